This is an optimization exercise on Yosys and OpenROAD, whose aim is small area, not a production implementation. In this exercise RTL edits were held to simulation tests only and were not proved equivalent to the original. The runs stand in the order in which they began. Some may have run side by side, so a run need not build on the results above it, and the first need not be the original design. The series may have gaps, and a smaller design here may also do less where the tests do not look. The clock cells of runs 18 to 21 come from the design's own scripts or RTL, not from TritonCTS. The clock port is modelled as an ideal driver, which makes a skipped or thinned clock tree look cheaper than it is; a real chip needs a root buffer or a tree. Power figures rest on the tool's default switching activity, not on a simulated workload.

`flow/run.sh`:
```
#!/bin/bash
# synth_recipe.tcl (not shown) runs the flow's synth.tcl, then flattens the netlist and writes it again
# the make line also repeats each setting of config.mk as NAME=value (left out here)
make -C /OpenROAD-flow-scripts/flow DESIGN_CONFIG=/design/flow/config.mk WORK_HOME=/design/flow/orfs CLKGATE_MAP_FILE= SYNTH_SCRIPT=/design/flow/synth_recipe.tcl finish
```
`flow/config.mk`:
```
export PLATFORM = sky130hd
export DESIGN_NAME = top_control_unit
export DESIGN_NICKNAME = top_control_unit
export VERILOG_FILES = /design/flow/design.v
export SDC_FILE = /design/flow/constraint.sdc
export NUM_CORES = 4
export LEC_CHECK = 0
export CAP_MARGIN = 20
export CORE_MARGIN = 2
export CORE_UTILIZATION = 40
export SLEW_MARGIN = 20
```
`flow/constraint.sdc`:
```
create_clock -name core_clock -period 30.0 [get_ports {clk}]
set_input_delay 6.0000 -clock core_clock [delete_from_list [all_inputs] [get_ports {clk}]]
set_output_delay 6.0000 -clock core_clock [all_outputs]
set_load 0.01 [all_outputs]
```
`flow/design.v`:
```
`timescale 1ns / 1ps
module helper_bcd_to_7seg(
    input wire [3:0] bcd_in,
    output reg [6:0] seg_out
);
    always @(*) begin
        case (bcd_in)
            4'd0: seg_out = 7'b1000000;
            4'd1: seg_out = 7'b1111001;
            4'd2: seg_out = 7'b0100100;
            4'd3: seg_out = 7'b0110000;
            4'd4: seg_out = 7'b0011001;
            4'd5: seg_out = 7'b0010010;
            4'd6: seg_out = 7'b0000010;
            4'd7: seg_out = 7'b1111000;
            4'd8: seg_out = 7'b0000000;
            4'd9: seg_out = 7'b0010000;
            4'd10: seg_out = 7'b0111111;  
            default: seg_out = 7'b1111111;  
        endcase
    end
endmodule
`timescale 1ns / 1ps
module seven_seg_display(
    input wire clk,
    input wire reset,  
    input wire [15:0] bcd_digit,   
    output wire [6:0] seg,  
    output wire [3:0] an            
);
    reg [2:0] digit_index;
    reg [3:0] current_bcd;
    reg [19:0] refresh_counter;
    wire [6:0] seg_out;
    helper_bcd_to_7seg d5 (.bcd_in(current_bcd),.seg_out(seg_out));
    always @(posedge clk or posedge reset) begin
        if (reset) begin
            refresh_counter <= 0;
            digit_index <= 0;
        end else begin
            refresh_counter <= refresh_counter + 1;
            if (refresh_counter == 10) begin
                refresh_counter <= 0;
                digit_index <= digit_index + 1;
                if (digit_index == 3'd3)  
                    digit_index <= 0;
            end
        end
    end
    always @(*) begin
        case (digit_index)
            3'd0: current_bcd = bcd_digit[3:0];      
            3'd1: current_bcd = bcd_digit[7:4];      
            3'd2: current_bcd = bcd_digit[11:8];     
            3'd3: current_bcd = bcd_digit[15:12];    
            default: current_bcd = 4'd15;            
        endcase
    end 
    assign seg = seg_out;
reg [3:0] an_reg;
always @(*) begin
    case (digit_index)
        3'd0: an_reg = 4'b1110;  
        3'd1: an_reg = 4'b1101;  
        3'd2: an_reg = 4'b1011;  
        3'd3: an_reg = 4'b0111;  
        default: an_reg = 4'b1111;
    endcase
end
assign an = an_reg;
endmodule
`timescale 1ns / 1ps
module bin_to_bcd #( parameter W = 18)   
  ( input [W-1:0] bin,   
    output reg [W+(W-4)/3:0] bcd);  
  integer i,j;
  always @(bin) begin
    for(i = 0; i <= W+(W-4)/3; i = i+1) bcd[i] = 0;      
    bcd[W-1:0] = bin;                                    
    for(i = 0; i <= W-4; i = i+1)                        
      for(j = 0; j <= i/3; j = j+1)                      
        if (bcd[W-i+4*j -: 4] > 4)                       
          bcd[W-i+4*j -: 4] = bcd[W-i+4*j -: 4] + 4'd3;  
  end
endmodule
`timescale 1ns / 1ps
  module serial_parallel_multiplier(
    input clk, rst,
    input start,
    input [7:0] x, y,
    output reg [15:0] P,
    output reg flag
    );
     reg state;
    reg [7:0] x_reg;
    reg [7:0] y_reg;
    reg s;
    reg [3:0] counter;
    always @(posedge clk , posedge rst) begin
        if (rst) begin
            flag <= 0;
            x_reg <= 0;
            y_reg <= 0;
            P <= 0;
            counter <= 0;
            state <= 0;
        end
        else if (start && state == 0) begin
            state <= 1;
            flag <= 0;
               s <= x[7] ^ y[7];
            y_reg <= y[7] ? (~y + 1) : y;
            x_reg <= x[7] ? (~x + 1) : x;
                P <= 0;
           counter <= 8;
        end
        else if (state) begin
            if (counter > 0) begin
                P <= P + (y_reg[0] ? ({8'b0, x_reg} << (8 - counter)) : 0);
                y_reg <= {y_reg[7], y_reg[7:1]};
                counter <= counter - 1;
            end
            else begin
                P <= s ? (~P + 1) : P;
                flag <= 1;
                state <= 0;
            end
        end
    end
endmodule
`timescale 1ns / 1ps
module top_control_unit(
    input wire clk,
    input wire reset,
    input wire btnL,
    input wire btnR,
    input wire btnC,
    input wire [7:0] multiplicand,
    input wire [7:0] multiplier,
    output wire [6:0] seg,
    output wire [3:0] an,
    output led
);
    wire left_pressed, right_pressed, start_pressed;
    pushbutton_detector pb_left (
        .clk(clk),
        .reset(reset),
        .x(btnL),
        .z(left_pressed)
    );
    pushbutton_detector pb_right (
        .clk(clk),
        .reset(reset),
        .x(btnR),
        .z(right_pressed)
    );
    pushbutton_detector pb_center (
        .clk(clk),
        .reset(reset),
        .x(btnC),
        .z(start_pressed)
    );
    wire [15:0] product;
    wire done;
    serial_parallel_multiplier spm (
        .clk(clk),
        .rst(reset),
        .start(start_pressed),
        .x(multiplicand),
        .y(multiplier),
        .P(product),
        .flag(done)
    );
    assign led = done;
    wire [19:0] bcd_unsigned;
    wire sign_bit = product[15];
    wire [15:0] productabs = sign_bit ? (~product + 1) : product;
    bin_to_bcd #(.W(16)) converter (
        .bin(productabs),
        .bcd(bcd_unsigned)
    );
    reg [1:0] state;
    wire [3:0] d0 = bcd_unsigned[3:0];
    wire [3:0] d1 = bcd_unsigned[7:4];
    wire [3:0] d2 = bcd_unsigned[11:8];
    wire [3:0] d3 = bcd_unsigned[15:12];
    wire [3:0] d4 = bcd_unsigned[19:16];
    wire [3:0] d5 = sign_bit ? 4'd10 : 4'd15;
    reg [15:0] active_digits;   
    wire tick;
    clockDivider #(50) divide (clk,reset,tick);
   always @(posedge clk or posedge reset) begin
    if (reset)
        state <= 0;
    else if (tick) begin
        case (state)
            2'd0: if (right_pressed) state <= 1;
            2'd1: begin
                if (right_pressed) state <= 2;
                else if (left_pressed) state <= 0;
            end
            2'd2: if (left_pressed) state <= 1;
            default: state <= 0;
        endcase
    end
end
    always @(*) begin
        case (state)
            2'd0: active_digits = {d5, d4, d3, d2};  
            2'd1: active_digits = {d5, d3, d2, d1};  
            2'd2: active_digits = {d5, d2, d1, d0};  
            default: active_digits = {d5, d4, d3, d2};
        endcase
    end
    seven_seg_display display_unit (
        .clk(clk),
        .reset(reset),
        .bcd_digit(active_digits),  
        .seg(seg),
        .an(an)
    );
endmodule
module pushbutton_detector(
input clk,reset,x,
output z
    );
wire tick;
clockDivider #(50) divide (clk,reset,tick);
wire out;
debouncer deb(clk,tick,reset,x,out);
wire out2;
synchronizer sync(clk,tick,reset,out,out2);
wire out3;
rising_edge rizz(clk,tick,reset,out2,out3);
assign z = out3;     
endmodule
module rising_edge(
input clk, en, reset, x,
output reg z
    );
    reg x_prev;
    always @(posedge clk or posedge reset) begin
        if (reset) begin
            x_prev <= 0;
            z <= 0;
        end else if (en) begin
            z <= x & ~x_prev;   
            x_prev <= x;
        end
    end
endmodule
module debouncer(input clk, en, rst, in, output out);
reg q1,q2,q3;
always@(posedge clk, posedge rst) begin
if(rst == 1'b1) begin
q1 <= 0;
q2 <= 0;
q3 <= 0;
end
else if (en) begin
q1 <= in;
q2 <= q1;
q3 <= q2;
end
end
assign out = (rst) ? 0 : q1&q2&q3;
endmodule
module synchronizer ( input wire clk, en, rst, sig, output reg sig1 );
 reg meta;
 always @(posedge clk, posedge rst) begin
 if (rst) begin
 meta <= 0;
 sig1 <= 0;
 end
 else if (en) begin
 meta <= sig;
 sig1 <= meta;
 end
 end
endmodule
module clockDivider #(parameter n = 50000000)
(input clk, rst, output tick);
wire [31:0] count;
reg clk_out;
counter_x_bit #(32,n) counterMod
(.clk(clk), .reset(rst),.en(1'b1), .count(count));
assign tick = (count == n-1) && !clk_out;
always @ (posedge clk, posedge rst) begin
if (rst)  
clk_out <= 0;
else if (count == n-1)
clk_out <= ~ clk_out;
end
endmodule
module counter_x_bit #(parameter x = 3, n = 6)
(input clk, reset, en, output reg [x-1:0] count);
always @(posedge clk, posedge reset) begin
if (reset == 1)
    count <= 0; 
else if(!en)
    count <= count; 
else if(count == n-1)
    count <= 0; 
else
    count <= count + 1;
end
endmodule
```
==> flow_metrics.tcl, run 1 <==
set metrics [dict create \
    portBuffers 32 \
    ant_nets 0 \
    critPathSlowestCell "or4_1" \
    cts_num_sinks 217 \
    grt_pass1_vias 16337 \
    ys_async_sr_fraction_pct 99.5 \
    vias_per_cell 5.89 \
    die_h_microns 225 \
    fmax_ghz 0.0436 \
    muxShareOfSynthArea_pct 5.68 \
    globalRouteMet1Util_pct 24.1 \
    synth_ff_type "dfrtp_1" \
    crit_buf_inv 3 \
    row_count 81 \
    fp.coreArea_sq_mm 0.0486 \
    synth_top_family_by_area "compound AO/OA/AOI/OAI gates" \
    drive_gt1_share_pct 7.98 \
    max_slew.worst_pin.slew_ns 0.978 \
    finalHoldViolCount 0 \
    nets 2411 \
    io_pins 33 \
    grt_busiest_layer "met2" \
    reg2regPathDepth 23 \
    antenna_found_initial 1 \
    drt-initial-drc-count 1087 \
    diodes 0 \
    cp.arrival_ns 16.96 \
    synthAdderAreaFrac_pct 5.59 \
    cpLargestDelayFamily "simple AND/OR/NAND/NOR gates" \
    routedWlPerCell_microns 15.3 \
    end_kind "output pin" \
    grt_overflow_total 0 \
    met3_usage_pct 1.45 \
    rsz0062_at_grt "no" \
    synthSimpleGateAreaFrac_pct 23.2 \
    crit_path_max_incr_delay_ns 0.71 \
    detailed_place_hpwl_mm 33.5 \
    htree_levels 1 \
    dieArea_sq_mm 0.0508 \
    netlist_area_sq_mm 0.0196 \
    finalClockSkew_ns 0.00810 \
    ctsHoldBuffers 0 \
    gp_congestion 0.885 \
    setup_viol 0 \
    synth_compound_area_share_pct 23.4 \
    met2_usage_pct 29.9 \
    die_w_microns 225 \
    synth_edf_count 1 \
    clkTransAtPathRegs_ns 0.06 \
    ys_seq_area_share_pct 27.7 \
    slew_viol_final 0 \
    grt_pass1_wl_mm 77.6 \
    vias 17315 \
    numCtsBuffers 23 \
    cts_resized 0 \
    post_cts_buffers 0 \
    tns_ns 0 \
    critical_path_class "reg -> out" \
    synth_cell_type_count 131 \
    totalWireLength_mm 44.9 \
    clk_latency_ns 0.50 \
    synth_xor_area_share_pct 10.7 \
    root_buffer "clkbuf_16" \
    synth_seq_cells 217 \
    path_depth 54 \
    start_kind "register" \
    cts_tree "yes" \
    synth_cells 2323 \
    area_growth_pct 7.81 \
    period_minus_slack_ns 22.96 \
    crit_fanout 12 \
    start_util_pct 40.3 \
    critPathRequiredTime_ns 24.00 \
    synth_nets 2431 \
    hp-class "reg -> reg" \
    grt_max_degree 95 \
    maxCapViolCount 0 \
    hold_depth 2 \
    cts.path.max_buffers 3 \
    status "no timing/DRC/antenna violations" \
    finalCritPeriodShare_pct 76.5 \
    syn_avg_cell_area_sq_um 8.44 \
    ys_warn_count 11 \
    drc_errors 0 \
    cpMostUsedCell "ha_1" \
    max-slew-margin-rel_pct 33.0 \
    dr.pass1.iters 5 \
    grtUsageTotal_pct 17.4 \
]
-- placed cells by master, fill, tap and decap left out, types with 57 or more instances in the layout --
master	Yosys	layout
a21oi_1	110	110
nor3_1	65	65
nand3_1	106	106
xnor2_1	168	167
nand2_1	211	211
xor2_1	57	57
ha_1	86	86
nor2_1	202	202
o21ai_0	105	104
inv_1	90	89
dfrtp_1	216	216
-- metrics by stage --
stage	cell area (sq um)	utilization, %	hold WS, ns	setup slack [ns]	std cells
2_1_floorplan	19600	-	0.427	9.93	2323
3_3_place_gp	20300	41.8	0.440	8.23	2899
3_5_place_dp	20300	41.8	0.456	7.69	2899
4_1_cts	21100	43.4	0.471	7.10	2939
5_1_grt	21100	43.4	0.491	5.70	2940
6_report	21100	43.4	0.466	7.04	2940
-- layout make-up --
| class | instances | area (sq um) |
|---|---|---|
| clock buffer | 36 | 684 |
| clock inverter | 4 | 70.1 |
| fill | 4791 | 27500 |
| inverter | 92 | 353 |
| multi-input combinational | 1934 | 13500 |
| sequential | 217 | 5440 |
| tap | 622 | 778 |
| timing repair buffer | 35 | 340 |
-- kinds of logic (layout without fill, tap and decap cells) --
kind of cell | Yosys count | in the layout
AOI/OAI and AO/OA | 617 | 617
xor gates and xnor gates | 233 | 233
adders and majority gates | 87 | 87
buffers and inverters | 172 | 167
DFF | 217 | 217
muxes | 102 | 102
and+or+nand+nor | 895 | 895
-- layer usage --
metal | vias to the layer above | share of wire [%]
met5 | - | 0.029
met1 | 8319 | 48
met2 | 339 | 47
li1 | 8601 | -
met3 | 54 | 3.3
met4 | 2 | 1.6
-- tightest hold or removal path, stage by stage (launching register included) --
cell     delay [ns]
dfrtp_1        0.32
nand2_1        0.06
nand2_1        0.06
-- cell usage after synthesis, types with 22 or more instances --
cell | count | area [sq um]
dfrtp_1 | 216 | 5410
nand2_1 | 211 | 792
nor2_1 | 202 | 758
xnor2_1 | 168 | 1470
a21oi_1 | 110 | 551
nand3_1 | 106 | 531
o21ai_0 | 105 | 526
inv_1 | 90 | 338
ha_1 | 86 | 1080
nor3_1 | 65 | 325
xor2_1 | 57 | 499
mux2i_1 | 51 | 510
nand4_1 | 51 | 319
clkbuf_1 | 50 | 188
and3_1 | 48 | 300
mux2_2 | 42 | 473
nor4_1 | 34 | 213
a211oi_1 | 32 | 240
nand2b_1 | 26 | 163
and2_1 | 25 | 156
a31oi_1 | 22 | 138
o211ai_1 | 22 | 165
or3_1 | 22 | 138
-- path summary, 6_finish.rpt --
check	startpoint	endpoint	slack [ns]
setup / recovery	spm.P[6]	seg[3]	7.04
max in group asynchronous	reset	pb_right.divide.counterMod.count[31]	22.60
hold reg to reg	spm.y_reg[7]	spm.y_reg[7]	0.47
setup reg to reg	spm.counter[0]	spm.P[15]	24.61
min in group asynchronous	reset	pb_center.divide.counterMod.count[21]	6.12
hold / removal	spm.y_reg[7]	spm.y_reg[7]	0.47
Power of run 1 is not shown: the default activity estimate is doubtful for this run.
==> run 2, diff against run 1 <==
==> flow/design.v (replaced) <==
`timescale 1ns / 1ps
module helper_bcd_to_7seg(
    input wire [3:0] bcd_in,
    output reg [6:0] seg_out
);
    always @(*) begin
        case (bcd_in)
            4'd0: seg_out = 7'b1000000;
            4'd1: seg_out = 7'b1111001;
            4'd2: seg_out = 7'b0100100;
            4'd3: seg_out = 7'b0110000;
            4'd4: seg_out = 7'b0011001;
            4'd5: seg_out = 7'b0010010;
            4'd6: seg_out = 7'b0000010;
            4'd7: seg_out = 7'b1111000;
            4'd8: seg_out = 7'b0000000;
            4'd9: seg_out = 7'b0010000;
            4'd10: seg_out = 7'b0111111;  
            default: seg_out = 7'b1111111;  
        endcase
    end
endmodule
`timescale 1ns / 1ps
module seven_seg_display(
    input wire [1:0] digit_index,
    input wire [1:0] state,
    input wire neg,
    input wire [19:0] bcd,
    output wire [6:0] seg,
    output reg [3:0] an
);
    reg [3:0] cur;
    always @(*) begin
        case ({state, digit_index})
            4'b00_00: cur = bcd[11:8];
            4'b00_01: cur = bcd[15:12];
            4'b00_10: cur = bcd[19:16];
            4'b01_00: cur = bcd[7:4];
            4'b01_01: cur = bcd[11:8];
            4'b01_10: cur = bcd[15:12];
            4'b10_00: cur = bcd[3:0];
            4'b10_01: cur = bcd[7:4];
            4'b10_10: cur = bcd[11:8];
            default:  cur = neg ? 4'd10 : 4'd15;
        endcase
    end
    helper_bcd_to_7seg d5 (.bcd_in(cur), .seg_out(seg));
    always @(*) begin
        case (digit_index)
            2'd0: an = 4'b1110;
            2'd1: an = 4'b1101;
            2'd2: an = 4'b1011;
            default: an = 4'b0111;
        endcase
    end
endmodule
`timescale 1ns / 1ps
module bin_to_bcd(
    input [7:0] x,
    output h,
    output [3:0] t, u
);
    wire [7:0] m = x[7] ? (~x + 1'b1) : x;
    assign h = (m >= 8'd100);
    wire [6:0] r = h ? m - 8'd100 : m;
    assign t = r / 7'd10;
    assign u = r % 7'd10;
endmodule
`timescale 1ns / 1ps
module serial_parallel_multiplier(
    input clk, rst,
    input start,
    input [7:0] x, y,
    output [19:0] bcd,
    output neg,
    output flag
);
    reg [3:0] cnt;
    reg [7:0] xr;      
    reg [7:0] yr;      
    reg s;             
    reg [16:0] p;      
    wire idle = (cnt == 4'd0) || (cnt == 4'd10);
    wire step = (cnt != 4'd0) && (cnt <= 4'd8);
    assign flag = (cnt == 4'd10);
    wire y7 = s ^ xr[7];
    wire ybit = yr[7] ^ (y7 & (|yr[6:0]));
    wire [3:0] xu, xt;
    wire xh;
    bin_to_bcd conv (.x(xr), .h(xh), .t(xt), .u(xu));
    wire [4:0] v0 = {p[3:0], 1'b0} + (ybit ? xu : 4'd0);
    wire [1:0] c1 = (v0 >= 5'd20) ? 2'd2 : (v0 >= 5'd10) ? 2'd1 : 2'd0;
    wire [3:0] n0 = v0 - (c1 == 2'd2 ? 5'd20 : c1 == 2'd1 ? 5'd10 : 5'd0);
    wire [4:0] v1 = {p[7:4], 1'b0} + (ybit ? xt : 4'd0) + c1;
    wire [1:0] c2 = (v1 >= 5'd20) ? 2'd2 : (v1 >= 5'd10) ? 2'd1 : 2'd0;
    wire [3:0] n1 = v1 - (c2 == 2'd2 ? 5'd20 : c2 == 2'd1 ? 5'd10 : 5'd0);
    wire [4:0] v2 = {p[11:8], 1'b0} + (ybit & xh) + c2;
    wire [1:0] c3 = (v2 >= 5'd20) ? 2'd2 : (v2 >= 5'd10) ? 2'd1 : 2'd0;
    wire [3:0] n2 = v2 - (c3 == 2'd2 ? 5'd20 : c3 == 2'd1 ? 5'd10 : 5'd0);
    wire [4:0] v3 = {p[15:12], 1'b0} + c3;
    wire c4 = (v3 >= 5'd10);
    wire [3:0] n3 = v3 - (c4 ? 5'd10 : 5'd0);
    always @(posedge clk or posedge rst) begin
        if (rst)
            cnt <= 0;
        else if (start && idle)
            cnt <= 1;
        else if (!idle)
            cnt <= cnt + 1'b1;
    end
    always @(posedge clk) begin
        if (start && idle) begin
            xr <= x;
            yr <= y;
            s <= x[7] ^ y[7];
            p <= 17'd0;
        end else if (step) begin
            yr <= {yr[6:0], 1'b0};
            p <= {c4, n3, n2, n1, n0};
        end
    end
    assign bcd = {3'd0, p};
    assign neg = s & (|p);
endmodule
`timescale 1ns / 1ps
module top_control_unit(
    input wire clk,
    input wire reset,
    input wire btnL,
    input wire btnR,
    input wire btnC,
    input wire [7:0] multiplicand,
    input wire [7:0] multiplier,
    output wire [6:0] seg,
    output wire [3:0] an,
    output led
);
    reg [1:0] c4;
    reg [4:0] c25;
    reg [3:0] c11;
    always @(posedge clk or posedge reset) begin
        if (reset) begin
            c4 <= 0;
            c25 <= 0;
            c11 <= 0;
        end else begin
            c4 <= c4 + 1'b1;
            c25 <= (c25 == 5'd24) ? 5'd0 : c25 + 1'b1;
            c11 <= (c11 == 4'd10) ? 4'd0 : c11 + 1'b1;
        end
    end
    wire tick = (c4 == 2'd1) && (c25 == 5'd24);
    wire [1:0] digit_index = c11[1:0] - c4;
    wire left_pressed, right_pressed, start_pressed;
    pushbutton_detector pb_left  (.clk(clk), .reset(reset), .en(tick), .x(btnL), .z(left_pressed));
    pushbutton_detector pb_right (.clk(clk), .reset(reset), .en(tick), .x(btnR), .z(right_pressed));
    pushbutton_detector pb_center(.clk(clk), .reset(reset), .en(tick), .x(btnC), .z(start_pressed));
    wire [19:0] bcd;
    wire neg;
    serial_parallel_multiplier spm (
        .clk(clk), .rst(reset), .start(start_pressed),
        .x(multiplicand), .y(multiplier),
        .bcd(bcd), .neg(neg), .flag(led)
    );
    reg [1:0] state;
    always @(posedge clk or posedge reset) begin
        if (reset)
            state <= 0;
        else if (tick) begin
            case (state)
                2'd0: if (right_pressed) state <= 1;
                2'd1: begin
                    if (right_pressed) state <= 2;
                    else if (left_pressed) state <= 0;
                end
                2'd2: if (left_pressed) state <= 1;
                default: state <= 0;
            endcase
        end
    end
    seven_seg_display display_unit (
        .digit_index(digit_index),
        .state(state),
        .neg(neg),
        .bcd(bcd),
        .seg(seg),
        .an(an)
    );
endmodule
module pushbutton_detector(
    input clk, reset, en, x,
    output reg z
);
    reg q1, q2, q3, meta, sig1, x_prev;
    always @(posedge clk or posedge reset) begin
        if (reset) begin
            q1 <= 0; q2 <= 0; q3 <= 0;
            meta <= 0; sig1 <= 0;
            x_prev <= 0; z <= 0;
        end else if (en) begin
            q1 <= x; q2 <= q1; q3 <= q2;
            meta <= q1 & q2 & q3;
            sig1 <= meta;
            z <= sig1 & ~x_prev;
            x_prev <= sig1;
        end
    end
endmodule
==> flow_metrics.tcl, run 2 <==
set metrics [dict create \
    dr.pass1.iters 8 \
    drc_errors 0 \
    htree_levels 3 \
    start_kind "register" \
    largest_reg_flops 17 \
    totalWireLength_mm 11.3 \
    ys_warn_count 5 \
    ys_seq_area_share_pct 33.5 \
    cpMostUsedCell "ha_1" \
    gp_congestion 0.899 \
    synth_cell_type_count 79 \
    ant_nets 0 \
    antenna_found_initial 0 \
    crit_fanout 12 \
    critPathRequiredTime_ns 30.19 \
    layout_commonest_cell "nand2_1" \
    root_buffer "clkbuf_16" \
    largest_registers "spm.p (17), spm.xr (8), spm.yr (8)" \
    yosys-top-cells-count "nand2_1 (63), nor2_1 (47), inv_1 (45), a21oi_1 (40), dfrtp_1 (38)" \
    fp.coreArea_sq_mm 0.0132 \
    slew_viol_final 0 \
    numCtsBuffers 9 \
    finalClockSkew_ns 0.00886 \
    critPathSlowestCell "fa_1" \
    setup_viol 0 \
    crit_path_max_incr_delay_ns 0.55 \
    area_growth_pct 13.6 \
    drive_gt1_share_pct 10.8 \
    die_w_microns 120 \
    status "no timing/DRC/antenna violations" \
    maxCapViolCount 0 \
    netlist_area_sq_mm 0.00538 \
    synth_ff_type "dfrtp_1" \
    synth.top_cells.by_area "dfrtp_1 (18%), edfxtp_1 (9.5%), ha_1 (8.4%)" \
    synth_top_area_cell "dfrtp_1" \
    finalCritPeriodShare_pct 35.9 \
    synth_cells 605 \
    grt_max_degree 39 \
    detailed_place_hpwl_mm 8.43 \
    cts.path.max_buffers 2 \
    start_util_pct 40.8 \
    grtUsageTotal_pct 16.2 \
    period_minus_slack_ns 10.78 \
    io_pins 33 \
    grt_pass1_wl_mm 19.3 \
    portBuffers 32 \
    cts_resized 0 \
    fin_area_sq_mm 0.00611 \
    vias_per_cell 5.50 \
    grt_pass1_vias 4240 \
    synth_top_area_share_pct 17.7 \
    syn_avg_cell_area_sq_um 8.89 \
    diodes 0 \
    synth_most_common_cell "nand2_1" \
    vias 4419 \
    die_h_microns 120 \
    final_cell_mix "nand2_1 (63), nor2_1 (47), inv_1 (45), a21oi_1 (40), dfrtp_1 (38)" \
    nets 686 \
    dpl_worst_slack_ns 19.34 \
    grt_overflow_total 0 \
    post_cts_buffers 0 \
    finalHoldViolCount 0 \
    largest_register "spm.p" \
    synth_nets 669 \
    max_slew.worst_pin.slew_ns 0.970 \
    fin_ws_ns 19.22 \
    clkTransAtPathRegs_ns 0.06 \
    cp.arrival_ns 10.97 \
    cts_tree "yes" \
    synth_edf_count 17 \
    end_kind "register" \
    max-slew-margin-rel_pct 35.2 \
    fmax_ghz 0.0928 \
    row_count 42 \
    routedWlPerCell_microns 14.0 \
    hold_ws_ns 0.454 \
    cts_num_sinks 72 \
    synth_seq_cells 72 \
    drt-initial-drc-count 401 \
    clk_latency_ns 0.33 \
    critical_path_class "reg -> reg" \
    dieArea_sq_mm 0.0144 \
    hp-class "reg -> reg" \
    tns_ns 0 \
    ys_async_sr_fraction_pct 52.8 \
    rsz0062_at_grt "no" \
    ctsHoldBuffers 0 \
    post_dp_cell_area_sq_mm 0.00582 \
]
run 2: metal layers:
metal / vias to the layer above / wire, microns / track usage [%]
li1: 2202 / - / -
met1: 2096 / 5240 / 21.3
met2: 97 / 5390 / 26.6
met3: 24 / 359 / 2.42
met4: 0 / 280 / 6.76
met5: - / 0 / 0
run 2: layout make-up:
type / count / area (sq um)
clock buffer: 11 / 253
inverter: 45 / 169
timing repair buffer: 37 / 358
multi-input combinational: 457 / 3280
fill: 1251 / 7080
sequential: 72 / 1800
clock inverter: 5 / 30.0
tap: 176 / 220
run 2: cell families after synthesis:
kind of cell    Yosys count  synth area share, %
flops                    72                 33.5
simple gates            199                 18.6
buf+inv                  76                 5.56
compound gates          148                 18.6
fa+ha+maj                43                 11.0
xor+xnor                 32                 5.35
mux                      35                 7.42
run 2: worst max-delay path, delay by kind of cell (launching register included):
kind                       cells  cell delay (ns)
and+or+nand+nor                9             1.61
DFF                            1             0.50
AOI/OAI and AO/OA             12             2.31
xor gates and xnor gates       4             1.05
buffers and inverters          5             0.43
muxes                          1             0.22
adders and majority gates     14             4.54
run 2: final timing paths:
path                                start           end  slack [ns]  depth (start not counted)
min in group asynchronous           reset        c11[3]        6.08                          3
worst max-delay path            spm.xr[0]     spm.p[15]       19.22                         45
max in group asynchronous           reset  pb_left.sig1       23.58                          3
worst min-delay path                c4[0]         c4[0]        0.45                          1
worst min register to register      c4[0]         c4[0]        0.45                          1
worst max register to register  spm.xr[0]     spm.p[15]       19.22                         45
run 2: metrics by stage:
stage               utilization, %  std cells
detailed placement            44.2        787
global route                  46.3        803
global placement              44.2        787
CTS                           46.3        803
finish                        46.3        803
floorplan                        -        605
Power of run 2 is not shown: the default activity estimate is doubtful for this run.
==> run 3, diff against run 2 <==
--- a/flow/config.mk
+++ b/flow/config.mk
@@ -7,2 +7,3 @@
 export LEC_CHECK = 0
+export ABC_AREA = 1
 export CAP_MARGIN = 20
@@ -10,2 +11,3 @@
 export CORE_UTILIZATION = 40
+export CTS_BUF_LIST = sky130_fd_sc_hd__clkbuf_8
 export SLEW_MARGIN = 20
==> flow_metrics.tcl, run 3 <==
set metrics [dict create \
    cts.path.max_buffers 2 \
    die_w_microns 114 \
    finalClockSkew_ns 0.0153 \
    critical_path_class "reg -> out" \
    cts_num_sinks 72 \
    clk_latency_ns 0.36 \
    drc_errors 0 \
    dieArea_sq_mm 0.0131 \
    drive_gt1_share_pct 10.9 \
    start_util_pct 40.8 \
    tns_ns 0 \
    start_kind "register" \
    post_cts_buffers 0 \
    synth_edf_count 17 \
    fp.coreArea_sq_mm 0.0120 \
    largest_reg_flops 17 \
    synth_top_area_share_pct 19.5 \
    row_count 40 \
    grtUsageTotal_pct 16.1 \
    synth_seq_cells 72 \
    hold_depth 1 \
    max-slew-margin-rel_pct 60.2 \
    vias_per_cell 4.91 \
    synth_ff_type "dfrtp_1" \
    synth_most_common_cell "nand2_1" \
    clkTransAtPathRegs_ns 0.08 \
    rsz0062_at_grt "no" \
    netlist_area_sq_mm 0.00488 \
    cp.arrival_ns 3.50 \
    largest_register "spm.p" \
    drt-initial-drc-count 136 \
    layout_commonest_cell "nand2_1" \
    antenna_found_initial 0 \
    ys_seq_area_share_pct 36.9 \
    finalCritPeriodShare_pct 31.7 \
    grt_pass1_vias 3819 \
    final_util_pct 46.4 \
    synth_cell_type_count 52 \
    slew_viol_final 0 \
    fin_ws_ns 20.50 \
    dpl_worst_slack_ns 20.86 \
    die_h_microns 114 \
    gp_congestion 0.848 \
    cts_resized 0 \
    ant_nets 0 \
    htree_levels 3 \
    synth_top_area_cell "dfrtp_1" \
    root_buffer "clkbuf_8" \
    portBuffers 32 \
    grt_overflow_total 0 \
    totalWireLength_mm 9.70 \
    synth_nets 672 \
    io_pins 33 \
    diodes 0 \
    synth_cells 608 \
    yosys-top-cells-count "nand2_1 (151), inv_1 (96), dfrtp_1 (38), ha_1 (36), o21ai_0 (34)" \
    hp-class "reg -> reg" \
    fmax_ghz 0.105 \
    status "no timing/DRC/antenna violations" \
    ys_warn_count 5 \
    cts_tree "yes" \
    period_minus_slack_ns 9.50 \
    dr.pass1.iters 4 \
    final_cell_mix "nand2_1 (151), inv_1 (96), dfrtp_1 (38), ha_1 (36), o21ai_0 (34)" \
    reg2regPathDepth 58 \
    ctsHoldBuffers 0 \
    area_growth_pct 13.7 \
    ys_async_sr_fraction_pct 52.8 \
    vias 3907 \
    nets 708 \
    critPathRequiredTime_ns 24.00 \
    numCtsBuffers 9 \
    routedWlPerCell_microns 12.2 \
    max_slew.worst_pin.slew_ns 0.595 \
    largest_registers "spm.p (17), spm.xr (8), spm.yr (8)" \
    syn_avg_cell_area_sq_um 8.03 \
    end_kind "output pin" \
    setup_viol 0 \
    grt_max_degree 39 \
    detailed_place_hpwl_mm 7.47 \
    finalHoldViolCount 0 \
    maxCapViolCount 0 \
    synth.top_cells.by_area "dfrtp_1 (19%), nand2_1 (12%), edfxtp_1 (10%)" \
    grt_pass1_wl_mm 17.0 \
    crit_fanout 4 \
]
## run 3: changes by cell type after synthesis, sizes merged, moves of 10 or more
cell    change
nand3      +20
inv        +59
clkbuf     -18
nor2       -13
xnor2      -10
mux2       -26
a21oi      -15
nand2     +107
## run 3: kinds of logic (layout without fill, tap and decap cells)
family / after synthesis / in the layout / synth area share (%)
AO/OA/AOI/OAI: 89 / 89 / 11.1
XOR/XNOR: 26 / 26 / 5.20
adder cells (fa/ha/maj): 43 / 43 / 12.1
AND/OR/NAND/NOR: 264 / 264 / 25.7
flip-flops: 72 / 72 / 36.9
buffers and inverters: 114 / 155 / 8.92
## run 3: critical path, stage by stage (launching register included)
cell and delay [ns]:
dfrtp_1 0.40, inv_1 0.10, ha_1 0.16, xor2_1 0.17
xor2_1 0.27, inv_1 0.07, nor2_1 0.12, inv_1 0.09
o22ai_2 0.17, inv_1 0.06, o2111ai_1 0.16, and2_1 0.22
inv_1 0.10, ha_1 0.29, nor2_1 0.04, o21ai_0 0.15
clkdlybuf4s50_1 0.56
## run 3: final cells by class
class	count	area, sq um
clock inverters	5	38.8
fillers	1169	6410
inverters	105	394
repair buffers	34	335
clock buffers	11	151
multi-input cells	422	2650
well taps	147	184
flip-flops and latches	72	1800
## run 3: worst paths after layout
path | from | endpoint | slack [ns]
max | c11[0] | seg[3] | 20.50
min | pb_left.x_prev | pb_left.z | 0.46
max reg2reg | spm.xr[0] | spm.p[15] | 20.91
min reg2reg | pb_left.x_prev | pb_left.z | 0.46
max in group asynchronous | reset | c25[3] | 23.62
min in group asynchronous | reset | spm.cnt[3] | 6.05
## run 3: layer usage
layer / part of all wire, % / vias up / global-route usage [%] / wire length, microns
li1: - / 2027 / - / -
met1: 46 / 1826 / 20.0 / 4430
met2: 50 / 39 / 28.0 / 4860
met3: 2.6 / 15 / 3.34 / 249
met4: 1.6 / 0 / 5.37 / 153
met5: 0 / - / 0 / 0
## run 3: metrics by stage
stage / cells / hold WS (ns) / instance area, sq um
floorplan: 608 / 0.428 / 4880
global placement: 780 / 0.447 / 5360
detailed placement: 780 / 0.452 / 5360
CTS: 796 / 0.465 / 5550
global route: 796 / 0.475 / 5550
finish: 796 / 0.459 / 5550
Power of run 3 is not shown: the default activity estimate is doubtful for this run.
==> run 4, diff against run 3 <==
==> flow/flow/run.sh (new file) <==
#!/bin/bash
bash standard.sh > standard.log 2>&1
==> flow/standard.sh (new file) <==
#!/bin/bash
# synth_recipe.tcl (not shown) runs the flow's synth.tcl, then flattens the netlist and writes it again
# the make line also repeats each setting of config.mk as NAME=value (left out here)
make -C /OpenROAD-flow-scripts/flow DESIGN_CONFIG=/design/flow/config.mk WORK_HOME=/design/flow/orfs CLKGATE_MAP_FILE= SYNTH_SCRIPT=/design/flow/synth_recipe.tcl "${@:-finish}"
removed: flow/run.sh
==> flow_metrics.tcl, run 4 <==
set metrics [dict create \
    status "no timing/DRC/antenna violations" \
    start_kind "register" \
    end_kind "output pin" \
    drt-initial-drc-count 136 \
    finalCritPeriodShare_pct 31.7 \
    hp-class "reg -> reg" \
    grtUsageTotal_pct 16.1 \
    synth_top_area_share_pct 19.5 \
    regArea_sq_mm 0.00180 \
    synth_compound_area_share_pct 11.1 \
    drc_errors 0 \
    layout_commonest_cell "nand2_1" \
    multiInputGateArea_sq_mm 0.00265 \
    synth_top_area_cell "dfrtp_1" \
    netlist_area_sq_mm 0.00488 \
    largest_register "spm.p" \
    fmax_ghz 0.105 \
    routedWlPerCell_microns 12.2 \
    synth.top_cells.by_area "dfrtp_1 (19%), nand2_1 (12%), edfxtp_1 (10%)" \
    ys_warn_count 5 \
    yosys-top-cells-count "nand2_1 (151), inv_1 (96), dfrtp_1 (38), ha_1 (36), o21ai_0 (34)" \
    totalWireLength_mm 9.70 \
    finalHoldViolCount 0 \
    grt_pass1_wl_mm 17.0 \
    area_growth_pct 13.7 \
    synth_nets 672 \
    synth_xor_area_share_pct 5.20 \
    max_slew.worst_pin.slew_ns 0.595 \
    diodes 0 \
    rsz0062_at_grt "no" \
    die_w_microns 114 \
    drive_gt1_share_pct 10.9 \
    ant_nets 0 \
    synth_cells 608 \
    gp_congestion 0.848 \
    fp.coreArea_sq_mm 0.0120 \
    clkTransAtPathRegs_ns 0.08 \
    antenna_found_initial 0 \
    portBuffers 32 \
    htree_levels 3 \
    syn_avg_cell_area_sq_um 8.03 \
    synthAdderAreaFrac_pct 12.1 \
    vias_per_cell 4.91 \
    final_cell_mix "nand2_1 (151), inv_1 (96), dfrtp_1 (38), ha_1 (36), o21ai_0 (34)" \
    clk_latency_ns 0.36 \
    synth_cell_type_count 52 \
    largest_registers "spm.p (17), spm.xr (8), spm.yr (8)" \
    grt_overflow_total 0 \
    synth_top_family_by_area "simple AND/OR/NAND/NOR gates" \
    cp.arrival_ns 3.50 \
    cts_resized 0 \
    slew_viol_final 0 \
    row_count 40 \
    largest_reg_flops 17 \
    crit_fanout 4 \
    cts_num_sinks 72 \
    vias 3907 \
    setup_viol 0 \
    maxCapViolCount 0 \
    ys_async_sr_fraction_pct 52.8 \
    numCtsBuffers 9 \
    synth_ff_type "dfrtp_1" \
    root_buffer "clkbuf_8" \
    cts.path.max_buffers 2 \
    muxShareOfSynthArea_pct 0 \
    synth_edf_count 17 \
    nets 708 \
    critPathRequiredTime_ns 24.00 \
    critical_path_class "reg -> out" \
    start_util_pct 40.8 \
    finalClockSkew_ns 0.0153 \
    grt_max_degree 39 \
    post_cts_buffers 0 \
    synth_seq_cells 72 \
    io_pins 33 \
    synth_most_common_cell "nand2_1" \
    synthSimpleGateAreaFrac_pct 25.7 \
    grt_pass1_vias 3819 \
    die_h_microns 114 \
    cts_tree "yes" \
    ys_seq_area_share_pct 36.9 \
    detailed_place_hpwl_mm 7.47 \
    max-slew-margin-rel_pct 60.2 \
    tns_ns 0 \
    dieArea_sq_mm 0.0131 \
    dr.pass1.iters 4 \
    period_minus_slack_ns 9.50 \
    ctsHoldBuffers 0 \
    fill_cells 1169 \
]
==> run 4: stage by stage <==
step,utilization [%],setup WS [ns],area (sq um),hold slack [ns],std cells
after floorplan,-,21.46,4880,0.428,608
after global placement,44.8,20.94,5360,0.447,780
after detailed placement,44.8,20.86,5360,0.452,780
after CTS,46.4,20.46,5550,0.465,796
after global routing,46.4,20.04,5550,0.475,796
final,46.4,20.50,5550,0.459,796
==> run 4: critical path, cell delays in order (launching register included) <==
cell	delay, ns
dfrtp_1	0.40
inv_1	0.10
ha_1	0.16
xor2_1	0.17
xor2_1	0.27
inv_1	0.07
nor2_1	0.12
inv_1	0.09
o22ai_2	0.17
inv_1	0.06
o2111ai_1	0.16
and2_1	0.22
inv_1	0.10
ha_1	0.29
nor2_1	0.04
o21ai_0	0.15
clkdlybuf4s50_1	0.56
==> run 4: cell type report <==
cell class | count | share of cell area (%)
multi-input cells | 422 | 47.7
clock inverters | 5 | 0.699
clock buffers | 11 | 2.73
repair buffers | 34 | 6.04
inverters | 105 | 7.10
well taps | 147 | 3.31
flip-flops and latches | 72 | 32.5
==> run 4: logic make-up (layout without fill, tap and decap cells) <==
kind of cell    count (synthesis)  count (layout)
simple gates                  264             264
xor+xnor                       26              26
flops                          72              72
compound gates                 89              89
fa+ha+maj                      43              43
buf+inv                       114             155
==> run 4: path summary, 6_finish.rpt <==
| path | from | to | slack (ns) | cells past startpoint |
|---|---|---|---|---|
| worst max-delay path | c11[0] | seg[3] | 20.50 | 16 |
| worst min-delay path | pb_left.x_prev | pb_left.z | 0.46 | 1 |
| worst max register to register | spm.xr[0] | spm.p[15] | 20.91 | 58 |
| worst min register to register | pb_left.x_prev | pb_left.z | 0.46 | 1 |
| max in group asynchronous | reset | c25[3] | 23.62 | 3 |
| min in group asynchronous | reset | spm.cnt[3] | 6.05 | 3 |
==> run 4: metal layers <==
layer	vias to the layer above	global-route usage, %	share of wire (%)
met4	0	5.37	1.6
met1	1826	20.0	46
met5	-	0	0
met2	39	28.0	50
met3	15	3.34	2.6
li1	2027	-	-
Power of run 4 is not shown: the default activity estimate is doubtful for this run.
==> run 5, diff against run 4 <==
==> flow/flow/run.sh (replaced) <==
#!/bin/bash
# Standard synthesis, then the combinational logic re-mapped for area with
# yosys/abc (registers untouched), then the standard layout with small port
# buffers and a lighter clock tree.
set -euo pipefail
W=$(pwd)
R=$W/orfs/results/sky130hd/top_control_unit/base
LIB=$FLOW_HOME/platforms/sky130hd/lib/sky130_fd_sc_hd__tt_025C_1v80.lib

bash standard.sh $R/1_2_yosys.v > synth.log 2>&1
cp $R/1_2_yosys.v synth_std.v
cp $LIB lib.lib
python3 flow/splitlib.py lib.lib comb.lib seq.lib > splitlib.log 2>&1
yosys -s flow/resyn.ys > resyn.log 2>&1
cp synth_resyn.v $R/1_2_yosys.v
rm -f lib.lib comb.lib seq.lib

bash standard.sh \
  "BUFFER_PORTS_ARGS=-buffer_cell sky130_fd_sc_hd__buf_1" \
  "CTS_ARGS=-sink_clustering_enable -repair_clock_nets -buf_list sky130_fd_sc_hd__clkbuf_8 -dont_use_dummy_load" \
  finish > layout.log 2>&1
==> flow/flow/resyn.abc (new file) <==
strash
dch -f
map -a
strash
dch -f
map -a
strash
dch -f
map -a
topo
==> flow/flow/resyn.ys (new file) <==
# Re-map the combinational logic of the standard synthesis for area.
# Registers are read as black boxes, so they keep their cells and names.
read_liberty -lib seq.lib
read_liberty -ignore_miss_func comb.lib
read_verilog -defer synth_std.v
hierarchy -top top_control_unit
flatten
delete t:$scopeinfo
opt_clean
tee -o stat_before.txt stat
abc -liberty lib.lib -dont_use *probe* -dont_use *lpflow* -dont_use *clkbuf* -dont_use *clkinv* -dont_use *dly* -script flow/resyn.abc
opt_clean -purge
hilomap -singleton -hicell sky130_fd_sc_hd__conb_1 HI -locell sky130_fd_sc_hd__conb_1 LO
splitnets
opt_clean -purge
tee -o stat_after.txt stat -liberty lib.lib
write_verilog -noattr -nohex -nodec synth_resyn.v
==> flow/flow/splitlib.py (new file) <==
import re,sys
src=open(sys.argv[1]).read()
# find cell groups by brace matching
out_comb=[];out_seq=[]
i=0
m=re.search(r'\n\s*cell\s*\(',src)
header=src[:m.start()]
pos=m.start()
cells=[]
while True:
    m=re.compile(r'\n\s*cell\s*\(\s*"?([\w]+)"?\s*\)\s*\{').search(src,pos)
    if not m: break
    j=m.end(); depth=1
    while depth:
        c=src[j]
        if c=='{': depth+=1
        elif c=='}': depth-=1
        j+=1
    body=src[m.start():j]
    seq=bool(re.search(r'\n\s*(ff|latch|statetable|ff_bank)\s*\(',body))
    cells.append((m.group(1),seq,body))
    pos=j
tail='\n}\n'
open(sys.argv[2],'w').write(header+''.join(b for n,s,b in cells if not s)+tail)
open(sys.argv[3],'w').write(header+''.join(b for n,s,b in cells if s)+tail)
print(len(cells), sum(s for n,s,b in cells))
--- a/flow/config.mk
+++ b/flow/config.mk
@@ -11,3 +11,2 @@
 export CORE_UTILIZATION = 40
-export CTS_BUF_LIST = sky130_fd_sc_hd__clkbuf_8
 export SLEW_MARGIN = 20
==> flow_metrics.tcl, run 5 <==
set metrics [dict create \
    status "no timing/DRC/antenna violations" \
    syn_avg_cell_area_sq_um 7.39 \
    cts_tree "yes" \
    slew_viol_final 0 \
    fp.coreArea_sq_mm 0.00977 \
    largest_registers "spm.p (17), spm.xr (8), spm.yr (8)" \
    htree_levels 3 \
    final_cell_mix "inv_1 (109), nand2_1 (97), nor2_1 (96), o21ai_0 (40), dfrtp_1 (38)" \
    antenna_found_initial 0 \
    largest_reg_flops 17 \
    portBuffers 32 \
    grtUsageTotal_pct 16.9 \
    layout_commonest_cell "inv_1" \
    vias 3559 \
    dieArea_sq_mm 0.0108 \
    row_count 36 \
    path_cells "inv_1, nor2_1, nor2_1, xor2_1, inv_1, nor2_1, inv_1, o22ai_1, inv_1, o2111ai_1, nand2_1, nor2_1, inv_1, nand2_1, inv_1, o21ai_0, buf_1" \
    grt_pass1_wl_mm 15.1 \
    start_kind "register" \
    cpMostUsedCell "inv_1" \
    ys_warn_count 5 \
    netlist_area_sq_mm 0.00401 \
    crit_fanout 4 \
    critPathSlowestCell "dfrtp_1" \
    synth_nets 564 \
    drive_gt1_share_pct 3.41 \
    cts_resized 0 \
    max_slew.worst_pin.slew_ns 0.869 \
    gp_congestion 0.923 \
    maxCapViolCount 0 \
    ant_nets 0 \
    m1WireLength_mm 4.01 \
    grt_pass1_vias 3474 \
    die_w_microns 104 \
    finalClockSkew_ns 0.0291 \
    numCtsBuffers 9 \
    rrSetupSlack_ns 21.02 \
    crit_buf_inv 7 \
    period_minus_slack_ns 9.01 \
    dr_wl_met3_microns 314 \
    io_pins 33 \
    cpLargestDelayFamily "simple AND/OR/NAND/NOR gates" \
    critical_path_class "reg -> out" \
    clk_latency_ns 0.34 \
    grt_overflow_total 0 \
    cts_num_sinks 72 \
    finalHoldViolCount 0 \
    start_util_pct 41.0 \
    end_kind "output pin" \
    highest_layer "met4" \
    root_buffer "clkbuf_8" \
    area_growth_pct 10.9 \
    drc_errors 0 \
    ctsHoldBuffers 0 \
    dr_wl_met2_mm 4.09 \
    synth_cells 543 \
    setup_viol 0 \
    hp-class "reg -> reg" \
    dr.pass1.iters 5 \
    crit_path_max_incr_delay_ns 0.40 \
    clkTransAtPathRegs_ns 0.06 \
    largest_register "spm.p" \
    cts.path.max_buffers 2 \
    fmax_ghz 0.111 \
    detailed_place_hpwl_mm 6.54 \
    finalCritPeriodShare_pct 30.0 \
    post_cts_buffers 0 \
    rsz0062_at_grt "no" \
    max-slew-margin-rel_pct 42.0 \
    tns_ns 0 \
    critPathRequiredTime_ns 24.00 \
    die_h_microns 104 \
    nets 610 \
    drt-initial-drc-count 211 \
    routedWlPerCell_microns 11.9 \
    diodes 0 \
    cp.arrival_ns 3.01 \
    vias_per_cell 4.94 \
    grt_max_degree 39 \
    totalWireLength_mm 8.56 \
]
## run 5: cell count changes in the layout (fill, tap and decap cells not counted), moves of 10 or more
cell,previous run,this run
nand3_1,28,9
clkdlybuf4s50_1,32,0
buf_1,0,32
nor2_1,30,96
ha_1,36,0
nand2_2,12,0
nand3_2,10,0
nand2_1,151,97
inv_1,96,109
## run 5: final cells by class
cell class	count	area, sq um
flip-flops and latches	72	1800
clock buffers	9	124
well taps	133	166
fillers	1001	5330
repair buffers	35	143
multi-input cells	362	1810
inverters	109	409
## run 5: worst paths after layout
path / depth (start not counted) / from / endpoint
hold reg to reg: 1 / c25[0] / c25[0]
setup / recovery: 17 / c11[1] / seg[3]
min in group asynchronous: 3 / reset / spm.cnt[3]
hold / removal: 1 / c25[0] / c25[0]
max in group asynchronous: 3 / reset / c25[4]
setup reg to reg: 66 / spm.xr[1] / spm.p[14]
## run 5: worst register-to-register path: cells and delay by family (launching register included)
family,cells,cell delay (ns)
and+or+nand+nor,34,3.71
DFF,1,0.41
adders and majority gates,1,0.38
xor gates and xnor gates,5,0.82
buffers and inverters,14,1.12
AOI/OAI and AO/OA,12,2.37
## run 5: metal layers
layer / track usage [%] / vias up
li1: - / 1832
met1: 21.0 / 1633
met2: 28.4 / 80
met3: 3.32 / 14
met4: 7.53 / 0
met5: 0 / -
## run 5: per-stage QoR
step / utilization, % / std cells / hold slack (ns) / setup WS (ns) / instance area, sq um
2_1_floorplan: - / 543 / 0.415 / 21.75 / 4010
3_3_place_gp: 44.3 / 711 / 0.435 / 21.40 / 4330
6_report: 45.5 / 720 / 0.443 / 20.99 / 4450
4_1_cts: 45.5 / 720 / 0.445 / 20.97 / 4450
3_5_place_dp: 44.3 / 711 / 0.435 / 21.18 / 4330
5_1_grt: 45.5 / 720 / 0.452 / 19.58 / 4450
Power of run 5 is not shown: the default activity estimate is doubtful for this run.
==> run 6, diff against run 5 <==
--- a/flow/design.v
+++ b/flow/design.v
@@ -58,3 +58,3 @@
 module bin_to_bcd(
-    input [7:0] x,
+    input [6:0] m,
     output h,
@@ -62,7 +62,13 @@
 );
-    wire [7:0] m = x[7] ? (~x + 1'b1) : x;
-    assign h = (m >= 8'd100);
-    wire [6:0] r = h ? m - 8'd100 : m;
-    assign t = r / 7'd10;
-    assign u = r % 7'd10;
+    function [3:0] add3(input [3:0] v);
+        add3 = (v >= 4'd5) ? v + 4'd3 : v;
+    endfunction
+    wire [3:0] a1 = add3({1'b0, m[6:4]});
+    wire [3:0] a2 = add3({a1[2:0], m[3]});
+    wire [3:0] a3 = add3({a2[2:0], m[2]});
+    wire [3:0] a4 = add3({1'b0, a1[3], a2[3], a3[3]});
+    wire [3:0] a5 = add3({a3[2:0], m[1]});
+    assign u = {a5[2:0], m[0]};
+    assign t = {a4[2:0], a5[3]};
+    assign h = a4[3];
 endmodule
@@ -84,2 +90,3 @@
     wire step = (cnt != 4'd0) && (cnt <= 4'd8);
+    wire cap = start && idle;
     assign flag = (cnt == 4'd10);
@@ -89,15 +96,10 @@
     wire xh;
-    bin_to_bcd conv (.x(xr), .h(xh), .t(xt), .u(xu));
-    wire [4:0] v0 = {p[3:0], 1'b0} + (ybit ? xu : 4'd0);
-    wire [1:0] c1 = (v0 >= 5'd20) ? 2'd2 : (v0 >= 5'd10) ? 2'd1 : 2'd0;
-    wire [3:0] n0 = v0 - (c1 == 2'd2 ? 5'd20 : c1 == 2'd1 ? 5'd10 : 5'd0);
-    wire [4:0] v1 = {p[7:4], 1'b0} + (ybit ? xt : 4'd0) + c1;
-    wire [1:0] c2 = (v1 >= 5'd20) ? 2'd2 : (v1 >= 5'd10) ? 2'd1 : 2'd0;
-    wire [3:0] n1 = v1 - (c2 == 2'd2 ? 5'd20 : c2 == 2'd1 ? 5'd10 : 5'd0);
-    wire [4:0] v2 = {p[11:8], 1'b0} + (ybit & xh) + c2;
-    wire [1:0] c3 = (v2 >= 5'd20) ? 2'd2 : (v2 >= 5'd10) ? 2'd1 : 2'd0;
-    wire [3:0] n2 = v2 - (c3 == 2'd2 ? 5'd20 : c3 == 2'd1 ? 5'd10 : 5'd0);
-    wire [4:0] v3 = {p[15:12], 1'b0} + c3;
-    wire c4 = (v3 >= 5'd10);
-    wire [3:0] n3 = v3 - (c4 ? 5'd10 : 5'd0);
+    bin_to_bcd conv (.m(xr[6:0] ^ {7{xr[7]}}), .h(xh), .t(xt), .u(xu));
+    wire k0, k1, k2, k3, c0, c1, c2, c3, k4, c4;
+    wire [3:0] n0, n1, n2, n3, n4;
+    bcd_step_digit s0 (.p(p[3:0]),   .kin(1'b0), .a(ybit ? xu : 4'd0),   .cin(ybit & xr[7]), .kout(k0), .cout(c0), .q(n0));
+    bcd_step_digit s1 (.p(p[7:4]),   .kin(k0),   .a(ybit ? xt : 4'd0),   .cin(c0), .kout(k1), .cout(c1), .q(n1));
+    bcd_step_digit s2 (.p(p[11:8]),  .kin(k1),   .a({3'd0, ybit & xh}), .cin(c1), .kout(k2), .cout(c2), .q(n2));
+    bcd_step_digit s3 (.p(p[15:12]), .kin(k2),   .a(4'd0),               .cin(c2), .kout(k3), .cout(c3), .q(n3));
+    wire n4b = k3 | c3;
     always @(posedge clk or posedge rst) begin
@@ -105,3 +107,3 @@
             cnt <= 0;
-        else if (start && idle)
+        else if (cap)
             cnt <= 1;
@@ -111,3 +113,3 @@
     always @(posedge clk) begin
-        if (start && idle) begin
+        if (cap) begin
             xr <= x;
@@ -115,7 +117,8 @@
             s <= x[7] ^ y[7];
+        end else
+            yr <= {yr[6:0], 1'b0};
+        if (cap)
             p <= 17'd0;
-        end else if (step) begin
-            yr <= {yr[6:0], 1'b0};
-            p <= {c4, n3, n2, n1, n0};
-        end
+        else if (step)
+            p <= {n4b, n3, n2, n1, n0};
     end
@@ -123,2 +126,17 @@
     assign neg = s & (|p);
+endmodule
+module bcd_step_digit(
+    input [3:0] p,
+    input kin,
+    input [3:0] a,
+    input cin,
+    output kout,
+    output cout,
+    output [3:0] q
+);
+    assign kout = p[3] | (p[2] & (p[1] | p[0]));
+    wire [3:0] pc = p + {1'b0, kout, kout};    
+    wire [4:0] sm = {1'b0, pc[2:0], kin} + {1'b0, a} + cin;
+    assign cout = sm[4] | (sm[3] & (sm[2] | sm[1]));
+    assign q = {sm[3] ^ (cout & (sm[2] | sm[1])), sm[2] ^ (cout & ~sm[1]), sm[1] ^ cout, sm[0]};
 endmodule
--- a/flow/flow/splitlib.py
+++ b/flow/flow/splitlib.py
@@ -1,2 +1,3 @@
-import re,sys
+import re,sys,os
+KEEPFA=os.environ.get('KEEPFA','0')=='1'
 src=open(sys.argv[1]).read()
@@ -19,3 +20,3 @@
     body=src[m.start():j]
-    seq=bool(re.search(r'\n\s*(ff|latch|statetable|ff_bank)\s*\(',body))
+    seq=bool(re.search(r'\n\s*(ff|latch|statetable|ff_bank)\s*\(',body)) or (KEEPFA and re.match(r'sky130_fd_sc_hd__(fa|ha)_\d',m.group(1)) is not None)
     cells.append((m.group(1),seq,body))
==> flow_metrics.tcl, run 6 <==
set metrics [dict create \
    detailed_place_hpwl_mm 6.25 \
    grt_pass1_vias 3239 \
    vias 3535 \
    post_cts_buffers 0 \
    numCtsBuffers 9 \
    htree_levels 3 \
    status "no timing/DRC/antenna violations" \
    maxCapViolCount 0 \
    ctsHoldBuffers 0 \
    largest_reg_flops 17 \
    cts_tree "yes" \
    synth_nets 568 \
    grt_max_degree 39 \
    max_slew.worst_pin.slew_ns 0.790 \
    max-slew-margin-rel_pct 46.8 \
    final_cell_mix "nand2_1 (115), nor2_1 (98), inv_1 (92), dfrtp_1 (38), o21ai_0 (37)" \
    cp.arrival_ns 2.70 \
    totalWireLength_mm 8.35 \
    ys_warn_count 6 \
    hp-class "reg -> reg" \
    largest_register "spm.p" \
    grtUsageTotal_pct 16.8 \
    grt_pass1_wl_mm 14.0 \
    start_util_pct 40.7 \
    layout_commonest_cell "nand2_1" \
    end_kind "output pin" \
    die_w_microns 103 \
    critPathRequiredTime_ns 24.00 \
    gp_congestion 0.858 \
    routedWlPerCell_microns 11.5 \
    dr.pass1.iters 5 \
    largest_registers "spm.p (17), spm.xr (8), spm.yr (8)" \
    finalHoldViolCount 0 \
    drt-initial-drc-count 198 \
    syn_avg_cell_area_sq_um 7.17 \
    start_kind "register" \
    row_count 36 \
    antenna_found_initial 0 \
    hold_ws_ns 0.452 \
    fmax_ghz 0.115 \
    io_pins 33 \
    fp.coreArea_sq_mm 0.00964 \
    drc_errors 0 \
    vias_per_cell 4.88 \
    drive_gt1_share_pct 2.88 \
    cts.path.max_buffers 2 \
    nets 614 \
    diodes 0 \
    area_growth_pct 11.0 \
    synth_cells 547 \
    slew_viol_final 0 \
    dieArea_sq_mm 0.0106 \
    cts_resized 0 \
    critical_path_class "reg -> out" \
    finalClockSkew_ns 0.0172 \
    netlist_area_sq_mm 0.00392 \
    rsz0062_at_grt "no" \
    fill_cells 995 \
    clk_latency_ns 0.35 \
    setup_viol 0 \
    grt_overflow_total 0 \
    finalCritPeriodShare_pct 29.0 \
    portBuffers 32 \
    clkTransAtPathRegs_ns 0.07 \
    root_buffer "clkbuf_8" \
    crit_fanout 5 \
    period_minus_slack_ns 8.70 \
    die_h_microns 103 \
    ant_nets 0 \
    cts_num_sinks 72 \
    tns_ns 0 \
]
## run 6: metrics by stage
stage          setup slack [ns]  cell area, sq um  utilization [%]  instances
5_1_grt                   20.94              4350             45.2        724
2_1_floorplan             21.98              3920                -        547
3_3_place_gp              21.80              4230             43.9        715
4_1_cts                   21.30              4350             45.2        724
3_5_place_dp              21.70              4230             43.9        715
6_report                  21.30              4350             45.2        724
## run 6: layer usage
layer | global-route usage, % | wire length, microns
met2 | 29.4 | 4060
met1 | 20.0 | 3900
met4 | 7.89 | 134
met5 | 0 | 0
met3 | 3.12 | 260
## run 6: layout make-up
type / instances / area, sq um / area share [%]
multi-input combinational: 383 / 1850 / 42.6
tap: 133 / 166 / 3.82
timing repair buffer: 35 / 143 / 3.28
inverter: 92 / 345 / 7.93
sequential: 72 / 1720 / 39.6
clock buffer: 9 / 124 / 2.85
## run 6: worst max-delay path, cell delays in order, from the launching register on
cell      delay (ns)
dfrtp_1         0.41
xnor2_1         0.30
xnor2_1         0.19
nor2_1          0.08
inv_1           0.09
o22ai_1         0.11
a221oi_1        0.27
nand3_1         0.14
inv_1           0.15
nand2_1         0.10
o21ai_0         0.21
nand2_1         0.08
nand2_1         0.07
buf_1           0.16
## run 6: worst paths after layout
check	from	to	slack, ns	cells past startpoint
worst max-delay path	c11[1]	seg[0]	21.30	13
max in group asynchronous	reset	c4[0]	23.93	3
worst min-delay path	spm.yr[0]	spm.yr[1]	0.45	2
worst max register to register	spm.xr[7]	spm.p[14]	22.87	52
worst min register to register	spm.yr[0]	spm.yr[1]	0.45	2
min in group asynchronous	reset	pb_left.q1	5.72	3
Power of run 6 is not shown: the default activity estimate is doubtful for this run.
==> run 7, diff against run 6 <==
--- a/flow/design.v
+++ b/flow/design.v
@@ -27,3 +27,3 @@
     input wire neg,
-    input wire [19:0] bcd,
+    input wire [14:0] prod,       
     output wire [6:0] seg,
@@ -31,17 +31,15 @@
 );
-    reg [3:0] cur;
+    wire [2:0] k = {1'b0, digit_index} + 3'd2 - {1'b0, state};
+    reg [6:0] v;
     always @(*) begin
-        case ({state, digit_index})
-            4'b00_00: cur = bcd[11:8];
-            4'b00_01: cur = bcd[15:12];
-            4'b00_10: cur = bcd[19:16];
-            4'b01_00: cur = bcd[7:4];
-            4'b01_01: cur = bcd[11:8];
-            4'b01_10: cur = bcd[15:12];
-            4'b10_00: cur = bcd[3:0];
-            4'b10_01: cur = bcd[7:4];
-            4'b10_10: cur = bcd[11:8];
-            default:  cur = neg ? 4'd10 : 4'd15;
+        case (k[2:1])
+            2'd0: v = prod[6:0];
+            2'd1: v = prod[13:7];
+            default: v = {6'd0, prod[14]};
         endcase
     end
+    wire [3:0] tens, units;
+    bin_to_bcd conv (.m(v), .t(tens), .u(units));
+    wire [3:0] cur = (digit_index == 2'd3) ? (neg ? 4'd10 : 4'd15) :
+                     (k[0] ? tens : units);
     helper_bcd_to_7seg d5 (.bcd_in(cur), .seg_out(seg));
@@ -59,3 +57,2 @@
     input [6:0] m,
-    output h,
     output [3:0] t, u
@@ -68,7 +65,5 @@
     wire [3:0] a3 = add3({a2[2:0], m[2]});
-    wire [3:0] a4 = add3({1'b0, a1[3], a2[3], a3[3]});
     wire [3:0] a5 = add3({a3[2:0], m[1]});
     assign u = {a5[2:0], m[0]};
-    assign t = {a4[2:0], a5[3]};
-    assign h = a4[3];
+    assign t = {a1[3], a2[3], a3[3], a5[3]};
 endmodule
@@ -79,3 +74,3 @@
     input [7:0] x, y,
-    output [19:0] bcd,
+    output [14:0] prod,    
     output neg,
@@ -87,3 +82,4 @@
     reg s;             
-    reg [16:0] p;      
+    reg [6:0] d0, d1;
+    reg d2;
     wire idle = (cnt == 4'd0) || (cnt == 4'd10);
@@ -94,12 +90,9 @@
     wire ybit = yr[7] ^ (y7 & (|yr[6:0]));
-    wire [3:0] xu, xt;
-    wire xh;
-    bin_to_bcd conv (.m(xr[6:0] ^ {7{xr[7]}}), .h(xh), .t(xt), .u(xu));
-    wire k0, k1, k2, k3, c0, c1, c2, c3, k4, c4;
-    wire [3:0] n0, n1, n2, n3, n4;
-    bcd_step_digit s0 (.p(p[3:0]),   .kin(1'b0), .a(ybit ? xu : 4'd0),   .cin(ybit & xr[7]), .kout(k0), .cout(c0), .q(n0));
-    bcd_step_digit s1 (.p(p[7:4]),   .kin(k0),   .a(ybit ? xt : 4'd0),   .cin(c0), .kout(k1), .cout(c1), .q(n1));
-    bcd_step_digit s2 (.p(p[11:8]),  .kin(k1),   .a({3'd0, ybit & xh}), .cin(c1), .kout(k2), .cout(c2), .q(n2));
-    bcd_step_digit s3 (.p(p[15:12]), .kin(k2),   .a(4'd0),               .cin(c2), .kout(k3), .cout(c3), .q(n3));
-    wire n4b = k3 | c3;
+    wire [6:0] xm = xr[6:0] ^ {7{xr[7]}};
+    wire [8:0] t0 = {1'b0, d0, 1'b0} + (ybit ? {2'b0, xm} : 9'd0) + (ybit & xr[7]);
+    wire [1:0] q0 = (t0 >= 9'd300) ? 2'd3 : (t0 >= 9'd200) ? 2'd2 : (t0 >= 9'd100) ? 2'd1 : 2'd0;
+    wire [6:0] n0 = t0 - q0 * 7'd100;
+    wire [7:0] t1 = {d1, 1'b0} + q0;
+    wire q1 = (t1 >= 8'd100);
+    wire [6:0] n1 = t1 - (q1 ? 8'd100 : 8'd0);
     always @(posedge clk or posedge rst) begin
@@ -119,24 +112,10 @@
             yr <= {yr[6:0], 1'b0};
-        if (cap)
-            p <= 17'd0;
-        else if (step)
-            p <= {n4b, n3, n2, n1, n0};
-    end
-    assign bcd = {3'd0, p};
-    assign neg = s & (|p);
-endmodule
-module bcd_step_digit(
-    input [3:0] p,
-    input kin,
-    input [3:0] a,
-    input cin,
-    output kout,
-    output cout,
-    output [3:0] q
-);
-    assign kout = p[3] | (p[2] & (p[1] | p[0]));
-    wire [3:0] pc = p + {1'b0, kout, kout};    
-    wire [4:0] sm = {1'b0, pc[2:0], kin} + {1'b0, a} + cin;
-    assign cout = sm[4] | (sm[3] & (sm[2] | sm[1]));
-    assign q = {sm[3] ^ (cout & (sm[2] | sm[1])), sm[2] ^ (cout & ~sm[1]), sm[1] ^ cout, sm[0]};
+        if (cap) begin
+            d0 <= 0; d1 <= 0; d2 <= 0;
+        end else if (step) begin
+            d0 <= n0; d1 <= n1; d2 <= q1;
+        end
+    end
+    assign prod = {d2, d1, d0};
+    assign neg = s & (|prod);
 endmodule
@@ -175,3 +154,3 @@
     pushbutton_detector pb_center(.clk(clk), .reset(reset), .en(tick), .x(btnC), .z(start_pressed));
-    wire [19:0] bcd;
+    wire [14:0] prod;
     wire neg;
@@ -180,3 +159,3 @@
         .x(multiplicand), .y(multiplier),
-        .bcd(bcd), .neg(neg), .flag(led)
+        .prod(prod), .neg(neg), .flag(led)
     );
@@ -202,3 +181,3 @@
         .neg(neg),
-        .bcd(bcd),
+        .prod(prod),
         .seg(seg),
==> flow_metrics.tcl, run 7 <==
set metrics [dict create \
    drc_errors 0 \
    grt_pass1_vias 3179 \
    hp-class "reg -> reg" \
    post_cts_buffers 0 \
    routedWlPerCell_microns 11.6 \
    maxCapViolCount 0 \
    clk_latency_ns 0.34 \
    fmax_ghz 0.0890 \
    cpMostUsedCell "nand2_1" \
    finalHoldViolCount 0 \
    diodes 0 \
    critical_path_class "reg -> out" \
    vias 3339 \
    cts_num_sinks 70 \
    portBuffers 32 \
    grt_max_degree 39 \
    row_count 35 \
    numCtsBuffers 9 \
    grtUsageTotal_pct 16.5 \
    ctsHoldBuffers 0 \
    area_growth_pct 10.6 \
    crit_fanout 7 \
    drive_gt1_share_pct 3.41 \
    fp.coreArea_sq_mm 0.00915 \
    synth_cells 515 \
    tns_ns 0 \
    max_slew.worst_pin.slew_ns 0.690 \
    end_kind "output pin" \
    min_to "pb_left.z" \
    gp_congestion 0.794 \
    rrSetupSlack_ns 24.75 \
    post_dp_cell_area_sq_mm 0.00402 \
    grt_pass1_wl_mm 13.4 \
    drt-initial-drc-count 123 \
    totalWireLength_mm 7.74 \
    detailed_place_hpwl_mm 5.67 \
    start_util_pct 41.0 \
    dr.pass1.iters 4 \
    htree_levels 3 \
    vias_per_cell 5.00 \
    reg2regPathDepth 35 \
    ant_nets 0 \
    r2r-start "spm.xr[7]" \
    status "no timing/DRC/antenna violations" \
    period_minus_slack_ns 11.23 \
    die_w_microns 101 \
    min-delay-start "pb_left.x_prev" \
    synth_nets 536 \
    ys_warn_count 6 \
    hold_ws_ns 0.442 \
    cpLargestDelayFamily "simple AND/OR/NAND/NOR gates" \
    root_buffer "clkbuf_8" \
    crit_buf_inv 8 \
    largest_registers "spm.xr (8), spm.yr (8)" \
    cts_resized 0 \
    slew_viol_final 0 \
    netlist_area_sq_mm 0.00375 \
    rsz0062_at_grt "no" \
    die_h_microns 101 \
    worst_r2r_endpoint "spm.d1[4]" \
    start_kind "register" \
    fin_area_sq_mm 0.00415 \
    antenna_found_initial 0 \
    finalCritPeriodShare_pct 37.4 \
    clkTransAtPathRegs_ns 0.07 \
    setup_viol 0 \
    hold_depth 1 \
    dieArea_sq_mm 0.0102 \
    critPathRequiredTime_ns 24.00 \
    fill_cells 946 \
    syn_avg_cell_area_sq_um 7.28 \
    cp.arrival_ns 5.23 \
    grt_overflow_total 0 \
    max-slew-margin-rel_pct 53.9 \
    io_pins 33 \
    crit_path_max_incr_delay_ns 0.40 \
    nets 580 \
    critPathSlowestCell "dfrtp_1" \
    finalClockSkew_ns 0.0218 \
    final_cell_mix "nand2_1 (120), inv_1 (85), nor2_1 (70), o21ai_0 (50), dfrtp_1 (38)" \
    cts.path.max_buffers 2 \
    layout_commonest_cell "nand2_1" \
    cts_tree "yes" \
]
[run 7: per-stage QoR]
step	util, %	setup slack [ns]	cells
after floorplan	-	19.78	515
after global placement	43.9	19.44	659
after detailed placement	43.9	19.12	659
after CTS	45.3	18.73	668
after global routing	45.3	17.95	668
final	45.3	18.77	668
[run 7: worst max-delay path by stage]
stage	start	end	slack (ns)	cells after the start
2_1_floorplan	c4[1]	seg[3]	19.78	33
3_3_place_gp	c11[0]	seg[3]	19.44	36
3_5_place_dp	c4[0]	seg[3]	19.12	36
4_1_cts	c4[0]	seg[3]	18.73	36
5_1_grt	c11[1]	seg[3]	17.95	40
6_report	c4[0]	seg[3]	18.77	36
[run 7: final cells by class]
type / count / area, sq um / area share (%)
Clock buffer: 9 / 124 / 2.99
Inverter: 85 / 319 / 7.69
Multi-Input combinational cell: 360 / 1760 / 42.4
Sequential cell: 70 / 1680 / 40.5
Tap cell: 111 / 139 / 3.35
Timing Repair Buffer: 33 / 128 / 3.08
[run 7: worst register-to-register path: cells and delay by family, from the launching register on]
kind / cells / cell delay, ns
and+or+nand+nor: 18 / 1.88
AOI/OAI and AO/OA: 7 / 1.47
DFF: 1 / 0.52
xor gates and xnor gates: 2 / 0.46
buffers and inverters: 8 / 0.80
[run 7: metal layers]
metal	GRT usage (%)	vias up	wire, microns	share of wire [%]
met1	19.7	1533	3660	47
li1	-	1760	-	-
met3	3.61	8	202	2.6
met2	28.9	38	3780	49
met4	6.22	0	102	1.3
met5	0	-	0	0
Power of run 7 is not shown: the default activity estimate is doubtful for this run.
==> run 8, diff against run 7 <==
--- a/flow/flow/run.sh
+++ b/flow/flow/run.sh
@@ -19,3 +19,3 @@
   "BUFFER_PORTS_ARGS=-buffer_cell sky130_fd_sc_hd__buf_1" \
-  "CTS_ARGS=-sink_clustering_enable -repair_clock_nets -buf_list sky130_fd_sc_hd__clkbuf_8 -dont_use_dummy_load" \
+  "CTS_ARGS=-sink_clustering_enable -repair_clock_nets -buf_list sky130_fd_sc_hd__clkbuf_8 -sink_clustering_size 40 -sink_clustering_max_diameter 200 -dont_use_dummy_load" \
   finish > layout.log 2>&1
==> flow_metrics.tcl, run 8 <==
set metrics [dict create \
    status "no timing/DRC/antenna violations" \
    max-slew-margin-rel_pct 53.9 \
    netlist_area_sq_mm 0.00375 \
    cp.arrival_ns 5.23 \
    cpMostUsedCell "nand2_1" \
    grt_pass1_vias 3179 \
    die_h_microns 101 \
    met2_usage_pct 28.9 \
    fill_cells 946 \
    setup_viol 0 \
    vias 3339 \
    crit_buf_inv 8 \
    nets 580 \
    start_kind "register" \
    critPathRequiredTime_ns 24.00 \
    grt_busiest_layer "met2" \
    grt_pass1_wl_mm 13.4 \
    globalRouteMet1Util_pct 19.7 \
    synth_nets 536 \
    gp_congestion 0.794 \
    start_util_pct 41.0 \
    routedWlPerCell_microns 11.6 \
    ant_nets 0 \
    grt_max_degree 39 \
    root_buffer "clkbuf_8" \
    io_pins 33 \
    max_slew.worst_pin.slew_ns 0.690 \
    rsz0062_at_grt "no" \
    cpLargestDelayFamily "simple AND/OR/NAND/NOR gates" \
    ctsHoldBuffers 0 \
    met3_usage_pct 3.61 \
    regArea_sq_mm 0.00168 \
    period_minus_slack_ns 11.23 \
    critPathSlowestCell "dfrtp_1" \
    hold_ws_ns 0.442 \
    antenna_found_initial 0 \
    cts_resized 0 \
    diodes 0 \
    multiInputGateArea_sq_mm 0.00176 \
    maxCapViolCount 0 \
    drt-initial-drc-count 123 \
    finalClockSkew_ns 0.0218 \
    detailed_place_hpwl_mm 5.67 \
    fin_ws_ns 18.77 \
    dpl_worst_slack_ns 19.12 \
    layout_commonest_cell "nand2_1" \
    htree_levels 3 \
    synth_cells 515 \
    critical_path_class "reg -> out" \
    hp-class "reg -> reg" \
    crit_fanout 7 \
    row_count 35 \
    portBuffers 32 \
    finalHoldViolCount 0 \
    finalCritPeriodShare_pct 37.4 \
    largest_registers "spm.xr (8), spm.yr (8)" \
    post_cts_buffers 0 \
    drive_gt1_share_pct 3.41 \
    cts_tree "yes" \
    clk_latency_ns 0.34 \
    totalWireLength_mm 7.74 \
    drc_errors 0 \
    dieArea_sq_mm 0.0102 \
    die_w_microns 101 \
    tns_ns 0 \
    final_cell_mix "nand2_1 (120), inv_1 (85), nor2_1 (70), o21ai_0 (50), dfrtp_1 (38)" \
    ys_warn_count 6 \
    numCtsBuffers 9 \
    clkTransAtPathRegs_ns 0.07 \
    grt_overflow_total 0 \
    end_kind "output pin" \
    crit_path_max_incr_delay_ns 0.40 \
    fmax_ghz 0.0890 \
    cts.path.max_buffers 2 \
    dr.pass1.iters 4 \
    syn_avg_cell_area_sq_um 7.28 \
    vias_per_cell 5.00 \
    cts_num_sinks 70 \
    area_growth_pct 10.6 \
    final_util_pct 45.3 \
    fp.coreArea_sq_mm 0.00915 \
    slew_viol_final 0 \
    grtUsageTotal_pct 16.5 \
]
run 8: worst paths after layout:
| path | start | to | slack, ns | cells past startpoint |
|---|---|---|---|---|
| min reg2reg | pb_left.x_prev | pb_left.z | 0.44 | 1 |
| min | pb_left.x_prev | pb_left.z | 0.44 | 1 |
| max in group asynchronous | reset | c11[0] | 23.91 | 3 |
| max | c4[0] | seg[3] | 18.77 | 36 |
| max reg2reg | spm.xr[7] | spm.d1[4] | 24.75 | 35 |
| min in group asynchronous | reset | pb_center.sig1 | 5.74 | 3 |
run 8: per-layer routing:
| layer | wire length, microns | up-vias |
|---|---|---|
| met5 | 0 | - |
| met1 | 3660 | 1533 |
| met3 | 202 | 8 |
| met4 | 102 | 0 |
| met2 | 3780 | 38 |
| li1 | - | 1760 |
run 8: area by class of cell:
cell class | count | share of cell area [%]
flip-flops and latches | 70 | 40.5
multi-input cells | 360 | 42.4
inverters | 85 | 7.69
well taps | 111 | 3.35
clock buffers | 9 | 2.99
repair buffers | 33 | 3.08
run 8: per-stage QoR:
stage / std cells / cell area [sq um]
CTS: 668 / 4140
global placement: 659 / 4020
detailed placement: 659 / 4020
global route: 668 / 4150
finish: 668 / 4150
floorplan: 515 / 3750
Power of run 8 is not shown: the default activity estimate is doubtful for this run.
==> run 9, diff against run 8 <==
--- a/flow/flow/run.sh
+++ b/flow/flow/run.sh
@@ -19,3 +19,3 @@
   "BUFFER_PORTS_ARGS=-buffer_cell sky130_fd_sc_hd__buf_1" \
-  "CTS_ARGS=-sink_clustering_enable -repair_clock_nets -buf_list sky130_fd_sc_hd__clkbuf_8 -sink_clustering_size 40 -sink_clustering_max_diameter 200 -dont_use_dummy_load" \
+  "CTS_ARGS=-sink_clustering_enable -repair_clock_nets -buf_list sky130_fd_sc_hd__clkbuf_16 -root_buf sky130_fd_sc_hd__clkbuf_16 -sink_clustering_size 100 -sink_clustering_max_diameter 500 -dont_use_dummy_load" \
   finish > layout.log 2>&1
==> flow_metrics.tcl, run 9 <==
set metrics [dict create \
    status "no timing/DRC/antenna violations" \
    routedWlPerCell_microns 11.7 \
    crit_fanout 7 \
    finalClockSkew_ns 0.0177 \
    grt_pass1_vias 3209 \
    critPathRequiredTime_ns 24.00 \
    grt_max_degree 39 \
    finalCritPeriodShare_pct 37.5 \
    setup_viol 0 \
    fmax_ghz 0.0889 \
    die_h_microns 101 \
    portBuffers 32 \
    largest_registers "spm.xr (8), spm.yr (8)" \
    final_cells 668 \
    period_minus_slack_ns 11.25 \
    syn_avg_cell_area_sq_um 7.28 \
    post_cts_buffers 0 \
    io_pins 33 \
    drive_gt1_share_pct 3.41 \
    vias_per_cell 5.02 \
    numPlacedInstances 659 \
    cts_resized 0 \
    gp_congestion 0.794 \
    drc_errors 0 \
    grtUsageTotal_pct 16.5 \
    htree_levels 3 \
    fp.coreArea_sq_mm 0.00915 \
    totalWireLength_mm 7.79 \
    area_growth_pct 13.3 \
    fin_area_sq_mm 0.00425 \
    cts_tree "yes" \
    final_cell_mix "nand2_1 (120), inv_1 (85), nor2_1 (70), o21ai_0 (50), dfrtp_1 (38)" \
    start_kind "register" \
    dpl_worst_slack_ns 19.12 \
    critical_path_class "reg -> out" \
    dr.pass1.iters 4 \
    cts_num_sinks 70 \
    critPathSlowestCell "dfrtp_1" \
    tns_ns 0 \
    cp.arrival_ns 5.25 \
    cpMostUsedCell "o21ai_0" \
    root_buffer "clkbuf_16" \
    die_w_microns 101 \
    synth_cells 515 \
    ant_nets 0 \
    synth_nets 536 \
    max_slew.worst_pin.slew_ns 0.691 \
    layout_commonest_cell "nand2_1" \
    dieArea_sq_mm 0.0102 \
    maxCapViolCount 0 \
    hp-class "reg -> reg" \
    clkTransAtPathRegs_ns 0.06 \
    ys_warn_count 6 \
    max-slew-margin-rel_pct 53.8 \
    finalHoldViolCount 0 \
    row_count 35 \
    post_dp_cell_area_sq_mm 0.00402 \
    start_util_pct 41.0 \
    ctsHoldBuffers 0 \
    fin_ws_ns 18.75 \
    cts.path.max_buffers 2 \
    grt_pass1_wl_mm 13.6 \
    fill_cells 941 \
    slew_viol_final 0 \
    nets 580 \
    rsz0062_at_grt "no" \
    vias 3354 \
    crit_buf_inv 8 \
    cpLargestDelayFamily "simple AND/OR/NAND/NOR gates" \
    end_kind "output pin" \
    antenna_found_initial 0 \
    numCtsBuffers 9 \
    detailed_place_hpwl_mm 5.67 \
    netlist_area_sq_mm 0.00375 \
    grt_overflow_total 0 \
    diodes 0 \
    crit_path_max_incr_delay_ns 0.39 \
    drt-initial-drc-count 134 \
    clk_latency_ns 0.33 \
]
[run 9: changes by cell type in the layout (fill, tap and decap cells not counted)]
cell,delta
clkbuf_8,-9
clkbuf_16,+9
[run 9: final cells by class]
class	count	area (sq um)	area share, %
multi-input combinational	360	1760	41.4
sequential	70	1680	39.6
inverter	85	319	7.51
timing repair buffer	33	128	3.00
tap	111	139	3.27
clock buffer	9	225	5.30
[run 9: worst paths after layout]
| check | startpoint | end | slack (ns) | cells after the start |
|---|---|---|---|---|
| max | c4[0] | seg[3] | 18.75 | 35 |
| min | spm.yr[4] | spm.yr[5] | 0.45 | 2 |
| max reg2reg | spm.xr[7] | spm.d1[4] | 24.75 | 35 |
| min reg2reg | spm.yr[4] | spm.yr[5] | 0.45 | 2 |
| max in group asynchronous | reset | state[1] | 23.89 | 3 |
| min in group asynchronous | reset | pb_center.sig1 | 5.76 | 3 |
[run 9: metal layers]
layer  track usage (%)  vias up  routed length (microns)
met1              20.0     1543                     3620
met4              6.22        0                      102
met5                 0        -                        0
li1                  -     1760                        -
met2              29.0       41                     3840
met3              3.19       10                      221
[run 9: stage by stage]
| step | util, % | hold WS (ns) |
|---|---|---|
| after CTS | 46.4 | 0.448 |
| final | 46.4 | 0.446 |
| after global placement | 43.9 | 0.428 |
| after floorplan | - | 0.419 |
| after global routing | 46.4 | 0.472 |
| after detailed placement | 43.9 | 0.432 |
[run 9: tightest hold or removal path, cell delays in order (launching register included)]
cell and delay [ns]:
dfxtp_1 0.32, nand2_1 0.05, nand2_1 0.04
Power of run 9 is not shown: the default activity estimate is doubtful for this run.
==> run 10, diff against run 9 <==
--- a/flow/design.v
+++ b/flow/design.v
@@ -3,20 +3,13 @@
     input wire [3:0] bcd_in,
-    output reg [6:0] seg_out
-);
-    always @(*) begin
-        case (bcd_in)
-            4'd0: seg_out = 7'b1000000;
-            4'd1: seg_out = 7'b1111001;
-            4'd2: seg_out = 7'b0100100;
-            4'd3: seg_out = 7'b0110000;
-            4'd4: seg_out = 7'b0011001;
-            4'd5: seg_out = 7'b0010010;
-            4'd6: seg_out = 7'b0000010;
-            4'd7: seg_out = 7'b1111000;
-            4'd8: seg_out = 7'b0000000;
-            4'd9: seg_out = 7'b0010000;
-            4'd10: seg_out = 7'b0111111;  
-            default: seg_out = 7'b1111111;  
-        endcase
-    end
+    output wire [6:0] seg_out
+);
+    wire A = bcd_in[3], B = bcd_in[2], C = bcd_in[1], D = bcd_in[0];
+    wire a = A | C | (B & D) | (~B & ~D);
+    wire b = ~B | (~C & ~D) | (C & D);
+    wire c = B | ~C | D;
+    wire d = A | (~B & ~D) | (~B & C) | (C & ~D) | (B & ~C & D);
+    wire e = (~B & ~D) | (C & ~D);
+    wire f = A | (~C & ~D) | (B & ~C) | (B & ~D);
+    wire g = A | (~B & C) | (B & ~C) | (C & ~D);
+    assign seg_out = ~{g, f, e, d, c, b, a};
 endmodule
@@ -32,15 +25,10 @@
     wire [2:0] k = {1'b0, digit_index} + 3'd2 - {1'b0, state};
-    reg [6:0] v;
-    always @(*) begin
-        case (k[2:1])
-            2'd0: v = prod[6:0];
-            2'd1: v = prod[13:7];
-            default: v = {6'd0, prod[14]};
-        endcase
-    end
+    wire [7:0] v = k[2] | k[1] ? prod[14:7] : {1'b0, prod[6:0]};
     wire [3:0] tens, units;
-    bin_to_bcd conv (.m(v), .t(tens), .u(units));
-    wire [3:0] cur = (digit_index == 2'd3) ? (neg ? 4'd10 : 4'd15) :
-                     (k[0] ? tens : units);
-    helper_bcd_to_7seg d5 (.bcd_in(cur), .seg_out(seg));
+    wire hund;
+    bin_to_bcd conv (.m(v), .hu(hund), .t(tens), .u(units));
+    wire [6:0] dseg;
+    helper_bcd_to_7seg d5 (.bcd_in(k[2] ? {3'd0, hund} : k[0] ? tens : units), .seg_out(dseg));
+    wire sign_digit = (digit_index == 2'd3);
+    assign seg = sign_digit ? {~neg, 6'b111111} : dseg;
     always @(*) begin
@@ -56,14 +44,22 @@
 module bin_to_bcd(
-    input [6:0] m,
+    input [7:0] m,
+    output hu,
     output [3:0] t, u
 );
-    function [3:0] add3(input [3:0] v);
-        add3 = (v >= 4'd5) ? v + 4'd3 : v;
-    endfunction
-    wire [3:0] a1 = add3({1'b0, m[6:4]});
-    wire [3:0] a2 = add3({a1[2:0], m[3]});
-    wire [3:0] a3 = add3({a2[2:0], m[2]});
-    wire [3:0] a5 = add3({a3[2:0], m[1]});
+    wire [3:0] a1, a2, a3, a4, a5, a6;
+    add3 s1 (.v({1'b0, m[7:5]}), .o(a1));
+    add3 s2 (.v({a1[2:0], m[4]}), .o(a2));
+    add3 s3 (.v({a2[2:0], m[3]}), .o(a3));
+    add3 s4 (.v({a3[2:0], m[2]}), .o(a4));
+    add3 s5 (.v({a4[2:0], m[1]}), .o(a5));
+    add3 s6 (.v({a1[3], a2[3], a3[3], a4[3]}), .o(a6));
     assign u = {a5[2:0], m[0]};
-    assign t = {a1[3], a2[3], a3[3], a5[3]};
+    assign t = {a6[2:0], a5[3]};
+    assign hu = a6[3];
+endmodule
+module add3(input [3:0] v, output [3:0] o);
+    assign o[3] = v[3] | (v[2] & (v[1] | v[0]));
+    assign o[2] = (v[3] & v[0]) | (v[2] & ~v[1] & ~v[0]);
+    assign o[1] = (v[3] & ~v[0]) | (~v[2] & v[1]) | (v[1] & v[0]);
+    assign o[0] = (v[3] & ~v[0]) | (~v[3] & ~v[2] & v[0]) | (v[2] & v[1] & ~v[0]);
 endmodule
@@ -82,4 +78,4 @@
     reg s;             
-    reg [6:0] d0, d1;
-    reg d2;
+    reg [6:0] d0;
+    reg [7:0] d1;
     wire idle = (cnt == 4'd0) || (cnt == 4'd10);
@@ -94,5 +90,3 @@
     wire [6:0] n0 = t0 - q0 * 7'd100;
-    wire [7:0] t1 = {d1, 1'b0} + q0;
-    wire q1 = (t1 >= 8'd100);
-    wire [6:0] n1 = t1 - (q1 ? 8'd100 : 8'd0);
+    wire [7:0] n1 = {d1[6:0], 1'b0} + q0;
     always @(posedge clk or posedge rst) begin
@@ -113,8 +107,8 @@
         if (cap) begin
-            d0 <= 0; d1 <= 0; d2 <= 0;
+            d0 <= 0; d1 <= 0;
         end else if (step) begin
-            d0 <= n0; d1 <= n1; d2 <= q1;
-        end
-    end
-    assign prod = {d2, d1, d0};
+            d0 <= n0; d1 <= n1;
+        end
+    end
+    assign prod = {d1, d0};
     assign neg = s & (|prod);
@@ -134,18 +128,26 @@
 );
-    reg [1:0] c4;
-    reg [4:0] c25;
-    reg [3:0] c11;
+    reg [1:0] a;
+    reg [4:0] s;
+    reg [1:0] digit_index;
+    reg [1:0] h;                        
+    wire [1:0] l = digit_index + a;     
+    wire wrap = h[1] & (l == 2'd2);     
+    wire f = s[4] ? (s[2] & (s[0] | s[3])) : ~s[2];
     always @(posedge clk or posedge reset) begin
         if (reset) begin
-            c4 <= 0;
-            c25 <= 0;
-            c11 <= 0;
+            a <= 0;
+            s <= 0;
+            digit_index <= 0;
+            h <= 0;
         end else begin
-            c4 <= c4 + 1'b1;
-            c25 <= (c25 == 5'd24) ? 5'd0 : c25 + 1'b1;
-            c11 <= (c11 == 4'd10) ? 4'd0 : c11 + 1'b1;
-        end
-    end
-    wire tick = (c4 == 2'd1) && (c25 == 5'd24);
-    wire [1:0] digit_index = c11[1:0] - c4;
+            a <= a + 1'b1;
+            s <= {s[3:0], f};
+            if (wrap) begin
+                h <= 2'b00;
+                digit_index <= digit_index + 1'b1;
+            end else if (l == 2'd3)
+                h <= {h[0], ~h[0]};
+        end
+    end
+    wire tick = (a == 2'd1) && (s == 5'b10000);
     wire left_pressed, right_pressed, start_pressed;
--- a/flow/flow/run.sh
+++ b/flow/flow/run.sh
@@ -19,3 +19,3 @@
   "BUFFER_PORTS_ARGS=-buffer_cell sky130_fd_sc_hd__buf_1" \
-  "CTS_ARGS=-sink_clustering_enable -repair_clock_nets -buf_list sky130_fd_sc_hd__clkbuf_16 -root_buf sky130_fd_sc_hd__clkbuf_16 -sink_clustering_size 100 -sink_clustering_max_diameter 500 -dont_use_dummy_load" \
+  "CTS_ARGS=-sink_clustering_enable -repair_clock_nets -buf_list sky130_fd_sc_hd__clkbuf_8 -dont_use_dummy_load" \
   finish > layout.log 2>&1
==> flow_metrics.tcl, run 10 <==
set metrics [dict create \
    status "no timing/DRC/antenna violations" \
    grt_overflow_total 0 \
    worst_r2r_endpoint "spm.d0[6]" \
    post_cts_buffers 0 \
    period_minus_slack_ns 10.76 \
    io_pins 33 \
    hp-class "reg -> reg" \
    r2r-start "spm.xr[7]" \
    cts_num_sinks 70 \
    largest_registers "spm.d1 (8), spm.xr (8), spm.yr (8)" \
    antenna_found_initial 0 \
    layout_commonest_cell "nand2_1" \
    portBuffers 32 \
    routedWlPerCell_microns 11.6 \
    final_cell_mix "nand2_1 (114), inv_1 (84), nor2_1 (78), o21ai_0 (48), dfrtp_1 (38)" \
    final_cells 655 \
    cts.path.max_buffers 2 \
    min-delay-start "s[3]" \
    drt-initial-drc-count 133 \
    cp.arrival_ns 4.76 \
    tns_ns 0 \
    detailed_place_hpwl_mm 5.69 \
    fill_cells 881 \
    grtUsageTotal_pct 16.2 \
    drc_errors 0 \
    finalHoldViolCount 0 \
    fp.coreArea_sq_mm 0.00881 \
    drive_gt1_share_pct 3.29 \
    syn_avg_cell_area_sq_um 7.30 \
    hold_depth 0 \
    critPathRequiredTime_ns 24.00 \
    start_kind "register" \
    ant_nets 0 \
    max-slew-margin-rel_pct 48.3 \
    diodes 0 \
    critical_path_class "reg -> out" \
    cpMostUsedCell "nand2_1" \
    start_util_pct 41.8 \
    clkTransAtPathRegs_ns 0.08 \
    grt_pass1_wl_mm 13.3 \
    clk_latency_ns 0.34 \
    die_h_microns 99.9 \
    crit_path_max_incr_delay_ns 0.50 \
    grt_max_degree 39 \
    ctsHoldBuffers 0 \
    numPlacedInstances 646 \
    cpLargestDelayFamily "compound AO/OA/AOI/OAI gates" \
    setup_viol 0 \
    fmax_ghz 0.0929 \
    vias 3309 \
    reg2regPathDepth 33 \
    cts_resized 0 \
    gp_congestion 0.873 \
    vias_per_cell 5.05 \
    end_kind "output pin" \
    die_w_microns 99.9 \
    maxCapViolCount 0 \
    nets 570 \
    row_count 34 \
    max_slew.worst_pin.slew_ns 0.773 \
    synth_cells 504 \
    numCtsBuffers 9 \
    slew_viol_final 0 \
    ys_warn_count 4 \
    totalWireLength_mm 7.60 \
    htree_levels 3 \
    rsz0062_at_grt "no" \
    finalCritPeriodShare_pct 35.9 \
    root_buffer "clkbuf_8" \
    min_to "s[4]" \
    grt_pass1_vias 3032 \
    dieArea_sq_mm 0.00998 \
    netlist_area_sq_mm 0.00368 \
    cts_tree "yes" \
    synth_nets 525 \
    finalClockSkew_ns 0.0234 \
    area_growth_pct 10.7 \
    crit_buf_inv 6 \
    rrSetupSlack_ns 25.45 \
    crit_fanout 14 \
    critPathSlowestCell "nor2_1" \
    dr.pass1.iters 4 \
]
run 10: cell type report:
| cell class | count | area (sq um) | area share (%) |
|---|---|---|---|
| multi-input combinational | 350 | 1680 | 41.3 |
| sequential | 70 | 1680 | 41.3 |
| inverter | 84 | 315 | 7.74 |
| timing repair buffer | 34 | 135 | 3.32 |
| tap | 108 | 135 | 3.32 |
| clock buffer | 9 | 124 | 3.04 |
run 10: how the worst max path moves through the flow:
stage	end	from	depth (start not counted)
detailed placement	seg[5]	digit_index[1]	26
global placement	seg[0]	digit_index[1]	26
floorplan	seg[3]	digit_index[1]	26
CTS	seg[5]	digit_index[1]	26
finish	seg[5]	digit_index[0]	26
global route	seg[5]	digit_index[0]	26
run 10: metrics by stage:
stage | cell area [sq um] | hold slack [ns] | setup slack [ns] | util, %
6_report | 4070 | 0.384 | 19.24 | 46.3
5_1_grt | 4070 | 0.397 | 18.50 | 46.3
4_1_cts | 4070 | 0.390 | 19.23 | 46.3
3_5_place_dp | 3950 | 0.371 | 19.64 | 44.9
3_3_place_gp | 3950 | 0.361 | 19.88 | 44.9
2_1_floorplan | 3680 | 0.354 | 20.38 | -
run 10: metal layers:
layer / part of all wire (%) / track usage [%] / vias up
met2: 46 / 26.0 / 64
li1: - / - / 1733
met5: 0 / 0 / -
met1: 49 / 21.8 / 1504
met4: 1.1 / 7.06 / 0
met3: 3.5 / 2.79 / 8
Power of run 10 is not shown: the default activity estimate is doubtful for this run.
==> run 11, diff against run 10 <==
--- a/flow/design.v
+++ b/flow/design.v
@@ -190,18 +190,14 @@
     input clk, reset, en, x,
-    output reg z
-);
-    reg q1, q2, q3, meta, sig1, x_prev;
-    always @(posedge clk or posedge reset) begin
-        if (reset) begin
-            q1 <= 0; q2 <= 0; q3 <= 0;
-            meta <= 0; sig1 <= 0;
-            x_prev <= 0; z <= 0;
-        end else if (en) begin
-            q1 <= x; q2 <= q1; q3 <= q2;
-            meta <= q1 & q2 & q3;
-            sig1 <= meta;
-            z <= sig1 & ~x_prev;
-            x_prev <= sig1;
-        end
-    end
-endmodule
+    output z
+);
+    reg [3:0] st;
+    wire [3:0] nx;
+    assign nx[0] = (~st[0] & x) | (st[2] & x);
+    assign nx[1] = (~st[3] & st[1]) | (st[2] & ~st[0] & x);
+    assign nx[2] = (st[0] & x) | (st[2] & st[1] & x);
+    assign nx[3] = st[1] & (st[3] | ~st[0]);
+    assign z = st[3] & ~st[1];
+    always @(posedge clk or posedge reset)
+        if (reset) st <= 4'd0;
+        else if (en) st <= nx;
+endmodule
==> flow_metrics.tcl, run 11 <==
set metrics [dict create \
    status "no timing/DRC/antenna violations" \
    r2r-start "spm.xr[7]" \
    finalCritPeriodShare_pct 35.1 \
    drt-initial-drc-count 145 \
    end_kind "output pin" \
    gp_congestion 0.852 \
    critPathSlowestCell "nor3_2" \
    cpLargestDelayFamily "simple AND/OR/NAND/NOR gates" \
    synth_nets 514 \
    reg2regPathDepth 28 \
    min_to "s[1]" \
    tns_ns 0 \
    layout_commonest_cell "nand2_1" \
    drc_errors 0 \
    period_minus_slack_ns 10.54 \
    clk_latency_ns 0.33 \
    totalWireLength_mm 7.30 \
    grt_overflow_total 0 \
    die_w_microns 97.1 \
    crit_fanout 15 \
    vias 3201 \
    post_dp_cell_area_sq_mm 0.00373 \
    nets 558 \
    max_slew.worst_pin.slew_ns 0.676 \
    setup_viol 0 \
    grt_pass1_wl_mm 13.3 \
    rsz0062_at_grt "no" \
    io_pins 33 \
    diodes 0 \
    grtUsageTotal_pct 16.7 \
    grt_max_degree 30 \
    critical_path_class "reg -> out" \
    row_count 33 \
    min-delay-start "s[0]" \
    rrSetupSlack_ns 25.52 \
    ctsHoldBuffers 0 \
    cts_tree "yes" \
    netlist_area_sq_mm 0.00347 \
    numPlacedInstances 631 \
    synth_cells 493 \
    worst_r2r_endpoint "spm.d1[7]" \
    cts_resized 0 \
    start_util_pct 41.8 \
    slew_viol_final 0 \
    largest_registers "spm.d1 (8), spm.xr (8), spm.yr (8)" \
    cts.path.max_buffers 2 \
    area_growth_pct 11.2 \
    detailed_place_hpwl_mm 5.67 \
    clkTransAtPathRegs_ns 0.06 \
    htree_levels 3 \
    die_h_microns 97.1 \
    hp-class "reg -> reg" \
    critPathRequiredTime_ns 24.00 \
    crit_path_max_incr_delay_ns 0.57 \
    dr.pass1.iters 5 \
    fp.coreArea_sq_mm 0.00830 \
    fmax_ghz 0.0949 \
    ant_nets 0 \
    finalClockSkew_ns 0.0231 \
    vias_per_cell 5.00 \
    fin_area_sq_mm 0.00386 \
    maxCapViolCount 0 \
    antenna_found_initial 0 \
    max-slew-margin-rel_pct 54.7 \
    final_cells 640 \
    cpMostUsedCell "inv_1" \
    cp.arrival_ns 4.54 \
    cts_num_sinks 61 \
    syn_avg_cell_area_sq_um 7.04 \
    post_cts_buffers 0 \
    crit_buf_inv 6 \
    grt_pass1_vias 3097 \
    start_kind "register" \
    numCtsBuffers 9 \
    root_buffer "clkbuf_8" \
    ys_warn_count 4 \
    hold_depth 0 \
    routedWlPerCell_microns 11.4 \
    final_cell_mix "nand2_1 (101), inv_1 (87), nor2_1 (63), o21ai_0 (48), a21oi_1 (33)" \
    portBuffers 32 \
    drive_gt1_share_pct 4.86 \
    finalHoldViolCount 0 \
    dieArea_sq_mm 0.00943 \
]
run 11: cell type report:
cell class	instances	area, sq um
Clock buffer	9	124
Fill cell	824	4440
Inverter	88	330
Multi-Input combinational cell	344	1690
Sequential cell	61	1460
Tap cell	105	131
Timing Repair Buffer	33	128
run 11: worst reg2reg max path, delay by kind of cell (launching register included):
| family | cells | cell delay [ns] |
|---|---|---|
| AO/OA/AOI/OAI | 7 | 1.24 |
| buffers and inverters | 5 | 0.43 |
| flip-flops | 1 | 0.49 |
| AND/OR/NAND/NOR | 16 | 2.17 |
run 11: layer usage:
layer,up-vias,routed length (microns),GRT usage (%)
li1,1713,-,-
met1,1442,3640,21.8
met2,42,3410,28.2
met3,4,196,2.66
met4,0,53,5.96
met5,-,0,0
run 11: how the worst max path moves through the flow:
stage             start      to  slack, ns  depth (start not counted)
2_1_floorplan  state[0]  seg[5]      20.06                         24
3_5_place_dp   state[0]  seg[3]      19.35                         25
6_report       state[0]  seg[3]      19.46                         25
3_3_place_gp   state[0]  seg[5]      19.65                         25
5_1_grt        state[0]  seg[3]      18.75                         26
4_1_cts        state[0]  seg[3]      19.02                         25
run 11: per-stage QoR:
stage / util [%] / setup WS (ns) / hold slack [ns]
floorplan: - / 20.06 / 0.354
global placement: 44.9 / 19.65 / 0.363
detailed placement: 44.9 / 19.35 / 0.364
CTS: 46.4 / 19.02 / 0.365
global route: 46.5 / 18.75 / 0.381
finish: 46.5 / 19.46 / 0.361
Power of run 11 is not shown: the default activity estimate is doubtful for this run.
==> run 12, diff against run 11 <==
--- a/flow/design.v
+++ b/flow/design.v
@@ -76,3 +76,2 @@
     reg [7:0] xr;      
-    reg [7:0] yr;      
     reg s;             
@@ -84,4 +83,4 @@
     assign flag = (cnt == 4'd10);
-    wire y7 = s ^ xr[7];
-    wire ybit = yr[7] ^ (y7 & (|yr[6:0]));
+    wire [7:0] ym = y[7] ? (~y + 1'b1) : y;
+    wire ybit = d1[7];
     wire [6:0] xm = xr[6:0] ^ {7{xr[7]}};
@@ -102,10 +101,10 @@
             xr <= x;
-            yr <= y;
             s <= x[7] ^ y[7];
-        end else
-            yr <= {yr[6:0], 1'b0};
+        end
         if (cap) begin
-            d0 <= 0; d1 <= 0;
+            d0 <= 0;
+            d1 <= ym;
         end else if (step) begin
-            d0 <= n0; d1 <= n1;
+            d0 <= n0;
+            d1 <= n1;
         end
==> flow_metrics.tcl, run 12 <==
set metrics [dict create \
    status "no timing/DRC/antenna violations" \
    drive_gt1_share_pct 2.98 \
    root_buffer "clkbuf_8" \
    worst_r2r_endpoint "spm.d0[6]" \
    synth_nets 485 \
    dieArea_sq_mm 0.00907 \
    crit_fanout 10 \
    grt_pass1_wl_mm 12.7 \
    post_cts_buffers 0 \
    row_count 33 \
    finalClockSkew_ns 0.0305 \
    cp.arrival_ns 4.83 \
    post_dp_cell_area_sq_mm 0.00361 \
    layout_commonest_cell "inv_1" \
    syn_avg_cell_area_sq_um 7.18 \
    portBuffers 32 \
    grt_pass1_vias 2833 \
    drc_errors 0 \
    area_growth_pct 10.5 \
    power_density_mw_per_mm2 31.0 \
    rsz0062_at_grt "no" \
    clkTransAtPathRegs_ns 0.10 \
    dr.pass1.iters 4 \
    io_pins 33 \
    r2r-start "spm.d1[7]" \
    fp.coreArea_sq_mm 0.00813 \
    largest_registers "spm.d1 (8), spm.xr (8), spm.d0 (7)" \
    vias_per_cell 5.05 \
    ant_nets 0 \
    detailed_place_hpwl_mm 5.68 \
    dpl_worst_slack_ns 19.57 \
    antenna_found_initial 0 \
    period_minus_slack_ns 10.83 \
    diodes 0 \
    drt-initial-drc-count 154 \
    fill_cells 836 \
    hp-class "reg -> reg" \
    min-delay-start "s[0]" \
    netlist_area_sq_mm 0.00333 \
    vdd_drop_max_uv 20.8 \
    gp_congestion 0.881 \
    cts_resized 0 \
    routedWlPerCell_microns 11.7 \
    finalHoldViolCount 0 \
    hold_depth 0 \
    setup_viol 0 \
    numPlacedInstances 604 \
    vias 3075 \
    fmax_ghz 0.0923 \
    maxCapViolCount 0 \
    slew_viol_final 0 \
    totalWireLength_mm 7.12 \
    fin_area_sq_mm 0.00368 \
    cts_tree "yes" \
    ys_warn_count 4 \
    synth_cells 464 \
    grt_max_degree 20 \
    numCtsBuffers 5 \
    final_cells 609 \
    grtUsageTotal_pct 17.4 \
    nets 527 \
    rrSetupSlack_ns 25.15 \
    end_kind "output pin" \
    tns_ns 0 \
    finalCritPeriodShare_pct 36.1 \
    max-slew-margin-rel_pct 58.6 \
    hold_ws_ns 0.389 \
    final_util_pct 45.3 \
    grt_overflow_total 0 \
    p_total_mw 0.114 \
    cts_num_sinks 53 \
    die_w_microns 95.3 \
    cts.path.max_buffers 2 \
    clk_latency_ns 0.31 \
    fin_ws_ns 19.17 \
    ctsHoldBuffers 0 \
    die_h_microns 95.3 \
    p_leak_nw 1.74 \
    critical_path_class "reg -> out" \
    start_kind "register" \
    start_util_pct 40.9 \
    htree_levels 2 \
    max_slew.worst_pin.slew_ns 0.615 \
    final_cell_mix "inv_1 (85), nor2_1 (75), nand2_1 (74), o21ai_0 (52), buf_1 (32)" \
    critPathRequiredTime_ns 24.00 \
    reg2regPathDepth 33 \
    min_to "s[1]" \
]
[run 12: metal layers]
layer	global-route usage (%)	vias up	routed length (microns)
met1	24.9	1381	3640
met4	5.19	0	108
met3	3.08	10	309
met5	0	-	0
met2	26.9	51	3070
li1	-	1633	-
[run 12: final cells by class]
| type | instances | area [sq um] | share of cell area (%) |
|---|---|---|---|
| multi-input combinational | 326 | 1640 | 44.4 |
| sequential | 53 | 1380 | 37.4 |
| inverter | 85 | 319 | 8.67 |
| timing repair buffer | 35 | 150 | 4.08 |
| tap | 105 | 131 | 3.57 |
| clock buffer | 5 | 68.8 | 1.87 |
[run 12: how the worst max path moves through the flow]
| stage | cells past startpoint | slack [ns] | to | start |
|---|---|---|---|---|
| detailed placement | 23 | 19.57 | seg[6] | state[0] |
| CTS | 23 | 19.21 | seg[6] | state[0] |
| global placement | 23 | 19.76 | seg[6] | state[0] |
| global route | 27 | 18.49 | seg[6] | state[0] |
| floorplan | 22 | 20.27 | seg[6] | state[0] |
| finish | 23 | 19.17 | seg[6] | state[0] |
[run 12: power breakdown]
part | switching [mW] | leakage [nW] | total (mW) | internal [mW]
logic | 0.00251 | 1.14 | 0.00400 | 0.00148
registers | 0 | 0.566 | 0.0743 | 0.0743
clock network | 0.0209 | 0.0359 | 0.0360 | 0.0151
[run 12: worst max-delay path: stages (launching register included)]
cell and delay [ns]:
dfrtp_1 0.39, inv_1 0.13, nor2_1 0.09, nand2_1 0.06
o21ai_0 0.10, nor2_1 0.43, inv_1 0.18, o21ai_0 0.39
inv_1 0.13, nor3_1 0.25, a21oi_1 0.10, o21ai_0 0.32
nand2_1 0.11, or2_2 0.31, o21ai_0 0.18, inv_1 0.11
a31oi_1 0.14, o21ai_0 0.14, o211ai_1 0.12, nand2_1 0.14
inv_1 0.14, o21ai_0 0.10, o32ai_1 0.26, buf_1 0.19
==> run 13, diff against run 12 <==
==> flow/flow/resyn.abc (replaced) <==
strash
&get -n
&deepsyn -T 120
&put
dch -f
amap
mfs
strash
dch -f
amap
topo
==> flow_metrics.tcl, run 13 <==
set metrics [dict create \
    netlist_area_sq_mm 0.00311 \
    vias_per_cell 5.33 \
    rsz0062_at_grt "no" \
    drt-initial-drc-count 112 \
    grt_pass1_wl_mm 11.7 \
    fp.coreArea_sq_mm 0.00761 \
    die_w_microns 92.1 \
    final_cell_mix "nor2_1 (74), inv_1 (64), nand2_1 (46), o21ai_0 (35), buf_1 (32)" \
    grt_pass1_vias 2687 \
    antenna_found_initial 0 \
    synth_nets 425 \
    max-slew-margin-rel_pct 56.3 \
    status "no timing/DRC/antenna violations" \
    cts_tree "yes" \
    ys_warn_count 4 \
    cts_num_sinks 53 \
    cpLargestDelayFamily "compound AO/OA/AOI/OAI gates" \
    power_density_mw_per_mm2 33.5 \
    cpMostUsedCell "nor2_1" \
    maxCapViolCount 0 \
    post_cts_buffers 0 \
    cts.path.max_buffers 2 \
    dr.pass1.iters 5 \
    met2_usage_pct 28.4 \
    grtUsageTotal_pct 16.9 \
    globalRouteMet1Util_pct 21.7 \
    htree_levels 2 \
    vdd_drop_max_uv 20.1 \
    totalWireLength_mm 6.82 \
    hp-class "reg -> reg" \
    io_pins 33 \
    syn_avg_cell_area_sq_um 7.69 \
    ctsHoldBuffers 0 \
    vias 2897 \
    numPlacedInstances 539 \
    fmax_ghz 0.0853 \
    drive_gt1_share_pct 1.58 \
    nets 465 \
    synth_cells 404 \
    diodes 0 \
    finalCritPeriodShare_pct 39.1 \
    critPathSlowestCell "o211ai_1" \
    layout_commonest_cell "nor2_1" \
    crit_fanout 9 \
    tns_ns 0 \
    finalClockSkew_ns 0.0156 \
    setup_viol 0 \
    numCtsBuffers 5 \
    root_buffer "clkbuf_8" \
    detailed_place_hpwl_mm 5.28 \
    critPathRequiredTime_ns 24.00 \
    area_growth_pct 10.4 \
    period_minus_slack_ns 11.72 \
    final_cells 544 \
    cts_resized 0 \
    end_kind "output pin" \
    die_h_microns 92.1 \
    portBuffers 32 \
    drc_errors 0 \
    grt_busiest_layer "met2" \
    gp_congestion 0.830 \
    slew_viol_final 0 \
    dieArea_sq_mm 0.00849 \
    crit_path_max_incr_delay_ns 0.51 \
    p_leak_nw 1.51 \
    grt_max_degree 30 \
    row_count 32 \
    finalHoldViolCount 0 \
    met3_usage_pct 2.96 \
    cp.arrival_ns 5.72 \
    start_util_pct 40.8 \
    clkTransAtPathRegs_ns 0.09 \
    start_kind "register" \
    max_slew.worst_pin.slew_ns 0.653 \
    clk_latency_ns 0.30 \
    grt_overflow_total 0 \
    ant_nets 0 \
    routedWlPerCell_microns 12.5 \
    critical_path_class "reg -> out" \
    largest_registers "spm.d1 (8), spm.xr (8), spm.d0 (7)" \
    final_util_pct 45.1 \
    crit_buf_inv 7 \
]
==> run 13: cell types whose count changed in the layout (fill, tap and decap cells not counted), sizes merged, moves of 4 or more <==
cell / change
o22ai: +9
nand2: -28
a21oi: -8
nand3: -4
inv: -20
o21ai: -17
o32ai: +11
nor3: -5
xor2: -18
o21a: +13
o31ai: -4
==> run 13: per-layer routing <==
metal	wire length (microns)	vias to the layer above	share of wire (%)
met1	3180	1315	47
met2	3170	73	46
met4	119	0	1.7
met3	351	8	5.1
met5	0	-	0
li1	-	1501	-
==> run 13: layout make-up <==
| cell class | instances | area, sq um |
|---|---|---|
| fill | 787 | 4180 |
| timing repair buffer | 33 | 128 |
| multi-input combinational | 286 | 1490 |
| inverter | 65 | 244 |
| tap | 102 | 128 |
| sequential | 53 | 1380 |
| clock buffer | 5 | 68.8 |
==> run 13: worst paths after layout <==
kind | slack (ns) | end | from | cells after the start
max | 18.28 | seg[0] | state[0] | 32
min | 0.38 | s[1] | s[0] | 0
max reg2reg | 24.90 | spm.d0[6] | spm.d1[7] | 29
min reg2reg | 0.38 | s[1] | s[0] | 0
max in group asynchronous | 23.85 | state[0] | reset | 2
min in group asynchronous | 5.73 | spm.cnt[1] | reset | 2
==> run 13: metrics by stage <==
stage	worst slack [ns]	instance area (sq um)	hold slack, ns	total power [mW]
2_1_floorplan	19.14	3110	0.354	0.0777
3_3_place_gp	18.94	3360	0.358	0.0793
3_5_place_dp	18.65	3360	0.363	0.0794
4_1_cts	18.31	3430	0.386	0.116
5_1_grt	17.44	3430	0.401	0.119
6_report	18.28	3430	0.384	0.115
==> run 13: worst reg2reg max path, delay by kind of cell (launching register included) <==
kind,cells,cell delay [ns]
simple gates,13,1.60
flops,1,0.45
compound gates,13,2.49
buf+inv,3,0.47
==> run 13: power breakdown <==
part	leakage, nW	internal (mW)	switching, mW
registers	0.602	0.0743	0
clock network	0.0359	0.0151	0.0220
logic	0.874	0.00120	0.00239
==> run 14, diff against run 13 <==
--- a/flow/design.v
+++ b/flow/design.v
@@ -79,6 +79,11 @@
     reg [7:0] d1;
-    wire idle = (cnt == 4'd0) || (cnt == 4'd10);
-    wire step = (cnt != 4'd0) && (cnt <= 4'd8);
+    wire idle = ~cnt[3] & ~cnt[1] & ~cnt[0];
+    wire step = cnt[3] | cnt[1];
     wire cap = start && idle;
-    assign flag = (cnt == 4'd10);
+    assign flag = ~cnt[3] & cnt[2] & ~cnt[1];
+    wire [3:0] cn;
+    assign cn[0] = (~cnt[2] & cnt[1]) | (cnt[3] & ~cnt[0]);
+    assign cn[1] = cnt[3] | (cnt[2] & cnt[1]);
+    assign cn[2] = ~(cnt[1] | (~cnt[2] & ~cnt[0] & ~start));
+    assign cn[3] = ~(cnt[0] | (~cnt[3] & ~cnt[1] & ~start));
     wire [7:0] ym = y[7] ? (~y + 1'b1) : y;
@@ -93,6 +98,4 @@
             cnt <= 0;
-        else if (cap)
-            cnt <= 1;
-        else if (!idle)
-            cnt <= cnt + 1'b1;
+        else
+            cnt <= cn;
     end
==> flow_metrics.tcl, run 14 <==
set metrics [dict create \
    crit_fanout 8 \
    hold_depth 0 \
    die_w_microns 91.8 \
    r2r-start "spm.xr[7]" \
    start_util_pct 41.8 \
    htree_levels 2 \
    clkTransAtPathRegs_ns 0.09 \
    switchingPower_mw 0.0245 \
    drc_errors 0 \
    power_frac_comb_pct 3.4 \
    max-slew-margin-rel_pct 48.1 \
    drive_gt1_share_pct 1.56 \
    status "no timing/DRC/antenna violations" \
    detailed_place_hpwl_mm 5.44 \
    dpl_worst_slack_ns 19.22 \
    finalCritPeriodShare_pct 37.5 \
    max_slew.worst_pin.slew_ns 0.770 \
    largest_registers "spm.d1 (8), spm.xr (8), spm.d0 (7)" \
    fmax_ghz 0.0890 \
    row_count 31 \
    sw_frac_of_total_pct 21.2 \
    finalClockSkew_ns 0.0170 \
    clk_latency_ns 0.30 \
    layout_commonest_cell "nor2_1" \
    netlist_area_sq_mm 0.00308 \
    io_pins 33 \
    final_cells 547 \
    die_h_microns 91.8 \
    grt_overflow_total 0 \
    grt_pass1_vias 2582 \
    finalHoldViolCount 0 \
    rrSetupSlack_ns 25.32 \
    area_growth_pct 10.9 \
    tns_ns 0 \
    drt-initial-drc-count 212 \
    dieArea_sq_mm 0.00842 \
    clock_power_share_pct 32.1 \
    cts.path.max_buffers 2 \
    fp.coreArea_sq_mm 0.00737 \
    ys_warn_count 4 \
    routedWlPerCell_microns 12.7 \
    post_cts_buffers 0 \
    critPathSlowestCell "a32oi_1" \
    cpMostUsedCell "nor2_1" \
    cp.arrival_ns 5.24 \
    hold_ws_ns 0.384 \
    reg2regPathDepth 22 \
    maxCapViolCount 0 \
    totalWireLength_mm 6.95 \
    grt_pass1_wl_mm 11.9 \
    cts_resized 0 \
    ant_nets 0 \
    rsz0062_at_grt "no" \
    diodes 0 \
    crit_path_max_incr_delay_ns 0.42 \
    setup_viol 0 \
    fin_area_sq_mm 0.00342 \
    start_kind "register" \
    gp_congestion 0.855 \
    synth_cells 409 \
    critPathRequiredTime_ns 24.00 \
    grtUsageTotal_pct 17.2 \
    dr.pass1.iters 5 \
    vias_per_cell 5.25 \
    slew_viol_final 0 \
    fin_ws_ns 18.76 \
    seqPwrFrac_pct 64.5 \
    numPlacedInstances 542 \
    portBuffers 32 \
    ctsHoldBuffers 0 \
    hp-class "reg -> reg" \
    syn_avg_cell_area_sq_um 7.53 \
    cellInternalPower_mw 0.0910 \
    p_leak_nw 1.51 \
    root_buffer "clkbuf_8" \
    numCtsBuffers 5 \
    final_cell_mix "nor2_1 (92), inv_1 (66), nand2_1 (42), o21ai_0 (37), buf_1 (32)" \
    vias 2871 \
    critical_path_class "reg -> out" \
    synth_nets 430 \
    final_util_pct 46.3 \
    p_total_mw 0.116 \
    nets 471 \
    grt_max_degree 25 \
    min-delay-start "s[1]" \
    cts_tree "yes" \
    period_minus_slack_ns 11.24 \
    vdd_drop_max_uv 17.5 \
    end_kind "output pin" \
    startpoint "state[1]" \
    worst_r2r_endpoint "spm.d0[6]" \
    min_to "s[2]" \
    post_dp_cell_area_sq_mm 0.00335 \
    cts_num_sinks 53 \
    antenna_found_initial 0 \
    power_density_mw_per_mm2 33.8 \
]
## run 14: worst max-delay path by stage
| stage | endpoint | slack, ns | depth (start not counted) |
|---|---|---|---|
| after global routing | seg[0] | 18.08 | 30 |
| after global placement | seg[0] | 19.48 | 28 |
| after CTS | seg[0] | 18.86 | 30 |
| after detailed placement | seg[0] | 19.22 | 30 |
| final | seg[0] | 18.76 | 30 |
| after floorplan | seg[0] | 19.65 | 28 |
## run 14: critical path: cells and delay by family (launching register included)
family / cells / cell delay (ns)
flip-flops: 1 / 0.38
buffers and inverters: 8 / 0.85
AO/OA/AOI/OAI: 10 / 2.07
AND/OR/NAND/NOR: 12 / 1.63
## run 14: power groups by stage
| stage | sequential (mW) | combinational, mW | clock [mW] |
|---|---|---|---|
| floorplan | 0.0760 | 0.00220 | 0 |
| global placement | 0.0760 | 0.00373 | 0 |
| detailed placement | 0.0760 | 0.00406 | 0 |
| CTS | 0.0745 | 0.00407 | 0.0385 |
| global route | 0.0745 | 0.00480 | 0.0403 |
| finish | 0.0745 | 0.00397 | 0.0371 |
## run 14: layout make-up
type | instances | area (sq um)
fillers | 770 | 3950
multi-input cells | 290 | 1460
flip-flops and latches | 53 | 1380
inverters | 66 | 248
repair buffers | 34 | 143
well taps | 99 | 124
clock buffers | 5 | 68.8
## run 14: per-layer routing
layer	part of all wire, %	global-route usage (%)	routed length, microns	vias to the layer above
met5	0	0	0	-
met4	1.5	4.85	101	0
met3	5.0	2.71	347	7
met2	42	25.4	2900	81
met1	52	26.2	3610	1292
li1	-	-	-	1491
==> run 15, diff against run 14 <==
--- a/flow/flow/run.sh
+++ b/flow/flow/run.sh
@@ -19,3 +19,3 @@
   "BUFFER_PORTS_ARGS=-buffer_cell sky130_fd_sc_hd__buf_1" \
-  "CTS_ARGS=-sink_clustering_enable -repair_clock_nets -buf_list sky130_fd_sc_hd__clkbuf_8 -dont_use_dummy_load" \
+  "CTS_ARGS=-sink_clustering_enable -repair_clock_nets -buf_list sky130_fd_sc_hd__clkbuf_4 -root_buf sky130_fd_sc_hd__clkbuf_8 -dont_use_dummy_load" \
   finish > layout.log 2>&1
==> flow_metrics.tcl, run 15 <==
set metrics [dict create \
    status "no timing/DRC/antenna violations" \
    p_total_mw 0.116 \
    max_slew.worst_pin.slew_ns 0.770 \
    setup_viol 0 \
    die_h_microns 91.8 \
    dr.pass1.iters 5 \
    vias 2871 \
    die_w_microns 91.8 \
    critical_path_class "reg -> out" \
    post_dp_cell_area_sq_mm 0.00335 \
    cp.arrival_ns 5.24 \
    largest_registers "spm.d1 (8), spm.xr (8), spm.d0 (7)" \
    critPathSlowestCell "a32oi_1" \
    antenna_found_initial 0 \
    root_buffer "clkbuf_8" \
    fmax_ghz 0.0890 \
    min_to "s[2]" \
    critPathRequiredTime_ns 24.00 \
    drive_gt1_share_pct 1.56 \
    vias_per_cell 5.25 \
    grt_overflow_total 0 \
    clkTransAtPathRegs_ns 0.09 \
    rsz0062_at_grt "no" \
    cpMostUsedCell "nor2_1" \
    post_cts_buffers 0 \
    period_minus_slack_ns 11.24 \
    fin_area_sq_mm 0.00342 \
    nets 471 \
    vdd_drop_max_uv 17.5 \
    start_kind "register" \
    detailed_place_hpwl_mm 5.44 \
    cts_resized 0 \
    final_cells 547 \
    portBuffers 32 \
    layout_commonest_cell "nor2_1" \
    final_cell_mix "nor2_1 (92), inv_1 (66), nand2_1 (42), o21ai_0 (37), buf_1 (32)" \
    finalClockSkew_ns 0.0170 \
    cts_tree "yes" \
    dieArea_sq_mm 0.00842 \
    crit_buf_inv 8 \
    reg2regPathDepth 22 \
    finalCritPeriodShare_pct 37.5 \
    grt_max_degree 25 \
    hold_depth 0 \
    slew_viol_final 0 \
    synth_nets 430 \
    row_count 31 \
    fill_cells 770 \
    crit_path_max_incr_delay_ns 0.42 \
    max-slew-margin-rel_pct 48.1 \
    numPlacedInstances 542 \
    finalHoldViolCount 0 \
    startpoint "state[1]" \
    drt-initial-drc-count 212 \
    worst_r2r_endpoint "spm.d0[6]" \
    tns_ns 0 \
    maxCapViolCount 0 \
    fp.coreArea_sq_mm 0.00737 \
    crit_fanout 8 \
    start_util_pct 41.8 \
    clk_latency_ns 0.30 \
    routedWlPerCell_microns 12.7 \
    gp_congestion 0.855 \
    numCtsBuffers 5 \
    r2r-start "spm.xr[7]" \
    rrSetupSlack_ns 25.32 \
    grt_pass1_vias 2582 \
    syn_avg_cell_area_sq_um 7.53 \
    dpl_worst_slack_ns 19.22 \
    cts.path.max_buffers 2 \
    hp-class "reg -> reg" \
    diodes 0 \
    grt_pass1_wl_mm 11.9 \
    grtUsageTotal_pct 17.2 \
    end_kind "output pin" \
    fin_ws_ns 18.76 \
    ctsHoldBuffers 0 \
    cts_num_sinks 53 \
    power_density_mw_per_mm2 33.8 \
    io_pins 33 \
    synth_cells 409 \
    area_growth_pct 10.9 \
    p_leak_nw 1.51 \
    min-delay-start "s[1]" \
    ant_nets 0 \
    netlist_area_sq_mm 0.00308 \
    ys_warn_count 4 \
    totalWireLength_mm 6.95 \
    cpLargestDelayFamily "compound AO/OA/AOI/OAI gates" \
    drc_errors 0 \
    htree_levels 2 \
]
-- run 15: cell counts in the layout (fill, tap and decap cells not counted) --
Identical to the previous run, type by type.
-- run 15: final cells by class --
cell class / count / area (sq um) / share of cell area (%)
inverters: 66 / 248 / 7.25
flip-flops and latches: 53 / 1380 / 40.3
repair buffers: 34 / 143 / 4.18
clock buffers: 5 / 68.8 / 2.01
multi-input cells: 290 / 1460 / 42.6
well taps: 99 / 124 / 3.63
-- run 15: routing by layer --
metal / share of wire (%) / up-vias / GRT usage [%]
li1: - / 1491 / -
met1: 52 / 1292 / 26.2
met2: 42 / 81 / 25.4
met3: 5.0 / 7 / 2.71
met4: 1.5 / 0 / 4.85
met5: 0 / - / 0
-- run 15: metrics by stage --
stage / util, % / hold WS [ns]
after floorplan: - / 0.354
after CTS: 46.3 / 0.381
final: 46.3 / 0.384
after global placement: 45.2 / 0.357
after detailed placement: 45.4 / 0.359
after global routing: 46.3 / 0.399
-- run 15: worst max path at each step --
stage	to	cells past startpoint
floorplan	seg[0]	28
global placement	seg[0]	28
detailed placement	seg[0]	30
CTS	seg[0]	30
global route	seg[0]	30
finish	seg[0]	30
-- run 15: where the power goes --
part	internal (mW)	switching [mW]
Sequential	0.0744	0.000107
Clock	0.0151	0.0219
Combinational	0.00151	0.00246
Total	0.0910	0.0245
==> run 16, diff against run 15 <==
--- a/flow/flow/run.sh
+++ b/flow/flow/run.sh
@@ -19,3 +19,4 @@
   "BUFFER_PORTS_ARGS=-buffer_cell sky130_fd_sc_hd__buf_1" \
-  "CTS_ARGS=-sink_clustering_enable -repair_clock_nets -buf_list sky130_fd_sc_hd__clkbuf_4 -root_buf sky130_fd_sc_hd__clkbuf_8 -dont_use_dummy_load" \
+  "CTS_ARGS=-sink_clustering_enable -repair_clock_nets -buf_list sky130_fd_sc_hd__clkbuf_8 -dont_use_dummy_load" \
+  "PRE_CTS_TCL=$W/flow/pre_cts.tcl" \
   finish > layout.log 2>&1
==> flow/flow/pre_cts.tcl (new file) <==
# One clock buffer for all registers: the clock port drives only this buffer.
insert_buffer -buffer_cell sky130_fd_sc_hd__clkbuf_16 -net clk -buffer_name clkbuf_root -net_name clk_root
==> flow_metrics.tcl, run 16 <==
set metrics [dict create \
    ctsHoldBuffers 0 \
    period_minus_slack_ns 11.32 \
    cts_resized 0 \
    post_cts_buffers 0 \
    start_util_pct 41.8 \
    p_leak_nw 1.52 \
    crit_fanout 8 \
    max-slew-margin-rel_pct 50.7 \
    synth_cells 409 \
    ant_nets 0 \
    grt_overflow_total 0 \
    fmax_ghz 0.0883 \
    rsz0062_at_grt "no" \
    synth_nets 430 \
    rrSetupSlack_ns 25.28 \
    fill_cells 767 \
    die_w_microns 91.8 \
    grt_pass1_vias 2594 \
    drt-initial-drc-count 185 \
    min-delay-start "s[1]" \
    gp_congestion 0.855 \
    finalClockSkew_ns 0.0169 \
    min_to "s[2]" \
    drive_gt1_share_pct 1.78 \
    cts_num_sinks 53 \
    finalCritPeriodShare_pct 37.7 \
    crit_path_max_incr_delay_ns 0.42 \
    netlist_area_sq_mm 0.00308 \
    io_pins 33 \
    critPathSlowestCell "a32oi_1" \
    vias_per_cell 5.21 \
    crit_buf_inv 8 \
    drc_errors 0 \
    diodes 0 \
    max_slew.worst_pin.slew_ns 0.731 \
    dr.pass1.iters 4 \
    clock_power_share_pct 36.0 \
    nets 472 \
    antenna_found_initial 0 \
    maxCapViolCount 0 \
    power_density_mw_per_mm2 35.6 \
    cp.arrival_ns 5.32 \
    reg2regPathDepth 22 \
    hold_depth 0 \
    grt_pass1_wl_mm 11.9 \
    syn_avg_cell_area_sq_um 7.53 \
    tns_ns 0 \
    fp.coreArea_sq_mm 0.00737 \
    sw_frac_of_total_pct 21.1 \
    cts_tree "yes" \
    critical_path_class "reg -> out" \
    setup_viol 0 \
    worst_r2r_endpoint "spm.d0[6]" \
    detailed_place_hpwl_mm 5.44 \
    vias 2854 \
    die_h_microns 91.8 \
    layout_commonest_cell "nor2_1" \
    finalHoldViolCount 0 \
    start_kind "register" \
    status "no timing/DRC/antenna violations" \
    ys_warn_count 4 \
    clkTransAtPathRegs_ns 0.09 \
    vdd_drop_max_uv 34.6 \
    seqPwrFrac_pct 60.8 \
    cellInternalPower_mw 0.0968 \
    grt_max_degree 25 \
    row_count 31 \
    power_frac_comb_pct 3.2 \
    portBuffers 32 \
    final_cell_mix "nor2_1 (92), inv_1 (66), nand2_1 (42), o21ai_0 (37), buf_1 (32)" \
    largest_registers "spm.d1 (8), spm.xr (8), spm.d0 (7)" \
    cpMostUsedCell "nor2_1" \
    end_kind "output pin" \
    dieArea_sq_mm 0.00842 \
    fin_ws_ns 18.68 \
    totalWireLength_mm 6.94 \
    critPathRequiredTime_ns 24.00 \
    area_growth_pct 11.7 \
    routedWlPerCell_microns 12.7 \
    numCtsBuffers 5 \
    clk_latency_ns 0.42 \
    switchingPower_mw 0.0258 \
    cpLargestDelayFamily "compound AO/OA/AOI/OAI gates" \
    slew_viol_final 0 \
    r2r-start "spm.xr[7]" \
    dpl_worst_slack_ns 19.22 \
    hp-class "reg -> reg" \
    grtUsageTotal_pct 17.2 \
]
==> run 16: final cells by class, without the clock buffers <==
cell class                      instances  area [sq um]  share of cell area [%]
Multi-Input combinational cell        290          1460                    42.3
Tap cell                               99           124                    3.60
Inverter                               66           248                    7.20
Timing Repair Buffer                   34           143                    4.15
Sequential cell                        53          1380                    40.0
==> run 16: through the flow <==
step	hold WS [ns]	utilization, %	instances	power (mW)	cell area [sq um]
detailed placement	0.359	45.4	542	0.0801	3350
floorplan	0.354	-	409	0.0782	3080
global route	0.399	46.7	548	0.128	3440
global placement	0.357	45.2	541	0.0798	3330
CTS	0.381	46.7	548	0.125	3440
finish	0.383	46.7	548	0.123	3440
==> run 16: per-layer routing <==
layer,wire length [microns],track usage (%),vias to the layer above
met3,261,2.71,2
met5,0,0,-
li1,-,-,1494
met2,2920,25.4,56
met4,40,4.60,0
met1,3710,26.2,1302
==> run 16: worst max path at each step <==
stage | slack (ns) | startpoint | depth (start not counted) | endpoint
2_1_floorplan | 19.65 | state[1] | 28 | seg[0]
3_3_place_gp | 19.48 | state[0] | 28 | seg[0]
3_5_place_dp | 19.22 | state[1] | 30 | seg[0]
4_1_cts | 18.74 | state[1] | 30 | seg[0]
5_1_grt | 17.95 | state[1] | 30 | seg[0]
6_report | 18.68 | state[1] | 30 | seg[0]
==> run 16: power groups by stage <==
| stage | Clock [mW] | Combinational, mW | Sequential, mW |
|---|---|---|---|
| 2_1_floorplan | 0 | 0.00220 | 0.0760 |
| 3_3_place_gp | 0 | 0.00373 | 0.0760 |
| 3_5_place_dp | 0 | 0.00406 | 0.0760 |
| 4_1_cts | 0.0463 | 0.00407 | 0.0745 |
| 5_1_grt | 0.0482 | 0.00480 | 0.0745 |
| 6_report | 0.0441 | 0.00397 | 0.0745 |
==> run 16: worst register-to-register path, delay by kind of cell (launching register included) <==
kind | cells | cell delay, ns
flip-flops | 1 | 0.57
AND/OR/NAND/NOR | 9 | 0.98
buffers and inverters | 2 | 0.34
AO/OA/AOI/OAI | 11 | 2.74
==> run 17, diff against run 16 <==
--- a/flow/design.v
+++ b/flow/design.v
@@ -153,3 +153,3 @@
     end
-    wire tick = (a == 2'd1) && (s == 5'b10000);
+    wire tick = (a == 2'd1) && s[4] && !s[3] && !s[1] && !s[0];
     wire left_pressed, right_pressed, start_pressed;
--- a/flow/flow/run.sh
+++ b/flow/flow/run.sh
@@ -20,3 +20,2 @@
   "CTS_ARGS=-sink_clustering_enable -repair_clock_nets -buf_list sky130_fd_sc_hd__clkbuf_8 -dont_use_dummy_load" \
-  "PRE_CTS_TCL=$W/flow/pre_cts.tcl" \
   finish > layout.log 2>&1
removed: flow/flow/pre_cts.tcl
==> flow_metrics.tcl, run 17 <==
set metrics [dict create \
    cpLargestDelayFamily "compound AO/OA/AOI/OAI gates" \
    final_util_pct 46.4 \
    totalWireLength_mm 6.81 \
    crit_path_max_incr_delay_ns 0.47 \
    cts_tree "yes" \
    critical_path_class "reg -> out" \
    cts_num_sinks 53 \
    detailed_place_hpwl_mm 5.38 \
    dr.pass1.iters 4 \
    post_cts_buffers 0 \
    fp.coreArea_sq_mm 0.00733 \
    routedWlPerCell_microns 12.7 \
    critPathRequiredTime_ns 24.00 \
    finalCritPeriodShare_pct 39.0 \
    drive_gt1_share_pct 1.60 \
    grt_overflow_total 0 \
    netlist_area_sq_mm 0.00305 \
    vias 2809 \
    p_leak_nw 1.55 \
    hp-class "reg -> reg" \
    gp_congestion 0.917 \
    drt-initial-drc-count 140 \
    ys_warn_count 4 \
    max-slew-margin-rel_pct 52.4 \
    cpMostUsedCell "nor2_1" \
    setup_viol 0 \
    power_density_mw_per_mm2 34.0 \
    row_count 31 \
    grt_max_degree 21 \
    synth_nets 419 \
    cp.arrival_ns 5.69 \
    cts.path.max_buffers 2 \
    dieArea_sq_mm 0.00834 \
    vias_per_cell 5.24 \
    drc_errors 0 \
    status "no timing/DRC/antenna violations" \
    area_growth_pct 11.4 \
    period_minus_slack_ns 11.69 \
    clk_latency_ns 0.30 \
    vdd_drop_max_uv 25.0 \
    synth_cells 398 \
    numPlacedInstances 531 \
    rsz0062_at_grt "no" \
    grtUsageTotal_pct 17.1 \
    die_h_microns 91.3 \
    hold_ws_ns 0.384 \
    start_kind "register" \
    layout_commonest_cell "nor2_1" \
    nets 460 \
    cts_resized 0 \
    io_pins 33 \
    rrSetupSlack_ns 25.38 \
    start_util_pct 41.6 \
    diodes 0 \
    tns_ns 0 \
    root_buffer "clkbuf_8" \
    ctsHoldBuffers 0 \
    max_slew.worst_pin.slew_ns 0.711 \
    maxCapViolCount 0 \
    crit_buf_inv 6 \
    grt_pass1_vias 2604 \
    finalHoldViolCount 0 \
    slew_viol_final 0 \
    crit_fanout 8 \
    end_kind "output pin" \
    portBuffers 32 \
    final_cell_mix "nor2_1 (70), inv_1 (68), nand2_1 (44), a21oi_1 (38), o21ai_0 (37)" \
    fill_cells 738 \
    ant_nets 0 \
    numCtsBuffers 5 \
    syn_avg_cell_area_sq_um 7.66 \
    finalClockSkew_ns 0.0153 \
    critPathSlowestCell "o21ai_0" \
    grt_pass1_wl_mm 11.7 \
    largest_registers "spm.d1 (8), spm.xr (8), spm.d0 (7)" \
    final_cells 536 \
    htree_levels 2 \
    fmax_ghz 0.0856 \
    die_w_microns 91.3 \
    antenna_found_initial 0 \
    clkTransAtPathRegs_ns 0.09 \
]
run 17: path summary, 6_finish.rpt:
path,startpoint,cells after the start,to
max,state[1],31,seg[6]
min,s[3],0,s[4]
max reg2reg,spm.d1[7],26,spm.d1[7]
min reg2reg,s[3],0,s[4]
max in group asynchronous,reset,3,state[0]
min in group asynchronous,reset,2,s[0]
run 17: power by group:
group          switching, mW  internal, mW  total, mW
logic                0.00263       0.00168    0.00431
clock network         0.0217        0.0151     0.0369
registers                  0        0.0743     0.0743
run 17: cell type report:
class / instances / area, sq um / share of cell area (%)
multi-input cells: 277 / 1420 / 41.8
well taps: 99 / 124 / 3.65
clock buffers: 5 / 68.8 / 2.03
flip-flops and latches: 53 / 1380 / 40.5
inverters: 68 / 255 / 7.51
repair buffers: 34 / 155 / 4.57
run 17: per-stage QoR:
stage               cell area [sq um]  power [mW]  worst slack, ns
finish                           3400       0.115            18.31
global route                     3400       0.120            17.42
CTS                              3400       0.118            18.40
detailed placement               3330      0.0802            18.74
global placement                 3300      0.0797            19.05
floorplan                        3050      0.0780            19.35
run 17: worst register-to-register path: stages (launching register included):
cell	delay, ns
edfxtp_1	0.43
inv_1	0.12
nor2_1	0.31
nand2_1	0.08
o21ai_0	0.11
and2_0	0.19
a21oi_1	0.06
nand2_1	0.08
o21ai_0	0.09
nand2_1	0.08
o21ai_0	0.12
a21oi_1	0.23
a22oi_1	0.14
o21ai_0	0.44
o31ai_1	0.13
o21ai_0	0.44
inv_1	0.12
nor2_1	0.15
inv_1	0.07
nor2_1	0.12
inv_1	0.07
nor2_1	0.17
nand2_1	0.09
nor2_1	0.19
nand2_1	0.10
o22ai_1	0.13
o32ai_1	0.09
run 17: layer usage:
layer  global-route usage, %  up-vias  routed length (microns)
li1                        -     1470                        -
met1                    23.7     1287                     3420
met2                    27.7       48                     3100
met3                    2.57        4                      212
met4                    4.92        0                       72
met5                       0        -                        0
==> run 18, diff against run 17 <==
--- a/flow/flow/run.sh
+++ b/flow/flow/run.sh
@@ -17,5 +17,5 @@
 
-bash standard.sh \
-  "BUFFER_PORTS_ARGS=-buffer_cell sky130_fd_sc_hd__buf_1" \
-  "CTS_ARGS=-sink_clustering_enable -repair_clock_nets -buf_list sky130_fd_sc_hd__clkbuf_8 -dont_use_dummy_load" \
-  finish > layout.log 2>&1
+ARGS=("BUFFER_PORTS_ARGS=-buffer_cell sky130_fd_sc_hd__buf_1")
+bash standard.sh "${ARGS[@]}" $R/3_place.odb $R/3_place.sdc > place.log 2>&1
+RDIR=$R LIBFILE=$LIB NCL=4 CLKBUF=sky130_fd_sc_hd__clkbuf_8 openroad -no_init -exit flow/cts.tcl > cts.log 2>&1
+bash standard.sh "${ARGS[@]}" finish > layout.log 2>&1
==> flow/flow/cts.tcl (new file) <==
# Clock tree: the registers are split into NCL groups of equal size by location;
# each group's clock pins are driven by one buffer at the group's centre, and
# the clock port drives only these buffers.
set R $::env(RDIR)
set NCL $::env(NCL)
set BUF $::env(CLKBUF)
read_db $R/3_place.odb
read_liberty $::env(LIBFILE)
read_sdc $R/3_place.sdc
set db [ord::get_db]
set block [ord::get_db_block]
set clknet [$block findNet clk]
set sinks {}
foreach it [$clknet getITerms] {
  if {[$it isInputSignal]} {
    set inst [$it getInst]
    set bb [$inst getBBox]
    lappend sinks [list $it [expr {([$bb xMin] + [$bb xMax]) / 2.0}] [expr {([$bb yMin] + [$bb yMax]) / 2.0}]]
  }
}
set n [llength $sinks]
puts "clock sinks: $n"
# balanced split: halves by x, then each half into NCL/2 parts by y
set byx [lsort -real -index 1 $sinks]
set half [expr {$n / 2}]
set parts [list [lrange $byx 0 [expr {$half - 1}]] [lrange $byx $half end]]
set groups {}
set per [expr {$NCL / 2}]
foreach p $parts {
  set byy [lsort -real -index 2 $p]
  set m [llength $byy]
  for {set c 0} {$c < $per} {incr c} {
    set lo [expr {int($c * $m / $per)}]
    set hi [expr {int(($c + 1) * $m / $per) - 1}]
    lappend groups [lrange $byy $lo $hi]
  }
}
set cents {}
foreach g $groups {
  set sx 0.0; set sy 0.0
  foreach s $g { set sx [expr {$sx + [lindex $s 1]}]; set sy [expr {$sy + [lindex $s 2]}] }
  set k [llength $g]
  lappend cents [list [expr {$sx / $k}] [expr {$sy / $k}]]
}
set master [$db findMaster $BUF]
for {set c 0} {$c < $NCL} {incr c} {
  set g [lindex $groups $c]
  if {[llength $g] == 0} continue
  set buf [odb::dbInst_create $block $master "clkbuf_leaf_$c"]
  set net [odb::dbNet_create $block "clk_leaf_$c"]
  $net setSigType CLOCK
  [$buf findITerm A] connect $clknet
  [$buf findITerm X] connect $net
  foreach s $g {
    set it [lindex $s 0]
    $it disconnect
    $it connect $net
  }
  set cx [expr {int([lindex [lindex $cents $c] 0])}]
  set cy [expr {int([lindex [lindex $cents $c] 1])}]
  $buf setLocation $cx $cy
  $buf setPlacementStatus PLACED
  puts "group $c: [llength $g] sinks, buffer at $cx $cy"
}
set_propagated_clock [all_clocks]
detailed_placement
check_placement -verbose
estimate_parasitics -placement
report_clock_skew
report_checks -path_delay min
write_db $R/4_1_cts.odb
write_sdc $R/4_cts.sdc
==> flow_metrics.tcl, run 18 <==
set metrics [dict create \
    status "no timing/DRC/antenna violations" \
    ant_nets 0 \
    crit_path_max_incr_delay_ns 0.47 \
    synth_nets 419 \
    diodes 0 \
    period_minus_slack_ns 11.57 \
    grt_pass1_vias 2596 \
    setup_viol 0 \
    layout_commonest_cell "nor2_1" \
    nets 459 \
    max_slew.worst_pin.slew_ns 0.675 \
    final_cells 535 \
    p_leak_nw 1.54 \
    critPathSlowestCell "o21ai_0" \
    r2r-start "spm.d1[7]" \
    critPathRequiredTime_ns 24.00 \
    end_kind "output pin" \
    grt_overflow_total 0 \
    start_util_pct 41.6 \
    finalClockSkew_ns 0.0195 \
    rrSetupSlack_ns 25.39 \
    crit_fanout 8 \
    hp-class "reg -> reg" \
    fp.coreArea_sq_mm 0.00733 \
    tns_ns 0 \
    hold_ws_ns 0.379 \
    portBuffers 32 \
    rsz0062_at_grt "no" \
    drive_gt1_share_pct 1.38 \
    vias 2785 \
    maxCapViolCount 0 \
    dr.pass1.iters 4 \
    reg2regPathDepth 26 \
    area_growth_pct 11.0 \
    io_pins 33 \
    critical_path_class "reg -> out" \
    cpMostUsedCell "nor2_1" \
    max-slew-margin-rel_pct 54.8 \
    worst_r2r_endpoint "spm.d1[7]" \
    row_count 31 \
    dieArea_sq_mm 0.00834 \
    die_w_microns 91.3 \
    totalWireLength_mm 6.77 \
    hold_depth 0 \
    numPlacedInstances 531 \
    finalCritPeriodShare_pct 38.6 \
    fmax_ghz 0.0864 \
    synth_cells 398 \
    detailed_place_hpwl_mm 5.38 \
    p_total_mw 0.109 \
    syn_avg_cell_area_sq_um 7.66 \
    drc_errors 0 \
    grtUsageTotal_pct 16.3 \
    largest_registers "spm.d1 (8), spm.xr (8), spm.d0 (7)" \
    final_cell_mix "nor2_1 (70), inv_1 (68), nand2_1 (44), a21oi_1 (38), o21ai_0 (37)" \
    vdd_drop_max_uv 23.4 \
    gp_congestion 0.917 \
    min_to "s[4]" \
    vias_per_cell 5.21 \
    min-delay-start "s[3]" \
    netlist_area_sq_mm 0.00305 \
    drt-initial-drc-count 138 \
    ys_warn_count 4 \
    grt_pass1_wl_mm 11.7 \
    antenna_found_initial 0 \
    start_kind "register" \
    clkTransAtPathRegs_ns 0.10 \
    cp.arrival_ns 5.57 \
    die_h_microns 91.3 \
    finalHoldViolCount 0 \
    clk_latency_ns 0.16 \
    routedWlPerCell_microns 12.7 \
    fin_ws_ns 18.43 \
    dpl_worst_slack_ns 18.74 \
    slew_viol_final 0 \
    power_density_mw_per_mm2 32.2 \
    grt_max_degree 21 \
]
run 18: cell count changes in the layout (fill, tap and decap cells not counted):
cell      change
clkbuf_8      -1
run 18: worst max-delay path by stage:
stage	startpoint	slack (ns)	end
after floorplan	state[1]	19.35	seg[0]
after global placement	digit_index[0]	19.05	seg[6]
after detailed placement	state[1]	18.74	seg[6]
after global routing	state[1]	17.55	seg[6]
final	state[1]	18.43	seg[6]
run 18: critical path, delay by kind of cell, from the launching register on:
family	cells	cell delay, ns
AOI/OAI and AO/OA	11	2.28
buffers and inverters	6	0.72
DFF	1	0.41
and+or+nand+nor	14	1.97
run 18: metal layers:
layer / routed length (microns) / track usage [%] / vias to the layer above
met2: 3120 / 27.8 / 47
met1: 3290 / 23.5 / 1267
li1: - / - / 1463
met4: 107 / 2.15 / 0
met5: 0 / 0 / -
met3: 251 / 0.996 / 8
run 18: final cells by class:
type                            instances  area, sq um
Inverter                               68          255
Tap cell                               99          124
Sequential cell                        53         1380
Timing Repair Buffer                   34          155
Fill cell                             738         3950
Multi-Input combinational cell        277         1420
Buffer                                  4         55.1
run 18: stage by stage:
step	utilization, %	cell area, sq um
floorplan	-	3050
global placement	45.0	3300
finish	46.2	3380
global route	46.2	3380
detailed placement	45.4	3330
run 18: report_power, final:
part | switching, mW | internal (mW)
Combinational | 0.00264 | 0.00168
Sequential | 0 | 0.0743
Clock | 0.0181 | 0.0123
==> run 19, diff against run 18 <==
--- a/flow/flow/run.sh
+++ b/flow/flow/run.sh
@@ -2,4 +2,6 @@
 # Standard synthesis, then the combinational logic re-mapped for area with
-# yosys/abc (registers untouched), then the standard layout with small port
-# buffers and a lighter clock tree.
+# yosys/abc (registers untouched: same cells and names), then the standard
+# layout with buf_1 port buffers, except that the clock tree is built by
+# flow/cts.tcl: four clkbuf_8, each driving a quarter of the registers, fed
+# directly by the clock port.
 set -euo pipefail
==> flow_metrics.tcl, run 19 <==
set metrics [dict create \
    layout_commonest_cell "nor2_1" \
    antenna_found_initial 0 \
    cpMostUsedCell "nor2_1" \
    crit_buf_inv 6 \
    netlist_area_sq_mm 0.00305 \
    startpoint "state[1]" \
    seqPwrFrac_pct 68.1 \
    crit_path_max_incr_delay_ns 0.47 \
    row_count 31 \
    crit_fanout 8 \
    largest_registers "spm.d1 (8), spm.xr (8), spm.d0 (7)" \
    cellInternalPower_mw 0.0882 \
    p_leak_nw 1.54 \
    setup_viol 0 \
    portBuffers 32 \
    routedWlPerCell_microns 12.7 \
    maxCapViolCount 0 \
    slew_viol_final 0 \
    drt-initial-drc-count 138 \
    p_total_mw 0.109 \
    dieArea_sq_mm 0.00834 \
    power_frac_comb_pct 4.0 \
    numPlacedInstances 531 \
    period_minus_slack_ns 11.57 \
    max_slew.worst_pin.slew_ns 0.675 \
    ant_nets 0 \
    hp-class "reg -> reg" \
    vdd_drop_max_uv 23.4 \
    drive_gt1_share_pct 1.38 \
    grtUsageTotal_pct 16.3 \
    synth_cells 398 \
    finalCritPeriodShare_pct 38.6 \
    clkTransAtPathRegs_ns 0.10 \
    cp.arrival_ns 5.57 \
    dr.pass1.iters 4 \
    critical_path_class "reg -> out" \
    drc_errors 0 \
    area_growth_pct 11.0 \
    hold_ws_ns 0.379 \
    synth_nets 419 \
    max-slew-margin-rel_pct 54.8 \
    start_util_pct 41.6 \
    grt_overflow_total 0 \
    sw_frac_of_total_pct 19.1 \
    rsz0062_at_grt "no" \
    nets 459 \
    vias_per_cell 5.21 \
    diodes 0 \
    switchingPower_mw 0.0208 \
    fmax_ghz 0.0864 \
    totalWireLength_mm 6.77 \
    grt_pass1_vias 2596 \
    critPathRequiredTime_ns 24.00 \
    clock_power_share_pct 27.9 \
    final_cell_mix "nor2_1 (70), inv_1 (68), nand2_1 (44), a21oi_1 (38), o21ai_0 (37)" \
    clk_latency_ns 0.16 \
    start_kind "register" \
    grt_pass1_wl_mm 11.7 \
    finalHoldViolCount 0 \
    fin_area_sq_mm 0.00338 \
    status "no timing/DRC/antenna violations" \
    tns_ns 0 \
    final_cells 535 \
    fp.coreArea_sq_mm 0.00733 \
    post_dp_cell_area_sq_mm 0.00333 \
    r2r-start "spm.d1[7]" \
    die_h_microns 91.3 \
    end_kind "output pin" \
    min-delay-start "s[3]" \
    io_pins 33 \
    die_w_microns 91.3 \
    gp_congestion 0.917 \
    detailed_place_hpwl_mm 5.38 \
    critPathSlowestCell "o21ai_0" \
    vias 2785 \
    cpLargestDelayFamily "compound AO/OA/AOI/OAI gates" \
    ys_warn_count 4 \
    finalClockSkew_ns 0.0195 \
    syn_avg_cell_area_sq_um 7.66 \
    grt_max_degree 21 \
    power_density_mw_per_mm2 32.2 \
]
run 19: cell counts in the layout (fill, tap and decap cells not counted):
Identical to the previous run, type by type.
run 19: per-stage QoR:
step	setup WS (ns)	utilization [%]
global placement	19.05	45.0
detailed placement	18.74	45.4
finish	18.43	46.2
global route	17.55	46.2
floorplan	19.35	-
run 19: worst reg2reg max path, cell delays in order (launching register included):
cell	delay, ns
edfxtp_1	0.42
inv_1	0.12
nor2_1	0.31
nand2_1	0.08
o21ai_0	0.11
and2_0	0.19
a21oi_1	0.06
nand2_1	0.08
o21ai_0	0.09
nand2_1	0.09
o21ai_0	0.12
a21oi_1	0.23
a22oi_1	0.14
o21ai_0	0.44
o31ai_1	0.13
o21ai_0	0.44
inv_1	0.12
nor2_1	0.15
inv_1	0.07
nor2_1	0.12
inv_1	0.07
nor2_1	0.17
nand2_1	0.10
nor2_1	0.19
nand2_1	0.10
o22ai_1	0.13
o32ai_1	0.09
run 19: power by group through the flow:
| stage | Clock (mW) | Sequential (mW) | Combinational, mW |
|---|---|---|---|
| after floorplan | 0 | 0.0758 | 0.00213 |
| after global placement | 0 | 0.0758 | 0.00392 |
| after detailed placement | 0 | 0.0758 | 0.00439 |
| after global routing | 0.0339 | 0.0743 | 0.00507 |
| final | 0.0304 | 0.0743 | 0.00432 |
run 19: cell type report:
cell class / count / area (sq um)
buffer: 4 / 55.1
fill: 738 / 3950
inverter: 68 / 255
multi-input combinational: 277 / 1420
sequential: 53 / 1380
tap: 99 / 124
timing repair buffer: 34 / 155
run 19: path summary, 6_finish.rpt:
check | end | slack (ns) | cells after the start
setup / recovery | seg[6] | 18.43 | 31
hold / removal | s[4] | 0.38 | 0
setup reg to reg | spm.d1[7] | 25.39 | 26
hold reg to reg | s[4] | 0.38 | 0
max in group asynchronous | pb_right.st[3] | 23.62 | 3
min in group asynchronous | digit_index[0] | 5.87 | 2
run 19: routing by layer:
layer / vias up / part of all wire, % / GRT usage, %
met2: 47 / 46 / 27.8
met4: 0 / 1.6 / 2.15
li1: 1463 / - / -
met5: - / 0 / 0
met3: 8 / 3.7 / 0.996
met1: 1267 / 49 / 23.5
==> run 20, diff against run 19 <==
--- a/flow/flow/resyn.ys
+++ b/flow/flow/resyn.ys
@@ -1,2 +1,3 @@
-# Re-map the combinational logic of the standard synthesis for area.
+# Re-map the combinational logic of the standard synthesis for area (of two
+# cells with the same area, only the stronger one is used).
 # Registers are read as black boxes, so they keep their cells and names.
@@ -10,3 +11,3 @@
 tee -o stat_before.txt stat
-abc -liberty lib.lib -dont_use *probe* -dont_use *lpflow* -dont_use *clkbuf* -dont_use *clkinv* -dont_use *dly* -script flow/resyn.abc
+abc -liberty lib.lib -dont_use *probe* -dont_use *lpflow* -dont_use *clkbuf* -dont_use *clkinv* -dont_use *dly* -dont_use sky130_fd_sc_hd__inv_1 -dont_use sky130_fd_sc_hd__a21boi_0 -dont_use sky130_fd_sc_hd__and2_0 -dont_use sky130_fd_sc_hd__o21ai_0 -dont_use sky130_fd_sc_hd__o311ai_0 -dont_use sky130_fd_sc_hd__or2_0 -dont_use sky130_fd_sc_hd__or2_1 -dont_use sky130_fd_sc_hd__mux2_1 -dont_use sky130_fd_sc_hd__a21bo_1 -dont_use sky130_fd_sc_hd__a31o_1 -dont_use sky130_fd_sc_hd__and4bb_1 -dont_use sky130_fd_sc_hd__o211a_1 -dont_use sky130_fd_sc_hd__o21ba_1 -dont_use sky130_fd_sc_hd__o221a_1 -dont_use sky130_fd_sc_hd__or3b_1 -dont_use sky130_fd_sc_hd__or4b_1 -script flow/resyn.abc
 opt_clean -purge
==> flow_metrics.tcl, run 20 <==
set metrics [dict create \
    status "no timing/DRC/antenna violations" \
    cellInternalPower_mw 0.0879 \
    start_util_pct 41.6 \
    crit_fanout 8 \
    largest_registers "spm.d1 (8), spm.xr (8), spm.d0 (7)" \
    grt_max_degree 30 \
    drt-initial-drc-count 97 \
    power_frac_comb_pct 3.7 \
    portBuffers 32 \
    switchingPower_mw 0.0208 \
    finalCritPeriodShare_pct 38.2 \
    crit_path_max_incr_delay_ns 0.48 \
    critPathRequiredTime_ns 24.00 \
    maxCapViolCount 0 \
    grtUsageTotal_pct 16.6 \
    end_kind "output pin" \
    nets 458 \
    power_density_mw_per_mm2 32.4 \
    tns_ns 0 \
    p_leak_nw 1.45 \
    synth_nets 419 \
    clk_latency_ns 0.15 \
    antenna_found_initial 0 \
    area_growth_pct 10.0 \
    die_w_microns 91.3 \
    vias 2771 \
    grt_pass1_wl_mm 11.9 \
    vdd_drop_max_uv 29.5 \
    hp-class "reg -> reg" \
    fmax_ghz 0.0872 \
    netlist_area_sq_mm 0.00305 \
    globalRouteMet1Util_pct 24.1 \
    met3_usage_pct 1.16 \
    dieArea_sq_mm 0.00834 \
    layout_commonest_cell "nor2_1" \
    ant_nets 0 \
    clkTransAtPathRegs_ns 0.10 \
    finalClockSkew_ns 0.0141 \
    cp.arrival_ns 5.47 \
    clock_power_share_pct 27.9 \
    io_pins 33 \
    hold_ws_ns 0.379 \
    vias_per_cell 5.19 \
    cpMostUsedCell "nor2_1" \
    ys_warn_count 4 \
    drc_errors 0 \
    syn_avg_cell_area_sq_um 7.66 \
    finalHoldViolCount 0 \
    die_h_microns 91.3 \
    critPathSlowestCell "o22ai_1" \
    start_kind "register" \
    grt_pass1_vias 2638 \
    fill_cells 754 \
    routedWlPerCell_microns 12.6 \
    met2_usage_pct 28.0 \
    slew_viol_final 0 \
    fin_ws_ns 18.53 \
    detailed_place_hpwl_mm 5.35 \
    fp.coreArea_sq_mm 0.00733 \
    setup_viol 0 \
    final_cell_mix "nor2_1 (70), inv_2 (68), nand2_1 (44), a21oi_1 (38), o21ai_1 (37)" \
    grt_overflow_total 0 \
    rsz0062_at_grt "no" \
    critical_path_class "reg -> out" \
    diodes 0 \
    grt_busiest_layer "met2" \
    synth_cells 398 \
    period_minus_slack_ns 11.47 \
    max_slew.worst_pin.slew_ns 0.737 \
    row_count 31 \
    gp_congestion 0.889 \
    seqPwrFrac_pct 68.3 \
    totalWireLength_mm 6.72 \
    max-slew-margin-rel_pct 50.7 \
    drive_gt1_share_pct 17.0 \
    dpl_worst_slack_ns 18.80 \
    dr.pass1.iters 4 \
    sw_frac_of_total_pct 19.1 \
]
run 20: worst paths after layout:
kind / slack, ns / depth (start not counted) / startpoint / end
worst min-delay path: 0.38 / 0 / s[0] / s[1]
min in group asynchronous: 5.89 / 2 / reset / digit_index[1]
max in group asynchronous: 23.72 / 2 / reset / h[0]
worst min register to register: 0.38 / 0 / s[0] / s[1]
worst max register to register: 25.67 / 27 / spm.d1[7] / spm.d1[7]
worst max-delay path: 18.53 / 31 / state[1] / seg[6]
run 20: worst max-delay path, delay by kind of cell (launching register included):
family | cells | cell delay (ns)
flip-flops | 1 | 0.42
AO/OA/AOI/OAI | 11 | 2.28
AND/OR/NAND/NOR | 15 | 2.14
buffers and inverters | 5 | 0.48
run 20: layout make-up:
type	instances	area, sq um	area share [%]
buffer	4	55.1	1.64
inverter	68	255	7.60
multi-input combinational	277	1420	42.3
sequential	53	1380	41.0
tap	99	124	3.69
timing repair buffer	33	128	3.80
run 20: metrics by stage:
| step | cells | utilization, % | power, mW | cell area, sq um |
|---|---|---|---|---|
| floorplan | 398 | - | 0.0781 | 3050 |
| global placement | 530 | 45.0 | 0.0798 | 3300 |
| detailed placement | 530 | 45.0 | 0.0799 | 3300 |
| global route | 534 | 45.8 | 0.113 | 3360 |
| finish | 534 | 45.8 | 0.109 | 3360 |
run 20: routing by layer:
layer  vias up  part of all wire [%]
met2        35                    46
met3         7                   2.7
li1       1488                     -
met5         -                     0
met1      1241                    50
met4         0                   1.5
run 20: power by group through the flow:
stage	Sequential, mW	Combinational [mW]	Clock, mW
finish	0.0743	0.00405	0.0304
global route	0.0743	0.00474	0.0342
detailed placement	0.0758	0.00410	0
global placement	0.0758	0.00401	0
floorplan	0.0758	0.00224	0
==> run 21, diff against run 20 <==
--- a/flow/design.v
+++ b/flow/design.v
@@ -102,6 +102,6 @@
     always @(posedge clk) begin
-        if (cap) begin
+        if (idle)
             xr <= x;
+        if (cap)
             s <= x[7] ^ y[7];
-        end
         if (cap) begin
==> flow_metrics.tcl, run 21 <==
set metrics [dict create \
    status "no timing/DRC/antenna violations" \
    critPathRequiredTime_ns 24.00 \
    crit_buf_inv 4 \
    diodes 0 \
    grt_pass1_vias 2692 \
    max-slew-margin-rel_pct 36.7 \
    fmax_ghz 0.0827 \
    crit_path_max_incr_delay_ns 0.72 \
    finalCritPeriodShare_pct 40.3 \
    drt-initial-drc-count 113 \
    grt_pass1_wl_mm 11.7 \
    fill_cells 801 \
    vdd_drop_max_uv 26.5 \
    gp_congestion 0.862 \
    fp.coreArea_sq_mm 0.00761 \
    routedWlPerCell_microns 12.5 \
    critical_path_class "reg -> out" \
    grt_busiest_layer "met2" \
    multiInputGateArea_sq_mm 0.00148 \
    cpLargestDelayFamily "compound AO/OA/AOI/OAI gates" \
    p_leak_nw 1.44 \
    critPathSlowestCell "o221ai_1" \
    antenna_found_initial 0 \
    drc_errors 0 \
    nets 466 \
    post_dp_cell_area_sq_mm 0.00333 \
    globalRouteMet1Util_pct 21.3 \
    met2_usage_pct 30.1 \
    period_minus_slack_ns 12.09 \
    grt_max_degree 30 \
    grtUsageTotal_pct 16.1 \
    final_cells 545 \
    finalClockSkew_ns 0.0170 \
    detailed_place_hpwl_mm 5.28 \
    syn_avg_cell_area_sq_um 7.58 \
    row_count 32 \
    synth_cells 407 \
    start_kind "register" \
    crit_fanout 12 \
    drive_gt1_share_pct 16.0 \
    start_util_pct 40.5 \
    slew_viol_final 0 \
    finalHoldViolCount 0 \
    netlist_area_sq_mm 0.00308 \
    largest_registers "spm.d1 (8), spm.xr (8), spm.d0 (7)" \
    dr.pass1.iters 5 \
    clk_latency_ns 0.16 \
    die_h_microns 91.8 \
    regArea_sq_mm 0.00138 \
    numPlacedInstances 541 \
    final_cell_mix "nor2_1 (86), inv_2 (62), nand2_1 (43), o21ai_1 (41), a21oi_1 (34)" \
    setup_viol 0 \
    power_density_mw_per_mm2 34.5 \
    tns_ns 0 \
    grt_overflow_total 0 \
    die_w_microns 91.8 \
    cp.arrival_ns 6.09 \
    area_growth_pct 9.82 \
    layout_commonest_cell "nor2_1" \
    synth_nets 428 \
    io_pins 33 \
    totalWireLength_mm 6.81 \
    ant_nets 0 \
    end_kind "output pin" \
    clkTransAtPathRegs_ns 0.10 \
    maxCapViolCount 0 \
    dieArea_sq_mm 0.00843 \
    vias_per_cell 5.19 \
    rsz0062_at_grt "no" \
    max_slew.worst_pin.slew_ns 0.950 \
    hp-class "reg -> reg" \
    vias 2828 \
    ys_warn_count 4 \
    fin_area_sq_mm 0.00339 \
    met3_usage_pct 1.07 \
    portBuffers 32 \
]
## run 21: changes by cell type in the layout (fill, tap and decap cells not counted), moves of 2 or more
cell      before  now
a21oi_1       38   34
or3_1          3    0
or2_2          1    5
and2_1         3    0
nor4_1         3    1
o221ai_1       1    3
o22ai_1       25   15
nand4_1        2    0
nor2_1        70   86
inv_2         68   62
o21ai_1       37   41
a211oi_1       1    4
nor3_1         4   13
## run 21: layer usage
layer,part of all wire (%),routed length (microns)
met5,0,0
met4,0.87,59
met3,3.1,212
met2,48,3290
met1,48,3250
## run 21: area by class of cell
cell class | instances | share of cell area (%)
repair buffers | 32 | 3.55
flip-flops and latches | 53 | 40.6
well taps | 102 | 3.77
multi-input cells | 292 | 43.6
inverters | 62 | 6.87
plain buffers | 4 | 1.63
## run 21: power breakdown
group	internal [mW]	switching (mW)	leakage (nW)
clock	0.0123	0.0182	0.0288
combinational	0.00393	0.00679	0.831
sequential	0.0751	0.000572	0.579
## run 21: per-stage QoR
| step | util [%] | power [mW] | hold slack (ns) | setup slack [ns] |
|---|---|---|---|---|
| 3_5_place_dp | 43.8 | 0.0879 | 0.367 | 18.32 |
| 3_3_place_gp | 43.8 | 0.0877 | 0.360 | 18.62 |
| 5_1_grt | 44.5 | 0.123 | 0.395 | 17.35 |
| 2_1_floorplan | - | 0.0850 | 0.354 | 19.10 |
| 6_report | 44.5 | 0.117 | 0.387 | 17.91 |
## run 21: final timing paths
check / end / cells past startpoint / startpoint / slack (ns)
min in group asynchronous: h[1] / 2 / reset / 5.87
setup reg to reg: spm.d1[7] / 29 / spm.xr[7] / 24.92
setup / recovery: seg[6] / 31 / state[1] / 17.91
hold / removal: s[1] / 0 / s[0] / 0.39
max in group asynchronous: spm.cnt[0] / 2 / reset / 23.72
hold reg to reg: s[1] / 0 / s[0] / 0.39

-- what the ideal ports hide --
In the flow no input, the clock included, has a driving cell. The finished layouts below were timed again as built, in two steps. Step 1 (the two cells are an assumption about what drives the block):
set clk [get_ports {clk}]
set_driving_cell -lib_cell sky130_fd_sc_hd__clkbuf_16 $clk
set_driving_cell -lib_cell sky130_fd_sc_hd__buf_2 [delete_from_list [all_inputs] $clk]
Step 2 times the ports against the registers' clock, not the clock port: input delays grow and output delays shrink by t, the midpoint of the rising clock arrivals with the driver on. a / b / c = ideal ports / drivers / drivers and shift; a / b = the first two.
run | t, ns | setup slack, ns | clock arrival spread, ns
run 1 | 0.544 | 7.038 / 6.990 / 7.533 | 0.015 / 0.015
run 2 | 0.362 | 19.220 / 19.220 / 19.220 | 0.012 / 0.012
run 3 | 0.382 | 20.501 / 20.470 / 20.851 | 0.016 / 0.015
run 4 | 0.382 | 20.501 / 20.470 / 20.851 | 0.016 / 0.015
run 5 | 0.364 | 20.991 / 20.957 / 21.016 | 0.029 / 0.029
run 6 | 0.368 | 21.304 / 21.273 / 21.641 | 0.017 / 0.017
run 7 | 0.366 | 18.770 / 18.737 / 19.103 | 0.023 / 0.023
run 8 | 0.366 | 18.770 / 18.737 / 19.103 | 0.023 / 0.023
run 9 | 0.356 | 18.754 / 18.716 / 19.072 | 0.017 / 0.018
run 10 | 0.357 | 19.241 / 19.214 / 19.570 | 0.027 / 0.027
run 11 | 0.347 | 19.459 / 19.429 / 19.776 | 0.025 / 0.025
run 12 | 0.324 | 19.170 / 19.139 / 19.463 | 0.032 / 0.031
run 13 | 0.326 | 18.280 / 18.248 / 18.574 | 0.016 / 0.016
run 14 | 0.326 | 18.761 / 18.731 / 19.057 | 0.017 / 0.016
run 15 | 0.326 | 18.761 / 18.731 / 19.057 | 0.017 / 0.016
run 16 | 0.435 | 18.675 / 18.654 / 19.089 | 0.017 / 0.016
run 17 | 0.323 | 18.311 / 18.282 / 18.604 | 0.016 / 0.015
run 18 | 0.208 | 18.433 / 18.372 / 18.580 | 0.022 / 0.021
run 19 | 0.208 | 18.433 / 18.372 / 18.580 | 0.022 / 0.021
run 20 | 0.206 | 18.529 / 18.470 / 18.676 | 0.014 / 0.014
run 21 | 0.206 | 17.910 / 17.852 / 18.058 | 0.017 / 0.017
After both steps every run listed still meets setup and hold.
